What follows belongs to an exercise in optimizing a design on an open flow for a short achievable clock period and few clock cycles; a production flow would make more cautious choices. At most, simulation tests tie the RTL to the original design; equivalence was not proved. Runs are listed by start time; runs that overlapped did not see each other's results, and the first one shown may already differ from the original design. The series may have gaps, and a smaller design here may also do less where the tests do not look. For runs 1 to 3, only the layout was checked, not whether the RTL still works. Power figures rest on the tool's default switching activity, not on a simulated workload.

## flow/design.v

```verilog
module register #(parameter WORD_LEN=32)(
    clk, 
    rst, 
    ld, 
    in, 
    out
    );
    input clk, rst, ld;
    input [WORD_LEN - 1: 0] in;
    output reg [WORD_LEN - 1: 0] out;
    always @(posedge clk or posedge rst) begin
        if (rst)
            out <= 0;
        else if (ld)
            out <= in;
    end
endmodule
module incrementer #(parameter WORD_LEN=32)(
    in, 
    out
    );
    input [WORD_LEN - 1:0] in;
    output [WORD_LEN - 1:0] out;
    assign out = in + 4;
endmodule
module mux2to1 #(parameter WORD_LEN=32) (
    a, 
    b, 
    sel_a, 
    sel_b, 
    out
    );
    input [WORD_LEN - 1:0] a, b;
    input sel_a, sel_b;
    output reg [WORD_LEN - 1:0] out;
    always @(a or b or sel_a or sel_b)
    begin
        out = 0;
        if (sel_a)
            out = a;
        else if (sel_b)
            out = b; 
    end
endmodule
module mux_3_to_1 
    #(parameter WIDTH=32)
(
    in1,
    in2,
    in3,
    sel,
    out
);
    input [WIDTH - 1 : 0] in1;
    input [WIDTH - 1 : 0] in2;
    input [WIDTH - 1 : 0] in3;
    input [1:0] sel;
    output reg [WIDTH - 1 : 0] out;
    always @(*) begin
        out = {WIDTH{1'b0}};
        if (sel == 2'b00)
            out = in1;
        else if (sel == 2'b01)
            out = in2;
        else if (sel == 2'b10)
            out = in3;
    end
endmodule
module IF_Stage(
    clk, 
    rst, 
    freeze, 
    branch_taken,
    branch_addr,
    instruction,
    PC,
    imem_addr,
    imem_data
);
    input clk, rst, freeze, branch_taken;
    input [32 - 1:0] branch_addr;
    output [32 - 1:0] instruction;
    output [32 - 1 : 0] PC;
    output [32 - 1 : 0] imem_addr;
    input [32 - 1:0] imem_data;
    wire[32 - 1 : 0] pc_in, pc_reg_out, pc_inc_out;
    register #(.WORD_LEN(32)) pc_reg(
        .clk(clk), 
        .rst(rst),
        .ld(~freeze), 
        .in(pc_in), 
        .out(pc_reg_out)
    );
    incrementer #(.WORD_LEN(32)) pc_inc(
        .in(pc_reg_out), 
        .out(pc_inc_out)
    );
    mux2to1 #(.WORD_LEN(32)) pc_mux(
        .a(pc_inc_out), 
        .b(branch_addr), 
        .sel_a(~branch_taken), 
        .sel_b(branch_taken), 
        .out(pc_in)
    );
    assign instruction = imem_data;
    assign imem_addr = pc_reg_out;
    assign PC = pc_inc_out;
endmodule
module IF_Stage_Reg (
	input clk, rst, freeze, flush,
	input[32 - 1:0] PC_in, instruction_in,
	output reg[32 - 1:0] PC, instruction
);
	always @(posedge clk, posedge rst) begin
		if (rst)
		begin
			PC <= 32'b0;
			instruction <= 32'b0;
		end
		else begin
			if (freeze) begin
			  	PC <= PC;
				instruction <= instruction;
			end
			else if (flush)
			begin
			  	PC <= 32'b0;
				instruction <= 32'b0;
			end
			else
			begin
			  	PC <= PC_in;
				instruction <= instruction_in;
			end
		end
	end
endmodule
module ControlUnit(
		mode, opcode, s,
		exe_cmd, mem_read, mem_write,
		wb_enable, branch_taken, status_write_enable
		);
	input[2 - 1 : 0] mode;
	input[4 - 1 : 0] opcode;
	input s;
	output reg[4 - 1 : 0] exe_cmd;
	output reg mem_read, mem_write, wb_enable,
			branch_taken, status_write_enable;
	always @(mode, opcode, s) begin
		exe_cmd = 0; mem_read = 0;
		mem_write = 0; wb_enable = 0;
		branch_taken = 0;
		status_write_enable = 0;
		case (mode)
			2'b00 : begin
				case (opcode) 
					4'b1101 : begin
						wb_enable = 1'b1;
						status_write_enable = s;
						exe_cmd = 4'b1101;
					end
					4'b1111 : begin
						wb_enable = 1'b1;
						status_write_enable = s;
						exe_cmd = 4'b1111;
					end
					4'b0100 : begin
						wb_enable = 1'b1;
						status_write_enable = s;
						exe_cmd = 4'b0100;
					end
					4'b0101 : begin
						wb_enable = 1'b1;
						status_write_enable = s;
						exe_cmd = 4'b0101;
					end
					4'b0010 : begin
						wb_enable = 1'b1;
						status_write_enable = s;
						exe_cmd = 4'b0010;
					end		
					4'b0110 : begin
						wb_enable = 1'b1;
						status_write_enable = s;
						exe_cmd = 4'b0110;
					end
					4'b0000 : begin
						wb_enable = 1'b1;
						status_write_enable = s;
						exe_cmd = 4'b0000;
					end
					4'b1100 : begin
						wb_enable = 1'b1;
						status_write_enable = s;
						exe_cmd = 4'b1100;
					end
					4'b0001 : begin
						wb_enable = 1'b1;
						status_write_enable = s;
						exe_cmd = 4'b0001;
					end
					4'b1010 : begin
						wb_enable = 1'b0;
						status_write_enable = 1'b1;
						exe_cmd = 4'b1010;
					end
					4'b1000: begin
						wb_enable = 1'b0;
						status_write_enable = 1'b1;
						exe_cmd = 4'b1000;
					end
				endcase
			end
			2'b01 : begin
				case (s) 
					1'b1: begin
						wb_enable = 1'b1;
						status_write_enable = 1'b1;
						exe_cmd = 4'b0100;
						mem_read = 1'b1;
					end
					1'b0: begin
						wb_enable = 1'b0;
						status_write_enable = 1'b0;
						exe_cmd = 4'b0100;
						mem_write = 1'b1;
					end
				endcase
			end
			2'b10 : begin
				branch_taken = 1'b1;
			end
		endcase
	end
endmodule
module Condition_Check (
    cond,
    stat_reg,
    cond_state
);
    input [4 - 1:0] cond;
    input [4 - 1:0] stat_reg;
    output cond_state;
    wire z, c, n, v;
    assign {z, c, n, v} = stat_reg;
    reg cond_state_reg;
    always @(cond, z, c, n, v) begin
        cond_state_reg = 1'b0;
        case(cond)
            4'b0000 : begin
                cond_state_reg = z;
            end
            4'b0001 : begin
                cond_state_reg = ~z;
            end
            4'b0010 : begin
                cond_state_reg = c;
            end
            4'b0011 : begin
                cond_state_reg = ~c;
            end
            4'b0100 : begin
                cond_state_reg = n;
            end
            4'b0101 : begin
                cond_state_reg = ~n;
            end
            4'b0110 : begin
                cond_state_reg = v;
            end
            4'b0111 : begin
                cond_state_reg = ~v;
            end
            4'b1000 : begin
                cond_state_reg = c & ~z;
            end
            4'b1001 : begin
                cond_state_reg = ~c | z;
            end
            4'b1010 : begin
                cond_state_reg = (n & v) | (~n & ~v);
            end
            4'b1011 : begin
                cond_state_reg = (n & ~v) | (~n & v);
            end
            4'b1100 : begin
                cond_state_reg = ~z & ((n & v) | (~n & ~v));
            end
            4'b1101 : begin
                cond_state_reg = z | (n & ~v) | (~n & ~v);
            end
            4'b1110 : begin
                cond_state_reg = 1'b1;
            end
        endcase
    end
    assign cond_state = cond_state_reg;
endmodule
module RegisterFile (
	clk, 
    rst, 
    src1, 
    src2, 
    dest_wb, 
	result_wb,  
    wb_enable,
	reg1, 
    reg2
);
    input clk, rst;
    input [4 - 1 : 0] src1, src2, dest_wb;
	input[32 - 1:0] result_wb;
    input wb_enable;
	output [32 - 1:0] reg1, reg2;
    reg[32 - 1:0] data[0:16 - 1];
    always @(negedge clk, posedge rst) begin
		if (rst) begin
            data[0] <= 32'd0;
            data[1] <= 32'd1;
            data[2] <= 32'd2;
            data[3] <= 32'd3;
            data[4] <= 32'd4;
            data[5] <= 32'd5;
            data[6] <= 32'd6;
            data[7] <= 32'd7;
            data[8] <= 32'd8;
            data[9] <= 32'd9;
            data[10] <= 32'd10;
            data[11] <= 32'd11;
            data[12] <= 32'd12;
            data[13] <= 32'd13;
            data[14] <= 32'd14;
            data[15] <= 32'd15;
        end
        else if (wb_enable) data[dest_wb] <= result_wb;
	end
    assign reg1 = data[src1];
    assign reg2 = data[src2];
endmodule 
module ID_Stage(
	clk,
	rst,
	PC_in,
	instruction_in,
	hazard,
	status_register_in,	
	wb_dest,
	wb_value,
	wb_enable_WB,
	PC,
	mem_read_out, 
	mem_write_out, 
	wb_enable_out,
	execute_command_out,
	branch_taken_out, 
	status_write_enable_out,
	reg_file_out1, 
	reg_file_out2,
	two_src,
	src1_out, 
	src2_out,
	immediate_out,
	signed_immediate,
	shift_operand,
	dest_reg_out  
);
	input clk;
	input rst;
	input[32 - 1: 0] PC_in;
	input[32 - 1:0] instruction_in;
	input hazard;
	input [3:0] status_register_in;
	input [4 - 1 : 0] wb_dest;
	input [32 - 1 : 0] wb_value;
	input wb_enable_WB;
	output[32 - 1: 0] PC;
	output mem_read_out, mem_write_out, wb_enable_out;
	output [4 - 1:0] execute_command_out;
	output branch_taken_out, status_write_enable_out;
	output [32 - 1:0] reg_file_out1, reg_file_out2;
	output two_src;
	output [4 - 1 : 0] src1_out, src2_out;
	output immediate_out;
	output [23:0] signed_immediate;
	output [12 - 1:0] shift_operand;
	output [4 - 1:0] dest_reg_out;  
	assign PC = PC_in;
	assign src1_out = instruction_in[19:16];
	wire two_src_mem_write_en;
	wire control_unit_mux_enable;
	wire mem_write;
	assign two_src_mem_write_en = cond_state == 1'b1 ? mem_write : 1'b0;  
	assign two_src = (~instruction_in[25]) | (two_src_mem_write_en);
	wire mem_read, wb_enable, branch_taken, status_write_enable;
	wire [4 - 1:0] execute_command;
	ControlUnit control_unit(
		.mode(instruction_in[27:26]),
		.opcode(instruction_in[24:21]), 
		.s(instruction_in[20]),
		.exe_cmd(execute_command), 
		.mem_read(mem_read), 
		.mem_write(mem_write),
		.wb_enable(wb_enable), 
		.branch_taken(branch_taken),
		.status_write_enable(status_write_enable)
	);
	wire cond_state;
	assign control_unit_mux_enable = ~cond_state | hazard;
	assign mem_read_out = control_unit_mux_enable == 1'b0 ? mem_read : 1'b0;
	assign mem_write_out = control_unit_mux_enable == 1'b0 ? mem_write : 1'b0;
	assign wb_enable_out = control_unit_mux_enable == 1'b0 ? wb_enable : 1'b0;
	assign branch_taken_out = control_unit_mux_enable == 1'b0 ? branch_taken : 1'b0;
	assign status_write_enable_out = control_unit_mux_enable == 1'b0 ? status_write_enable : 1'b0;
	assign execute_command_out = control_unit_mux_enable == 1'b0 ? execute_command : 4'b0;
	wire[4 - 1:0] reg_file_src1, reg_file_src2;
	assign reg_file_src1 = instruction_in[19:16];
	assign reg_file_src2 = two_src_mem_write_en ? instruction_in[15:12] : instruction_in[3:0];
	assign src2_out = reg_file_src2; 
	RegisterFile register_file(
		.clk(clk), 
		.rst(rst),
    	.src1(reg_file_src1), 
		.src2(reg_file_src2),
		.dest_wb(wb_dest),
		.result_wb(wb_value),
    	.wb_enable(wb_enable_WB),
		.reg1(reg_file_out1), .reg2(reg_file_out2)
	);
	Condition_Check condition_check(
		.cond(instruction_in[31:28]),
		.stat_reg(status_register_in),
		.cond_state(cond_state)
    );
	assign shift_operand = instruction_in[11:0];
	assign signed_immediate = instruction_in[23:0];
	assign dest_reg_out = instruction_in[15:12];
	assign immediate_out = instruction_in[25];
endmodule
module HazardDetector (
    input [4 - 1:0] src1, src2,
    input [4 - 1:0] exe_wb_dest,
    input [4 - 1:0]mem_wb_dest,
    input two_src, 
    input exe_wb_enable,
    input mem_wb_enable,
    input hazard_ignore,
    input EXE_mem_read_en,
    output reg hazard
);  
    always @(*)
    begin
        hazard = 1'b0;
        if (~hazard_ignore) begin
            if ((src1 == exe_wb_dest) && (exe_wb_enable == 1'b1))
                hazard = 1'b1;
            else
            if ((src1 == mem_wb_dest) && (mem_wb_enable == 1'b1))
                hazard = 1'b1;
            else
            if ((src2 == exe_wb_dest) && (exe_wb_enable == 1'b1) && (two_src == 1'b1))
                hazard = 1'b1;            
            else
            if ((src2 == mem_wb_dest) && (mem_wb_enable == 1'b1) && (two_src == 1'b1))
                hazard = 1'b1;    
            else
                hazard = 1'b0;
        end
        if (hazard_ignore) begin
            if ((src1 == exe_wb_dest) && EXE_mem_read_en)
                hazard = 1'b1;
            else
            if ((src2 == exe_wb_dest) && (two_src == 1'b1) && EXE_mem_read_en)
                hazard = 1'b1;
            else
                hazard = 1'b0;
        end
    end
endmodule
module ID_Stage_Reg(
	clk, 
	rst, 
	flush, 
	pc_in, 
	mem_read_in, 
	mem_write_in, 
	wb_enable_in,
	branch_taken_in, 
	status_write_enable_in, 
	execute_command_in, 
	val_rn_in, 
	val_rm_in,
	immediate_in, 
	signed_immediate_in, 
	shift_operand_in, 
	dest_reg_in,
	status_register_in, 
	pc_out, 
	mem_read_out, 
	mem_write_out, 
	wb_enable_out,
	branch_taken_out, 
	status_write_enable_out, 
	execute_command_out, 
	val_rn_out,
	val_rm_out,
	immediate_out, 
	signed_immediate_out, 
	shift_operand_out, 
	dest_reg_out,
	status_register_out,
	src1_in,
	src2_in,
	src1_out,
	src2_out,
	freeze
);
	input clk, rst, flush;
	input[32 - 1: 0] pc_in;
	input mem_read_in, mem_write_in, wb_enable_in;
	input branch_taken_in, status_write_enable_in;
	input [4 - 1:0] execute_command_in;
	input [32 - 1:0] val_rn_in, val_rm_in;
	input immediate_in;
	input [23:0] signed_immediate_in;
	input [12 - 1:0] shift_operand_in;
	input [4 - 1:0] dest_reg_in;
	input [3:0] status_register_in;
	input freeze;
	output reg[32 - 1: 0] pc_out;
	output reg mem_read_out, mem_write_out, wb_enable_out;
	output reg branch_taken_out, status_write_enable_out;
	output reg [4 - 1:0] execute_command_out;
	output reg [32 - 1:0] val_rn_out, val_rm_out;
	output reg immediate_out;
	output reg [23:0] signed_immediate_out;
	output reg [12 - 1:0] shift_operand_out;
	output reg [4 - 1:0] dest_reg_out;
	output reg [3:0] status_register_out;	
	input [4 - 1 : 0] src1_in, src2_in;
	output reg [4 - 1 : 0] src1_out, src2_out;
	always @(posedge clk, posedge rst) 
        if (rst) begin
			pc_out <= 32'b0;
			{mem_read_out, mem_write_out, wb_enable_out} <= {3'b0};
			{branch_taken_out, status_write_enable_out} <= {2'b0};
			execute_command_out <= 4'b0;
			{val_rn_out, val_rm_out} <= {32'b0, 32'b0};
			immediate_out <= 1'b0;
			signed_immediate_out <= 24'b0;
			shift_operand_out <= 12'b0;
			dest_reg_out <= 4'b0;
			status_register_out <= 4'b0;
		end
        else
		begin
			if (freeze)
			begin
			end
			else
			if (flush)
			begin
				pc_out <= 32'b0;
				{mem_read_out, mem_write_out, wb_enable_out} <= {3'b0};
				{branch_taken_out, status_write_enable_out} <= {2'b0};
				execute_command_out <= 4'b0;
				{val_rn_out, val_rm_out} <= {32'b0, 32'b0};
				immediate_out <= 1'b0;
				signed_immediate_out <= 24'b0;
				shift_operand_out <= 12'b0;
				dest_reg_out <= 4'b0;
				status_register_out <= 4'b0;
				src1_out <= 4'b0;
				src2_out <= 4'b0;
			end
			else
			begin
			  	pc_out <= pc_in;
				{mem_read_out, mem_write_out, wb_enable_out} <= {mem_read_in, mem_write_in, wb_enable_in};
				{branch_taken_out, status_write_enable_out} <= {branch_taken_in, status_write_enable_in};
				execute_command_out <= execute_command_in;
				{val_rn_out, val_rm_out} <= {val_rn_in, val_rm_in};
				immediate_out <= immediate_in;
				signed_immediate_out <= signed_immediate_in;
				shift_operand_out <= shift_operand_in;
				dest_reg_out <= dest_reg_in;
				status_register_out <= status_register_in;
            	src1_out <= src1_in;
				src2_out <= src2_in;
			end
		end
endmodule
module val2gen(
		input [32 - 1:0] val_rm,
        input [11:0] shift_operand,
        input immediate, is_mem_command,
        output reg [32 - 1:0] val2_out
		);
    reg [2 * (32) - 1 : 0] tmp;
    integer i;
    always @(val_rm, shift_operand, immediate, is_mem_command) begin
        val2_out = 32'b0;
        tmp = 0;
        if (is_mem_command == 1'b0) begin
            if (immediate == 1'b1) begin
                val2_out = {24'b0 ,shift_operand[7 : 0]};
                tmp = {val2_out, val2_out} >> (({{2'b0},shift_operand[11 : 8]}) << 1);
                val2_out = tmp[32 - 1 : 0];
            end 
            else 
            if(immediate == 1'b0 && shift_operand[4] == 0) begin
                case(shift_operand[6:5])
                    2'b00 : begin
                        val2_out = val_rm << shift_operand[11 : 7];
                    end
                    2'b01 : begin
                        val2_out = val_rm >> shift_operand[11 : 7];
                    end
                    2'b10 : begin
                        val2_out = val_rm >>> shift_operand[11 : 7];
                    end
                    2'b11 : begin
                        tmp = {val_rm, val_rm} >> (shift_operand[11 : 7]);
                        val2_out = tmp[32 - 1 : 0];
                    end
                endcase
            end
        end 
        else  
        begin
            val2_out = { {20{shift_operand[11]}} , shift_operand[11 : 0]}; 
        end
    end
endmodule 
module ALU (
    alu_in1, 
    alu_in2,
    alu_command,
    status_register,
    alu_out,
    alu_status_register_out
    );
    input [32 - 1:0] alu_in1, alu_in2;
    input [4 - 1:0] alu_command;
    input [3:0] status_register;
    output reg [32 - 1:0] alu_out;
    output [3:0] alu_status_register_out;
    wire cin;
    assign cin = status_register[1];
    wire z, n; 
    assign z = (alu_out == 32'b0) ? 1'b1 : 1'b0;
    assign n = (alu_out[32 - 1]); 
    reg v, cout; 
    assign alu_status_register_out = {z, cout, n, v};
    always @(*) begin
        cout = 1'b0;
        v = 1'b0;
        case (alu_command)
            4'b1101:
                alu_out = alu_in2;
            4'b1111:
                alu_out = ~alu_in2; 
            4'b0100:
                begin
                    {cout, alu_out} = alu_in1 + alu_in2;
                    v = ((alu_in1[32 - 1] == alu_in2[32 - 1])
                            & (alu_out[32 - 1] != alu_in1[32 - 1]));
                end
            4'b0101:
                begin
                    {cout, alu_out} = alu_in1 + alu_in2 + cin;
                    v = ((alu_in1[32 - 1] == alu_in2[32 - 1]) 
                        & (alu_out[32 - 1] != alu_in1[32 - 1]));
                end
            4'b0010:
                begin
                    {cout, alu_out} = alu_in1 - alu_in2;
                    v = ((alu_in1[32 - 1] == ~alu_in2[32 - 1])
                        & (alu_out[32 - 1] != alu_in1[32 - 1]));
                end
            4'b0110:
                begin
                    {cout, alu_out} = alu_in1 - alu_in2 - 1 + cin;
                    v = ((alu_in1[32 - 1] == alu_in2[32 - 1])
                        & (alu_out[32 - 1] != alu_in1[32 - 1]));
                end
            4'b0000:
                alu_out	 = 	alu_in1 & alu_in2;
            4'b1100:
                alu_out	 = 	alu_in1 | alu_in2;
            4'b0001:
                alu_out	 = 	alu_in1 ^ alu_in2;
            4'b1010:
                begin
                    {cout, alu_out} = {alu_in1[31], {alu_in1}} - {alu_in2[31], {alu_in2}};
                        v = ((alu_in1[32 - 1] == ~alu_in2[32 - 1])
                            & (alu_out[32 - 1] != alu_in1[32 - 1]));
                end
            4'b1000:
                alu_out	 = 	alu_in1 & alu_in2;
            4'b0100:
                alu_out	 = 	alu_in1 + alu_in2;
            4'b0100:
                alu_out	 = 	alu_in1 + alu_in2;
            default:
                alu_out  =  32'b0;
        endcase
    end    
endmodule
module EXE_Stage(
	clk, 
	rst,
	pc_in, 
	wb_enable_in, 
	mem_read_in, 
	mem_write_in, 
	status_register_write_enable, 
	branch_taken_in, 
	execute_command_in,
	immediate_in, 
	signed_immediate_24_in, 
	shift_operand_in, 
	val_rn_in, 
	val_rm_in, 
	status_register_in,
	pc_out,
	status_bits, 
	alu_res,
	branch_address,
	alu_res_in_MEM,
	wb_value_WB,
	alu_mux_src_1_sel,
	alu_mux_src_2_sel,
	val_rm_mux_out
);
	input clk, rst;
	input [32 - 1: 0] pc_in;
	input wb_enable_in, mem_read_in, mem_write_in, status_register_write_enable, branch_taken_in;
	input [4 - 1 : 0] execute_command_in;
	input immediate_in;
	input [23:0] signed_immediate_24_in;
	input [12 - 1 : 0] shift_operand_in;
	input [32 - 1: 0] val_rn_in, val_rm_in;
	input [3:0] status_register_in; 
	input [32 - 1 : 0] alu_res_in_MEM;
	input [32 - 1 : 0] wb_value_WB;
	input [1:0] alu_mux_src_1_sel;
	input [1:0] alu_mux_src_2_sel;
	output [32 - 1: 0] pc_out;
	output [3:0] status_bits;
	output [32 - 1 : 0] alu_res;
	output [32 - 1 : 0] branch_address;
	output [32 - 1 : 0] val_rm_mux_out;
	assign pc_out = pc_in;
	wire [32 - 1 : 0] alu_out;
	wire [32 - 1 : 0] val2out;
	wire [32 - 1 : 0] alu_mux_rn_out;
	wire [32 - 1 : 0] alu_mux_rm_out;
	ALU alu(
    	.alu_in1(alu_mux_rn_out), 
		.alu_in2(val2out),
    	.alu_command(execute_command_in),
    	.status_register(status_register_in),
    	.alu_out(alu_out),
    	.alu_status_register_out(status_bits)
    );
	assign alu_res = alu_out;
	wire is_mem_command;
	assign is_mem_command = mem_read_in | mem_write_in;
	mux_3_to_1 #(32) alu_mux_src_1(
		.in1(val_rn_in),
		.in2(alu_res_in_MEM),
		.in3(wb_value_WB),
		.sel(alu_mux_src_1_sel),
		.out(alu_mux_rn_out)
	);
	mux_3_to_1 #(32) alu_mux_src_2(
		.in1(val_rm_in),
		.in2(alu_res_in_MEM),
		.in3(wb_value_WB),
		.sel(alu_mux_src_2_sel),
		.out(alu_mux_rm_out)
	);
	assign val_rm_mux_out = alu_mux_rm_out;
	val2gen v2g(
		.val_rm(alu_mux_rm_out),
        .shift_operand(shift_operand_in),
        .immediate(immediate_in), 
		.is_mem_command(is_mem_command),
        .val2_out(val2out)
		);
	wire [32 - 1 : 0] adder_out;
	wire [32 - 1 : 0] sign_immediate_extended = { {8{signed_immediate_24_in[23]}}, signed_immediate_24_in}; 
	assign adder_out = pc_in + (sign_immediate_extended << 2);	
	assign branch_address = adder_out;
endmodule 
module EXE_Stage_Reg(
	clk,
	rst,
	pc_in,
	wb_enable_in,
	mem_read_in,
	mem_write_in,
	alu_res_in,
	val_rm_in,
	dest_in,
	pc_out,
	wb_enable_out,
	mem_read_out,
	mem_write_out,
	alu_res_out,
	val_rm_out,
	dest_out,
	freeze
);
	input clk, rst;
	input [32 - 1 : 0] pc_in;
	input wb_enable_in, mem_read_in, mem_write_in;
	input [32 - 1 : 0] alu_res_in, val_rm_in;
	input [4 - 1 : 0] dest_in;
	input freeze;
	output reg[32 - 1 : 0] pc_out;
	output reg wb_enable_out, mem_read_out, mem_write_out;
	output reg [32 - 1 : 0] alu_res_out, val_rm_out;
	output reg [4 - 1 : 0] dest_out;
	always @(posedge clk, posedge rst) 
        if (rst)
		begin
            pc_out <= 32'b0;
			{wb_enable_out, mem_read_out, mem_write_out} <= {3'b0};
			{alu_res_out, val_rm_out} <= {32'b0, 32'b0};
			dest_out <= 4'b0;
		end
        else
		begin
			if (freeze)
			begin
			end
			else
			begin
				pc_out <= pc_in;
				{wb_enable_out, mem_read_out, mem_write_out} <= {wb_enable_in, mem_read_in, mem_write_in};
				{alu_res_out, val_rm_out} <= {alu_res_in, val_rm_in};
				dest_out <= dest_in;
			end
		end
endmodule
module StatusRegister(
    clk,
    rst,
    ld,
    in,
    out
);
    input clk;
    input rst;
    input ld;
    input [3:0] in;
    output reg [3:0] out;
    always@(negedge clk, posedge rst) 
	begin
		if (rst) 
            out <= 0;
		else 
        if (ld) 
            out <= in;
	end
endmodule
module MEM_Stage(
	clk,
	rst,
	pc_in,
	mem_write_in,
	mem_read_in,
	alu_res_in,
	val_rm_in,
	data_mem_out,
	pc_out,
	alu_res_out_MEM,
	freeze_MEM,
	dmem_addr,
	dmem_wdata,
	dmem_read,
	dmem_write,
	dmem_rdata,
	dmem_ready
);
	input clk;
	input rst;
	input [32 - 1 : 0] pc_in;
	input mem_write_in;
	input mem_read_in;
	input [32 - 1 : 0] alu_res_in;
	input [32 - 1 : 0] val_rm_in;
	output [32 - 1 : 0] data_mem_out;
	output [32 - 1 : 0] pc_out;
	output freeze_MEM;
	output [32 - 1 : 0] dmem_addr;
	output [32 - 1 : 0] dmem_wdata;
	output dmem_read, dmem_write;
	input [32 - 1 : 0] dmem_rdata;
	input dmem_ready;
	assign pc_out = pc_in;
	output [32 - 1 : 0] alu_res_out_MEM;
	assign alu_res_out_MEM = alu_res_in;
	assign dmem_addr = alu_res_in;
	assign dmem_wdata = val_rm_in;
	assign dmem_read = mem_read_in;
	assign dmem_write = mem_write_in;
	assign data_mem_out = dmem_rdata;
	assign freeze_MEM = (mem_read_in | mem_write_in) & ~dmem_ready;
endmodule
module MEM_Stage_Reg(
	clk,
	rst,
	pc_in,
	wb_enable_in,
	mem_read_in,
	alu_res_in,
	data_mem_in,
	dest_reg_in,
	wb_enable_out,
	mem_read_out,
	alu_res_out,
	data_mem_out,
	dest_reg_out,
	pc_out,
	freeze
);
	input clk;
	input rst;
	input [32 - 1 : 0] pc_in;
	input wb_enable_in;
	input mem_read_in;
	input [32 - 1 : 0] alu_res_in;
	input [32 - 1 : 0] data_mem_in;
	input [4 - 1 : 0] dest_reg_in;
	input freeze;
	output reg wb_enable_out;
	output reg mem_read_out;
	output reg [32 - 1 : 0] alu_res_out;
	output reg [32 - 1 : 0] data_mem_out;
	output reg [4 - 1 : 0] dest_reg_out;
	output reg [32 - 1 : 0] pc_out;
	always @(posedge clk, posedge rst) 
        if (rst)
		begin
			wb_enable_out <= 1'b0;
			mem_read_out <= 1'b0;
			alu_res_out <= 32'b0;
			data_mem_out <= 32'b0;
			dest_reg_out <= 4'b0;
			pc_out <= 32'b0;
		end
        else
		begin
			if (freeze)
			begin
			end
			else
			begin
				wb_enable_out <= wb_enable_in;
				mem_read_out <= mem_read_in;
				alu_res_out <= alu_res_in;
				data_mem_out <= data_mem_in;
				dest_reg_out <= dest_reg_in;
				pc_out <= pc_in;
			end
		end
endmodule
module WB_Stage(
	clk,
	rst,
	pc_in,
	mem_read,
	alu_res_in,
	data_mem_in,
	wb_value,
	pc_out
);
	input clk;
	input rst;
	input [32 - 1 : 0] pc_in;
	input mem_read;
	input [32 - 1 : 0] alu_res_in;
	input [32 - 1 : 0] data_mem_in;
	output [32 - 1 : 0] wb_value;
	output [32 - 1 : 0] pc_out;
	assign pc_out = pc_in;
	mux2to1  #(.WORD_LEN(32)) wb_stage_mux(
		.a(data_mem_in), .sel_a(mem_read),
		.b(alu_res_in), .sel_b(~mem_read),
		.out(wb_value)
	);
endmodule 
module Forwarding 
(
    en_forwarding,
	WB_wb_en, 
    MEM_wb_en,
    MEM_dst, 
    WB_dst, 
    src1_in, 
    src2_in,
    sel_src1, 
    sel_src2,
    ignore_hazard
);
    input en_forwarding;
	input WB_wb_en, MEM_wb_en;
    input [4 - 1:0] MEM_dst, WB_dst, src1_in, src2_in;
    output reg [1:0] sel_src1, sel_src2;
    output reg ignore_hazard;
	always@(*) begin
		sel_src1 = 2'b0;
		sel_src2 = 2'b0;
        ignore_hazard = 1'b0;
        if (en_forwarding && WB_wb_en) begin
            if (WB_dst == src1_in) begin
                sel_src1 = 2'b10;  
                ignore_hazard = 1'b1;
            end
            if (WB_dst == src2_in) begin
                sel_src2 = 2'b10;  
                ignore_hazard = 1'b1;
            end
        end
        if (en_forwarding && MEM_wb_en) begin
            if (MEM_dst == src1_in) begin
                sel_src1 = 2'b01;
                ignore_hazard = 1'b1;
            end
            if (MEM_dst == src2_in) begin
                sel_src2 = 2'b01;
                ignore_hazard = 1'b1;
            end
        end
	end
endmodule
module ARM(
	input clk, rst,
	output [32 - 1:0] imem_addr,
	input [32 - 1:0] imem_data,
	output [32 - 1:0] dmem_addr,
	output [32 - 1:0] dmem_wdata,
	output dmem_read,
	output dmem_write,
	input [32 - 1:0] dmem_rdata,
	input dmem_ready
);
	wire frwrd_mode = 1'b1;  
	wire freeze, branch_taken, flush;
	wire[32 - 1:0] 	PC_IF, PC_IF_Reg,
								PC_ID, PC_ID_Reg,
								PC_EXE, PC_EXE_Reg,
								PC_MEM, PC_MEM_Reg,
								PC_WB;
	wire [3:0] actual_status_register_out; 
	wire[32 - 1:0] 	Instruction_IF, Instruction_IF_Reg;
	wire hazard;
	assign freeze = hazard;
	wire branch_taken_ID_Reg;
	assign flush = branch_taken_ID_Reg;
	wire branch_taken_EXE;
	assign branch_taken_EXE = branch_taken_ID_Reg;
	wire [32 - 1 : 0] branch_address_EXE;
	wire freeze_MEM;  
	IF_Stage IF_Stage(
		.clk(clk), 
		.rst(rst),
		.freeze(freeze | freeze_MEM), 
		.branch_taken(branch_taken_EXE),
		.branch_addr(branch_address_EXE),
		.PC(PC_IF),
		.instruction(Instruction_IF),
		.imem_addr(imem_addr),
		.imem_data(imem_data)
	);
	IF_Stage_Reg IF_Stage_Reg(
		.clk(clk), 
		.rst(rst),
		.freeze(freeze | freeze_MEM), 
		.flush(flush),
		.PC_in(PC_IF), 
		.instruction_in(Instruction_IF),
        .PC(PC_IF_Reg), 
		.instruction(Instruction_IF_Reg)
	);
	wire mem_read_ID, mem_read_ID_Reg;
	wire mem_write_ID, mem_write_ID_Reg;
	wire wb_enable_ID, wb_enable_ID_Reg;
	wire [4 - 1:0] execute_command_ID, execute_command_ID_Reg;
	wire branch_taken_ID; 
	wire status_write_enable_ID, status_write_enable_ID_Reg;
	wire [32 - 1:0] reg_file_1_ID, reg_file_1_ID_Reg;
	wire [32 - 1:0] reg_file_2_ID, reg_file_2_ID_Reg;
	wire immediate_ID, immediate_ID_Reg;
	wire [23:0] signed_immediate_ID, signed_immediate_ID_Reg;
	wire [12 - 1:0] shift_operand_ID, shift_operand_ID_Reg;
	wire [4 - 1:0] dest_reg_ID, dest_reg_ID_Reg;
	wire [3:0] status_register_ID_Reg, status_register_ID;
	wire two_src_ID;
	wire [4 - 1 : 0] src1_ID, src2_ID;
	wire [4 - 1 : 0] dest_reg_EXE_Reg;
	wire wb_enable_MEM_Reg;
	wire [32 - 1 : 0] wb_value_WB;
	wire [4 - 1 : 0] dest_reg_MEM_Reg;
	ID_Stage ID_Stage(
		.clk(clk), 
		.rst(rst), 
		.PC_in(PC_IF_Reg), 
		.hazard(hazard),
		.instruction_in(Instruction_IF_Reg), 
		.PC(PC_ID), 
		.status_register_in(actual_status_register_out),
		.wb_dest(dest_reg_MEM_Reg),
		.wb_value(wb_value_WB),
		.wb_enable_WB(wb_enable_MEM_Reg),
		.mem_read_out(mem_read_ID), 
		.mem_write_out(mem_write_ID), 
		.wb_enable_out(wb_enable_ID),
		.execute_command_out(execute_command_ID),
		.branch_taken_out(branch_taken_ID), 
		.status_write_enable_out(status_write_enable_ID),
		.reg_file_out1(reg_file_1_ID), 
		.reg_file_out2(reg_file_2_ID), 
		.two_src(two_src_ID),
		.src1_out(src1_ID),
		.src2_out(src2_ID),
		.immediate_out(immediate_ID),
		.signed_immediate(signed_immediate_ID), 
		.shift_operand(shift_operand_ID),
		.dest_reg_out(dest_reg_ID)
	);
	wire wb_enable_EXE_Reg;
	wire ignore_hazard_FWD;
	HazardDetector HazardDetector(
		.src1(src1_ID), 
		.src2(src2_ID),
		.exe_wb_dest(dest_reg_ID_Reg), 
		.mem_wb_dest(dest_reg_EXE_Reg),  
		.two_src(two_src_ID), 
		.exe_wb_enable(wb_enable_ID_Reg),  
		.mem_wb_enable(wb_enable_EXE_Reg),  
		.EXE_mem_read_en(mem_read_ID_Reg),
		.hazard(hazard),
		.hazard_ignore(frwrd_mode)
	);
	assign status_register_ID = actual_status_register_out;
	wire [4 - 1 : 0] src1_ID_Reg, src2_ID_Reg;
	ID_Stage_Reg ID_Stage_Reg(
		.clk(clk), 
		.rst(rst), 
		.flush(flush), 
		.pc_in(PC_ID), 
		.mem_read_in(mem_read_ID),
		.mem_write_in(mem_write_ID), 
		.wb_enable_in(wb_enable_ID),
		.branch_taken_in(branch_taken_ID), 
		.status_write_enable_in(status_write_enable_ID), 
		.execute_command_in(execute_command_ID), 
		.val_rn_in(reg_file_1_ID), 
		.val_rm_in(reg_file_2_ID),
		.immediate_in(immediate_ID), 
		.signed_immediate_in(signed_immediate_ID),
		.shift_operand_in(shift_operand_ID), 
		.dest_reg_in(dest_reg_ID),
		.status_register_in(status_register_ID), 
		.pc_out(PC_ID_Reg), 
		.mem_read_out(mem_read_ID_Reg),
		.mem_write_out(mem_write_ID_Reg), 
		.wb_enable_out(wb_enable_ID_Reg),
		.branch_taken_out(branch_taken_ID_Reg), 
		.status_write_enable_out(status_write_enable_ID_Reg), 
		.execute_command_out(execute_command_ID_Reg), 
		.val_rn_out(reg_file_1_ID_Reg), 
		.val_rm_out(reg_file_2_ID_Reg),
		.immediate_out(immediate_ID_Reg), 
		.signed_immediate_out(signed_immediate_ID_Reg),
		.shift_operand_out(shift_operand_ID_Reg), 
		.dest_reg_out(dest_reg_ID_Reg),
		.status_register_out(status_register_ID_Reg),
		.freeze(freeze_MEM),
		.src1_in(src1_ID),
		.src2_in(src2_ID),
		.src1_out(src1_ID_Reg),
		.src2_out(src2_ID_Reg)
	);
	wire [32 - 1 : 0] alu_res_EXE;
	wire [3:0] alu_status_bits;
	wire [32 - 1 : 0] val_rm_mux_out_EXE;
	wire [32 - 1 : 0] alu_res_out_MEM;
	wire [1 : 0] sel_src1_FWD, sel_src2_FWD;
	EXE_Stage EXE_Stage(
		.clk(clk), 
		.rst(rst),
		.pc_in(PC_ID_Reg), 
		.wb_enable_in(wb_enable_ID_Reg), 
		.mem_read_in(mem_read_ID_Reg), 
		.mem_write_in(mem_write_ID_Reg), 
		.status_register_write_enable(status_write_enable_ID_Reg), 
		.branch_taken_in(branch_taken_ID_Reg), 
		.execute_command_in(execute_command_ID_Reg),
		.immediate_in(immediate_ID_Reg), 
		.signed_immediate_24_in(signed_immediate_ID_Reg), 
		.shift_operand_in(shift_operand_ID_Reg), 
		.val_rn_in(reg_file_1_ID_Reg), 
		.val_rm_in(reg_file_2_ID_Reg), 
		.status_register_in(status_register_ID_Reg),
		.pc_out(PC_EXE),
		.status_bits(alu_status_bits), 
		.alu_res(alu_res_EXE),
		.branch_address(branch_address_EXE),
		.alu_res_in_MEM(alu_res_out_MEM),  
		.wb_value_WB(wb_value_WB),
		.alu_mux_src_1_sel(sel_src1_FWD),  
		.alu_mux_src_2_sel(sel_src2_FWD),  
		.val_rm_mux_out(val_rm_mux_out_EXE)
	);
	wire mem_read_EXE_Reg;
	wire mem_write_EXE_Reg;
	wire [32 - 1 : 0] alu_res_EXE_Reg;
	wire [32 - 1 : 0] val_rm_EXE_Reg;
	EXE_Stage_Reg EXE_Stage_Reg(
		.clk(clk),
		.rst(rst),
		.pc_in(PC_EXE),
		.wb_enable_in(wb_enable_ID_Reg),
		.mem_read_in(mem_read_ID_Reg),
		.mem_write_in(mem_write_ID_Reg),
		.alu_res_in(alu_res_EXE),
		.val_rm_in(val_rm_mux_out_EXE),
		.dest_in(dest_reg_ID_Reg),
		.freeze(freeze_MEM),
		.pc_out(PC_EXE_Reg),
		.wb_enable_out(wb_enable_EXE_Reg),
		.mem_read_out(mem_read_EXE_Reg),
		.mem_write_out(mem_write_EXE_Reg),
		.alu_res_out(alu_res_EXE_Reg),
		.val_rm_out(val_rm_EXE_Reg),
		.dest_out(dest_reg_EXE_Reg)
	);
	StatusRegister StatusRegister(
		.clk(clk),
		.rst(rst),
		.ld(status_write_enable_ID_Reg),
		.in(alu_status_bits),
		.out(actual_status_register_out)
	);
	wire [32 - 1 : 0] data_mem_MEM;
	MEM_Stage MEM_Stage(
		.clk(clk),
		.rst(rst),
		.pc_in(PC_EXE_Reg),
		.mem_write_in(mem_write_EXE_Reg),
		.mem_read_in(mem_read_EXE_Reg),
		.alu_res_in(alu_res_EXE_Reg),
		.val_rm_in(val_rm_EXE_Reg),
		.data_mem_out(data_mem_MEM),
		.pc_out(PC_MEM),
		.alu_res_out_MEM(alu_res_out_MEM),
		.freeze_MEM(freeze_MEM),
		.dmem_addr(dmem_addr),
		.dmem_wdata(dmem_wdata),
		.dmem_read(dmem_read),
		.dmem_write(dmem_write),
		.dmem_rdata(dmem_rdata),
		.dmem_ready(dmem_ready)
	);
	wire mem_read_MEM_Reg;
	wire [32 - 1 : 0] alu_res_MEM_Reg;
	wire [32 - 1 : 0] data_mem_MEM_Reg;
	MEM_Stage_Reg MEM_Stage_Reg(
		.clk(clk),
		.rst(rst),
		.pc_in(PC_MEM),
		.wb_enable_in(wb_enable_EXE_Reg),
		.mem_read_in(mem_read_EXE_Reg),
		.alu_res_in(alu_res_EXE_Reg),
		.data_mem_in(data_mem_MEM),
		.dest_reg_in(dest_reg_EXE_Reg),
		.freeze(freeze_MEM),
		.wb_enable_out(wb_enable_MEM_Reg),
		.mem_read_out(mem_read_MEM_Reg),
		.alu_res_out(alu_res_MEM_Reg),
		.data_mem_out(data_mem_MEM_Reg),
		.dest_reg_out(dest_reg_MEM_Reg),
		.pc_out(PC_MEM_Reg)
	);
	WB_Stage WB_Stage(
		.clk(clk),
		.rst(rst),
		.pc_in(PC_MEM_Reg),
		.mem_read(mem_read_MEM_Reg),
		.alu_res_in(alu_res_MEM_Reg),
		.data_mem_in(data_mem_MEM_Reg),
		.wb_value(wb_value_WB),
		.pc_out(PC_WB)
	);
	Forwarding Forwarding ( 
		.en_forwarding(frwrd_mode),
		.WB_wb_en(wb_enable_MEM_Reg), 
		.MEM_wb_en(wb_enable_EXE_Reg),
		.MEM_dst(dest_reg_EXE_Reg), 
		.WB_dst(dest_reg_MEM_Reg), 
		.src1_in(src1_ID_Reg), 
		.src2_in(src2_ID_Reg),
		.sel_src1(sel_src1_FWD), 
		.sel_src2(sel_src2_FWD),
		.ignore_hazard(ignore_hazard_FWD)
	);
endmodule 
```

## flow/run.sh

```bash
#!/bin/bash
# synth_recipe.tcl (not shown) runs the flow's synth.tcl, then flattens the netlist and writes it again
# the make line also repeats each setting of config.mk as NAME=value (left out here)
make -C /OpenROAD-flow-scripts/flow DESIGN_CONFIG=/design/flow/config.mk WORK_HOME=/design/flow/orfs CLKGATE_MAP_FILE= SYNTH_SCRIPT=/design/flow/synth_recipe.tcl finish
```

## flow/config.mk

```make
export PLATFORM = sky130hd
export DESIGN_NAME = ARM
export DESIGN_NICKNAME = ARM
export VERILOG_FILES = /design/flow/design.v
export SDC_FILE = /design/flow/constraint.sdc
export NUM_CORES = 4
export LEC_CHECK = 0
export CAP_MARGIN = 20
export CORE_MARGIN = 2
export CORE_UTILIZATION = 40
export SLEW_MARGIN = 20
```

## flow/constraint.sdc

```tcl
create_clock -name core_clock -period 20.0 [get_ports {clk}]
set_input_delay 4.0000 -clock core_clock [delete_from_list [all_inputs] [get_ports {clk}]]
set_output_delay 4.0000 -clock core_clock [all_outputs]
set_load 0.01 [all_outputs]
```

==> results of run 1 <==
## registers in the layout, summed over array words and instances, names as in the netlist, 4 cells and up
signal,cells
ID_Stage.register_file.data,512
EXE_Stage_Reg.alu_res_out,32
EXE_Stage_Reg.val_rm_out,32
ID_Stage_Reg.pc_out,32
ID_Stage_Reg.val_rm_out,32
ID_Stage_Reg.val_rn_out,32
IF_Stage.pc_reg.out,32
IF_Stage_Reg.PC,32
IF_Stage_Reg.instruction,32
MEM_Stage_Reg.alu_res_out,32
MEM_Stage_Reg.data_mem_out,32
ID_Stage_Reg.signed_immediate_out,24
EXE_Stage_Reg.dest_out,4
ID_Stage_Reg.execute_command_out,4
ID_Stage_Reg.src1_out,4
ID_Stage_Reg.src2_out,4
MEM_Stage_Reg.dest_reg_out,4
StatusRegister.out,4
## report_power, final
group	internal, uW	total, uW	leakage, uW	switching (uW)
Clock	1130	1980	0.00190	850
Combinational	3060	9250	0.0141	6190
Sequential	2590	3380	0.0116	788
## cell families (layout without fill, tap and decap cells)
kind of cell    Yosys count  after routing  synth area share
compound gates         2410           2410            0.2787
mux                     129            129           0.02771
fa+ha+maj               151            151           0.03321
simple gates           2543           2543            0.1947
buf+inv                 699            781           0.04877
flops                   892            892            0.3891
other cells               0              3                 0
xor+xnor                183            183           0.02784
## worst max path at each step
stage,cells past startpoint,slack [ns],to,startpoint
floorplan,1,-5.79,ID_Stage.register_file.data[0][0]$_DFFE_NP0P_,rst
global placement,28,0.76,StatusRegister.out[1]$_DFFE_NP0P_,MEM_Stage_Reg.dest_reg_out[0]$_DFFE_PP0N_
detailed placement,28,0.51,StatusRegister.out[1]$_DFFE_NP0P_,MEM_Stage_Reg.dest_reg_out[0]$_DFFE_PP0N_
CTS,28,0.48,StatusRegister.out[1]$_DFFE_NP0P_,MEM_Stage_Reg.dest_reg_out[0]$_DFFE_PP0N_
global route,28,0.05,StatusRegister.out[1]$_DFFE_NP0P_,MEM_Stage_Reg.dest_reg_out[0]$_DFFE_PP0N_
finish,27,0.35,StatusRegister.out[3]$_DFFE_NP0P_,MEM_Stage_Reg.dest_reg_out[0]$_DFFE_PP0N_
## what timing repair did
item / 4_1_cts / 5_1_grt
endpoints found under the hold margin: 0 / 0
setup endpoints to repair: 0 / 2
hold buffers: 0 / 0
gates resized for setup: 0 / 3
setup buffers: 0 / 0
## cell usage after synthesis, drive strengths merged, types with 32 or more instances
cell	count	area [sq um]
a22oi	350	2628
nor3	94	481.7
mux2i	84	840.8
o31ai	113	978.4
a22o	71	621.9
o21a	46	345.3
inv	129	484.2
xor2	64	560.5
dfrtn	484	12110
a221oi	113	1013
dfrtp	368	9209
dfstp	32	840.8
o41ai	40	357.8
and3	61	391.6
a31oi	59	369.1
o311ai	55	496.7
nand2	984	3694
a21oi	664	3364
nand4	89	556.8
nand2b	41	256.5
a211oi	41	312.8
clkbuf	462	1734
xnor2	119	1042
ha	148	1852
nor2	826	3100
o22ai	83	519.3
o221ai	35	312.8
buf	106	581.8
o21ai	468	2342
o211ai	47	357.8
nand3	237	1186
## worst register-to-register path, stage by stage (launching register included)
cell,delay [ns]
sky130_fd_sc_hd__dfrtp_1,0.45
sky130_fd_sc_hd__xor2_1,0.23
sky130_fd_sc_hd__nor3_4,0.58
sky130_fd_sc_hd__buf_4,0.29
sky130_fd_sc_hd__a21oi_2,0.09
sky130_fd_sc_hd__o311ai_0,0.99
sky130_fd_sc_hd__nand2_1,0.22
sky130_fd_sc_hd__mux4_2,0.61
sky130_fd_sc_hd__a2111o_1,0.48
sky130_fd_sc_hd__o31ai_4,0.49
sky130_fd_sc_hd__ha_1,0.53
sky130_fd_sc_hd__nor2b_1,0.26
sky130_fd_sc_hd__a2111oi_1,0.43
sky130_fd_sc_hd__buf_4,0.20
sky130_fd_sc_hd__o31a_1,0.23
sky130_fd_sc_hd__o211ai_1,0.28
sky130_fd_sc_hd__a211oi_1,0.34
sky130_fd_sc_hd__xor2_1,0.42
sky130_fd_sc_hd__nand4_1,0.26
sky130_fd_sc_hd__nor4_4,0.45
sky130_fd_sc_hd__nand2_1,0.14
sky130_fd_sc_hd__nor4_1,0.30
sky130_fd_sc_hd__xnor2_1,0.17
sky130_fd_sc_hd__nor2_1,0.05
sky130_fd_sc_hd__a2111oi_0,0.49
sky130_fd_sc_hd__buf_4,0.22
sky130_fd_sc_hd__nand4_1,0.13
sky130_fd_sc_hd__o41ai_2,0.31
## area by class of cell
class / instances / area [sq um]
Clock inverter: 73 / 614.3
Tap cell: 1903 / 2381
Sequential cell: 892 / 22410
Antenna cell: 3 / 7.507
Multi-Input combinational cell: 5416 / 32870
Inverter: 130 / 494.2
Fill cell: 14195 / 77820
Timing Repair Buffer: 431 / 3696
Clock buffer: 147 / 3017
## routing by layer
metal / part of all wire / up-vias
met1: 0.39 / 28531
met3: 0.11 / 981
met4: 0.072 / 14
met5: 0.00036 / -
li1: - / 25648
met2: 0.43 / 3516
## through the flow
| step | setup TNS [ns] | instances | instance area (sq um) | setup slack [ns] | util |
|---|---|---|---|---|---|
| 3_5_place_dp | 0 | 8773 | 61820 | 0.5124 | 0.4314 |
| 6_report | 0 | 8995 | 65490 | 0.3467 | 0.4570 |
| 2_1_floorplan | -2889.23 | 7007 | 57580 | -5.794 | - |
| 4_1_cts | 0 | 8992 | 65450 | 0.4791 | 0.4567 |
| 5_1_grt | 0 | 8992 | 65480 | 0.05229 | 0.4569 |
| 3_3_place_gp | 0 | 8773 | 61820 | 0.7644 | 0.4314 |
==> flow_results.xml, run 1 <==
<?xml version="1.0" encoding="UTF-8"?>
<metrics>
  <group name="outcome">
    <metric name="status" unit="">finished clean</metric>
  </group>
  <group name="critical_path">
    <metric name="cp.buffers_inverters" unit="">3</metric>
    <metric name="rr_worst_depth" unit="">27</metric>
    <metric name="rr_startpoint" unit="">MEM_Stage_Reg.dest_reg_out[0]$_DFFE_PP0N_</metric>
    <metric name="worst_path_most_repeated_cell" unit="">sky130_fd_sc_hd__buf_4</metric>
    <metric name="cp-end-kind" unit="">flop</metric>
    <metric name="required" unit="ns">10.68</metric>
    <metric name="cpMaxStageDelayCell" unit="">sky130_fd_sc_hd__o311ai_0</metric>
    <metric name="worst_path_dominant_cell_family" unit="">compound AO/OA/AOI/OAI gates</metric>
    <metric name="path_class" unit="">reg -&gt; reg</metric>
    <metric name="crit_arrival" unit="ns">10.33</metric>
    <metric name="worst_setup_path_start_kind" unit="">flop</metric>
    <metric name="cp_slowest_stage_delay" unit="ns">0.99</metric>
    <metric name="worstPathMaxFanout" unit="">16</metric>
    <metric name="rrSetupSlack" unit="ns">0.35</metric>
    <metric name="critical_path.reg2reg.endpoint" unit="">StatusRegister.out[3]$_DFFE_NP0P_</metric>
  </group>
  <group name="global_routing">
    <metric name="most_crowded_layer_after_global_routing" unit="">met2</metric>
    <metric name="groute.layer.met2.usage" unit="">0.5411</metric>
    <metric name="grt_antenna_before_repair" unit="">11</metric>
    <metric name="grt_use_met3" unit="">0.09545</metric>
    <metric name="overflow" unit="">0</metric>
    <metric name="pin_count_of_the_biggest_net_entering_global_routing" unit="">166</metric>
    <metric name="groute.layer.met1.usage" unit="">0.4628</metric>
    <metric name="grt_first_pass_wirelength" unit="um">391300</metric>
    <metric name="grt_usage" unit="">0.3599</metric>
    <metric name="via_count_of_the_first_global_routing_pass" unit="">55243</metric>
  </group>
  <group name="yosys">
    <metric name="yosysWarnings" unit="">16</metric>
    <metric name="synthArstFlopShare" unit="">0.9910</metric>
    <metric name="synth_edf_count" unit="">8</metric>
    <metric name="synth_cells" unit="">7007</metric>
    <metric name="ys_types" unit="">112</metric>
    <metric name="post_synth.cell_area_avg" unit="sq um">8.217</metric>
    <metric name="postSynthRegisterBits" unit="">892</metric>
    <metric name="synth_flop_cell" unit="">sky130_fd_sc_hd__dfrtn_1</metric>
    <metric name="seq_area_frac_synth" unit="">0.3891</metric>
    <metric name="synth.cell_area" unit="sq um">57580</metric>
  </group>
  <group name="detailed_routing">
    <metric name="antenna_violating_nets_post_route" unit="">0</metric>
    <metric name="drt_iter0_markers" unit="">8134</metric>
    <metric name="final_routed_drc_violation_total" unit="">0</metric>
    <metric name="total_via_count_in_the_routed_design" unit="">58690</metric>
    <metric name="route.final.wire_length" unit="um">271800</metric>
    <metric name="detail_route.wl_per_cell" unit="um">30.22</metric>
    <metric name="avgViaCountPerCell" unit="">6.525</metric>
    <metric name="first_pass_iters" unit="">9</metric>
  </group>
  <group name="floorplanning">
    <metric name="number_of_placed_i_o_pins" unit="">165</metric>
    <metric name="start_util" unit="">0.4018</metric>
    <metric name="floorplan.core_area" unit="sq um">143300</metric>
    <metric name="die_height" unit="um">383.4</metric>
    <metric name="rows" unit="">139</metric>
    <metric name="dieWidth" unit="um">383.4</metric>
    <metric name="floorplan.die_area" unit="sq um">147000</metric>
  </group>
  <group name="flow_run">
    <metric name="drv.max_cap_violation_count" unit="">0</metric>
  </group>
  <group name="clock_tree">
    <metric name="h_tree_level_count" unit="">3</metric>
    <metric name="cts_tree" unit="">yes</metric>
    <metric name="clockRootBuffer" unit="">sky130_fd_sc_hd__clkbuf_16</metric>
    <metric name="number_of_clock_sinks" unit="">892</metric>
    <metric name="clk_path_buf_depth" unit="">3</metric>
    <metric name="clock_latency" unit="ns">0.76</metric>
    <metric name="clkSlewWorstSetupHoldPaths" unit="ns">0.06</metric>
    <metric name="cts_buffers" unit="">100</metric>
  </group>
  <group name="timing">
    <metric name="fin_hold_ws" unit="ns">0.4444</metric>
    <metric name="finClkSkew" unit="ns">0.1195</metric>
    <metric name="worst_pin_slew" unit="ns">1.228</metric>
    <metric name="finalSetupViolCount" unit="">0</metric>
    <metric name="hold_viol" unit="">0</metric>
    <metric name="timing.max_slew.rel_slack" unit="">0.1775</metric>
    <metric name="grt_setup_unrepaired" unit="">no</metric>
    <metric name="timing.final.max_slew_violations" unit="">0</metric>
  </group>
  <group name="final_layout">
    <metric name="layout_commonest_cell" unit="">sky130_fd_sc_hd__nand2_1</metric>
    <metric name="post_route_cells_drive_above_1_share" unit="">0.1004</metric>
    <metric name="flow.area_growth_from_synthesis" unit="%">13.75</metric>
    <metric name="num-nets-final" unit="">7221</metric>
    <metric name="layout.cells.most_common_list" unit="">983 x sky130_fd_sc_hd__nand2_1, 790 x sky130_fd_sc_hd__nor2_1, 654 x sky130_fd_sc_hd__a21oi_1</metric>
  </group>
  <group name="pwr">
    <metric name="peakVddDrop" unit="uV">175.1</metric>
    <metric name="powerDensity" unit="nW/um^2">223.1</metric>
    <metric name="power.static_leakage" unit="uW">0.02755</metric>
    <metric name="total_power_consumption" unit="uW">14610</metric>
  </group>
  <group name="placement">
    <metric name="finalWeightedCongestion" unit="">1.086</metric>
    <metric name="place.port_buffers" unit="">164</metric>
    <metric name="detailedPlacementHpwl" unit="um">181700</metric>
  </group>
  <group name="min_path">
    <metric name="min_delay_worst_endpoint" unit="">IF_Stage.pc_reg.out[0]$_DFFE_PP0P_</metric>
    <metric name="hold_path.startpoint" unit="">ID_Stage_Reg.pc_out[0]$_DFFE_PP0N_</metric>
    <metric name="worstHoldPathCells" unit="">2</metric>
    <metric name="hold_path.class" unit="">reg -&gt; reg</metric>
  </group>
</metrics>
==> run 2, diff against run 1 <==
==> flow/design.v (replaced) <==
module ARM(
	input clk, rst,
	output [31:0] imem_addr,
	input [31:0] imem_data,
	output [31:0] dmem_addr,
	output [31:0] dmem_wdata,
	output dmem_read,
	output dmem_write,
	input [31:0] dmem_rdata,
	input dmem_ready
);
	reg [29:0] pc;           
	reg [31:0] ir;           
	reg        ir_v;
	reg [29:0] pc_d;         
	reg        x_wen, x_fwe, x_ld;
	reg [3:0]  x_dest;
	reg [3:0]  x_op;
	reg [31:0] x_a, x_b, x_imm;
	reg        x_fa, x_fb;   
	reg        x_isimm, x_zero;
	reg [1:0]  x_sht;
	reg [4:0]  x_sha;
	reg [3:0]  x_ldflags;    
	reg [31:0] m_addr, m_wdata;
	reg        m_rd, m_wr;
	reg [31:0] lr;
	reg        w_wen;
	reg [3:0]  w_dest;
	reg [3:0]  flags;        
	wire [31:0] rf [0:15];
	genvar gi;
	generate
		for (gi = 0; gi < 16; gi = gi + 1) begin : g_rf
			reg [31:0] r;
			always @(posedge clk or posedge rst)
				if (rst) r <= gi;
				else if (w_wen && w_dest == gi) r <= lr;
			assign rf[gi] = r;
		end
	endgenerate
	assign imem_addr = {pc, 2'b00};
	assign dmem_addr = m_addr;
	assign dmem_wdata = m_wdata;
	assign dmem_read = m_rd;
	assign dmem_write = m_wr;
	wire [31:0] xa = x_fa ? lr : x_a;
	wire [31:0] xbs = x_fb ? lr : x_b;
	wire [63:0] x_rr = {xbs, xbs} >> x_sha;
	reg  [31:0] x_sh;
	always @(*) begin
		case (x_sht)
			2'b00: x_sh = xbs << x_sha;
			2'b11: x_sh = x_rr[31:0];
			default: x_sh = xbs >> x_sha;
		endcase
	end
	wire [31:0] xb = x_isimm ? x_imm : (x_zero ? 32'd0 : x_sh);
	wire cin = flags[1];    
	wire op_add = (x_op == 4'b0100);
	wire op_adc = (x_op == 4'b0101);
	wire op_sub = (x_op == 4'b0010);
	wire op_sbc = (x_op == 4'b0110);
	wire op_cmp = (x_op == 4'b1010);
	wire inv_b = op_sub | op_sbc | op_cmp;
	wire add_cin = op_sub | op_cmp | ((op_adc | op_sbc) & cin);
	wire [31:0] xbx = inv_b ? ~xb : xb;
	wire [32:0] sum = {1'b0, xa} + {1'b0, xbx} + {32'd0, add_cin};
	reg [31:0] alu;
	reg c_out, v_out;
	always @(*) begin
		c_out = 1'b0;
		v_out = 1'b0;
		case (x_op)
			4'b1101: alu = xb;
			4'b1111: alu = ~xb;
			4'b0100, 4'b0101: begin
				alu = sum[31:0];
				c_out = sum[32];
				v_out = (xa[31] == xb[31]) & (sum[31] != xa[31]);
			end
			4'b0010: begin
				alu = sum[31:0];
				c_out = ~sum[32];
				v_out = (xa[31] != xb[31]) & (sum[31] != xa[31]);
			end
			4'b0110: begin
				alu = sum[31:0];
				c_out = ~sum[32];
				v_out = (xa[31] == xb[31]) & (sum[31] != xa[31]);
			end
			4'b1010: begin
				alu = sum[31:0];
				c_out = ~(xa[31] ^ xb[31] ^ sum[32]);
				v_out = (xa[31] != xb[31]) & (sum[31] != xa[31]);
			end
			4'b0000, 4'b1000: alu = xa & xb;
			4'b1100: alu = xa | xb;
			4'b0001: alu = xa ^ xb;
			default: alu = 32'd0;
		endcase
	end
	wire [3:0] alu_flags = {alu == 32'd0, c_out, alu[31], v_out};
	wire [3:0] x_flags = x_ld ? x_ldflags : alu_flags;
	wire [31:0] x_res = x_ld ? dmem_rdata : alu;
	wire [3:0] cond = ir[31:28];
	wire [1:0] mode = ir[27:26];
	wire       d_i = ir[25];
	wire [3:0] opc = ir[24:21];
	wire       d_s = ir[20];
	wire [3:0] rn = ir[19:16];
	wire [3:0] rd = ir[15:12];
	wire is_dp = (mode == 2'b00);
	wire is_mem = (mode == 2'b01);
	wire is_br = (mode == 2'b10);
	wire is_ld = is_mem & d_s;
	wire is_st = is_mem & ~d_s;
	reg dp_ok, dp_nowb;
	always @(*) begin
		dp_ok = 1'b0;
		dp_nowb = 1'b0;
		case (opc)
			4'b1101, 4'b1111, 4'b0100, 4'b0101, 4'b0010, 4'b0110,
			4'b0000, 4'b1100, 4'b0001: dp_ok = 1'b1;
			4'b1010, 4'b1000: begin dp_ok = 1'b1; dp_nowb = 1'b1; end
			default: ;
		endcase
	end
	wire d_wen = (is_dp & dp_ok & ~dp_nowb) | is_ld;
	wire d_fwe = (is_dp & dp_ok & (d_s | dp_nowb)) | is_ld;
	wire [3:0] srcb = is_st ? rd : ir[3:0];
	wire [31:0] rfa = rf[rn];
	wire [31:0] rfb = rf[srcb];
	wire [31:0] bya = (w_wen && w_dest == rn) ? lr : rfa;
	wire [31:0] byb = (w_wen && w_dest == srcb) ? lr : rfb;
	wire fwda = x_wen && (x_dest == rn);
	wire fwdb = x_wen && (x_dest == srcb);
	wire [31:0] off = {{20{ir[11]}}, ir[11:0]};
	wire [32:0] asum = {1'b0, bya} + {1'b0, off};
	wire [3:0] d_ldflags = {asum[31:0] == 32'd0, asum[32], asum[31],
	                        (bya[31] == off[31]) & (asum[31] != bya[31])};
	wire [31:0] d_wdata = fwdb ? x_res : byb;
	wire [63:0] imm_rr = {24'd0, ir[7:0], 24'd0, ir[7:0]} >> {ir[11:8], 1'b0};
	wire [3:0] ff = x_fwe ? x_flags : flags;
	wire fz = ff[3], fc = ff[2], fn = ff[1], fv = ff[0];
	reg cpass;
	always @(*) begin
		case (cond)
			4'b0000: cpass = fz;
			4'b0001: cpass = ~fz;
			4'b0010: cpass = fc;
			4'b0011: cpass = ~fc;
			4'b0100: cpass = fn;
			4'b0101: cpass = ~fn;
			4'b0110: cpass = fv;
			4'b0111: cpass = ~fv;
			4'b1000: cpass = fc & ~fz;
			4'b1001: cpass = ~fc | fz;
			4'b1010: cpass = (fn == fv);
			4'b1011: cpass = (fn != fv);
			4'b1100: cpass = ~fz & (fn == fv);
			4'b1101: cpass = fz | ~fv;
			4'b1110: cpass = 1'b1;
			default: cpass = 1'b0;
		endcase
	end
	wire stall_mem = (m_rd | m_wr) & ~dmem_ready;
	wire stall_dep = ir_v & is_mem & fwda;
	wire hold = stall_mem | stall_dep;
	wire go = ir_v & ~stall_dep;           
	wire exe = go & cpass;
	wire br_taken = ir_v & is_br & cpass;
	wire [29:0] br_target = pc_d + 30'd1 + {{6{ir[23]}}, ir[23:0]};
	always @(posedge clk or posedge rst) begin
		if (rst) begin
			pc <= 30'd0;
			ir <= 32'd0;
			ir_v <= 1'b0;
			pc_d <= 30'd0;
		end else if (!hold) begin
			pc <= br_taken ? br_target : pc + 30'd1;
			ir <= imem_data;
			ir_v <= ~br_taken;
			pc_d <= pc;
		end
	end
	always @(posedge clk or posedge rst) begin
		if (rst) begin
			x_wen <= 1'b0;
			x_fwe <= 1'b0;
			x_ld <= 1'b0;
			m_rd <= 1'b0;
			m_wr <= 1'b0;
		end else if (!stall_mem) begin
			x_wen <= exe & d_wen;
			x_fwe <= exe & d_fwe;
			x_ld <= is_ld;
			m_rd <= exe & is_ld;
			m_wr <= exe & is_st;
		end
	end
	always @(posedge clk) begin
		if (!stall_mem) begin
			x_dest <= rd;
			x_op <= is_dp ? opc : 4'b0100;
			x_a <= bya;
			x_b <= byb;
			x_fa <= fwda;
			x_fb <= fwdb;
			x_imm <= imm_rr[31:0];
			x_isimm <= d_i;
			x_zero <= ir[4];
			x_sht <= ir[6:5];
			x_sha <= ir[11:7];
			x_ldflags <= d_ldflags;
			m_addr <= asum[31:0];
			m_wdata <= d_wdata;
		end
	end
	always @(posedge clk or posedge rst) begin
		if (rst) begin
			w_wen <= 1'b0;
			w_dest <= 4'd0;
			lr <= 32'd0;
			flags <= 4'd0;
		end else if (!stall_mem) begin
			w_wen <= x_wen;
			w_dest <= x_dest;
			lr <= x_res;
			if (x_fwe) flags <= x_flags;
		end
	end
endmodule
==> run 2 against run 1 <==
  * Sequential share of layout area up 3.1 points
  * Register-to-register slack improved by 9.7 ns
  * Synthesized cell count fell by 27%
  * Die area fell by 10%
  * First-iteration DRC count down 23%
  * Count of clock-buffer cells in the layout down 28
  * Total power fell by 15%
  * Largest power group unchanged
  * Cell area shrank 11%
==> flow_results.xml, run 2 <==
<?xml version="1.0" encoding="UTF-8"?>
<metrics>
  <group name="placement">
    <metric name="place.port_buffers" unit="">162</metric>
    <metric name="dp_cells" unit="">6705</metric>
    <metric name="detailedPlacementHpwl" unit="um">145200</metric>
    <metric name="finalWeightedCongestion" unit="">1.046</metric>
  </group>
  <group name="yosys">
    <metric name="synth_edf_count" unit="">182</metric>
    <metric name="yosysWarnings" unit="">1</metric>
    <metric name="synth_flop_cell" unit="">sky130_fd_sc_hd__dfrtp_1</metric>
    <metric name="post-synth-top-area-cell" unit="">sky130_fd_sc_hd__dfrtp_1</metric>
    <metric name="synth_cells" unit="">5143</metric>
    <metric name="ys_types" unit="">93</metric>
    <metric name="yosysMostFrequentCell" unit="">sky130_fd_sc_hd__dfrtp_1</metric>
    <metric name="share_of_synthesized_area_spent_on_multiplexers" unit="">0.1582</metric>
    <metric name="seq_area_frac_synth" unit="">0.4228</metric>
    <metric name="synth_xor_xnor_area_share" unit="">0.01954</metric>
    <metric name="postSynthRegisterBits" unit="">833</metric>
    <metric name="combinational_family_with_the_most_area_after_synthesis" unit="">compound AO/OA/AOI/OAI gates</metric>
    <metric name="area_fraction_in_compound_gates_after_synthesis" unit="">0.1981</metric>
    <metric name="post_synth.cell_area_avg" unit="sq um">10.02</metric>
    <metric name="yosys.area_share.adder" unit="">0.03966</metric>
    <metric name="synthArstFlopShare" unit="">0.7815</metric>
    <metric name="synth.cell_area" unit="sq um">51550</metric>
    <metric name="synth-simple-area-share" unit="">0.1202</metric>
    <metric name="yosysTopAreaCellShare" unit="">0.3005</metric>
    <metric name="largest_cells_by_area_after_synthesis" unit="">sky130_fd_sc_hd__dfrtp_1 30%, sky130_fd_sc_hd__mux2_2 13%, sky130_fd_sc_hd__edfxtp_1 11%</metric>
    <metric name="synth_top_cells_by_count" unit="">619 x sky130_fd_sc_hd__dfrtp_1, 582 x sky130_fd_sc_hd__mux2_2, 459 x sky130_fd_sc_hd__nand2_1</metric>
  </group>
  <group name="global_routing">
    <metric name="grt_usage" unit="">0.3333</metric>
    <metric name="via_count_of_the_first_global_routing_pass" unit="">44452</metric>
    <metric name="pin_count_of_the_biggest_net_entering_global_routing" unit="">89</metric>
    <metric name="grt_antenna_before_repair" unit="">14</metric>
    <metric name="grt_first_pass_wirelength" unit="um">321200</metric>
    <metric name="overflow" unit="">0</metric>
  </group>
  <group name="timing">
    <metric name="timing.final.crit_share" unit="">0.4988</metric>
    <metric name="fin_setup_tns" unit="ns">0</metric>
    <metric name="finClkSkew" unit="ns">0.07921</metric>
    <metric name="finalSetupViolCount" unit="">0</metric>
    <metric name="fin_hold_ws" unit="ns">0.4493</metric>
    <metric name="finalWorstPathRequiredPeriod" unit="ns">9.976</metric>
    <metric name="grt_setup_unrepaired" unit="">no</metric>
    <metric name="hold_viol" unit="">0</metric>
    <metric name="timing.final.max_slew_violations" unit="">0</metric>
    <metric name="timing.max_slew.rel_slack" unit="">0.1456</metric>
    <metric name="worst_pin_slew" unit="ns">1.268</metric>
    <metric name="max_freq" unit="GHz">0.1002</metric>
  </group>
  <group name="final_layout">
    <metric name="layout_commonest_cell" unit="">sky130_fd_sc_hd__dfrtp_1</metric>
    <metric name="number_of_antenna_repair_diodes" unit="">0</metric>
    <metric name="registers.top_by_ff_count" unit="">g_rf.r</metric>
    <metric name="finalNonFillerCells" unit="">6881</metric>
    <metric name="num-fill-cells" unit="">11931</metric>
    <metric name="layout.cells.most_common_list" unit="">619 x sky130_fd_sc_hd__dfrtp_1, 582 x sky130_fd_sc_hd__mux2_2, 456 x sky130_fd_sc_hd__nand2_1</metric>
    <metric name="largest_register_ffs" unit="">512</metric>
    <metric name="num-nets-final" unit="">5367</metric>
    <metric name="final_core_util" unit="">0.4575</metric>
    <metric name="flow.area_growth_from_synthesis" unit="%">13.30</metric>
    <metric name="post_route_cells_drive_above_1_share" unit="">0.1991</metric>
  </group>
  <group name="pwr">
    <metric name="powerDensity" unit="nW/um^2">212.4</metric>
    <metric name="p_sw" unit="uW">6276</metric>
    <metric name="p_comb_frac" unit="">0.578</metric>
    <metric name="share_seq_of_total_power" unit="">0.271</metric>
    <metric name="total_power_consumption" unit="uW">12400</metric>
    <metric name="peakVddDrop" unit="uV">104.0</metric>
    <metric name="power.static_leakage" unit="uW">0.02476</metric>
    <metric name="internal_power_contribution" unit="uW">6129</metric>
    <metric name="sw_frac_of_total" unit="">0.5059</metric>
    <metric name="power.clock.fraction" unit="">0.150</metric>
  </group>
  <group name="floorplanning">
    <metric name="number_of_placed_i_o_pins" unit="">165</metric>
    <metric name="die_height" unit="um">363</metric>
    <metric name="floorplan.die_area" unit="sq um">131800</metric>
    <metric name="start_util" unit="">0.4038</metric>
    <metric name="floorplan.core_area" unit="sq um">127700</metric>
    <metric name="rows" unit="">131</metric>
    <metric name="dieWidth" unit="um">363</metric>
  </group>
  <group name="clock_tree">
    <metric name="cts_buffers" unit="">92</metric>
    <metric name="post_cts.repair.setup_buffers" unit="">0</metric>
    <metric name="number_of_clock_sinks" unit="">833</metric>
    <metric name="postCtsHoldBufs" unit="">0</metric>
    <metric name="cts_tree" unit="">yes</metric>
    <metric name="h_tree_level_count" unit="">3</metric>
    <metric name="clk_path_buf_depth" unit="">3</metric>
    <metric name="post_cts_resize_count" unit="">0</metric>
    <metric name="clock_latency" unit="ns">0.75</metric>
    <metric name="clockRootBuffer" unit="">sky130_fd_sc_hd__clkbuf_16</metric>
    <metric name="clkSlewWorstSetupHoldPaths" unit="ns">0.06</metric>
  </group>
  <group name="critical_path">
    <metric name="path_class" unit="">reg -&gt; reg</metric>
    <metric name="required" unit="ns">20.64</metric>
    <metric name="cp-end-kind" unit="">flop</metric>
    <metric name="worst_setup_path_start_kind" unit="">flop</metric>
    <metric name="crit_arrival" unit="ns">10.62</metric>
    <metric name="worstPathMaxFanout" unit="">58</metric>
  </group>
  <group name="detailed_routing">
    <metric name="total_via_count_in_the_routed_design" unit="">46517</metric>
    <metric name="first_pass_iters" unit="">9</metric>
    <metric name="final_routed_drc_violation_total" unit="">0</metric>
    <metric name="antenna_violating_nets_post_route" unit="">0</metric>
    <metric name="drt_iter0_markers" unit="">6295</metric>
    <metric name="avgViaCountPerCell" unit="">6.760</metric>
    <metric name="detail_route.wl_per_cell" unit="um">32.56</metric>
    <metric name="route.final.wire_length" unit="um">224000</metric>
  </group>
  <group name="min_path">
    <metric name="hold_path.class" unit="">reg -&gt; reg</metric>
  </group>
  <group name="outcome">
    <metric name="status" unit="">finished clean</metric>
  </group>
  <group name="flow_run">
    <metric name="drv.max_cap_violation_count" unit="">0</metric>
  </group>
</metrics>
run 2: changes by cell type after synthesis, sizes merged, moves of 174 or more:
cell	change
a21oi	-422
nand2	-525
nor2	-536
dfrtn	-484
edfxtp	+174
o21ai	-241
dfrtp	+251
mux2	+559
run 2: power groups by stage:
stage / clock network [uW] / logic, uW / registers (uW)
6_report: 1870 / 7170 / 3360
5_1_grt: 1950 / 7550 / 3440
4_1_cts: 1880 / 6940 / 3330
3_5_place_dp: 0 / 6890 / 3350
3_3_place_gp: 0 / 6860 / 3350
2_1_floorplan: 0 / 4400 / 3030
run 2: metrics by stage:
stage | instance area, sq um | worst slack (ns)
6_report | 58410 | 10.02
5_1_grt | 58410 | 9.517
4_1_cts | 58380 | 10.52
3_5_place_dp | 55070 | 10.62
3_3_place_gp | 55070 | 10.80
2_1_floorplan | 51560 | 7.130
run 2: cell type report:
type                            instances  area [sq um]  share of cell area
Multi-Input combinational cell       3777         28010              0.4795
Sequential cell                       833         21800              0.3731
Timing Repair Buffer                  307          2726             0.04667
Clock buffer                          119          2555             0.04374
Tap cell                             1662          2079             0.03560
Clock inverter                         55         754.5             0.01292
Inverter                              128         491.7            0.008418
run 2: worst max-delay path, cell delays in order, from the launching register on:
cell and delay [ns]:
sky130_fd_sc_hd__edfxtp_1 0.88, sky130_fd_sc_hd__and2_1 0.95, sky130_fd_sc_hd__a222oi_1 0.28, sky130_fd_sc_hd__and2_1 0.30, sky130_fd_sc_hd__a221oi_1 0.29, sky130_fd_sc_hd__o21ai_0 0.21, sky130_fd_sc_hd__a211oi_1 1.08, sky130_fd_sc_hd__o21ai_0 0.38
sky130_fd_sc_hd__xnor2_1 0.22, sky130_fd_sc_hd__ha_1 0.46, sky130_fd_sc_hd__a211oi_1 0.14, sky130_fd_sc_hd__o21ai_0 0.17, sky130_fd_sc_hd__o311ai_0 0.24, sky130_fd_sc_hd__a311oi_1 0.78, sky130_fd_sc_hd__nor3_1 0.15, sky130_fd_sc_hd__o31ai_1 0.34
sky130_fd_sc_hd__mux2i_1 0.12, sky130_fd_sc_hd__a211oi_1 0.37, sky130_fd_sc_hd__nand4_1 0.15, sky130_fd_sc_hd__nor4_2 0.47, sky130_fd_sc_hd__and4b_1 0.28, sky130_fd_sc_hd__o31ai_1 0.09, sky130_fd_sc_hd__o311a_4 0.19, sky130_fd_sc_hd__nor2_8 0.74
sky130_fd_sc_hd__mux2_2 0.41, sky130_fd_sc_hd__a21oi_1 0.14
run 2: cells by family after synthesis:
family                   count (synthesis)
XOR/XNOR                               115
buffers and inverters                  534
AND/OR/NAND/NOR                       1315
flip-flops                             833
AO/OA/AOI/OAI                         1472
multiplexers                           712
other                                    1
adder cells (fa/ha/maj)                161
run 2: metal layers:
metal	vias to the layer above	global-route usage	routed length, um
li1	19484	-	-
met1	23349	0.4513	90170
met2	2993	0.4776	92980
met3	675	0.08965	25810
met4	16	0.1934	14950
met5	-	0.0007262	125
run 2: path summary, 6_finish.rpt:
kind / from / to / slack [ns] / depth (start not counted)
min: ir[25]$_DFFE_PP0N_ / x_isimm$_DFFE_PN_ / 0.45 / 0
max in group asynchronous: rst / pc_d[27]$_DFFE_PP0N_ / 12.56 / 6
max: x_sha[1]$_DFFE_PN_ / pc[23]$_DFFE_PP0N_ / 10.02 / 25
min in group asynchronous: rst / g_rf[3].r[7]$_DFFE_PP0P_ / 3.77 / 2
min reg2reg: ir[25]$_DFFE_PP0N_ / x_isimm$_DFFE_PN_ / 0.45 / 0
max reg2reg: x_sha[1]$_DFFE_PN_ / pc[23]$_DFFE_PP0N_ / 10.02 / 25
==> run 3, diff against run 2 <==
--- a/flow/design.v
+++ b/flow/design.v
@@ -29,16 +29,19 @@
 	reg [3:0]  w_dest;
 	reg [3:0]  flags;        
 	wire [31:0] rf [0:15];
+	reg  [15:0] wr;
 	genvar gi;
 	generate
 		for (gi = 0; gi < 16; gi = gi + 1) begin : g_rf
 			reg [31:0] r;
-			always @(posedge clk or posedge rst)
-				if (rst) r <= gi;
-				else if (w_wen && w_dest == gi) r <= lr;
-			assign rf[gi] = r;
+			always @(posedge clk)
+				if (w_wen && w_dest == gi) r <= lr;
+			assign rf[gi] = wr[gi] ? r : gi;
 		end
 	endgenerate
+	always @(posedge clk or posedge rst)
+		if (rst) wr <= 16'd0;
+		else if (w_wen) wr[w_dest] <= 1'b1;
 	assign imem_addr = {pc, 2'b00};
 	assign dmem_addr = m_addr;
 	assign dmem_wdata = m_wdata;
@@ -100,7 +103,9 @@
 			default: alu = 32'd0;
 		endcase
 	end
-	wire [3:0] alu_flags = {alu == 32'd0, c_out, alu[31], v_out};
+	wire z_sum = &(~((xa ^ xbx) ^ {xa[30:0] | xbx[30:0], add_cin}));
+	wire is_arith = op_add | op_adc | op_sub | op_sbc | op_cmp;
+	wire [3:0] alu_flags = {is_arith ? z_sum : (alu == 32'd0), c_out, alu[31], v_out};
 	wire [3:0] x_flags = x_ld ? x_ldflags : alu_flags;
 	wire [31:0] x_res = x_ld ? dmem_rdata : alu;
 	wire [3:0] cond = ir[31:28];
@@ -137,7 +142,8 @@
 	wire fwdb = x_wen && (x_dest == srcb);
 	wire [31:0] off = {{20{ir[11]}}, ir[11:0]};
 	wire [32:0] asum = {1'b0, bya} + {1'b0, off};
-	wire [3:0] d_ldflags = {asum[31:0] == 32'd0, asum[32], asum[31],
+	wire z_asum = &(~((bya ^ off) ^ {bya[30:0] | off[30:0], 1'b0}));
+	wire [3:0] d_ldflags = {z_asum, asum[32], asum[31],
 	                        (bya[31] == off[31]) & (asum[31] != bya[31])};
 	wire [31:0] d_wdata = fwdb ? x_res : byb;
 	wire [63:0] imm_rr = {24'd0, ir[7:0], 24'd0, ir[7:0]} >> {ir[11:8], 1'b0};
@@ -174,13 +180,15 @@
 	always @(posedge clk or posedge rst) begin
 		if (rst) begin
 			pc <= 30'd0;
-			ir <= 32'd0;
 			ir_v <= 1'b0;
-			pc_d <= 30'd0;
 		end else if (!hold) begin
 			pc <= br_taken ? br_target : pc + 30'd1;
+			ir_v <= ~br_taken;
+		end
+	end
+	always @(posedge clk) begin
+		if (!hold) begin
 			ir <= imem_data;
-			ir_v <= ~br_taken;
 			pc_d <= pc;
 		end
 	end
@@ -220,14 +228,16 @@
 	always @(posedge clk or posedge rst) begin
 		if (rst) begin
 			w_wen <= 1'b0;
-			w_dest <= 4'd0;
-			lr <= 32'd0;
 			flags <= 4'd0;
 		end else if (!stall_mem) begin
 			w_wen <= x_wen;
+			if (x_fwe) flags <= x_flags;
+		end
+	end
+	always @(posedge clk) begin
+		if (!stall_mem) begin
 			w_dest <= x_dest;
 			lr <= x_res;
-			if (x_fwe) flags <= x_flags;
 		end
 	end
 endmodule
==> flow/flow/run.sh (new file) <==
#!/bin/bash
# Layout flow: the standard ORFS flow, with timing repair (floorplan,
# CTS and global-route repair_timing) aiming for a setup slack of
# SETUP_SLACK_MARGIN ns instead of 0, so the layout is optimised for the
# shortest period it can reach. Constraints (constraint.sdc) are unchanged.
set -uo pipefail
cd "$(dirname "$0")/.."
export SETUP_SLACK_MARGIN=15
bash standard.sh > flow_make.log 2>&1
==> flow/standard.sh (new file) <==
#!/bin/bash
# synth_recipe.tcl (not shown) runs the flow's synth.tcl, then flattens the netlist and writes it again
# the make line also repeats each setting of config.mk as NAME=value (left out here)
make -C /OpenROAD-flow-scripts/flow DESIGN_CONFIG=/design/flow/config.mk WORK_HOME=/design/flow/orfs CLKGATE_MAP_FILE= SYNTH_SCRIPT=/design/flow/synth_recipe.tcl "${@:-finish}"
removed: flow/run.sh
==> run 3 against run 2 <==
  * Still clean on timing, DRC and antenna
  * Synthesized area up 1.8%
  * Global-route usage up 3.3 points
  * Total power down 2.1%
  * Synthesized cell count up 0.14%
  * Non-clock buffer count up 308
  * Critical endpoint is now pc[3]$_DFFE_PP0N_
==> flow_results.xml, run 3 <==
<?xml version="1.0" encoding="UTF-8"?>
<metrics>
  <group name="outcome">
    <metric name="status" unit="">finished clean</metric>
  </group>
  <group name="final_layout">
    <metric name="flow.area_growth_from_synthesis" unit="%">24.91</metric>
    <metric name="num-nets-final" unit="">5781</metric>
    <metric name="registers.top_by_ff_count" unit="">g_rf.r</metric>
    <metric name="largest_register_ffs" unit="">512</metric>
    <metric name="layout_commonest_cell" unit="">sky130_fd_sc_hd__nand3_1</metric>
    <metric name="post_route_cells_drive_above_1_share" unit="">0.2414</metric>
    <metric name="layout.cells.most_common_list" unit="">940 x sky130_fd_sc_hd__nand3_1, 792 x sky130_fd_sc_hd__edfxtp_1, 314 x sky130_fd_sc_hd__buf_4</metric>
    <metric name="finalNonFillerCells" unit="">7319</metric>
  </group>
  <group name="detailed_routing">
    <metric name="detail_route.wl_per_cell" unit="um">34.98</metric>
    <metric name="route.final.wire_length" unit="um">256100</metric>
    <metric name="total_via_count_in_the_routed_design" unit="">50631</metric>
    <metric name="drt_iter0_markers" unit="">9156</metric>
    <metric name="antenna_violating_nets_post_route" unit="">0</metric>
    <metric name="avgViaCountPerCell" unit="">6.918</metric>
    <metric name="first_pass_iters" unit="">10</metric>
    <metric name="final_routed_drc_violation_total" unit="">0</metric>
  </group>
  <group name="clock_tree">
    <metric name="number_of_clock_sinks" unit="">851</metric>
    <metric name="clkSlewWorstSetupHoldPaths" unit="ns">0.06</metric>
    <metric name="cts_buffers" unit="">96</metric>
    <metric name="clockRootBuffer" unit="">sky130_fd_sc_hd__clkbuf_16</metric>
    <metric name="postCtsHoldBufs" unit="">0</metric>
    <metric name="h_tree_level_count" unit="">3</metric>
    <metric name="clk_path_buf_depth" unit="">3</metric>
    <metric name="cts_tree" unit="">yes</metric>
    <metric name="clock_latency" unit="ns">0.78</metric>
  </group>
  <group name="timing">
    <metric name="max_freq" unit="GHz">0.1274</metric>
    <metric name="finClkSkew" unit="ns">0.1246</metric>
    <metric name="finalWorstPathRequiredPeriod" unit="ns">7.851</metric>
    <metric name="hold_viol" unit="">0</metric>
    <metric name="fin_setup_tns" unit="ns">0</metric>
    <metric name="grt_setup_unrepaired" unit="">yes</metric>
    <metric name="finalSetupViolCount" unit="">0</metric>
    <metric name="timing.final.crit_share" unit="">0.3925</metric>
    <metric name="timing.final.max_slew_violations" unit="">0</metric>
    <metric name="timing.max_slew.rel_slack" unit="">0.1101</metric>
    <metric name="worst_pin_slew" unit="ns">1.323</metric>
  </group>
  <group name="flow_run">
    <metric name="drv.max_cap_violation_count" unit="">0</metric>
  </group>
  <group name="floorplanning">
    <metric name="dieWidth" unit="um">366.2</metric>
    <metric name="die_height" unit="um">366.2</metric>
    <metric name="start_util" unit="">0.4042</metric>
    <metric name="floorplan.die_area" unit="sq um">134100</metric>
    <metric name="number_of_placed_i_o_pins" unit="">165</metric>
    <metric name="rows" unit="">132</metric>
    <metric name="floorplan.core_area" unit="sq um">129800</metric>
  </group>
  <group name="yosys">
    <metric name="synth_edf_count" unit="">792</metric>
    <metric name="postSynthRegisterBits" unit="">851</metric>
    <metric name="synthArstFlopShare" unit="">0.06698</metric>
    <metric name="largest_cells_by_area_after_synthesis" unit="">sky130_fd_sc_hd__edfxtp_1 45%, sky130_fd_sc_hd__nand3_1 9.0%, sky130_fd_sc_hd__ha_1 5.4%</metric>
    <metric name="seq_area_frac_synth" unit="">0.4812</metric>
    <metric name="synth.cell_area" unit="sq um">52480</metric>
    <metric name="synth_top_cells_by_count" unit="">947 x sky130_fd_sc_hd__nand3_1, 792 x sky130_fd_sc_hd__edfxtp_1, 316 x sky130_fd_sc_hd__clkbuf_1</metric>
    <metric name="yosysTopAreaCellShare" unit="">0.4532</metric>
    <metric name="yosysWarnings" unit="">1</metric>
    <metric name="post-synth-top-area-cell" unit="">sky130_fd_sc_hd__edfxtp_1</metric>
    <metric name="synth_cells" unit="">5150</metric>
    <metric name="post_synth.cell_area_avg" unit="sq um">10.19</metric>
    <metric name="yosysMostFrequentCell" unit="">sky130_fd_sc_hd__nand3_1</metric>
    <metric name="ys_types" unit="">99</metric>
    <metric name="synth_flop_cell" unit="">sky130_fd_sc_hd__edfxtp_1</metric>
  </group>
  <group name="critical_path">
    <metric name="cp.buffers_inverters" unit="">6</metric>
    <metric name="rrSetupSlack" unit="ns">12.15</metric>
    <metric name="worst_path_dominant_cell_family" unit="">compound AO/OA/AOI/OAI gates</metric>
    <metric name="crit_arrival" unit="ns">8.49</metric>
    <metric name="cp_slowest_stage_delay" unit="ns">0.59</metric>
    <metric name="critical_path.reg2reg.endpoint" unit="">pc[3]$_DFFE_PP0N_</metric>
    <metric name="rr_worst_depth" unit="">30</metric>
    <metric name="path_class" unit="">reg -&gt; reg</metric>
    <metric name="worstPathMaxFanout" unit="">9</metric>
    <metric name="cpMaxStageDelayCell" unit="">sky130_fd_sc_hd__mux4_2</metric>
    <metric name="cp-end-kind" unit="">flop</metric>
    <metric name="rr_startpoint" unit="">x_fb$_DFFE_PN_</metric>
    <metric name="worst_setup_path_start_kind" unit="">flop</metric>
    <metric name="worst_setup_path_startpoint" unit="">x_fb$_DFFE_PN_</metric>
    <metric name="cp-endpoint" unit="">pc[3]$_DFFE_PP0N_</metric>
    <metric name="required" unit="ns">20.64</metric>
    <metric name="critical_path_cell_count" unit="">30</metric>
  </group>
  <group name="min_path">
    <metric name="worstHoldPathCells" unit="">0</metric>
    <metric name="hold_path.class" unit="">reg -&gt; reg</metric>
  </group>
  <group name="pwr">
    <metric name="sw_frac_of_total" unit="">0.4841</metric>
    <metric name="share_seq_of_total_power" unit="">0.247</metric>
    <metric name="powerDensity" unit="nW/um^2">185.3</metric>
    <metric name="peakVddDrop" unit="uV">113.4</metric>
    <metric name="internal_power_contribution" unit="uW">6265</metric>
    <metric name="p_comb_frac" unit="">0.608</metric>
    <metric name="power.static_leakage" unit="uW">0.02416</metric>
    <metric name="power.clock.fraction" unit="">0.145</metric>
    <metric name="p_sw" unit="uW">5880</metric>
  </group>
  <group name="placement">
    <metric name="dp_cells" unit="">6806</metric>
    <metric name="finalWeightedCongestion" unit="">1.018</metric>
    <metric name="detailedPlacementHpwl" unit="um">150900</metric>
    <metric name="place.port_buffers" unit="">162</metric>
  </group>
  <group name="global_routing">
    <metric name="grt_first_pass_wirelength" unit="um">353900</metric>
    <metric name="grt_usage" unit="">0.3659</metric>
    <metric name="grt_antenna_before_repair" unit="">14</metric>
    <metric name="pin_count_of_the_biggest_net_entering_global_routing" unit="">58</metric>
    <metric name="overflow" unit="">0</metric>
    <metric name="via_count_of_the_first_global_routing_pass" unit="">46744</metric>
  </group>
</metrics>
==> run 3: changes by cell type after synthesis, sizes merged, moves of 70 or more <==
cell,previous run,this run
o21ai,227,119
edfxtp,182,792
a22oi,385,23
nand2,459,260
nand3,136,947
mux2,582,168
inv,124,194
dfrtp,619,57
a31oi,19,92
nand4,106,200
nor4,18,91
==> run 3: routing by layer <==
layer / track usage / wire, um
met1: 0.4768 / 91470
met2: 0.5131 / 102500
met3: 0.1297 / 40590
met4: 0.2346 / 21390
met5: 0 / 66
==> run 3: worst min-delay path by stage <==
stage                                 from           endpoint  slack, ns
after floorplan           ir[25]$_DFFE_PN_  x_isimm$_DFFE_PN_       0.40
final                     ir[25]$_DFFE_PN_  x_isimm$_DFFE_PN_       0.44
after detailed placement  ir[25]$_DFFE_PN_  x_isimm$_DFFE_PN_       0.42
after CTS                 ir[25]$_DFFE_PN_  x_isimm$_DFFE_PN_       0.44
after global routing      ir[25]$_DFFE_PN_  x_isimm$_DFFE_PN_       0.45
after global placement    ir[25]$_DFFE_PN_  x_isimm$_DFFE_PN_       0.42
==> run 3: kinds of logic after synthesis <==
logic type               Yosys count  share of synthesized area
AO/OA/AOI/OAI                    913                     0.1192
multiplexers                     292                    0.06812
buffers and inverters            578                    0.04394
adder cells (fa/ha/maj)          229                    0.05517
flip-flops                       851                     0.4812
XOR/XNOR                         185                    0.03088
AND/OR/NAND/NOR                 2101                     0.2014
other                              1                 0.00007146
==> run 3: per-stage QoR <==
stage,area [sq um],total power [uW],setup slack [ns],hold slack (ns),util
after global routing,65520,12410,12.06,0.4506,0.5047
after CTS,63630,11290,12.40,0.4360,0.4902
final,65550,12140,12.15,0.4357,0.5049
after detailed placement,56380,8661,10.76,0.4205,0.4343
after global placement,56370,8661,10.69,0.4163,0.4342
after floorplan,52990,6358,13.07,0.4003,-
==> run 3: worst register-to-register path, delay by kind of cell (launching register included) <==
family / cells / cell delay, ns
simple gates: 4 / 1.06
fa+ha+maj: 1 / 0.39
buf+inv: 6 / 0.98
flops: 1 / 0.48
xor+xnor: 2 / 0.38
mux: 3 / 0.90
compound gates: 14 / 3.53
==> run 3: power groups by stage <==
stage,Clock [uW],Sequential [uW],Combinational (uW)
after floorplan,0,2890,3470
final,1760,3000,7390
after detailed placement,0,3120,5540
after CTS,1750,2970,6570
after global placement,0,3120,5540
after global routing,1830,3010,7580
==> run 3: layout make-up <==
cell class                 count  area [sq um]
tap                         1742          2180
clock buffer                 117          2554
sequential                   851         25300
timing repair buffer         615          6435
clock inverter                60         509.2
inverter                     195         767.0
antenna                       13         32.53
fill                       11619         64270
multi-input combinational   3726         27770
==> run 3: repair_timing <==
action,4_1_cts,5_1_grt
gates cloned,36,6
buffers inserted,204,74
resized for setup,836,227
pin swaps,115,114
setup endpoints to repair,508,293
==> run 4, diff against run 3 <==
==> flow/design.v (replaced) <==
module ARM(
	input clk, rst,
	output [31:0] imem_addr,
	input [31:0] imem_data,
	output [31:0] dmem_addr,
	output [31:0] dmem_wdata,
	output dmem_read,
	output dmem_write,
	input [31:0] dmem_rdata,
	input dmem_ready
);
	reg [29:0] pc;           
	reg [31:0] ir;           
	reg        ir_v;
	reg        ir_pred;      
	reg [29:0] pc_d;         
	reg        btb_v;
	reg [29:0] btb_pc, btb_tgt;
	reg        bt_ins;       
	reg [29:0] bt_pc, bt_tgt;
	reg        x_wen, x_fwe, x_ld;
	reg [3:0]  x_dest;
	reg [31:0] x_a, x_b;     
	reg        x_arith, x_and, x_orr, x_eor;   
	reg        x_ci1, x_cin;                   
	reg        x_csub, x_ccmp, x_vq;           
	reg [3:0]  x_ldflags;    
	reg [31:0] m_addr, m_wdata;
	reg        m_rd, m_wr;
	reg [31:0] lr;
	reg        w_wen;
	reg [3:0]  w_dest;
	reg [3:0]  flags;        
	wire [31:0] rf [0:15];
	reg  [15:0] wr;
	genvar gi;
	generate
		for (gi = 0; gi < 16; gi = gi + 1) begin : g_rf
			reg [31:0] r;
			always @(posedge clk)
				if (w_wen && w_dest == gi) r <= lr;
			assign rf[gi] = wr[gi] ? r : gi;
		end
	endgenerate
	always @(posedge clk or posedge rst)
		if (rst) wr <= 16'd0;
		else if (w_wen) wr[w_dest] <= 1'b1;
	assign imem_addr = {pc, 2'b00};
	assign dmem_addr = m_addr;
	assign dmem_wdata = m_wdata;
	assign dmem_read = m_rd;
	assign dmem_write = m_wr;
	wire add_cin = x_ci1 | (x_cin & flags[1]);   
	wire [32:0] sum = {1'b0, x_a} + {1'b0, x_b} + {32'd0, add_cin};
	wire [31:0] alu = x_arith ? sum[31:0] :
	                  x_and ? (x_a & x_b) :
	                  x_orr ? (x_a | x_b) :
	                  x_eor ? (x_a ^ x_b) : x_b;
	wire z_sum = &(~((x_a ^ x_b) ^ {x_a[30:0] | x_b[30:0], add_cin}));
	wire z_log = (alu == 32'd0);
	wire c_arith = x_ccmp ? (x_a[31] ^ x_b[31] ^ sum[32]) : (sum[32] ^ x_csub);
	wire v_arith = ((x_a[31] == x_b[31]) ^ x_vq) & (sum[31] != x_a[31]);
	wire [3:0] alu_flags = x_arith ? {z_sum, c_arith, sum[31], v_arith}
	                               : {z_log, 1'b0, alu[31], 1'b0};
	wire [3:0] x_flags = x_ld ? x_ldflags : alu_flags;
	wire [31:0] x_res = x_ld ? dmem_rdata : alu;
	wire [3:0] cond = ir[31:28];
	wire [1:0] mode = ir[27:26];
	wire       d_i = ir[25];
	wire [3:0] opc = ir[24:21];
	wire       d_s = ir[20];
	wire [3:0] rn = ir[19:16];
	wire [3:0] rd = ir[15:12];
	wire [3:0] rm = ir[3:0];
	wire is_dp = (mode == 2'b00);
	wire is_mem = (mode == 2'b01);
	wire is_br = (mode == 2'b10);
	wire is_ld = is_mem & d_s;
	wire is_st = is_mem & ~d_s;
	wire o_and = (opc == 4'b0000), o_eor = (opc == 4'b0001), o_sub = (opc == 4'b0010);
	wire o_add = (opc == 4'b0100), o_adc = (opc == 4'b0101), o_sbc = (opc == 4'b0110);
	wire o_tst = (opc == 4'b1000), o_cmp = (opc == 4'b1010), o_orr = (opc == 4'b1100);
	wire o_mov = (opc == 4'b1101), o_mvn = (opc == 4'b1111);
	wire o_arith = o_add | o_adc | o_sub | o_sbc | o_cmp;
	wire o_nowb = o_tst | o_cmp;
	wire dp_ok = is_dp & (o_arith | o_and | o_eor | o_tst | o_orr | o_mov | o_mvn);
	wire d_wen = (dp_ok & ~o_nowb) | is_ld;
	wire d_fwe = (dp_ok & (d_s | o_nowb)) | is_ld;
	wire use_rn = (dp_ok & ~o_mov & ~o_mvn) | is_mem;
	wire use_rm = dp_ok & ~d_i & ~ir[4];
	wire [3:0] srcb = is_st ? rd : rm;
	wire [31:0] rfa = rf[rn];
	wire [31:0] rfb = rf[srcb];
	wire [31:0] bya = (w_wen && w_dest == rn) ? lr : rfa;
	wire [31:0] byb = (w_wen && w_dest == srcb) ? lr : rfb;
	wire [4:0] sha = ir[11:7];
	wire [63:0] b_rr = {byb, byb} >> sha;
	reg  [31:0] b_sh;
	always @(*) begin
		case (ir[6:5])
			2'b00: b_sh = byb << sha;
			2'b11: b_sh = b_rr[31:0];
			default: b_sh = byb >> sha;       
		endcase
	end
	wire [63:0] imm_rr = {24'd0, ir[7:0], 24'd0, ir[7:0]} >> {ir[11:8], 1'b0};
	wire [31:0] op2 = d_i ? imm_rr[31:0] : (ir[4] ? 32'd0 : b_sh);
	wire d_inv = o_sub | o_sbc | o_cmp | o_mvn;
	wire [31:0] off = {{20{ir[11]}}, ir[11:0]};
	wire [32:0] asum = {1'b0, bya} + {1'b0, off};
	wire z_asum = &(~((bya ^ off) ^ {bya[30:0] | off[30:0], 1'b0}));
	wire [3:0] d_ldflags = {z_asum, asum[32], asum[31],
	                        (bya[31] == off[31]) & (asum[31] != bya[31])};
	wire [31:0] d_wdata = (x_wen && x_dest == rd) ? x_res : byb;
	wire [3:0] ff = x_fwe ? x_flags : flags;
	wire fz = ff[3], fc = ff[2], fn = ff[1], fv = ff[0];
	reg cpass;
	always @(*) begin
		case (cond)
			4'b0000: cpass = fz;
			4'b0001: cpass = ~fz;
			4'b0010: cpass = fc;
			4'b0011: cpass = ~fc;
			4'b0100: cpass = fn;
			4'b0101: cpass = ~fn;
			4'b0110: cpass = fv;
			4'b0111: cpass = ~fv;
			4'b1000: cpass = fc & ~fz;
			4'b1001: cpass = ~fc | fz;
			4'b1010: cpass = (fn == fv);
			4'b1011: cpass = (fn != fv);
			4'b1100: cpass = ~fz & (fn == fv);
			4'b1101: cpass = fz | ~fv;        
			4'b1110: cpass = 1'b1;
			default: cpass = 1'b0;
		endcase
	end
	wire stall_mem = (m_rd | m_wr) & ~dmem_ready;
	wire stall_dep = ir_v & x_wen & ((use_rn & (x_dest == rn)) | (use_rm & (x_dest == rm)));
	wire hold = stall_mem | stall_dep;
	wire go = ir_v & ~stall_dep;
	wire exe = go & cpass;
	wire br_far = (ir[23:0] != 24'd0);
	wire br_taken = ir_v & is_br & cpass & br_far;
	wire [29:0] pc_d1 = pc_d + 30'd1;
	wire [29:0] br_target = pc_d1 + {{6{ir[23]}}, ir[23:0]};
	wire pred_ok = (pc == br_target);
	wire redir_t = br_taken & ~(ir_pred & pred_ok);
	wire redir_f = ir_v & ir_pred & ~br_taken;
	wire f_hit = btb_v && (pc == btb_pc);
	wire [29:0] f_next = f_hit ? btb_tgt : pc + 30'd1;
	always @(posedge clk or posedge rst) begin
		if (rst) begin
			pc <= 30'd0;
			ir_v <= 1'b0;
			btb_v <= 1'b0;
			bt_ins <= 1'b0;
		end else begin
			if (!hold) begin
				pc <= redir_t ? br_target : (redir_f ? pc_d1 : f_next);
				ir_v <= ~(redir_t | redir_f);
			end
			bt_ins <= ~hold & redir_t & ir[23];
			if (bt_ins)
				btb_v <= 1'b1;
			else if (~hold & redir_f & ~is_br)
				btb_v <= 1'b0;
		end
	end
	always @(posedge clk) begin
		if (!hold) begin
			ir <= imem_data;
			pc_d <= pc;
			ir_pred <= f_hit;
		end
		bt_pc <= pc_d;
		bt_tgt <= br_target;
		if (bt_ins) begin
			btb_pc <= bt_pc;
			btb_tgt <= bt_tgt;
		end
	end
	always @(posedge clk or posedge rst) begin
		if (rst) begin
			x_wen <= 1'b0;
			x_fwe <= 1'b0;
			m_rd <= 1'b0;
			m_wr <= 1'b0;
		end else if (!stall_mem) begin
			x_wen <= exe & d_wen;
			x_fwe <= exe & d_fwe;
			m_rd <= exe & is_ld;
			m_wr <= exe & is_st;
		end
	end
	always @(posedge clk) begin
		if (!stall_mem) begin
			x_ld <= is_ld;
			x_dest <= rd;
			x_a <= bya;
			x_b <= d_inv ? ~op2 : op2;
			x_arith <= o_arith;
			x_and <= o_and | o_tst;
			x_orr <= o_orr;
			x_eor <= o_eor;
			x_ci1 <= o_sub | o_cmp;
			x_cin <= o_adc | o_sbc;
			x_csub <= o_sub | o_sbc;
			x_ccmp <= o_cmp;
			x_vq <= o_sbc;
			x_ldflags <= d_ldflags;
			m_addr <= asum[31:0];
			m_wdata <= d_wdata;
		end
	end
	always @(posedge clk or posedge rst) begin
		if (rst) begin
			w_wen <= 1'b0;
			flags <= 4'd0;
		end else if (!stall_mem) begin
			w_wen <= x_wen;
			if (x_fwe) flags <= x_flags;
		end
	end
	always @(posedge clk) begin
		if (!stall_mem) begin
			w_dest <= x_dest;
			lr <= x_res;
		end
	end
endmodule
==> run 4 against run 3 <==
  * Routed wire length increased by 19%
  * Die area increased by 8.7%
  * Global-route usage increased by 3.4 points
  * Largest power group unchanged
  * Synthesized area increased by 8.9%
  * Hold slack got worse by 0.039 ns
  * Sequential cell count increased by 83
  * Sequential power increased by 13%
  * Critical endpoint is now x_ldflags[2]$_DFFE_PN_
  * Final cell count increased by 13%
  * Critical path type unchanged
  * Critical path depth decreased by 7
==> flow_results.xml, run 4 <==
<?xml version="1.0" encoding="UTF-8"?>
<metrics>
  <group name="floorplanning">
    <metric name="rows" unit="">138</metric>
    <metric name="die_height" unit="um">381.9</metric>
    <metric name="dieWidth" unit="um">381.9</metric>
    <metric name="number_of_placed_i_o_pins" unit="">165</metric>
    <metric name="start_util" unit="">0.4034</metric>
    <metric name="floorplan.core_area" unit="sq um">141600</metric>
    <metric name="floorplan.die_area" unit="sq um">145800</metric>
  </group>
  <group name="timing">
    <metric name="worst_pin_slew" unit="ns">1.324</metric>
    <metric name="finalWorstPathRequiredPeriod" unit="ns">6.040</metric>
    <metric name="grt_setup_unrepaired" unit="">yes</metric>
    <metric name="finalSetupViolCount" unit="">0</metric>
    <metric name="timing.max_slew.rel_slack" unit="">0.1079</metric>
    <metric name="finClkSkew" unit="ns">0.09227</metric>
    <metric name="fin_setup_tns" unit="ns">0</metric>
    <metric name="max_freq" unit="GHz">0.1656</metric>
    <metric name="timing.final.max_slew_violations" unit="">0</metric>
    <metric name="timing.final.crit_share" unit="">0.3020</metric>
    <metric name="postLayoutSetupSlackWorst" unit="ns">13.96</metric>
    <metric name="hold_viol" unit="">0</metric>
  </group>
  <group name="yosys">
    <metric name="largest_cells_by_area_after_synthesis" unit="">sky130_fd_sc_hd__edfxtp_1 43%, sky130_fd_sc_hd__nand3_1 4.4%, sky130_fd_sc_hd__nand2_1 4.1%</metric>
    <metric name="area_fraction_in_compound_gates_after_synthesis" unit="">0.1617</metric>
    <metric name="synth_top_cells_by_count" unit="">816 x sky130_fd_sc_hd__edfxtp_1, 626 x sky130_fd_sc_hd__nand2_1, 498 x sky130_fd_sc_hd__nand3_1</metric>
    <metric name="synth-simple-area-share" unit="">0.1784</metric>
    <metric name="yosysWarnings" unit="">1</metric>
    <metric name="share_of_synthesized_area_spent_on_multiplexers" unit="">0.05750</metric>
    <metric name="post-synth-top-area-cell" unit="">sky130_fd_sc_hd__edfxtp_1</metric>
    <metric name="yosysTopAreaCellShare" unit="">0.4290</metric>
    <metric name="yosysMostFrequentCell" unit="">sky130_fd_sc_hd__edfxtp_1</metric>
    <metric name="yosys.area_share.adder" unit="">0.03711</metric>
    <metric name="synth_cells" unit="">5739</metric>
    <metric name="synth.cell_area" unit="sq um">57120</metric>
    <metric name="postSynthRegisterBits" unit="">934</metric>
    <metric name="synthArstFlopShare" unit="">0.06210</metric>
    <metric name="synth_flop_cell" unit="">sky130_fd_sc_hd__edfxtp_1</metric>
    <metric name="ys_types" unit="">117</metric>
    <metric name="combinational_family_with_the_most_area_after_synthesis" unit="">simple AND/OR/NAND/NOR gates</metric>
    <metric name="synth_edf_count" unit="">816</metric>
    <metric name="seq_area_frac_synth" unit="">0.4754</metric>
    <metric name="synth_xor_xnor_area_share" unit="">0.04755</metric>
    <metric name="post_synth.cell_area_avg" unit="sq um">9.953</metric>
  </group>
  <group name="final_layout">
    <metric name="stdcell_area" unit="sq um">74890</metric>
    <metric name="layout_commonest_cell" unit="">sky130_fd_sc_hd__edfxtp_1</metric>
    <metric name="registers.top_by_ff_count" unit="">g_rf.r</metric>
    <metric name="post_route_cells_drive_above_1_share" unit="">0.2826</metric>
    <metric name="num-nets-final" unit="">6523</metric>
    <metric name="flow.area_growth_from_synthesis" unit="%">31.11</metric>
    <metric name="finalNonFillerCells" unit="">8282</metric>
    <metric name="largest_register_ffs" unit="">512</metric>
    <metric name="layout.cells.most_common_list" unit="">816 x sky130_fd_sc_hd__edfxtp_1, 602 x sky130_fd_sc_hd__nand2_1, 471 x sky130_fd_sc_hd__nand3_1</metric>
  </group>
  <group name="critical_path">
    <metric name="path_cells" unit="">buf_12, nor2_1, nand2_1, buf_12, buf_4, buf_4, o2111ai_1, nor4_1, a21oi_1, mux2_2, inv_1, ha_1, o211a_1, o21a_1, o21ai_2, a21oi_2, a41o_1, nor4_2, nor3_1, nor2_1, o21ai_2, o31ai_2, a21oi_1</metric>
    <metric name="cpMaxStageDelayCell" unit="">sky130_fd_sc_hd__a21oi_1</metric>
    <metric name="worstPathMaxFanout" unit="">9</metric>
    <metric name="cp_slowest_stage_delay" unit="ns">0.82</metric>
    <metric name="required" unit="ns">20.51</metric>
    <metric name="path_class" unit="">reg -&gt; reg</metric>
    <metric name="cp-end-kind" unit="">flop</metric>
    <metric name="crit_arrival" unit="ns">6.55</metric>
    <metric name="worst_setup_path_start_kind" unit="">flop</metric>
  </group>
  <group name="global_routing">
    <metric name="grt_antenna_before_repair" unit="">27</metric>
    <metric name="grt_usage" unit="">0.3997</metric>
    <metric name="grt_first_pass_wirelength" unit="um">411700</metric>
    <metric name="pin_count_of_the_biggest_net_entering_global_routing" unit="">75</metric>
    <metric name="overflow" unit="">0</metric>
    <metric name="via_count_of_the_first_global_routing_pass" unit="">52518</metric>
  </group>
  <group name="clock_tree">
    <metric name="clock_latency" unit="ns">0.81</metric>
    <metric name="postCtsHoldBufs" unit="">0</metric>
    <metric name="cts_tree" unit="">yes</metric>
    <metric name="number_of_clock_sinks" unit="">934</metric>
    <metric name="clockRootBuffer" unit="">sky130_fd_sc_hd__clkbuf_16</metric>
    <metric name="clk_path_buf_depth" unit="">3</metric>
    <metric name="clkSlewWorstSetupHoldPaths" unit="ns">0.06</metric>
    <metric name="h_tree_level_count" unit="">3</metric>
    <metric name="cts_buffers" unit="">103</metric>
  </group>
  <group name="detailed_routing">
    <metric name="avgViaCountPerCell" unit="">7.021</metric>
    <metric name="detail_route.wl_per_cell" unit="um">36.93</metric>
    <metric name="total_via_count_in_the_routed_design" unit="">58144</metric>
    <metric name="route.final.wire_length" unit="um">305800</metric>
    <metric name="drt_iter0_markers" unit="">11377</metric>
    <metric name="first_pass_iters" unit="">17</metric>
    <metric name="final_routed_drc_violation_total" unit="">0</metric>
    <metric name="antenna_violating_nets_post_route" unit="">0</metric>
  </group>
  <group name="pwr">
    <metric name="peakVddDrop" unit="uV">100.3</metric>
    <metric name="powerDensity" unit="nW/um^2">174.6</metric>
    <metric name="power.static_leakage" unit="uW">0.02725</metric>
  </group>
  <group name="flow_run">
    <metric name="drv.max_cap_violation_count" unit="">0</metric>
  </group>
  <group name="outcome">
    <metric name="status" unit="">finished clean</metric>
  </group>
  <group name="placement">
    <metric name="place.port_buffers" unit="">162</metric>
    <metric name="dp_cells" unit="">7541</metric>
    <metric name="dp_slack" unit="ns">11.81</metric>
    <metric name="finalWeightedCongestion" unit="">1.046</metric>
    <metric name="detailedPlacementHpwl" unit="um">185900</metric>
    <metric name="placed_area" unit="sq um">61310</metric>
  </group>
  <group name="min_path">
    <metric name="hold_path.class" unit="">reg -&gt; reg</metric>
  </group>
</metrics>
[run 4: cell types whose count changed after synthesis, sizes merged, moves of 58 or more]
cell	delta
nand3	-449
ha	-62
nand2	+366
o21ai	+116
dfxtp	+58
xnor2	+61
mux2i	+73
nand4	-82
xor2	+59
[run 4: where the power goes]
group / switching, uW / total (uW) / leakage [uW] / internal [uW]
Sequential: 549 / 3380 / 0.00898 / 2830
Clock: 895 / 2050 / 0.00172 / 1150
Combinational: 4890 / 7650 / 0.0165 / 2760
[run 4: path summary, 6_finish.rpt]
path                              startpoint                     end  slack [ns]  cells past startpoint
setup reg to reg            ir[18]$_DFFE_PN_  x_ldflags[2]$_DFFE_PN_       13.96                     23
setup / recovery            ir[18]$_DFFE_PN_  x_ldflags[2]$_DFFE_PN_       13.96                     23
hold / removal             bt_pc[19]$_DFF_P_    btb_pc[19]$_DFFE_PP_        0.40                      0
hold reg to reg            bt_pc[19]$_DFF_P_    btb_pc[19]$_DFFE_PP_        0.40                      0
max in group asynchronous                rst       pc[9]$_DFFE_PP0N_       15.29                      3
min in group asynchronous                rst       wr[3]$_DFFE_PP0P_        3.84                      3
[run 4: kinds of logic after synthesis]
group	after synthesis
AOI/OAI and AO/OA	1321
xor gates and xnor gates	307
muxes	296
buffers and inverters	611
DFF	934
other	1
and+or+nand+nor	2102
adders and majority gates	167
[run 4: metal layers]
| metal | GRT usage | share of wire | vias to the layer above |
|---|---|---|---|
| li1 | - | - | 22848 |
| met4 | 0.2533 | 0.091 | 44 |
| met2 | 0.5509 | 0.39 | 5453 |
| met1 | 0.4967 | 0.36 | 27987 |
| met5 | 0.01852 | 0.0029 | - |
| met3 | 0.1899 | 0.16 | 1812 |
[run 4: area by class of cell]
| type | instances | area [sq um] |
|---|---|---|
| repair inverters | 1 | 8.758 |
| fillers | 12444 | 66690 |
| multi-input cells | 4198 | 31930 |
| diodes | 16 | 40.04 |
| flip-flops and latches | 934 | 27220 |
| inverters | 174 | 686.9 |
| clock buffers | 128 | 2743 |
| well taps | 1890 | 2365 |
| clock inverters | 64 | 820.8 |
| repair buffers | 877 | 9077 |
[run 4: stage by stage]
step / hold slack, ns / total power, uW / util
after CTS: 0.3993 / 12020 / 0.5041
final: 0.3970 / 13080 / 0.5290
after detailed placement: 0.3887 / 9032 / 0.4330
after floorplan: 0.3690 / 6554 / -
after global placement: 0.3855 / 9032 / 0.4329
after global routing: 0.4059 / 13270 / 0.5287
[run 4: worst max-delay path: cells and delay by family (launching register included)]
| kind | cells | cell delay (ns) |
|---|---|---|
| and+or+nand+nor | 6 | 1.19 |
| muxes | 1 | 0.51 |
| AOI/OAI and AO/OA | 10 | 2.30 |
| adders and majority gates | 1 | 0.38 |
| buffers and inverters | 5 | 0.93 |
| DFF | 1 | 0.41 |
[run 4: repair_timing]
action / CTS / global route
resized for setup: 1125 / 446
buffers inserted: 332 / 164
pin swaps: 161 / 231
setup endpoints to repair: 410 / 299
cloned: 31 / 5
Testbench counts for the RTL of run 4, summed over its fixed seeds: cycles 28,788.
==> run 5, diff against run 4 <==
--- a/flow/design.v
+++ b/flow/design.v
@@ -14,10 +14,15 @@
 	reg        ir_v;
 	reg        ir_pred;      
 	reg [29:0] pc_d;         
+	reg [29:0] pc_d1;        
+	reg [23:0] ir_poff;      
+	reg [15:0] rn_oh, sb_oh;  
 	reg        btb_v;
 	reg [29:0] btb_pc, btb_tgt;
+	reg [23:0] btb_off;
 	reg        bt_ins;       
 	reg [29:0] bt_pc, bt_tgt;
+	reg [23:0] bt_off;
 	reg        x_wen, x_fwe, x_ld;
 	reg [3:0]  x_dest;
 	reg [31:0] x_a, x_b;     
@@ -25,7 +30,8 @@
 	reg        x_ci1, x_cin;                   
 	reg        x_csub, x_ccmp, x_vq;           
 	reg [3:0]  x_ldflags;    
-	reg [31:0] m_addr, m_wdata;
+	reg [31:0] m_addr, m_wdata;     
+	reg [31:0] m_addr_s, m_wdata_s;  
 	reg        m_rd, m_wr;
 	reg [31:0] lr;
 	reg        w_wen;
@@ -89,8 +95,16 @@
 	wire use_rn = (dp_ok & ~o_mov & ~o_mvn) | is_mem;
 	wire use_rm = dp_ok & ~d_i & ~ir[4];
 	wire [3:0] srcb = is_st ? rd : rm;
-	wire [31:0] rfa = rf[rn];
-	wire [31:0] rfb = rf[srcb];
+	reg [31:0] rfa, rfb;
+	integer k;
+	always @(*) begin
+		rfa = 32'd0;
+		rfb = 32'd0;
+		for (k = 0; k < 16; k = k + 1) begin
+			rfa = rfa | ({32{rn_oh[k]}} & rf[k]);
+			rfb = rfb | ({32{sb_oh[k]}} & rf[k]);
+		end
+	end
 	wire [31:0] bya = (w_wen && w_dest == rn) ? lr : rfa;
 	wire [31:0] byb = (w_wen && w_dest == srcb) ? lr : rfb;
 	wire [4:0] sha = ir[11:7];
@@ -107,9 +121,11 @@
 	wire [31:0] op2 = d_i ? imm_rr[31:0] : (ir[4] ? 32'd0 : b_sh);
 	wire d_inv = o_sub | o_sbc | o_cmp | o_mvn;
 	wire [31:0] off = {{20{ir[11]}}, ir[11:0]};
-	wire [32:0] asum = {1'b0, bya} + {1'b0, off};
+	wire [31:0] asum;
+	wire a_cout;
+	ks_add #(32) u_aadd (.a(bya), .b(off), .cin(1'b0), .sum(asum), .cout(a_cout));
 	wire z_asum = &(~((bya ^ off) ^ {bya[30:0] | off[30:0], 1'b0}));
-	wire [3:0] d_ldflags = {z_asum, asum[32], asum[31],
+	wire [3:0] d_ldflags = {z_asum, a_cout, asum[31],
 	                        (bya[31] == off[31]) & (asum[31] != bya[31])};
 	wire [31:0] d_wdata = (x_wen && x_dest == rd) ? x_res : byb;
 	wire [3:0] ff = x_fwe ? x_flags : flags;
@@ -142,13 +158,15 @@
 	wire exe = go & cpass;
 	wire br_far = (ir[23:0] != 24'd0);
 	wire br_taken = ir_v & is_br & cpass & br_far;
-	wire [29:0] pc_d1 = pc_d + 30'd1;
-	wire [29:0] br_target = pc_d1 + {{6{ir[23]}}, ir[23:0]};
-	wire pred_ok = (pc == br_target);
+	wire [29:0] br_target;
+	wire br_co;
+	ks_add #(30) u_badd (.a(pc_d1), .b({{6{ir[23]}}, ir[23:0]}), .cin(1'b0), .sum(br_target), .cout(br_co));
+	wire pred_ok = (ir[23:0] == ir_poff);
 	wire redir_t = br_taken & ~(ir_pred & pred_ok);
 	wire redir_f = ir_v & ir_pred & ~br_taken;
 	wire f_hit = btb_v && (pc == btb_pc);
-	wire [29:0] f_next = f_hit ? btb_tgt : pc + 30'd1;
+	wire [29:0] pc_1 = pc + 30'd1;
+	wire [29:0] f_next = f_hit ? btb_tgt : pc_1;
 	always @(posedge clk or posedge rst) begin
 		if (rst) begin
 			pc <= 30'd0;
@@ -170,14 +188,20 @@
 	always @(posedge clk) begin
 		if (!hold) begin
 			ir <= imem_data;
+			rn_oh <= 16'd1 << imem_data[19:16];
+			sb_oh <= 16'd1 << ((imem_data[27:26] == 2'b01 && !imem_data[20]) ? imem_data[15:12] : imem_data[3:0]);
 			pc_d <= pc;
+			pc_d1 <= pc_1;
 			ir_pred <= f_hit;
+			ir_poff <= btb_off;
 		end
 		bt_pc <= pc_d;
 		bt_tgt <= br_target;
+		bt_off <= ir[23:0];
 		if (bt_ins) begin
 			btb_pc <= bt_pc;
 			btb_tgt <= bt_tgt;
+			btb_off <= bt_off;
 		end
 	end
 	always @(posedge clk or posedge rst) begin
@@ -209,8 +233,17 @@
 			x_ccmp <= o_cmp;
 			x_vq <= o_sbc;
 			x_ldflags <= d_ldflags;
-			m_addr <= asum[31:0];
-			m_wdata <= d_wdata;
+			m_addr_s <= asum;
+			m_wdata_s <= d_wdata;
+		end
+	end
+	always @(posedge clk or posedge rst) begin
+		if (rst) begin
+			m_addr <= 32'd0;
+			m_wdata <= 32'd0;
+		end else begin
+			m_addr <= stall_mem ? m_addr_s : asum;
+			m_wdata <= stall_mem ? m_wdata_s : d_wdata;
 		end
 	end
 	always @(posedge clk or posedge rst) begin
@@ -229,3 +262,31 @@
 		end
 	end
 endmodule
+module ks_add #(parameter W = 32, parameter L = 5) (
+	input  [W-1:0] a, b,
+	input          cin,
+	output [W-1:0] sum,
+	output         cout
+);
+	wire [W-1:0] p0 = a ^ b;
+	wire [W-1:0] g [0:L];
+	wire [W-1:0] p [0:L];
+	assign g[0] = (a & b) | {{(W-1){1'b0}}, p0[0] & cin};
+	assign p[0] = p0;
+	genvar l, i;
+	generate
+		for (l = 0; l < L; l = l + 1) begin : lv
+			for (i = 0; i < W; i = i + 1) begin : bt
+				if (i >= (1 << l)) begin : c
+					assign g[l+1][i] = g[l][i] | (p[l][i] & g[l][i-(1<<l)]);
+					assign p[l+1][i] = p[l][i] & p[l][i-(1<<l)];
+				end else begin : n
+					assign g[l+1][i] = g[l][i];
+					assign p[l+1][i] = p[l][i];
+				end
+			end
+		end
+	endgenerate
+	assign sum = p0 ^ {g[L][W-2:0], cin};
+	assign cout = g[L][W-1];
+endmodule
==> run 5 against run 4 <==
  * Sequential share of layout area increased by 11 points
  * Cell area is 9.0% lower
  * Global-route usage fell by 11 points
  * Sequential cell count up 199
  * Combinational power is 22% lower
  * Largest cell class is now registers
  * Largest power group unchanged
==> flow_results.xml, run 5 <==
<?xml version="1.0" encoding="UTF-8"?>
<metrics>
  <group name="outcome">
    <metric name="status" unit="">finished clean</metric>
  </group>
  <group name="floorplanning">
    <metric name="start_util" unit="">0.4040</metric>
    <metric name="rows" unit="">138</metric>
    <metric name="floorplan.core_area" unit="sq um">141800</metric>
    <metric name="floorplan.die_area" unit="sq um">146200</metric>
    <metric name="number_of_placed_i_o_pins" unit="">165</metric>
    <metric name="die_height" unit="um">382.4</metric>
    <metric name="dieWidth" unit="um">382.4</metric>
  </group>
  <group name="global_routing">
    <metric name="most_crowded_layer_after_global_routing" unit="">met2</metric>
    <metric name="overflow" unit="">0</metric>
    <metric name="grt_first_pass_wirelength" unit="um">309100</metric>
    <metric name="grt_antenna_before_repair" unit="">4</metric>
    <metric name="grt_usage" unit="">0.2909</metric>
    <metric name="via_count_of_the_first_global_routing_pass" unit="">43509</metric>
    <metric name="pin_count_of_the_biggest_net_entering_global_routing" unit="">73</metric>
    <metric name="grt_use_met3" unit="">0.06357</metric>
    <metric name="groute.layer.met1.usage" unit="">0.3988</metric>
    <metric name="groute.layer.met2.usage" unit="">0.4312</metric>
  </group>
  <group name="yosys">
    <metric name="synth_top_cells_by_count" unit="">863 x sky130_fd_sc_hd__edfxtp_1, 393 x sky130_fd_sc_hd__nand2_1, 285 x sky130_fd_sc_hd__a22oi_1</metric>
    <metric name="yosys.area_share.adder" unit="">0.03679</metric>
    <metric name="combinational_family_with_the_most_area_after_synthesis" unit="">compound AO/OA/AOI/OAI gates</metric>
    <metric name="share_of_synthesized_area_spent_on_multiplexers" unit="">0.06397</metric>
    <metric name="synth-simple-area-share" unit="">0.1020</metric>
    <metric name="synth_edf_count" unit="">863</metric>
    <metric name="post-synth-top-area-cell" unit="">sky130_fd_sc_hd__edfxtp_1</metric>
    <metric name="postSynthRegisterBits" unit="">1133</metric>
    <metric name="largest_cells_by_area_after_synthesis" unit="">sky130_fd_sc_hd__edfxtp_1 45%, sky130_fd_sc_hd__dfrtp_1 5.3%, sky130_fd_sc_hd__dfxtp_1 5.2%</metric>
    <metric name="seq_area_frac_synth" unit="">0.5575</metric>
    <metric name="yosysWarnings" unit="">3</metric>
    <metric name="synthArstFlopShare" unit="">0.1077</metric>
    <metric name="synth_xor_xnor_area_share" unit="">0.03946</metric>
    <metric name="yosysTopAreaCellShare" unit="">0.4525</metric>
    <metric name="synth.cell_area" unit="sq um">57270</metric>
    <metric name="post_synth.cell_area_avg" unit="sq um">11.79</metric>
    <metric name="synth_flop_cell" unit="">sky130_fd_sc_hd__edfxtp_1</metric>
    <metric name="ys_types" unit="">96</metric>
    <metric name="yosysMostFrequentCell" unit="">sky130_fd_sc_hd__edfxtp_1</metric>
    <metric name="area_fraction_in_compound_gates_after_synthesis" unit="">0.1670</metric>
    <metric name="synth_cells" unit="">4857</metric>
  </group>
  <group name="critical_path">
    <metric name="worst_path_dominant_cell_family" unit="">flip-flops</metric>
    <metric name="cp-end-kind" unit="">output pin</metric>
    <metric name="worst_setup_path_start_kind" unit="">flop</metric>
    <metric name="cpMaxStageDelayCell" unit="">sky130_fd_sc_hd__dfrtp_2</metric>
    <metric name="required" unit="ns">16.00</metric>
    <metric name="path_class" unit="">reg -&gt; out</metric>
    <metric name="rrSetupSlack" unit="ns">14.84</metric>
    <metric name="crit_arrival" unit="ns">1.43</metric>
    <metric name="worstPathMaxFanout" unit="">3</metric>
    <metric name="rr_startpoint" unit="">x_a[3]$_DFFE_PN_</metric>
    <metric name="critical_path_cell_count" unit="">1</metric>
    <metric name="critical_path.reg2reg.endpoint" unit="">pc[19]$_DFFE_PP0N_</metric>
    <metric name="rr_worst_depth" unit="">16</metric>
    <metric name="cp_slowest_stage_delay" unit="ns">0.49</metric>
    <metric name="cp.buffers_inverters" unit="">1</metric>
    <metric name="path_cells" unit="">buf_6</metric>
  </group>
  <group name="final_layout">
    <metric name="post_route_cells_drive_above_1_share" unit="">0.1705</metric>
    <metric name="stdcell_area" unit="sq um">68180</metric>
    <metric name="finalNonFillerCells" unit="">7116</metric>
    <metric name="registers.top_by_ff_count" unit="">g_rf.r</metric>
    <metric name="num-fill-cells" unit="">12564</metric>
    <metric name="layout_commonest_cell" unit="">sky130_fd_sc_hd__edfxtp_1</metric>
    <metric name="num-nets-final" unit="">5347</metric>
    <metric name="layout.cells.most_common_list" unit="">863 x sky130_fd_sc_hd__edfxtp_1, 388 x sky130_fd_sc_hd__nand2_1, 284 x sky130_fd_sc_hd__a22oi_1</metric>
    <metric name="flow.area_growth_from_synthesis" unit="%">19.05</metric>
    <metric name="largest_register_ffs" unit="">512</metric>
  </group>
  <group name="min_path">
    <metric name="hold_path.class" unit="">reg -&gt; reg</metric>
    <metric name="hold_path.startpoint" unit="">pc_d[7]$_DFFE_PN_</metric>
    <metric name="worstHoldPathCells" unit="">0</metric>
    <metric name="min_delay_worst_endpoint" unit="">bt_pc[7]$_DFF_P_</metric>
  </group>
  <group name="placement">
    <metric name="finalWeightedCongestion" unit="">0.9829</metric>
    <metric name="place.port_buffers" unit="">162</metric>
    <metric name="dp_cells" unit="">6716</metric>
    <metric name="detailedPlacementHpwl" unit="um">132700</metric>
    <metric name="placed_area" unit="sq um">61070</metric>
  </group>
  <group name="clock_tree">
    <metric name="h_tree_level_count" unit="">3</metric>
    <metric name="clk_path_buf_depth" unit="">3</metric>
    <metric name="number_of_clock_sinks" unit="">1133</metric>
    <metric name="cts_tree" unit="">yes</metric>
    <metric name="clock_latency" unit="ns">0.80</metric>
    <metric name="clockRootBuffer" unit="">sky130_fd_sc_hd__clkbuf_16</metric>
    <metric name="clkSlewWorstSetupHoldPaths" unit="ns">0.07</metric>
    <metric name="cts_buffers" unit="">117</metric>
  </group>
  <group name="detailed_routing">
    <metric name="final_routed_drc_violation_total" unit="">0</metric>
    <metric name="detail_route.wl_per_cell" unit="um">31.05</metric>
    <metric name="antenna_violating_nets_post_route" unit="">0</metric>
    <metric name="avgViaCountPerCell" unit="">6.387</metric>
    <metric name="total_via_count_in_the_routed_design" unit="">45451</metric>
    <metric name="route.final.wire_length" unit="um">220900</metric>
    <metric name="drt_iter0_markers" unit="">6276</metric>
    <metric name="first_pass_iters" unit="">8</metric>
  </group>
  <group name="timing">
    <metric name="hold_viol" unit="">0</metric>
    <metric name="timing.final.max_slew_violations" unit="">0</metric>
    <metric name="finalWorstPathRequiredPeriod" unit="ns">5.432</metric>
    <metric name="finClkSkew" unit="ns">0.09655</metric>
    <metric name="timing.max_slew.rel_slack" unit="">0.2330</metric>
    <metric name="timing.final.crit_share" unit="">0.2716</metric>
    <metric name="max_freq" unit="GHz">0.1841</metric>
    <metric name="worst_pin_slew" unit="ns">1.138</metric>
    <metric name="fin_hold_ws" unit="ns">0.3383</metric>
    <metric name="grt_setup_unrepaired" unit="">yes</metric>
    <metric name="finalSetupViolCount" unit="">0</metric>
    <metric name="fin_setup_tns" unit="ns">0</metric>
  </group>
  <group name="pwr">
    <metric name="peakVddDrop" unit="uV">98.89</metric>
    <metric name="powerDensity" unit="nW/um^2">178.5</metric>
    <metric name="total_power_consumption" unit="uW">12170</metric>
    <metric name="power.static_leakage" unit="uW">0.02542</metric>
  </group>
  <group name="flow_run">
    <metric name="drv.max_cap_violation_count" unit="">0</metric>
  </group>
</metrics>
run 5: cell types whose count changed after synthesis, sizes merged, moves of 88 or more:
cell	delta
a221oi	+111
nand2	-233
nor2	-118
a22oi	+245
nand3	-420
dfxtp	+88
a22o	+123
clkbuf	-94
run 5: power by group:
| part | internal, uW | switching, uW |
|---|---|---|
| sequential | 3380 | 486 |
| clock | 1350 | 1010 |
| combinational | 2200 | 3740 |
run 5: per-layer routing:
metal | up-vias | share of wire
li1 | 19242 | -
met1 | 22542 | 0.40
met2 | 3078 | 0.43
met3 | 589 | 0.12
met4 | 0 | 0.062
met5 | - | 0
run 5: timing repair:
action / CTS / global route
pin swaps: 44 / 54
cloned: 19 / 11
buffers inserted: 79 / 60
gates resized for setup: 633 / 122
setup endpoints to repair: 643 / 334
hold buffers: 0 / 0
run 5: cell families after synthesis:
family                     after synthesis
xor gates and xnor gates               258
muxes                                  306
DFF                                   1133
and+or+nand+nor                       1189
adders and majority gates              166
other                                    1
AOI/OAI and AO/OA                     1313
buffers and inverters                  491
run 5: final cells by class:
cell class | instances | area [sq um] | share of cell area
antenna | 7 | 17.52 | 0.0002569
sequential | 1133 | 31970 | 0.4689
inverter | 184 | 737.0 | 0.01081
multi-input combinational | 3236 | 24490 | 0.3592
clock inverter | 75 | 960.9 | 0.01409
tap | 1890 | 2365 | 0.03468
clock buffer | 149 | 3241 | 0.04753
timing repair buffer | 435 | 4305 | 0.06314
timing repair inverter | 7 | 91.34 | 0.001340
run 5: worst max-delay path by stage:
stage	start	to	slack (ns)
after floorplan	rst	bt_ins$_DFF_PP0_	14.50
after global placement	dmem_ready	pc[25]$_DFFE_PP0N_	11.91
after detailed placement	dmem_ready	pc[25]$_DFFE_PP0N_	11.84
after CTS	pc[18]$_DFFE_PP0N_	imem_addr[20]	14.53
after global routing	pc[7]$_DFFE_PP0N_	imem_addr[9]	14.52
final	pc[18]$_DFFE_PP0N_	imem_addr[20]	14.57
run 5: per-stage QoR:
stage | utilization | worst slack (ns)
5_1_grt | 0.4809 | 14.52
4_1_cts | 0.4717 | 14.53
6_report | 0.4810 | 14.57
2_1_floorplan | - | 14.50
3_5_place_dp | 0.4308 | 11.84
3_3_place_gp | 0.4308 | 11.91
Testbench counts for the RTL of run 5, summed over its fixed seeds: cycles 28,788.
==> run 6, diff against run 5 <==
--- a/flow/design.v
+++ b/flow/design.v
@@ -26,6 +26,8 @@
 	reg        x_wen, x_fwe, x_ld;
 	reg [3:0]  x_dest;
 	reg [31:0] x_a, x_b;     
+	reg        x_fa;         
+	reg [31:0] lr;           
 	reg        x_arith, x_and, x_orr, x_eor;   
 	reg        x_ci1, x_cin;                   
 	reg        x_csub, x_ccmp, x_vq;           
@@ -33,9 +35,6 @@
 	reg [31:0] m_addr, m_wdata;     
 	reg [31:0] m_addr_s, m_wdata_s;  
 	reg        m_rd, m_wr;
-	reg [31:0] lr;
-	reg        w_wen;
-	reg [3:0]  w_dest;
 	reg [3:0]  flags;        
 	wire [31:0] rf [0:15];
 	reg  [15:0] wr;
@@ -44,28 +43,29 @@
 		for (gi = 0; gi < 16; gi = gi + 1) begin : g_rf
 			reg [31:0] r;
 			always @(posedge clk)
-				if (w_wen && w_dest == gi) r <= lr;
+				if (x_wen && x_dest == gi) r <= x_res;
 			assign rf[gi] = wr[gi] ? r : gi;
 		end
 	endgenerate
 	always @(posedge clk or posedge rst)
 		if (rst) wr <= 16'd0;
-		else if (w_wen) wr[w_dest] <= 1'b1;
+		else if (x_wen) wr[x_dest] <= 1'b1;
 	assign imem_addr = {pc, 2'b00};
 	assign dmem_addr = m_addr;
 	assign dmem_wdata = m_wdata;
 	assign dmem_read = m_rd;
 	assign dmem_write = m_wr;
 	wire add_cin = x_ci1 | (x_cin & flags[1]);   
-	wire [32:0] sum = {1'b0, x_a} + {1'b0, x_b} + {32'd0, add_cin};
+	wire [31:0] xa = x_fa ? lr : x_a;
+	wire [32:0] sum = {1'b0, xa} + {1'b0, x_b} + {32'd0, add_cin};
 	wire [31:0] alu = x_arith ? sum[31:0] :
-	                  x_and ? (x_a & x_b) :
-	                  x_orr ? (x_a | x_b) :
-	                  x_eor ? (x_a ^ x_b) : x_b;
-	wire z_sum = &(~((x_a ^ x_b) ^ {x_a[30:0] | x_b[30:0], add_cin}));
+	                  x_and ? (xa & x_b) :
+	                  x_orr ? (xa | x_b) :
+	                  x_eor ? (xa ^ x_b) : x_b;
+	wire z_sum = &(~((xa ^ x_b) ^ {xa[30:0] | x_b[30:0], add_cin}));
 	wire z_log = (alu == 32'd0);
-	wire c_arith = x_ccmp ? (x_a[31] ^ x_b[31] ^ sum[32]) : (sum[32] ^ x_csub);
-	wire v_arith = ((x_a[31] == x_b[31]) ^ x_vq) & (sum[31] != x_a[31]);
+	wire c_arith = x_ccmp ? (xa[31] ^ x_b[31] ^ sum[32]) : (sum[32] ^ x_csub);
+	wire v_arith = ((xa[31] == x_b[31]) ^ x_vq) & (sum[31] != xa[31]);
 	wire [3:0] alu_flags = x_arith ? {z_sum, c_arith, sum[31], v_arith}
 	                               : {z_log, 1'b0, alu[31], 1'b0};
 	wire [3:0] x_flags = x_ld ? x_ldflags : alu_flags;
@@ -105,8 +105,8 @@
 			rfb = rfb | ({32{sb_oh[k]}} & rf[k]);
 		end
 	end
-	wire [31:0] bya = (w_wen && w_dest == rn) ? lr : rfa;
-	wire [31:0] byb = (w_wen && w_dest == srcb) ? lr : rfb;
+	wire [31:0] bya = rfa;
+	wire [31:0] byb = rfb;
 	wire [4:0] sha = ir[11:7];
 	wire [63:0] b_rr = {byb, byb} >> sha;
 	reg  [31:0] b_sh;
@@ -152,7 +152,8 @@
 		endcase
 	end
 	wire stall_mem = (m_rd | m_wr) & ~dmem_ready;
-	wire stall_dep = ir_v & x_wen & ((use_rn & (x_dest == rn)) | (use_rm & (x_dest == rm)));
+	wire fwda = x_wen & (x_dest == rn);
+	wire stall_dep = ir_v & x_wen & (((use_rn & ~dp_ok) & (x_dest == rn)) | (use_rm & (x_dest == rm)));
 	wire hold = stall_mem | stall_dep;
 	wire go = ir_v & ~stall_dep;
 	wire exe = go & cpass;
@@ -222,6 +223,7 @@
 			x_ld <= is_ld;
 			x_dest <= rd;
 			x_a <= bya;
+			x_fa <= fwda;
 			x_b <= d_inv ? ~op2 : op2;
 			x_arith <= o_arith;
 			x_and <= o_and | o_tst;
@@ -248,18 +250,14 @@
 	end
 	always @(posedge clk or posedge rst) begin
 		if (rst) begin
-			w_wen <= 1'b0;
 			flags <= 4'd0;
 		end else if (!stall_mem) begin
-			w_wen <= x_wen;
 			if (x_fwe) flags <= x_flags;
 		end
 	end
 	always @(posedge clk) begin
-		if (!stall_mem) begin
-			w_dest <= x_dest;
+		if (!stall_mem)
 			lr <= x_res;
-		end
 	end
 endmodule
 module ks_add #(parameter W = 32, parameter L = 5) (
--- a/flow/config.mk
+++ b/flow/config.mk
@@ -7,5 +7,5 @@
 export LEC_CHECK = 0
 export CAP_MARGIN = 20
 export CORE_MARGIN = 2
-export CORE_UTILIZATION = 40
+export CORE_UTILIZATION = 65
 export SLEW_MARGIN = 20
==> run 6 against run 5 <==
  * Still clean on timing, DRC and antenna
  * Hold slack better by 0.0059 ns
  * Clock power is 11% lower
  * Worst setup slack worse by 0.014 ns
  * Die area shrank 39%
  * Sequential cell count decreased by 4
  * Utilization grew 31 points
  * Non-clock buffer count rose by 105
  * Synthesized cell count grew 3.8%
  * Final cell count decreased by 6.9%
  * First-iteration DRC count rose by 35%
  * Critical endpoint is now pc[16]$_DFFE_PP0N_
  * Largest power group unchanged
  * Highest routed layer is now met5
==> flow_results.xml, run 6 <==
<?xml version="1.0" encoding="UTF-8"?>
<metrics>
  <group name="critical_path">
    <metric name="rr_startpoint" unit="">x_fa$_DFFE_PN_</metric>
    <metric name="worstPathMaxFanout" unit="">7</metric>
    <metric name="cpMaxStageDelayCell" unit="">sky130_fd_sc_hd__or4b_4</metric>
    <metric name="cp_slowest_stage_delay" unit="ns">0.58</metric>
    <metric name="cp-end-kind" unit="">flop</metric>
    <metric name="worst_setup_path_startpoint" unit="">x_fa$_DFFE_PN_</metric>
    <metric name="path_class" unit="">reg -&gt; reg</metric>
    <metric name="worst_setup_path_start_kind" unit="">flop</metric>
    <metric name="required" unit="ns">20.62</metric>
    <metric name="crit_arrival" unit="ns">6.06</metric>
  </group>
  <group name="yosys">
    <metric name="synth_edf_count" unit="">860</metric>
    <metric name="largest_cells_by_area_after_synthesis" unit="">sky130_fd_sc_hd__edfxtp_1 46%, sky130_fd_sc_hd__dfrtp_1 5.4%, sky130_fd_sc_hd__dfxtp_1 5.2%</metric>
    <metric name="post_synth.cell_area_avg" unit="sq um">11.20</metric>
    <metric name="synth_top_cells_by_count" unit="">860 x sky130_fd_sc_hd__edfxtp_1, 448 x sky130_fd_sc_hd__nand2_1, 358 x sky130_fd_sc_hd__a22oi_1</metric>
    <metric name="yosysTopAreaCellShare" unit="">0.4571</metric>
    <metric name="yosysWarnings" unit="">3</metric>
    <metric name="synthArstFlopShare" unit="">0.1072</metric>
    <metric name="yosysMostFrequentCell" unit="">sky130_fd_sc_hd__edfxtp_1</metric>
    <metric name="post-synth-top-area-cell" unit="">sky130_fd_sc_hd__edfxtp_1</metric>
    <metric name="synth_flop_cell" unit="">sky130_fd_sc_hd__edfxtp_1</metric>
    <metric name="synth_cells" unit="">5043</metric>
    <metric name="synth.cell_area" unit="sq um">56500</metric>
    <metric name="ys_types" unit="">100</metric>
    <metric name="postSynthRegisterBits" unit="">1129</metric>
    <metric name="seq_area_frac_synth" unit="">0.5631</metric>
  </group>
  <group name="timing">
    <metric name="timing.max_slew.rel_slack" unit="">0.1528</metric>
    <metric name="finalSetupViolCount" unit="">0</metric>
    <metric name="grt_setup_unrepaired" unit="">yes</metric>
    <metric name="finClkSkew" unit="ns">0.07300</metric>
    <metric name="timing.final.crit_share" unit="">0.2723</metric>
    <metric name="hold_viol" unit="">0</metric>
    <metric name="finalWorstPathRequiredPeriod" unit="ns">5.446</metric>
    <metric name="timing.final.max_slew_violations" unit="">0</metric>
    <metric name="fin_setup_tns" unit="ns">0</metric>
    <metric name="worst_pin_slew" unit="ns">1.268</metric>
    <metric name="max_freq" unit="GHz">0.1836</metric>
  </group>
  <group name="clock_tree">
    <metric name="clockRootBuffer" unit="">sky130_fd_sc_hd__clkbuf_16</metric>
    <metric name="clkSlewWorstSetupHoldPaths" unit="ns">0.07</metric>
    <metric name="cts_buffers" unit="">107</metric>
    <metric name="clock_latency" unit="ns">0.74</metric>
    <metric name="number_of_clock_sinks" unit="">1129</metric>
    <metric name="h_tree_level_count" unit="">3</metric>
    <metric name="cts_tree" unit="">yes</metric>
    <metric name="clk_path_buf_depth" unit="">3</metric>
  </group>
  <group name="detailed_routing">
    <metric name="topRoutingLayerUsed" unit="">met5</metric>
    <metric name="antenna_violating_nets_post_route" unit="">0</metric>
    <metric name="avgViaCountPerCell" unit="">7.392</metric>
    <metric name="route.layer.met1.wl" unit="um">75170</metric>
    <metric name="drt_iter0_markers" unit="">8452</metric>
    <metric name="route.met2.wl" unit="um">91650</metric>
    <metric name="first_pass_iters" unit="">7</metric>
    <metric name="final_routed_drc_violation_total" unit="">0</metric>
    <metric name="detail_route.wl_per_cell" unit="um">33.53</metric>
    <metric name="route.final.wire_length" unit="um">222200</metric>
    <metric name="total_via_count_in_the_routed_design" unit="">48990</metric>
    <metric name="met3RoutedLength" unit="um">37510</metric>
  </group>
  <group name="final_layout">
    <metric name="area.sequential" unit="sq um">31860</metric>
    <metric name="num-fill-cells" unit="">5197</metric>
    <metric name="num-nets-final" unit="">5606</metric>
    <metric name="stdcell_area" unit="sq um">68000</metric>
    <metric name="final_core_util" unit="">0.7863</metric>
    <metric name="post_route_cells_drive_above_1_share" unit="">0.1992</metric>
    <metric name="layout.cells.most_common_list" unit="">860 x sky130_fd_sc_hd__edfxtp_1, 442 x sky130_fd_sc_hd__nand2_1, 350 x sky130_fd_sc_hd__a22oi_1</metric>
    <metric name="largest_register_ffs" unit="">512</metric>
    <metric name="layout_commonest_cell" unit="">sky130_fd_sc_hd__edfxtp_1</metric>
    <metric name="registers.top_by_ff_count" unit="">g_rf.r</metric>
    <metric name="flow.area_growth_from_synthesis" unit="%">20.35</metric>
    <metric name="multiInputGateArea" unit="sq um">25070</metric>
  </group>
  <group name="placement">
    <metric name="place.port_buffers" unit="">162</metric>
    <metric name="finalWeightedCongestion" unit="">1.003</metric>
    <metric name="placed_area" unit="sq um">59890</metric>
    <metric name="detailedPlacementHpwl" unit="um">130600</metric>
  </group>
  <group name="global_routing">
    <metric name="pin_count_of_the_biggest_net_entering_global_routing" unit="">75</metric>
    <metric name="grt_first_pass_wirelength" unit="um">310700</metric>
    <metric name="grt_usage" unit="">0.4791</metric>
    <metric name="overflow" unit="">0</metric>
    <metric name="via_count_of_the_first_global_routing_pass" unit="">45746</metric>
    <metric name="grt_antenna_before_repair" unit="">8</metric>
  </group>
  <group name="min_path">
    <metric name="hold_path.class" unit="">reg -&gt; reg</metric>
    <metric name="hold_path.startpoint" unit="">pc_d[14]$_DFFE_PN_</metric>
  </group>
  <group name="pwr">
    <metric name="powerDensity" unit="nW/um^2">182.4</metric>
    <metric name="p_sw" unit="uW">5458</metric>
    <metric name="internal_power_contribution" unit="uW">6947</metric>
    <metric name="power.static_leakage" unit="uW">0.02587</metric>
    <metric name="sw_frac_of_total" unit="">0.4400</metric>
    <metric name="power.clock.fraction" unit="">0.171</metric>
    <metric name="peakVddDrop" unit="uV">127.2</metric>
    <metric name="p_comb_frac" unit="">0.517</metric>
    <metric name="share_seq_of_total_power" unit="">0.311</metric>
  </group>
  <group name="floorplanning">
    <metric name="rows" unit="">108</metric>
    <metric name="floorplan.die_area" unit="sq um">89300</metric>
    <metric name="dieWidth" unit="um">298.8</metric>
    <metric name="die_height" unit="um">298.8</metric>
    <metric name="start_util" unit="">0.6533</metric>
    <metric name="number_of_placed_i_o_pins" unit="">165</metric>
    <metric name="floorplan.core_area" unit="sq um">86480</metric>
  </group>
  <group name="outcome">
    <metric name="status" unit="">finished clean</metric>
  </group>
  <group name="flow_run">
    <metric name="drv.max_cap_violation_count" unit="">0</metric>
  </group>
</metrics>
==> run 6: changes by cell type after synthesis, moves of 29 or more <==
cell                       before  now
sky130_fd_sc_hd__a21oi_1      189  255
sky130_fd_sc_hd__nand2_1      393  448
sky130_fd_sc_hd__nor2_1       209  263
sky130_fd_sc_hd__a211oi_1      51   82
sky130_fd_sc_hd__mux2i_1      222  175
sky130_fd_sc_hd__a221oi_1     132   46
sky130_fd_sc_hd__o22ai_1       33   74
sky130_fd_sc_hd__o21ai_0      154  195
sky130_fd_sc_hd__mux4_2        43    0
sky130_fd_sc_hd__a22oi_1      285  358
sky130_fd_sc_hd__nand3_1       78  234
sky130_fd_sc_hd__a22o_1       129   42
sky130_fd_sc_hd__and3_1        60   21
sky130_fd_sc_hd__o21a_1        52   23
==> run 6: power by group through the flow <==
stage          Clock [uW]  Sequential, uW  Combinational [uW]
2_1_floorplan           0            3800                3150
3_3_place_gp            0            3880                5080
3_5_place_dp            0            3900                5150
4_1_cts              2100            3820                5780
5_1_grt              2200            3890                6600
6_report             2120            3860                6420
==> run 6: cells by family (layout without fill, tap and decap cells) <==
kind of cell / after synthesis / count (layout) / share of synthesized area
buffers and inverters: 489 / 906 / 0.03388
flip-flops: 1129 / 1129 / 0.5631
XOR/XNOR: 248 / 248 / 0.03844
adder cells (fa/ha/maj): 166 / 166 / 0.03729
multiplexers: 232 / 232 / 0.04236
other: 1 / 8 / 0.00006637
AO/OA/AOI/OAI: 1349 / 1350 / 0.1621
AND/OR/NAND/NOR: 1429 / 1433 / 0.1228
==> run 6: routing by layer <==
layer	vias up	track usage
met5	-	0
met4	4	0.2843
met3	1261	0.1657
met2	4868	0.6871
met1	23093	0.6333
li1	19764	-
==> run 6: critical path, delay by kind of cell (launching register included) <==
kind / cells / cell delay (ns)
fa+ha+maj: 2 / 0.74
compound gates: 9 / 1.33
buf+inv: 7 / 1.10
flops: 1 / 0.52
mux: 2 / 0.46
simple gates: 5 / 1.21
==> run 6: final cells by class <==
cell class                 instances  area share
multi-input combinational       3431      0.3687
sequential                      1129      0.4685
timing repair inverter             5    0.001030
tap                             1155     0.02125
clock inverter                    61     0.01080
inverter                         159    0.009494
clock buffer                     141     0.04322
antenna                            6   0.0002208
timing repair buffer             540     0.07680
==> run 6: timing repair <==
item                                    in CTS  in global routing
cloned                                      28                  3
endpoints found under the setup margin     593                285
resized for setup                          774                174
buffers inserted                           156                 43
pin swaps                                   77                 66
hold buffers                                 0                  0
==> run 6: final timing paths <==
path,to,slack (ns),cells past startpoint
max in group asynchronous,wr[3]$_DFFE_PP0P_,15.34,4
worst min register to register,bt_pc[14]$_DFF_P_,0.34,0
worst max register to register,pc[16]$_DFFE_PP0N_,14.55,25
worst max-delay path,pc[16]$_DFFE_PP0N_,14.55,25
min in group asynchronous,m_wdata[31]$_DFF_PP0_,3.83,3
worst min-delay path,bt_pc[14]$_DFF_P_,0.34,0
==> run 6: metrics by stage <==
stage	instances	power, uW	hold slack, ns	worst slack [ns]
after CTS	6574	11700	0.3436	14.63
final	6627	12410	0.3442	14.55
after floorplan	5044	6948	0.3233	14.52
after global placement	6188	8961	0.3238	11.93
after detailed placement	6188	9050	0.3285	11.84
after global routing	6621	12690	0.3485	14.41
Testbench counts for the RTL of run 6, summed over its fixed seeds: cycles 28,192.
==> run 7, diff against run 6 <==
--- a/flow/design.v
+++ b/flow/design.v
@@ -10,6 +10,8 @@
 	input dmem_ready
 );
 	reg [29:0] pc;           
+	reg [29:0] fa_q;         
+	reg        started;      
 	reg [31:0] ir;           
 	reg        ir_v;
 	reg        ir_pred;      
@@ -26,10 +28,8 @@
 	reg        x_wen, x_fwe, x_ld;
 	reg [3:0]  x_dest;
 	reg [31:0] x_a, x_b;     
-	reg        x_fa;         
-	reg [31:0] lr;           
 	reg        x_arith, x_and, x_orr, x_eor;   
-	reg        x_ci1, x_cin;                   
+	reg        x_addcin;                       
 	reg        x_csub, x_ccmp, x_vq;           
 	reg [3:0]  x_ldflags;    
 	reg [31:0] m_addr, m_wdata;     
@@ -50,22 +50,23 @@
 	always @(posedge clk or posedge rst)
 		if (rst) wr <= 16'd0;
 		else if (x_wen) wr[x_dest] <= 1'b1;
-	assign imem_addr = {pc, 2'b00};
+	assign imem_addr = {fa_q, 2'b00};
 	assign dmem_addr = m_addr;
 	assign dmem_wdata = m_wdata;
 	assign dmem_read = m_rd;
 	assign dmem_write = m_wr;
-	wire add_cin = x_ci1 | (x_cin & flags[1]);   
-	wire [31:0] xa = x_fa ? lr : x_a;
-	wire [32:0] sum = {1'b0, xa} + {1'b0, x_b} + {32'd0, add_cin};
+	wire add_cin = x_addcin;
+	wire [31:0] xa = x_a;
+	wire [31:0] xb = x_b;
+	wire [32:0] sum = {1'b0, xa} + {1'b0, xb} + {32'd0, add_cin};
 	wire [31:0] alu = x_arith ? sum[31:0] :
-	                  x_and ? (xa & x_b) :
-	                  x_orr ? (xa | x_b) :
-	                  x_eor ? (xa ^ x_b) : x_b;
-	wire z_sum = &(~((xa ^ x_b) ^ {xa[30:0] | x_b[30:0], add_cin}));
+	                  x_and ? (xa & xb) :
+	                  x_orr ? (xa | xb) :
+	                  x_eor ? (xa ^ xb) : xb;
+	wire z_sum = &(~((xa ^ xb) ^ {xa[30:0] | xb[30:0], add_cin}));
 	wire z_log = (alu == 32'd0);
-	wire c_arith = x_ccmp ? (xa[31] ^ x_b[31] ^ sum[32]) : (sum[32] ^ x_csub);
-	wire v_arith = ((xa[31] == x_b[31]) ^ x_vq) & (sum[31] != xa[31]);
+	wire c_arith = x_ccmp ? (xa[31] ^ xb[31] ^ sum[32]) : (sum[32] ^ x_csub);
+	wire v_arith = ((xa[31] == xb[31]) ^ x_vq) & (sum[31] != xa[31]);
 	wire [3:0] alu_flags = x_arith ? {z_sum, c_arith, sum[31], v_arith}
 	                               : {z_log, 1'b0, alu[31], 1'b0};
 	wire [3:0] x_flags = x_ld ? x_ldflags : alu_flags;
@@ -119,6 +120,15 @@
 	end
 	wire [63:0] imm_rr = {24'd0, ir[7:0], 24'd0, ir[7:0]} >> {ir[11:8], 1'b0};
 	wire [31:0] op2 = d_i ? imm_rr[31:0] : (ir[4] ? 32'd0 : b_sh);
+	wire [63:0] f_rr = {alu, alu} >> sha;
+	reg  [31:0] f_sh;
+	always @(*) begin
+		case (ir[6:5])
+			2'b00: f_sh = alu << sha;
+			2'b11: f_sh = f_rr[31:0];
+			default: f_sh = alu >> sha;
+		endcase
+	end
 	wire d_inv = o_sub | o_sbc | o_cmp | o_mvn;
 	wire [31:0] off = {{20{ir[11]}}, ir[11:0]};
 	wire [31:0] asum;
@@ -128,33 +138,57 @@
 	wire [3:0] d_ldflags = {z_asum, a_cout, asum[31],
 	                        (bya[31] == off[31]) & (asum[31] != bya[31])};
 	wire [31:0] d_wdata = (x_wen && x_dest == rd) ? x_res : byb;
-	wire [3:0] ff = x_fwe ? x_flags : flags;
-	wire fz = ff[3], fc = ff[2], fn = ff[1], fv = ff[0];
-	reg cpass;
+	wire fz = flags[3], fc = flags[2], fn = flags[1], fv = flags[0];
+	wire az = x_flags[3], ac = x_flags[2], an = x_flags[1], av = x_flags[0];
+	reg cp_r;
 	always @(*) begin
 		case (cond)
-			4'b0000: cpass = fz;
-			4'b0001: cpass = ~fz;
-			4'b0010: cpass = fc;
-			4'b0011: cpass = ~fc;
-			4'b0100: cpass = fn;
-			4'b0101: cpass = ~fn;
-			4'b0110: cpass = fv;
-			4'b0111: cpass = ~fv;
-			4'b1000: cpass = fc & ~fz;
-			4'b1001: cpass = ~fc | fz;
-			4'b1010: cpass = (fn == fv);
-			4'b1011: cpass = (fn != fv);
-			4'b1100: cpass = ~fz & (fn == fv);
-			4'b1101: cpass = fz | ~fv;        
-			4'b1110: cpass = 1'b1;
-			default: cpass = 1'b0;
+			4'b0000: cp_r = fz;
+			4'b0001: cp_r = ~fz;
+			4'b0010: cp_r = fc;
+			4'b0011: cp_r = ~fc;
+			4'b0100: cp_r = fn;
+			4'b0101: cp_r = ~fn;
+			4'b0110: cp_r = fv;
+			4'b0111: cp_r = ~fv;
+			4'b1000: cp_r = fc & ~fz;
+			4'b1001: cp_r = ~fc | fz;
+			4'b1010: cp_r = (fn == fv);
+			4'b1011: cp_r = (fn != fv);
+			4'b1100: cp_r = ~fz & (fn == fv);
+			4'b1101: cp_r = fz | ~fv;        
+			4'b1110: cp_r = 1'b1;
+			default: cp_r = 1'b0;
 		endcase
 	end
+	reg cp_x;
+	always @(*) begin
+		case (cond)
+			4'b0000: cp_x = az;
+			4'b0001: cp_x = ~az;
+			4'b0010: cp_x = ac;
+			4'b0011: cp_x = ~ac;
+			4'b0100: cp_x = an;
+			4'b0101: cp_x = ~an;
+			4'b0110: cp_x = av;
+			4'b0111: cp_x = ~av;
+			4'b1000: cp_x = ac & ~az;
+			4'b1001: cp_x = ~ac | az;
+			4'b1010: cp_x = (an == av);
+			4'b1011: cp_x = (an != av);
+			4'b1100: cp_x = ~az & (an == av);
+			4'b1101: cp_x = az | ~av;        
+			4'b1110: cp_x = 1'b1;
+			default: cp_x = 1'b0;
+		endcase
+	end
+	wire cpass = x_fwe ? cp_x : cp_r;
 	wire stall_mem = (m_rd | m_wr) & ~dmem_ready;
 	wire fwda = x_wen & (x_dest == rn);
-	wire stall_dep = ir_v & x_wen & (((use_rn & ~dp_ok) & (x_dest == rn)) | (use_rm & (x_dest == rm)));
+	wire fwdb = x_wen & ~x_ld & (x_dest == rm) & use_rm;
+	wire stall_dep = ir_v & x_wen & ((use_rn & ~dp_ok & (x_dest == rn)) | (x_ld & use_rm & (x_dest == rm)));
 	wire hold = stall_mem | stall_dep;
+	wire hold_f = hold | ~started;
 	wire go = ir_v & ~stall_dep;
 	wire exe = go & cpass;
 	wire br_far = (ir[23:0] != 24'd0);
@@ -168,26 +202,34 @@
 	wire f_hit = btb_v && (pc == btb_pc);
 	wire [29:0] pc_1 = pc + 30'd1;
 	wire [29:0] f_next = f_hit ? btb_tgt : pc_1;
+	wire br_tk = ir_v & is_br & br_far;           
+	wire [29:0] nx_fall = (ir_v & ir_pred) ? pc_d1 : f_next;
+	wire [29:0] nx_pass = br_tk ? ((ir_pred & pred_ok) ? f_next : br_target) : nx_fall;
+	wire [29:0] pc_next = cpass ? nx_pass : nx_fall;
 	always @(posedge clk or posedge rst) begin
 		if (rst) begin
 			pc <= 30'd0;
 			ir_v <= 1'b0;
 			btb_v <= 1'b0;
 			bt_ins <= 1'b0;
+			started <= 1'b0;
 		end else begin
-			if (!hold) begin
-				pc <= redir_t ? br_target : (redir_f ? pc_d1 : f_next);
+			started <= 1'b1;
+			if (!hold_f) begin
+				pc <= pc_next;
 				ir_v <= ~(redir_t | redir_f);
 			end
-			bt_ins <= ~hold & redir_t & ir[23];
+			bt_ins <= ~hold_f & redir_t & ir[23];
 			if (bt_ins)
 				btb_v <= 1'b1;
-			else if (~hold & redir_f & ~is_br)
+			else if (~hold_f & redir_f & ~is_br)
 				btb_v <= 1'b0;
 		end
 	end
+	always @(posedge clk)
+		fa_q <= hold_f ? pc : pc_next;
 	always @(posedge clk) begin
-		if (!hold) begin
+		if (!hold_f) begin
 			ir <= imem_data;
 			rn_oh <= 16'd1 << imem_data[19:16];
 			sb_oh <= 16'd1 << ((imem_data[27:26] == 2'b01 && !imem_data[20]) ? imem_data[15:12] : imem_data[3:0]);
@@ -222,32 +264,32 @@
 		if (!stall_mem) begin
 			x_ld <= is_ld;
 			x_dest <= rd;
-			x_a <= bya;
-			x_fa <= fwda;
-			x_b <= d_inv ? ~op2 : op2;
+			x_a <= fwda ? x_res : bya;
+			x_b <= fwdb ? (d_inv ? ~f_sh : f_sh) : (d_inv ? ~op2 : op2);
 			x_arith <= o_arith;
 			x_and <= o_and | o_tst;
 			x_orr <= o_orr;
 			x_eor <= o_eor;
-			x_ci1 <= o_sub | o_cmp;
-			x_cin <= o_adc | o_sbc;
+			x_addcin <= o_sub | o_cmp | ((o_adc | o_sbc) & (x_fwe ? x_flags[1] : flags[1]));
 			x_csub <= o_sub | o_sbc;
 			x_ccmp <= o_cmp;
 			x_vq <= o_sbc;
 			x_ldflags <= d_ldflags;
-			m_addr_s <= asum;
-			m_wdata_s <= d_wdata;
 		end
 	end
 	always @(posedge clk or posedge rst) begin
 		if (rst) begin
-			m_addr <= 32'd0;
-			m_wdata <= 32'd0;
-		end else begin
-			m_addr <= stall_mem ? m_addr_s : asum;
-			m_wdata <= stall_mem ? m_wdata_s : d_wdata;
+			m_addr_s <= 32'd0;
+			m_wdata_s <= 32'd0;
+		end else if (!stall_mem) begin
+			m_addr_s <= asum;
+			m_wdata_s <= d_wdata;
 		end
 	end
+	always @(posedge clk) begin
+		m_addr <= stall_mem ? m_addr_s : asum;
+		m_wdata <= stall_mem ? m_wdata_s : d_wdata;
+	end
 	always @(posedge clk or posedge rst) begin
 		if (rst) begin
 			flags <= 4'd0;
@@ -255,10 +297,6 @@
 			if (x_fwe) flags <= x_flags;
 		end
 	end
-	always @(posedge clk) begin
-		if (!stall_mem)
-			lr <= x_res;
-	end
 endmodule
 module ks_add #(parameter W = 32, parameter L = 5) (
 	input  [W-1:0] a, b,
==> run 7 against run 6 <==
  * Sequential power is 5.7% lower
  * Combinational power is 2% lower
  * Clock skew down 0.0055 ns
  * Critical path type is now reg -> out
  * Final cell count up 13%
  * Utilization fell by 2.7 points
  * Die area up 10%
==> flow_results.xml, run 7 <==
<?xml version="1.0" encoding="UTF-8"?>
<metrics>
  <group name="timing">
    <metric name="timing.final.crit_share" unit="">0.2646</metric>
    <metric name="max_freq" unit="GHz">0.1889</metric>
    <metric name="finClkSkew" unit="ns">0.06751</metric>
    <metric name="fin_hold_ws" unit="ns">0.3412</metric>
    <metric name="hold_viol" unit="">0</metric>
    <metric name="worst_pin_slew" unit="ns">1.358</metric>
    <metric name="finalSetupViolCount" unit="">0</metric>
    <metric name="fin_setup_tns" unit="ns">0</metric>
    <metric name="finalWorstPathRequiredPeriod" unit="ns">5.293</metric>
    <metric name="timing.final.max_slew_violations" unit="">0</metric>
    <metric name="timing.max_slew.rel_slack" unit="">0.09138</metric>
    <metric name="grt_setup_unrepaired" unit="">yes</metric>
  </group>
  <group name="critical_path">
    <metric name="critical_path.reg2reg.endpoint" unit="">m_addr_s[30]$_DFF_PP0_</metric>
    <metric name="required" unit="ns">16.00</metric>
    <metric name="rrSetupSlack" unit="ns">14.77</metric>
    <metric name="worst_setup_path_startpoint" unit="">m_addr[17]$_DFF_P_</metric>
    <metric name="crit_arrival" unit="ns">1.29</metric>
    <metric name="cp_slowest_stage_delay" unit="ns">0.42</metric>
    <metric name="cp-end-kind" unit="">output pin</metric>
    <metric name="path_cells" unit="">buf_6</metric>
    <metric name="cp.buffers_inverters" unit="">1</metric>
    <metric name="rr_startpoint" unit="">rn_oh[2]$_SDFFCE_PP0N_</metric>
    <metric name="worstPathMaxFanout" unit="">1</metric>
    <metric name="path_class" unit="">reg -&gt; out</metric>
    <metric name="worst_path_dominant_cell_family" unit="">flip-flops</metric>
    <metric name="cpMaxStageDelayCell" unit="">sky130_fd_sc_hd__dfxtp_4</metric>
    <metric name="worst_setup_path_start_kind" unit="">flop</metric>
    <metric name="cp-endpoint" unit="">dmem_addr[17]</metric>
    <metric name="rr_worst_depth" unit="">21</metric>
    <metric name="critical_path_cell_count" unit="">1</metric>
  </group>
  <group name="floorplanning">
    <metric name="rows" unit="">113</metric>
    <metric name="number_of_placed_i_o_pins" unit="">165</metric>
    <metric name="floorplan.core_area" unit="sq um">95150</metric>
    <metric name="floorplan.die_area" unit="sq um">98680</metric>
    <metric name="die_height" unit="um">314.1</metric>
    <metric name="dieWidth" unit="um">314.1</metric>
    <metric name="start_util" unit="">0.6570</metric>
  </group>
  <group name="clock_tree">
    <metric name="h_tree_level_count" unit="">3</metric>
    <metric name="cts_tree" unit="">yes</metric>
    <metric name="cts_buffers" unit="">108</metric>
    <metric name="clock_latency" unit="ns">0.76</metric>
    <metric name="postCtsHoldBufs" unit="">0</metric>
    <metric name="clkSlewWorstSetupHoldPaths" unit="ns">0.07</metric>
    <metric name="clockRootBuffer" unit="">sky130_fd_sc_hd__clkbuf_16</metric>
    <metric name="clk_path_buf_depth" unit="">3</metric>
    <metric name="number_of_clock_sinks" unit="">1126</metric>
  </group>
  <group name="placement">
    <metric name="detailedPlacementHpwl" unit="um">159000</metric>
    <metric name="finalWeightedCongestion" unit="">1.070</metric>
    <metric name="place.port_buffers" unit="">162</metric>
    <metric name="dp_cells" unit="">7123</metric>
  </group>
  <group name="yosys">
    <metric name="synth_cells" unit="">5972</metric>
    <metric name="synth_top_cells_by_count" unit="">826 x sky130_fd_sc_hd__edfxtp_1, 584 x sky130_fd_sc_hd__nand3_1, 443 x sky130_fd_sc_hd__nor2_1</metric>
    <metric name="synth.cell_area" unit="sq um">62520</metric>
    <metric name="synth_edf_count" unit="">826</metric>
    <metric name="postSynthRegisterBits" unit="">1126</metric>
    <metric name="yosysMostFrequentCell" unit="">sky130_fd_sc_hd__edfxtp_1</metric>
    <metric name="largest_cells_by_area_after_synthesis" unit="">sky130_fd_sc_hd__edfxtp_1 40%, sky130_fd_sc_hd__dfxtp_1 5.7%, sky130_fd_sc_hd__dfrtp_1 4.9%</metric>
    <metric name="post-synth-top-area-cell" unit="">sky130_fd_sc_hd__edfxtp_1</metric>
    <metric name="post_synth.cell_area_avg" unit="sq um">10.47</metric>
    <metric name="seq_area_frac_synth" unit="">0.5026</metric>
    <metric name="yosysWarnings" unit="">3</metric>
    <metric name="synth_flop_cell" unit="">sky130_fd_sc_hd__edfxtp_1</metric>
    <metric name="synthArstFlopShare" unit="">0.1083</metric>
    <metric name="yosysTopAreaCellShare" unit="">0.3967</metric>
    <metric name="ys_types" unit="">116</metric>
  </group>
  <group name="pwr">
    <metric name="share_seq_of_total_power" unit="">0.301</metric>
    <metric name="internal_power_contribution" unit="uW">6595</metric>
    <metric name="power.static_leakage" unit="uW">0.02671</metric>
    <metric name="powerDensity" unit="nW/um^2">167.6</metric>
    <metric name="p_sw" unit="uW">5520</metric>
    <metric name="p_comb_frac" unit="">0.522</metric>
    <metric name="sw_frac_of_total" unit="">0.4556</metric>
    <metric name="power.clock.fraction" unit="">0.178</metric>
    <metric name="peakVddDrop" unit="uV">133.3</metric>
  </group>
  <group name="detailed_routing">
    <metric name="detail_route.wl_per_cell" unit="um">35.39</metric>
    <metric name="avgViaCountPerCell" unit="">7.754</metric>
    <metric name="route.final.wire_length" unit="um">264300</metric>
    <metric name="total_via_count_in_the_routed_design" unit="">57896</metric>
    <metric name="final_routed_drc_violation_total" unit="">0</metric>
    <metric name="antenna_violating_nets_post_route" unit="">0</metric>
    <metric name="drt_iter0_markers" unit="">12363</metric>
    <metric name="first_pass_iters" unit="">15</metric>
  </group>
  <group name="final_layout">
    <metric name="flow.area_growth_from_synthesis" unit="%">15.64</metric>
    <metric name="num-fill-cells" unit="">6285</metric>
    <metric name="layout.cells.most_common_list" unit="">826 x sky130_fd_sc_hd__edfxtp_1, 580 x sky130_fd_sc_hd__nand3_1, 429 x sky130_fd_sc_hd__nand2_1</metric>
    <metric name="registers.top_by_ff_count" unit="">g_rf.r</metric>
    <metric name="layout_commonest_cell" unit="">sky130_fd_sc_hd__edfxtp_1</metric>
    <metric name="finalNonFillerCells" unit="">7467</metric>
    <metric name="num-nets-final" unit="">6333</metric>
    <metric name="post_route_cells_drive_above_1_share" unit="">0.1757</metric>
    <metric name="largest_register_ffs" unit="">512</metric>
  </group>
  <group name="global_routing">
    <metric name="pin_count_of_the_biggest_net_entering_global_routing" unit="">142</metric>
    <metric name="grt_usage" unit="">0.5174</metric>
    <metric name="via_count_of_the_first_global_routing_pass" unit="">53542</metric>
    <metric name="grt_antenna_before_repair" unit="">11</metric>
    <metric name="overflow" unit="">0</metric>
    <metric name="grt_first_pass_wirelength" unit="um">367700</metric>
  </group>
  <group name="outcome">
    <metric name="status" unit="">finished clean</metric>
  </group>
  <group name="flow_run">
    <metric name="drv.max_cap_violation_count" unit="">0</metric>
  </group>
  <group name="min_path">
    <metric name="hold_path.class" unit="">reg -&gt; reg</metric>
  </group>
</metrics>
-- run 7: logic make-up after synthesis --
kind of cell / share of synthesized area
other: 0.0001201
adders and majority gates: 0.03370
muxes: 0.07855
AOI/OAI and AO/OA: 0.1537
buffers and inverters: 0.03857
xor gates and xnor gates: 0.03584
and+or+nand+nor: 0.1570
DFF: 0.5026
-- run 7: area by class of cell --
class / instances / area (sq um) / area share
Timing Repair inverter: 3 / 26.28 / 0.0003635
Clock inverter: 57 / 600.6 / 0.008308
Inverter: 157 / 638.1 / 0.008827
Antenna cell: 10 / 25.02 / 0.0003461
Sequential cell: 1126 / 31600 / 0.4371
Multi-Input combinational cell: 4247 / 30080 / 0.4160
Tap cell: 1265 / 1583 / 0.02189
Clock buffer: 145 / 3115 / 0.04310
Timing Repair Buffer: 457 / 4631 / 0.06405
-- run 7: per-layer routing --
metal  GRT usage  vias up  wire length (um)  share of wire
li1            -    22926                 -              -
met1      0.6680    27072             87230           0.33
met2      0.7011     6258            103300           0.39
met3      0.2540     1630             51510           0.19
met4      0.3042       10             22150          0.084
met5    0.003385        -                68        0.00026
-- run 7: worst min path at each step --
stage               slack (ns)                 to               start  cells past startpoint
floorplan                 0.32   bt_pc[0]$_DFF_P_   pc_d[0]$_DFFE_PN_                      0
global placement          0.32   bt_pc[6]$_DFF_P_   pc_d[6]$_DFFE_PN_                      0
detailed placement        0.33  bt_pc[18]$_DFF_P_  pc_d[18]$_DFFE_PN_                      0
CTS                       0.34  bt_pc[18]$_DFF_P_  pc_d[18]$_DFFE_PN_                      0
global route              0.35  bt_pc[15]$_DFF_P_  pc_d[15]$_DFFE_PN_                      0
finish                    0.34  bt_pc[27]$_DFF_P_  pc_d[27]$_DFFE_PN_                      0
-- run 7: power groups by stage --
stage	clock network (uW)	registers, uW	logic [uW]
floorplan	0	3450	3360
global placement	0	3590	5290
detailed placement	0	3600	5370
CTS	2130	3600	5650
global route	2230	3650	6450
finish	2150	3640	6320
-- run 7: timing repair --
item                                    4_1_cts  5_1_grt
cloned                                       14        4
gates resized for setup                     746      190
setup buffers                                56       56
pin swaps                                    34       49
endpoints found under the setup margin      637      331
-- run 7: stage by stage --
step,total power [uW],setup WS [ns],utilization,instance area [sq um]
6_report,12120,14.71,0.7598,72290
5_1_grt,12330,14.71,0.7595,72270
4_1_cts,11390,14.70,0.7450,70890
3_5_place_dp,8971,11.24,0.6885,65510
3_3_place_gp,8885,11.34,0.6884,65510
2_1_floorplan,6807,12.82,-,62870
Testbench counts for the RTL of run 7, summed over its fixed seeds: cycles 27,989.

[port drivers added, routing unchanged]
The flow's constraints put no driver on any port. The routed layouts listed below were extracted and timed again, unchanged, in two steps.
Step 1 assumes that a clkbuf_16 drives the clock port and a buf_2 every other input.
Step 2, shift: input delay + t, output delay - t, t = (earliest + latest rising clock arrival at the registers) / 2. This alone moves slack from input paths to output paths.
Three values: ideal, step 1, step 2; two values: the first two.
run	shift t [ns]	setup WS [ns]	latest minus earliest clock arrival (ns)	pins driven straight from the clock port
run 2	0.784	10.024 / 10.024 / 10.024	0.081 / 0.080	1
run 3	0.810	12.149 / 12.149 / 12.149	0.125 / 0.124	1
run 4	0.854	13.960 / 13.960 / 13.960	0.095 / 0.094	1
run 5	0.837	14.567 / 14.478 / 14.151	0.097 / 0.098	1
run 6	0.783	14.554 / 14.554 / 14.092	0.073 / 0.073	1
run 7	0.806	14.707 / 14.628 / 14.121	0.068 / 0.069	1
After both steps every run listed still meets setup and hold. For run 7, which loses most, drivers alone change the setup slack by -0.079 ns; drivers and shift together by -0.586 ns.
